Background: an optimization exercise with open tools, aiming at small area and a short achievable clock period. Do not read the settings as production practice. Only simulation tests tie the RTL to the original design; equivalence was not proved. Order is by start time. A run may have started before the one above it ended, and the first run may already hold edits. Some runs may be left out. An edit can pass the tests and still lose a function that they never use.

File: flow/design.v
module PE (
    input clk,
    input rst,
    input signed [7:0] ifmap,
    input signed [7:0] weight,
    input signed [31:0] bias,
    input en,
    output reg signed [31:0] opsum,
    output reg valid
);
    wire signed [31:0] ifmap_adjusted = {{24{ifmap[7]}},ifmap};  
    wire signed [31:0] weight_adjusted = {{24{weight[7]}},weight};  
    always @(posedge clk) begin
        if(rst) begin
            opsum <= 32'd0;
            valid <= 1'd0;  
        end 
        else begin
            opsum <= (en)? (ifmap_adjusted * weight_adjusted + bias) : 32'd0;
            valid <= en;
        end 
    end
endmodule
module PE_block (
    input clk,
    input rst,
    input i_en,
    input [7:0] ifmap,
    input [8 * 8 - 1 : 0] weight,
    input [8 * 32 - 1 : 0] bias,
    output [8 * 32 - 1 : 0] ofmap,
    output valid
);
    wire [31:0] opsum [0 : 4 - 1][0 : 8 - 1];
    wire [8 - 1 : 0] valid_chain [0 : 4 - 1];
    assign valid = (&valid_chain[4 - 1]);
    genvar gen;
    generate
        for (gen = 0; gen < 8; gen = gen + 1) begin: ofmap_gen
            assign ofmap[gen * 32 +: 32] = opsum[4 - 1][gen];
        end
        for (gen = 0; gen < 8 * 4; gen = gen + 1) begin: PE_block
            if(gen < 8) begin  
                PE pe(
                    .clk(clk),
                    .rst(rst),
                    .ifmap(ifmap),
                    .weight(weight[gen * 8 +: 8]),
                    .bias(bias[gen * 32 +: 32]),
                    .en(i_en),
                    .opsum(opsum[0][gen]),
                    .valid(valid_chain[0][gen])
                );
            end
            else begin  
                PE pe(
                    .clk(clk),
                    .rst(rst),
                    .ifmap(ifmap),
                    .weight(weight[(gen % 8) * 8 +: 8]),
                    .bias(opsum[gen / 8 - 1][gen % 8]),
                    .en(valid_chain[gen / 8 - 1][gen % 8]),
                    .opsum(opsum[gen / 8][gen % 8]),
                    .valid(valid_chain[gen / 8][gen % 8])
                );
            end
        end
    endgenerate
endmodule
module Adder_tree (
    input clk,
    input rst,
    input en,
    input [8 * 2 * 32 - 1 : 0] data_in,
    output logic [8 * 32 - 1 : 0] data_out,
    output logic valid
);
    integer i, j;
    logic [31:0] sum [0 : 8 - 1];
    always @(*) begin
        for (i = 0; i < 8; i = i + 1) begin
            sum[i] = 32'd0;
            for (j = 0; j < 2; j = j + 1)
                sum[i] = sum[i] + data_in[(i + j * 8) * 32 +: 32];
        end
    end
    always @(posedge clk) begin
        if(rst) begin
            data_out <= '0;  
            valid <= 0;  
        end
        else begin
            for (i = 0; i < 8; i = i + 1) begin
                data_out[i * 32 +: 32] <= (en)? sum[i] : 32'd0;
            end
            valid <= en;  
        end
    end
endmodule
module PE_array (
    input clk, 
    input rst,
    input i_en,
    input [8 * 2 - 1 : 0] ifmap,
    input [8 * 8 * 2 - 1 : 0] weight,
    input [8 * 4 * 8 - 1 : 0] bias,
    output [8 * 4 * 8 - 1 : 0] ofmap,
    output valid
);
    wire [8 * 4 * 8 * 2 - 1 : 0] opsum;
    wire [2 - 1 : 0] valid_chain;
    wire valid_pe = (&valid_chain);
    wire [8 * 4 * 8 - 1 : 0] bias_zero = '0;
    genvar gen;
    generate
        for(gen = 0 ; gen < 2; gen = gen + 1) begin: PE_array
            PE_block pe_block(
                .clk(clk),
                .rst(rst),
                .i_en(i_en),
                .ifmap(ifmap[gen * 8 +: 8]),
                .weight(weight[gen * 8 * 8 +: 8 * 8]),
                .bias((gen == 0) ? bias : bias_zero),  
                .ofmap(opsum[gen * 8 * 4 * 8 +: 8 * 4 * 8]),
                .valid(valid_chain[gen])
            );
        end
    endgenerate
    Adder_tree u_Adder_tree(
        .clk(clk),
        .rst(rst),
        .en       	(valid_pe        ),
        .data_in  	(opsum   ),
        .data_out 	(ofmap  ),
        .valid    	(valid     )
    );
endmodule
File: flow/run.sh
#!/bin/bash
# synth_recipe.tcl (not shown) runs the flow's synth.tcl, then flattens the netlist and writes it again
# the make line also repeats each setting of config.mk as NAME=value (left out here)
make -C /OpenROAD-flow-scripts/flow DESIGN_CONFIG=/design/flow/config.mk WORK_HOME=/design/flow/orfs CLKGATE_MAP_FILE= SYNTH_SCRIPT=/design/flow/synth_recipe.tcl finish
File: flow/config.mk
export PLATFORM = sky130hd
export DESIGN_NAME = PE_array
export DESIGN_NICKNAME = PE_array
export VERILOG_FILES = /design/flow/design.v
export SDC_FILE = /design/flow/constraint.sdc
export NUM_CORES = 4
export LEC_CHECK = 0
export CAP_MARGIN = 20
export CORE_MARGIN = 2
export CORE_UTILIZATION = 40
export SLEW_MARGIN = 20
File: flow/constraint.sdc
create_clock -name core_clock -period 10.0 [get_ports {clk}]
set_input_delay 2.0000 -clock core_clock [delete_from_list [all_inputs] [get_ports {clk}]]
set_output_delay 2.0000 -clock core_clock [all_outputs]
set_load 0.01 [all_outputs]
==> parameters.txt, run 1 <==
Parameter                              Value

Outcome
  Run status  no timing/DRC/antenna violations

Setup path
  Flop-to-flop setup slack    5.71 ns
  Logic depth of the worst register-to-register path    15
  Critical path origin    ifmap[5]
  Worst Path Arrival    between 9 and 10 ns
  Startpoint type of the worst setup path    input port
  Data required time at the worst endpoint    10.76 ns
  Slowest-stage cell, CP    xnor2_1
  Critical path capture point type    flip-flop
  CP Max Fanout    24
  Most frequent cell on the critical path    a21oi_1
  Reg-to-Reg End    u_Adder_tree.data_out[30]
  Crit path kind    in -> reg
  Largest incremental delay on the critical path    between 0.9 and 1 ns

Layout
  Relative area change from synthesis to final layout    14.22%
  Filler cell count in the final layout    43160
  Total number of nets in the final design    25140
  Design area    202800 um2
  Share of cells above drive strength 1    0.04651

Logic synthesis
  Net Count, Synth    24250
  Library cell with the largest summed area after synthesis    dfxtp_1
  Register area share after synthesis    0.2459
  Number of distinct standard cells referenced by the synthesized netlist    99
  Asr flop ratio synth    0
  Cells after synthesis    20480
  Number of enable flip-flop cells after synthesis    0
  Area share of the largest cell type after synthesis    0.2459
  Post-synthesis average cell area    8.671 um2
  Number of synthesis warnings    4
  Synth Register Bits    approximately 2200
  Netlist area before placement    around 180000 um2
  Dominant cells by area after synthesis    dfxtp_1 25%, ha_1 17%, fa_1 11%, nor2_1 5.2%, xnor2_1 5.1%
  Commonest register cell after synthesis    dfxtp_1

STA
  Least-Margin Pin Slew    1.260 ns
  Worst slew slack as a fraction of its limit    0.1557
  Setup repair after global routing missed its margin    no
  Setup-failing EPs final    0
  Final-report max-slew violation count    0
  Fmax    110.0 MHz
  Final Critical Period    9.091 ns
  Share of the cycle needed by the critical path after routing    0.9091
  Endpoints failing hold    0
  Worst-case clock skew    between 0.05 and 0.06 ns

Route
  Drt drc    0
  Number of optimization iterations in the first detailed-route pass    6
  Detail Route Antenna Nets    0
  Initial drt markers    7543
  Average wire per standard cell    18.37 um
  Overall routed net length    between 500000 and 600000 um
  Via count    approximately 140k
  Via-to-Cell Ratio    5.206

Die
  Overall die area    449300 um2
  Die boundary height    670.3 um
  Floorplan row count    244
  Die boundary width    670.3 um
  Area of the placeable core    441800 um2
  Number of primary I/O pins    660
  Initial Utilization    0.4020

Clock network
  Total of hold buffers inserted after clock tree synthesis    0
  Sinks on Clock Net    2181
  Clock-pin slew reported for the worst setup and hold paths after clock tree synthesis    0.06 ns
  Clk latency of the worst-skew pair    0.94 ns
  H-Tree Depth    5
  Count of buffers added by post-CTS timing repair for setup    0
  Maximum number of buffers from clock root to sink    4
  Number of buffers added by the clock tree synthesis step    about 280
  Post_cts resized    0
  Root Buffer    clkbuf_16
  TritonCTS clock tree    built

Placement
  Half-perimeter wire length after detailed placement    408200 um
  Routability congestion estimate from global placement    0.9040
  Count of input and output buffers    659
  Post-Place Cell Area    193300 um2

Worst hold path
  Number of instances on the worst hold path    2
  Path category of the worst min-delay check    reg -> reg

GRT
  First-pass GRT wire length    791800 um
  Tot GR Track Use    0.2207
  Leftover overflow at the end of global routing    0
  Maximum number of pins on one net before global-route repair    158
  Antenna violations before repair    97
  Number of global-route vias before repair    142600

Job
  Max Cap Violations    0
-- metal layers --
metal | track usage | part of all wire
met5 | 0 | 0.00053
met4 | 0.08260 | 0.042
met3 | 0.03476 | 0.050
met2 | 0.3837 | 0.48
met1 | 0.2739 | 0.43
-- cells in the mapped netlist (all sizes together) (16+ instances only) --
library cell / count
fa: 960
o21bai: 284
or3: 99
a221o: 29
nor3: 393
nor4: 41
a21oi: 1394
o2111ai: 23
nand2: 858
nand3: 327
a211o: 54
a31o: 38
a311oi: 22
and4: 42
o31ai: 69
o31a: 30
clkbuf: 373
a21boi: 37
nand2b: 271
xor2: 737
a2111oi: 47
a31oi: 157
nor3b: 46
dfxtp: 2181
xnor2: 1035
or2: 53
and3: 209
a221oi: 25
o21ai: 771
o22ai: 34
o211ai: 119
ha: 2403
a41oi: 47
nor2: 2476
o41ai: 25
and2: 977
nand4: 125
mux2: 16
buf: 18
inv: 1830
nor2b: 282
a211oi: 211
a21o: 843
o21a: 226
-- layout by cell type, fill, tap and decap left out, types with 210 or more instances in the layout --
cell type,n
nor2_1,2476
fa_1,960
xor2_1,735
xnor2_1,1011
a21oi_1,1392
nor3_1,392
dfxtp_1,2181
clkbuf_16,282
nand2_1,858
nor2b_1,282
ha_1,2402
a211oi_1,210
o21bai_1,284
inv_1,1819
nand3_1,327
o21a_1,226
clkdlybuf4s50_1,643
nand2b_1,266
and2_1,977
buf_4,326
o21ai_0,705
a21o_1,843
-- state kept, by name, summed over array words and instances, names as in the netlist --
| name | cells |
|---|---|
| PE_array.pe_block.PE_block.genblk1.pe.opsum | 1920 |
| PE_array.pe_block.PE_block.genblk1.pe.valid | 4 |
| u_Adder_tree.valid | 1 |
| u_Adder_tree.data_out | 256 |
-- final cells by class --
cell class / instances / area, um2 / area share
Antenna cell: 37 / 92.59 / 0.0004565
Clock buffer: 373 / 7899 / 0.03894
Clock inverter: 114 / 1519 / 0.007489
Inverter: 1831 / 6892 / 0.03398
Multi-Input combinational cell: 16080 / 125900 / 0.6206
Sequential cell: 2181 / 43660 / 0.2153
Tap cell: 5904 / 7387 / 0.03642
Timing Repair Buffer: 1010 / 9494 / 0.04681
-- critical path: cells and delay by family --
| kind | cells | cell delay, ns |
|---|---|---|
| adder cells (fa/ha/maj) | 6 | 2.62 |
| AO/OA/AOI/OAI | 14 | 2.47 |
| buffers and inverters | 7 | 1.33 |
| XOR/XNOR | 2 | 1.13 |
| AND/OR/NAND/NOR | 3 | 0.31 |
-- stage by stage --
step                      std cells  worst slack [ns]  utilization   TNS, ns  hold WS [ns]
after CTS                     27490             1.048       0.4589         0        0.5418
after detailed placement      27000           0.06274       0.4375         0        0.5305
after global routing          27510            0.2530       0.4590         0        0.5689
after global placement        27000            0.1349       0.4375         0        0.5262
after floorplan               20480          -0.06551            -  -0.06551        0.5161
final                         27530            0.9087       0.4591         0        0.5381
-- cell families (layout without fill, tap and decap cells) --
logic type / Yosys count / after routing / share of synthesized area
other cells: 0 / 37 / 0
mux: 28 / 28 / 0.001691
simple gates: 6264 / 6264 / 0.1703
flops: 2181 / 2181 / 0.2459
xor+xnor: 1775 / 1775 / 0.08778
buf+inv: 2222 / 3328 / 0.04697
fa+ha+maj: 3363 / 3363 / 0.2775
compound gates: 4646 / 4646 / 0.1698
-- worst min path at each step --
stage | start | end
floorplan | flip-flop | flip-flop
global placement | flip-flop | flip-flop
detailed placement | flip-flop | flip-flop
CTS | flip-flop | flip-flop
global route | flip-flop | flip-flop
finish | flip-flop | flip-flop
Power of run 1 is left out: the tool's default activity adds up to more than one toggle a clock period on the data nets, which glitch-free logic cannot reach.
==> run 2: changes to the inputs <==
==> flow/design.v (replaced) <==
module PE_array (
    input clk,
    input rst,
    input i_en,
    input [15:0] ifmap,
    input [127:0] weight,
    input [255:0] bias,
    output [255:0] ofmap,
    output valid
);
    localparam ROWS = 8;
    reg [15:0]  x_r;
    reg [127:0] w_r;
    reg [4:0]   v;
    reg [31:0] ps0 [0:ROWS-1];    
    reg [31:0] ps1 [0:ROWS-1];    
    reg [31:0] ps2 [0:ROWS-1];    
    reg [31:0] ps3 [0:ROWS-1];    
    reg [31:0] y   [0:ROWS-1];    
    wire signed [16:0] p [0:ROWS-1];
    genvar r;
    generate
        for (r = 0; r < ROWS; r = r + 1) begin : row
            wire signed [7:0] x0 = x_r[7:0];
            wire signed [7:0] x1 = x_r[15:8];
            wire signed [7:0] w0 = w_r[r*8 +: 8];
            wire signed [7:0] w1 = w_r[(8+r)*8 +: 8];
            assign p[r] = x0 * w0 + x1 * w1;
            wire [31:0] pe = {{15{p[r][16]}}, p[r]};
            always @(posedge clk) begin
                ps0[r] <= bias[r*32 +: 32];
                ps1[r] <= ps0[r] + pe;
                ps2[r] <= ps1[r] + pe;
                ps3[r] <= ps2[r] + pe;
                y[r]   <= ps3[r] + pe;
            end
            assign ofmap[r*32 +: 32] = y[r];
        end
    endgenerate
    always @(posedge clk) begin
        x_r <= ifmap;
        w_r <= weight;
    end
    always @(posedge clk) begin
        if (rst) v <= 5'd0;
        else     v <= {v[3:0], i_en};
    end
    assign valid = v[4];
endmodule
==> run 2 against run 1 <==
Against the previous run: still clean; register-to-register slack got worse by 5.1 ns; cell count down 38%; hold slack worse by 0.097 ns; critical path type is now reg -> reg; largest cell class unchanged; wire length is 42% lower; design area shrank 34%; non-clock buffer count is 250 lower; highest routed layer unchanged; sequential share of layout area down 0.26 points.
==> parameters.txt, run 2 <==
Parameter                              Value

Outcome
  Run status  no timing/DRC/antenna violations

Layout
  Most common cell after layout, fill and taps aside    inv_1
  Top library cells by usage in the layout, fill and taps aside    1554 x inv_1, 1448 x ha_1, 1413 x dfxtp_1
  Relative area change from synthesis to final layout    15.47%
  Total number of nets in the final design    16050
  Share of cells above drive strength 1    0.03517
  Final instance count without filler cells    17110

Logic synthesis
  Dominant cells by area after synthesis    dfxtp_1 25%, fa_1 20%, ha_1 16%, xnor2_1 6.0%, inv_1 5.0%
  Cell with the most instances after synthesis    inv_1
  Netlist area before placement    between 100000 and 150000 um2
  Register area share after synthesis    0.2451
  Commonest register cell after synthesis    dfxtp_1
  Number of distinct standard cells referenced by the synthesized netlist    85
  Cells after synthesis    12220
  Number of synthesis warnings    6
  Area share of the largest cell type after synthesis    0.2451
  Number of enable flip-flop cells after synthesis    0
  Synth Register Bits    1429
  Asr flop ratio synth    0
  Net Count, Synth    15250
  Post-synthesis average cell area    about 9.6 um2
  Library cell with the largest summed area after synthesis    dfxtp_1
  Most frequent cells after synthesis    1558 x inv_1, 1448 x ha_1, 1429 x dfxtp_1, 1176 x fa_1, 804 x xnor2_1

Setup path
  Data required time at the worst endpoint    10.76 ns
  Crit-path leading delay family    adder cells
  Reg-to-Reg End    ps2[0][31]
  Largest incremental delay on the critical path    0.67 ns
  Critical path capture point type    flip-flop
  Critical path origin    x_r[4]
  CP bufs+invs    5
  Most frequent cell on the critical path    fa_1
  Worst Path Arrival    around 10 ns
  Slowest-stage cell, CP    nor4_1
  Source of the worst register-to-register timing path    x_r[4]
  Flop-to-flop setup slack    0.61 ns
  CP Max Fanout    26
  Crit path kind    reg -> reg
  Startpoint type of the worst setup path    flip-flop
  Logic depth of the worst register-to-register path    32

Die
  Die boundary height    between 500 and 600 um
  Die boundary width    544.2 um
  Initial Utilization    0.4017
  Overall die area    around 300000 um2
  Area of the placeable core    ~290000 um2
  Floorplan row count    198
  Number of primary I/O pins    660

GRT
  Maximum number of pins on one net before global-route repair    65
  Met1 global-route usage    0.2750
  Tot GR Track Use    0.1983
  Antenna violations before repair    63
  First-pass GRT wire length    468600 um
  Met3 Track Usage GR    0.03567
  Global-route track usage on met2    0.3148
  Leftover overflow at the end of global routing    0
  Peak-usage layer in the global routing report    met2
  Number of global-route vias before repair    86260

STA
  Worst slew slack as a fraction of its limit    0.3043
  Final Critical Period    9.393 ns
  Fmax    106.5 MHz
  Worst-case clock skew    0.04854 ns
  Setup-failing EPs final    0
  Share of the cycle needed by the critical path after routing    0.9393
  Least-Margin Pin Slew    1.044 ns
  Final-report max-slew violation count    0
  Endpoints failing hold    0
  Setup repair after global routing missed its margin    no
  Setup Total Neg Slack    0 ns

Clock network
  H-Tree Depth    4
  Clk latency of the worst-skew pair    0.87 ns
  Root Buffer    clkbuf_16
  Number of buffers added by the clock tree synthesis step    175
  Total of hold buffers inserted after clock tree synthesis    0
  Sinks on Clock Net    approximately 1400
  Clock-pin slew reported for the worst setup and hold paths after clock tree synthesis    0.06 ns
  Maximum number of buffers from clock root to sink    4
  TritonCTS clock tree    built

Placement
  Routability congestion estimate from global placement    roughly 0.86
  Half-perimeter wire length after detailed placement    235400 um
  Total placed cells including tap cells    ~17000
  Count of input and output buffers    659

Worst hold path
  Hold Path Sink    v[3]
  Path category of the worst min-delay check    reg -> reg
  Critical hold path startpoint    v[2]
  Number of instances on the worst hold path    1

Route
  Via-to-Cell Ratio    around 5
  Average wire per standard cell    roughly 17 um
  Overall routed net length    slightly below 300000 um
  Detail Route Antenna Nets    0
  Initial drt markers    4473
  Number of optimization iterations in the first detailed-route pass    5
  Drt drc    0
  Via count    approximately 85000

Job
  Max Cap Violations    0
## run 2: cell count changes after synthesis, moves of 248 or more
| cell | previous run | this run |
|---|---|---|
| a21o_1 | 843 | 383 |
| a21oi_1 | 1392 | 800 |
| and2_1 | 977 | 652 |
| dfxtp_1 | 2181 | 1429 |
| ha_1 | 2403 | 1448 |
| inv_1 | 1830 | 1558 |
| nand2_1 | 858 | 602 |
| nor2_1 | 2476 | 693 |
| nor3_1 | 393 | 145 |
| o21ai_0 | 705 | 326 |
| xor2_1 | 737 | 270 |
## run 2: how the worst max path moves through the flow
stage               cells after the start    endpoint  slack (ns)
global placement                       30  ps2[0][31]        0.61
floorplan                              33  ps1[6][30]        0.16
detailed placement                     30  ps2[0][31]        0.58
CTS                                    30  ps2[0][31]        0.58
finish                                 32  ps2[0][31]        0.61
global route                           32    y[2][30]        0.03
## run 2: logic make-up after synthesis
logic type      share of synthesized area
buf+inv                           0.05463
mux                             0.0003537
simple gates                       0.1221
xor+xnor                          0.08058
flops                              0.2451
fa+ha+maj                          0.3569
compound gates                     0.1404
## run 2: per-layer routing
metal  wire, um  share of wire
met3      16270          0.056
met4       7423          0.025
met5        296         0.0010
met1     138700           0.47
met2     130100           0.44
## run 2: repair_timing
item / 4_1_cts / 5_1_grt
endpoints found under the setup margin: 0 / 3
gates resized for setup: 0 / 3
setup buffers: 0 / 0
## run 2: final cells by class
| cell class | instances | area, um2 |
|---|---|---|
| Antenna cell | 41 | 102.6 |
| Clock buffer | 236 | 4920 |
| Clock inverter | 82 | 1023 |
| Fill cell | 27850 | 155800 |
| Inverter | 1567 | 5882 |
| Multi-Input combinational cell | 9092 | 81830 |
| Sequential cell | 1429 | 28670 |
| Tap cell | 3900 | 4880 |
| Timing Repair Buffer | 760 | 7492 |
## run 2: metrics by stage
stage	setup WS (ns)	area [um2]	hold slack, ns	util
finish	0.6067	134800	0.4414	0.4639
global route	0.02737	134800	0.4589	0.4638
CTS	0.5764	134700	0.4439	0.4635
detailed placement	0.5819	128700	0.4317	0.4430
global placement	0.6122	128700	0.4199	0.4430
floorplan	0.1631	116800	0.4138	-
Power of run 2 is left out for the same reason.
==> run 3: changes to the inputs <==
==> flow/design.v (replaced) <==
module PE_array (
    input clk,
    input rst,
    input i_en,
    input [15:0] ifmap,
    input [127:0] weight,
    input [255:0] bias,
    output [255:0] ofmap,
    output valid
);
    localparam ROWS = 8;
    reg  [3:0] neg_r [0:1];
    reg  [3:0] one_r [0:1];
    reg  [3:0] two_r [0:1];
    reg  [15:0] k_r;               
    wire [3:0] neg_c [0:1];
    wire [3:0] one_c [0:1];
    wire [3:0] two_c [0:1];
    genvar l, j;
    generate
        for (l = 0; l < 2; l = l + 1) begin : enc
            wire [8:0] xe = {ifmap[l*8 +: 8], 1'b0};
            for (j = 0; j < 4; j = j + 1) begin : dig
                wire b2 = xe[2*j+2], b1 = xe[2*j+1], b0 = xe[2*j];
                assign neg_c[l][j] = b2;
                assign one_c[l][j] = b1 ^ b0;
                assign two_c[l][j] = (b2 & ~b1 & ~b0) | (~b2 & b1 & b0);
            end
        end
    endgenerate
    wire [15:0] kc = {8'd0, neg_c[0][3], 1'b0, neg_c[0][2], 1'b0, neg_c[0][1], 1'b0, neg_c[0][0]}
                   + {8'd0, neg_c[1][3], 1'b0, neg_c[1][2], 1'b0, neg_c[1][1], 1'b0, neg_c[1][0]}
                   + 16'd22016;
    reg [127:0] w_r;
    reg [4:0]   v;
    always @(posedge clk) begin
        neg_r[0] <= neg_c[0]; neg_r[1] <= neg_c[1];
        one_r[0] <= one_c[0]; one_r[1] <= one_c[1];
        two_r[0] <= two_c[0]; two_r[1] <= two_c[1];
        k_r <= kc;
        w_r <= weight;
    end
    reg [31:0] ps0 [0:ROWS-1];    
    reg [31:0] ps1 [0:ROWS-1];    
    reg [31:0] ps2 [0:ROWS-1];    
    reg [31:0] ps3 [0:ROWS-1];    
    reg [31:0] y   [0:ROWS-1];    
    genvar r;
    generate
        for (r = 0; r < ROWS; r = r + 1) begin : row
            wire [8:0] u00;
            booth_pp pp00 (.w(w_r[(0*8 + r)*8 +: 8]), .neg(neg_r[0][0]), .one(one_r[0][0]), .two(two_r[0][0]), .u(u00));
            wire [8:0] u01;
            booth_pp pp01 (.w(w_r[(0*8 + r)*8 +: 8]), .neg(neg_r[0][1]), .one(one_r[0][1]), .two(two_r[0][1]), .u(u01));
            wire [8:0] u02;
            booth_pp pp02 (.w(w_r[(0*8 + r)*8 +: 8]), .neg(neg_r[0][2]), .one(one_r[0][2]), .two(two_r[0][2]), .u(u02));
            wire [8:0] u03;
            booth_pp pp03 (.w(w_r[(0*8 + r)*8 +: 8]), .neg(neg_r[0][3]), .one(one_r[0][3]), .two(two_r[0][3]), .u(u03));
            wire [8:0] u10;
            booth_pp pp10 (.w(w_r[(1*8 + r)*8 +: 8]), .neg(neg_r[1][0]), .one(one_r[1][0]), .two(two_r[1][0]), .u(u10));
            wire [8:0] u11;
            booth_pp pp11 (.w(w_r[(1*8 + r)*8 +: 8]), .neg(neg_r[1][1]), .one(one_r[1][1]), .two(two_r[1][1]), .u(u11));
            wire [8:0] u12;
            booth_pp pp12 (.w(w_r[(1*8 + r)*8 +: 8]), .neg(neg_r[1][2]), .one(one_r[1][2]), .two(two_r[1][2]), .u(u12));
            wire [8:0] u13;
            booth_pp pp13 (.w(w_r[(1*8 + r)*8 +: 8]), .neg(neg_r[1][3]), .one(one_r[1][3]), .two(two_r[1][3]), .u(u13));
            wire t_s1 = u00[4] ^ u01[2];
            wire t_c2 = u00[4] & u01[2];
            wire t_s3 = u00[5] ^ u01[3] ^ u02[1];
            wire t_c4 = (u00[5] & u01[3]) | (u00[5] & u02[1]) | (u01[3] & u02[1]);
            wire t_s5 = u00[6] ^ u01[4] ^ u02[2];
            wire t_c6 = (u00[6] & u01[4]) | (u00[6] & u02[2]) | (u01[4] & u02[2]);
            wire t_s7 = u03[0] ^ u10[6] ^ u11[4];
            wire t_c8 = (u03[0] & u10[6]) | (u03[0] & u11[4]) | (u10[6] & u11[4]);
            wire t_s9 = u00[7] ^ u01[5] ^ u02[3];
            wire t_c10 = (u00[7] & u01[5]) | (u00[7] & u02[3]) | (u01[5] & u02[3]);
            wire t_s11 = u03[1] ^ u10[7] ^ u11[5];
            wire t_c12 = (u03[1] & u10[7]) | (u03[1] & u11[5]) | (u10[7] & u11[5]);
            wire t_s13 = u12[3] ^ u13[1];
            wire t_c14 = u12[3] & u13[1];
            wire t_s15 = u00[8] ^ u01[6] ^ u02[4];
            wire t_c16 = (u00[8] & u01[6]) | (u00[8] & u02[4]) | (u01[6] & u02[4]);
            wire t_s17 = u03[2] ^ u10[8] ^ u11[6];
            wire t_c18 = (u03[2] & u10[8]) | (u03[2] & u11[6]) | (u10[8] & u11[6]);
            wire t_s19 = u12[4] ^ u13[2] ^ k_r[8];
            wire t_c20 = (u12[4] & u13[2]) | (u12[4] & k_r[8]) | (u13[2] & k_r[8]);
            wire t_s21 = u01[7] ^ u02[5] ^ u03[3];
            wire t_c22 = (u01[7] & u02[5]) | (u01[7] & u03[3]) | (u02[5] & u03[3]);
            wire t_s23 = u11[7] ^ u12[5] ^ u13[3];
            wire t_c24 = (u11[7] & u12[5]) | (u11[7] & u13[3]) | (u12[5] & u13[3]);
            wire t_s25 = u01[8] ^ u02[6] ^ u03[4];
            wire t_c26 = (u01[8] & u02[6]) | (u01[8] & u03[4]) | (u02[6] & u03[4]);
            wire t_s27 = u11[8] ^ u12[6];
            wire t_c28 = u11[8] & u12[6];
            wire t_s29 = u02[7] ^ u03[5];
            wire t_c30 = u02[7] & u03[5];
            wire t_s31 = u00[2] ^ u01[0];
            wire t_c32 = u00[2] & u01[0];
            wire t_s33 = u00[3] ^ u01[1] ^ u10[3];
            wire t_c34 = (u00[3] & u01[1]) | (u00[3] & u10[3]) | (u01[1] & u10[3]);
            wire t_s35 = u02[0] ^ u10[4] ^ u11[2];
            wire t_c36 = (u02[0] & u10[4]) | (u02[0] & u11[2]) | (u10[4] & u11[2]);
            wire t_s37 = u12[0] ^ k_r[4];
            wire t_c38 = u12[0] & k_r[4];
            wire t_s39 = u10[5] ^ u11[3] ^ u12[1];
            wire t_c40 = (u10[5] & u11[3]) | (u10[5] & u12[1]) | (u11[3] & u12[1]);
            wire t_s41 = k_r[5] ^ t_s3 ^ t_c2;
            wire t_c42 = (k_r[5] & t_s3) | (k_r[5] & t_c2) | (t_s3 & t_c2);
            wire t_s43 = u12[2] ^ u13[0] ^ k_r[6];
            wire t_c44 = (u12[2] & u13[0]) | (u12[2] & k_r[6]) | (u13[0] & k_r[6]);
            wire t_s45 = t_s5 ^ t_s7 ^ t_c4;
            wire t_c46 = (t_s5 & t_s7) | (t_s5 & t_c4) | (t_s7 & t_c4);
            wire t_s47 = k_r[7] ^ t_s9 ^ t_s11;
            wire t_c48 = (k_r[7] & t_s9) | (k_r[7] & t_s11) | (t_s9 & t_s11);
            wire t_s49 = t_s13 ^ t_c6 ^ t_c8;
            wire t_c50 = (t_s13 & t_c6) | (t_s13 & t_c8) | (t_c6 & t_c8);
            wire t_s51 = t_s15 ^ t_s17 ^ t_s19;
            wire t_c52 = (t_s15 & t_s17) | (t_s15 & t_s19) | (t_s17 & t_s19);
            wire t_s53 = t_c10 ^ t_c12 ^ t_c14;
            wire t_c54 = (t_c10 & t_c12) | (t_c10 & t_c14) | (t_c12 & t_c14);
            wire t_s55 = k_r[9] ^ t_s21 ^ t_s23;
            wire t_c56 = (k_r[9] & t_s21) | (k_r[9] & t_s23) | (t_s21 & t_s23);
            wire t_s57 = t_c16 ^ t_c18 ^ t_c20;
            wire t_c58 = (t_c16 & t_c18) | (t_c16 & t_c20) | (t_c18 & t_c20);
            wire t_s59 = u13[4] ^ k_r[10] ^ t_s25;
            wire t_c60 = (u13[4] & k_r[10]) | (u13[4] & t_s25) | (k_r[10] & t_s25);
            wire t_s61 = t_s27 ^ t_c22 ^ t_c24;
            wire t_c62 = (t_s27 & t_c22) | (t_s27 & t_c24) | (t_c22 & t_c24);
            wire t_s63 = u12[7] ^ u13[5] ^ k_r[11];
            wire t_c64 = (u12[7] & u13[5]) | (u12[7] & k_r[11]) | (u13[5] & k_r[11]);
            wire t_s65 = t_s29 ^ t_c26 ^ t_c28;
            wire t_c66 = (t_s29 & t_c26) | (t_s29 & t_c28) | (t_c26 & t_c28);
            wire t_s67 = u02[8] ^ u03[6] ^ u12[8];
            wire t_c68 = (u02[8] & u03[6]) | (u02[8] & u12[8]) | (u03[6] & u12[8]);
            wire t_s69 = u13[6] ^ k_r[12] ^ t_c30;
            wire t_c70 = (u13[6] & k_r[12]) | (u13[6] & t_c30) | (k_r[12] & t_c30);
            wire t_s71 = u03[7] ^ u13[7];
            wire t_c72 = u03[7] & u13[7];
            wire t_s73 = u10[2] ^ u11[0];
            wire t_c74 = u10[2] & u11[0];
            wire t_s75 = u11[1] ^ k_r[3] ^ t_s33;
            wire t_c76 = (u11[1] & k_r[3]) | (u11[1] & t_s33) | (k_r[3] & t_s33);
            wire t_s77 = t_s1 ^ t_s35 ^ t_s37;
            wire t_c78 = (t_s1 & t_s35) | (t_s1 & t_s37) | (t_s35 & t_s37);
            wire t_s79 = t_s39 ^ t_s41 ^ t_c36;
            wire t_c80 = (t_s39 & t_s41) | (t_s39 & t_c36) | (t_s41 & t_c36);
            wire t_s81 = t_s43 ^ t_s45 ^ t_c40;
            wire t_c82 = (t_s43 & t_s45) | (t_s43 & t_c40) | (t_s45 & t_c40);
            wire t_s83 = t_s47 ^ t_s49 ^ t_c44;
            wire t_c84 = (t_s47 & t_s49) | (t_s47 & t_c44) | (t_s49 & t_c44);
            wire t_s85 = t_s51 ^ t_s53 ^ t_c48;
            wire t_c86 = (t_s51 & t_s53) | (t_s51 & t_c48) | (t_s53 & t_c48);
            wire t_s87 = t_s55 ^ t_s57 ^ t_c52;
            wire t_c88 = (t_s55 & t_s57) | (t_s55 & t_c52) | (t_s57 & t_c52);
            wire t_s89 = t_s59 ^ t_s61 ^ t_c56;
            wire t_c90 = (t_s59 & t_s61) | (t_s59 & t_c56) | (t_s61 & t_c56);
            wire t_s91 = t_s63 ^ t_s65 ^ t_c60;
            wire t_c92 = (t_s63 & t_s65) | (t_s63 & t_c60) | (t_s65 & t_c60);
            wire t_s93 = t_s67 ^ t_s69 ^ t_c64;
            wire t_c94 = (t_s67 & t_s69) | (t_s67 & t_c64) | (t_s69 & t_c64);
            wire t_s95 = k_r[13] ^ t_s71 ^ t_c68;
            wire t_c96 = (k_r[13] & t_s71) | (k_r[13] & t_c68) | (t_s71 & t_c68);
            wire t_s97 = u03[8] ^ u13[8] ^ k_r[14];
            wire t_c98 = (u03[8] & u13[8]) | (u03[8] & k_r[14]) | (u13[8] & k_r[14]);
            wire t_s99 = u00[0] ^ u10[0];
            wire t_c100 = u00[0] & u10[0];
            wire t_s101 = u00[1] ^ u10[1] ^ k_r[1];
            wire t_c102 = (u00[1] & u10[1]) | (u00[1] & k_r[1]) | (u10[1] & k_r[1]);
            wire t_s103 = k_r[2] ^ t_s31 ^ t_s73;
            wire t_c104 = (k_r[2] & t_s31) | (k_r[2] & t_s73) | (t_s31 & t_s73);
            wire t_s105 = t_c32 ^ t_s75 ^ t_c74;
            wire t_c106 = (t_c32 & t_s75) | (t_c32 & t_c74) | (t_s75 & t_c74);
            wire t_s107 = t_c34 ^ t_s77 ^ t_c76;
            wire t_c108 = (t_c34 & t_s77) | (t_c34 & t_c76) | (t_s77 & t_c76);
            wire t_s109 = t_c38 ^ t_s79 ^ t_c78;
            wire t_c110 = (t_c38 & t_s79) | (t_c38 & t_c78) | (t_s79 & t_c78);
            wire t_s111 = t_c42 ^ t_s81 ^ t_c80;
            wire t_c112 = (t_c42 & t_s81) | (t_c42 & t_c80) | (t_s81 & t_c80);
            wire t_s113 = t_c46 ^ t_s83 ^ t_c82;
            wire t_c114 = (t_c46 & t_s83) | (t_c46 & t_c82) | (t_s83 & t_c82);
            wire t_s115 = t_c50 ^ t_s85 ^ t_c84;
            wire t_c116 = (t_c50 & t_s85) | (t_c50 & t_c84) | (t_s85 & t_c84);
            wire t_s117 = t_c54 ^ t_s87 ^ t_c86;
            wire t_c118 = (t_c54 & t_s87) | (t_c54 & t_c86) | (t_s87 & t_c86);
            wire t_s119 = t_c58 ^ t_s89 ^ t_c88;
            wire t_c120 = (t_c58 & t_s89) | (t_c58 & t_c88) | (t_s89 & t_c88);
            wire t_s121 = t_c62 ^ t_s91 ^ t_c90;
            wire t_c122 = (t_c62 & t_s91) | (t_c62 & t_c90) | (t_s91 & t_c90);
            wire t_s123 = t_c66 ^ t_s93 ^ t_c92;
            wire t_c124 = (t_c66 & t_s93) | (t_c66 & t_c92) | (t_s93 & t_c92);
            wire t_s125 = t_c70 ^ t_s95 ^ t_c94;
            wire t_c126 = (t_c70 & t_s95) | (t_c70 & t_c94) | (t_s95 & t_c94);
            wire t_s127 = t_c72 ^ t_s97 ^ t_c96;
            wire t_c128 = (t_c72 & t_s97) | (t_c72 & t_c96) | (t_s97 & t_c96);
            wire t_s129 = k_r[15] ^ t_c98;
            wire t_c130 = k_r[15] & t_c98;
            wire [16:0] ts = {t_c130, t_s129, t_s127, t_s125, t_s123, t_s121, t_s119, t_s117, t_s115, t_s113, t_s111, t_s109, t_s107, t_s105, t_s103, t_s101, k_r[0]};
            wire [16:0] tc = {1'b0, t_c128, t_c126, t_c124, t_c122, t_c120, t_c118, t_c116, t_c114, t_c112, t_c110, t_c108, t_c106, t_c104, t_c102, t_c100, t_s99};
            wire [31:0] s1, c1, s2, c2, s3, c3, s4, c4;
            csa32 a1 (.a(ps0[r]), .b(ts), .c(tc), .s(s1), .co(c1));
            csa32 a2 (.a(ps1[r]), .b(ts), .c(tc), .s(s2), .co(c2));
            csa32 a3 (.a(ps2[r]), .b(ts), .c(tc), .s(s3), .co(c3));
            csa32 a4 (.a(ps3[r]), .b(ts), .c(tc), .s(s4), .co(c4));
            always @(posedge clk) begin
                ps0[r] <= bias[r*32 +: 32] - 32'h0004_0000;
                ps1[r] <= s1 + c1;
                ps2[r] <= s2 + c2;
                ps3[r] <= s3 + c3;
                y[r]   <= s4 + c4;
            end
            assign ofmap[r*32 +: 32] = y[r];
        end
    endgenerate
    always @(posedge clk) begin
        if (rst) v <= 5'd0;
        else     v <= {v[3:0], i_en};
    end
    assign valid = v[4];
endmodule
module booth_pp (
    input [7:0] w,
    input neg,
    input one,
    input two,
    output [8:0] u
);
    wire [8:0] we = {w[7], w};
    wire [8:0] w2 = {w, 1'b0};
    wire [8:0] m = ({9{one}} & we) | ({9{two}} & w2);
    wire [8:0] e = m ^ {9{neg}};
    assign u = {~e[8], e[7:0]};
endmodule
module csa32 (
    input [31:0] a,
    input [17-1:0] b,
    input [17-1:0] c,
    output [31:0] s,
    output [31:0] co
);
    wire [31:0] be = {{(32-17){1'b0}}, b};
    wire [31:0] ce = {{(32-17){1'b0}}, c};
    wire [31:0] mj = (a & be) | (a & ce) | (be & ce);
    assign s = a ^ be ^ ce;
    assign co = {mj[30:0], 1'b0};
endmodule
==> run 3 against run 2 <==
Against the previous run: global-route usage is 2.5 points higher; first-iteration DRC count shrank 1.2%; clock-buffer cell count decreased by 10; via count down 19%; critical path depth fell by 15; largest cell class unchanged; highest routed layer unchanged.
==> parameters.txt, run 3 <==
Parameter                              Value

Outcome
  Run status  no timing/DRC/antenna violations

Logic synthesis
  Number of distinct standard cells referenced by the synthesized netlist    85
  Number of enable flip-flop cells after synthesis    0
  Cells after synthesis    9521
  Library cell with the largest summed area after synthesis    dfxtp_1
  Commonest register cell after synthesis    dfxtp_1
  Net Count, Synth    11500
  Most frequent cells after synthesis    1445 x dfxtp_1, 1050 x xnor2_1, 1002 x inv_1, 896 x fa_1, 684 x ha_1
  Netlist area before placement    95220 um2
  Dominant cells by area after synthesis    dfxtp_1 30%, fa_1 19%, xnor2_1 9.7%, ha_1 9.0%, xor2_1 4.9%
  Synth Register Bits    ~1400
  Post-synthesis average cell area    10.00 um2
  Number of synthesis warnings    17
  Asr flop ratio synth    0
  Register area share after synthesis    0.3038
  Area share of the largest cell type after synthesis    0.3038
  Cell with the most instances after synthesis    dfxtp_1

Layout
  Most common cell after layout, fill and taps aside    dfxtp_1
  Design area    between 100000 and 150000 um2
  Relative area change from synthesis to final layout    16.23%
  Filler cell count in the final layout    22180
  Final instance count without filler cells    13370
  Share of cells above drive strength 1    0.03778
  Total number of nets in the final design    between 10000 and 15000
  Top library cells by usage in the layout, fill and taps aside    1415 x dfxtp_1, 1050 x xnor2_1, 1000 x inv_1

STA
  Endpoints failing hold    0
  Setup repair after global routing missed its margin    no
  Final Critical Period    roughly 7.0 ns
  Fmax    around 140 MHz
  Worst slew slack as a fraction of its limit    0.2872
  Setup slack of the critical path after layout    3.020 ns
  Least-Margin Pin Slew    1.042 ns
  Worst-case clock skew    0.04535 ns
  Final-report max-slew violation count    0
  Share of the cycle needed by the critical path after routing    0.6980
  Setup Total Neg Slack    0 ns
  Setup-failing EPs final    0

Setup path
  Crit path kind    reg -> reg
  CP Max Fanout    46
  Worst Path Arrival    7.70 ns
  Source of the worst register-to-register timing path    neg_r[0][1]
  Logic depth of the worst register-to-register path    17
  Critical path origin    neg_r[0][1]
  Data required time at the worst endpoint    10.72 ns
  Reg-to-Reg End    ps2[2][26]
  Flop-to-flop setup slack    3.02 ns
  Startpoint type of the worst setup path    flip-flop
  Critical path capture point type    flip-flop
  Endpoint of the worst setup timing path    ps2[2][26]

Route
  Average wire per standard cell    20.29 um
  Wl on met1    118800 um
  Via count    approximately 70000
  Drt drc    0
  Met2 routed wirelength    125000 um
  Number of optimization iterations in the first detailed-route pass    6
  Initial drt markers    4418
  Overall routed net length    271200 um
  Detail Route Antenna Nets    0
  Via-to-Cell Ratio    5.141
  Highest routed layer    met5
  Sum of met3 wire segment lengths after detailed routing    15280 um

Placement
  Routability congestion estimate from global placement    between 0.9 and 1
  Count of input and output buffers    approximately 660
  Worst slack after detailed placement    approximately 3.1 ns
  Half-perimeter wire length after detailed placement    215000 um
  Total placed cells including tap cells    13020
  Post-Place Cell Area    roughly 100000 um2

Die
  Die boundary width    between 400 and 500 um
  Die boundary height    roughly 490 um
  Number of primary I/O pins    660
  Overall die area    242000 um2
  Initial Utilization    0.4011
  Area of the placeable core    between 200000 and 250000 um2
  Floorplan row count    179

Clock network
  TritonCTS clock tree    built
  H-Tree Depth    4
  Post_cts resized    0
  Root Buffer    clkbuf_16
  Clk latency of the worst-skew pair    0.84 ns
  Sinks on Clock Net    1445
  Count of buffers added by post-CTS timing repair for setup    0
  Maximum number of buffers from clock root to sink    3
  Number of buffers added by the clock tree synthesis step    170
  Clock-pin slew reported for the worst setup and hold paths after clock tree synthesis    about 0.060 ns
  Total of hold buffers inserted after clock tree synthesis    0

Worst hold path
  Critical hold path startpoint    ps3[6][31]
  Path category of the worst min-delay check    reg -> reg

GRT
  Leftover overflow at the end of global routing    0
  Tot GR Track Use    0.2233
  Number of global-route vias before repair    roughly 70000
  Maximum number of pins on one net before global-route repair    66
  Antenna violations before repair    68
  First-pass GRT wire length    418100 um

Job
  Max Cap Violations    0
## run 3: changes by cell type after synthesis, moves of 112 or more
| cell | delta |
|---|---|
| o21ai_0 | -112 |
| xnor2_1 | +246 |
| and2_1 | -618 |
| o21ai_1 | -122 |
| ha_1 | -764 |
| a21oi_1 | -405 |
| a22oi_1 | +445 |
| a21o_1 | -165 |
| nor2_1 | -332 |
| clkbuf_2 | +113 |
| xor2_1 | +258 |
| inv_1 | -556 |
| fa_1 | -280 |
## run 3: worst min path at each step
stage | end | slack [ns] | cells past startpoint
2_1_floorplan | ps3[6][31] | 0.41 | 1
3_3_place_gp | y[3][31] | 0.41 | 1
3_5_place_dp | y[6][31] | 0.41 | 1
4_1_cts | ps1[0][26] | 0.41 | 1
5_1_grt | ps1[0][26] | 0.44 | 1
6_report | y[6][31] | 0.42 | 1
## run 3: cell families (layout without fill, tap and decap cells)
family	count (synthesis)	in the layout	share of synthesized area
simple gates	1795	1795	0.09185
compound gates	1772	1772	0.1261
fa+ha+maj	1580	1580	0.2783
xor+xnor	1578	1578	0.1451
flops	1445	1445	0.3038
buf+inv	1349	1993	0.05468
mux	2	2	0.0002102
other cells	0	35	0
## run 3: per-layer routing
metal	track usage	up-vias
met4	0.09606	30
met5	0	-
met1	0.2955	33390
met3	0.03654	470
met2	0.3599	2018
li1	-	32810
## run 3: final cells by class
class                           count  area (um2)  area share
Timing Repair Buffer              680        6792     0.06136
Antenna cell                       35       87.58   0.0007913
Sequential cell                  1445       29030      0.2623
Tap cell                         3167        3963     0.03580
Inverter                         1003        3765     0.03402
Clock inverter                     84        1199     0.01083
Multi-Input combinational cell   6727       61090      0.5519
Clock buffer                      226        4758     0.04299
## run 3: worst max-delay path: stages (launching register included)
cell and delay (ns):
dfxtp_4 0.90, buf_4 0.58, xor2_1 0.27, fa_1 0.45
inv_1 0.08, fa_1 0.43, fa_1 0.49, fa_1 0.58
inv_1 0.15, fa_1 0.51, inv_1 0.04, ha_1 0.34
a21oi_1 0.13, o21ai_0 0.51, a31oi_1 0.31, o21ai_0 0.69
nand3_1 0.20, xnor2_1 0.17
## run 3: per-stage QoR
stage	hold WS [ns]	utilization
global placement	0.4133	0.4407
CTS	0.4104	0.4658
global route	0.4351	0.4661
floorplan	0.4095	-
finish	0.4216	0.4662
detailed placement	0.4148	0.4407
Power of run 3 is left out for the same reason.
==> run 4: changes to the inputs <==
--- a/flow/config.mk
+++ b/flow/config.mk
@@ -10,2 +10,3 @@
 export CORE_UTILIZATION = 40
+export SETUP_SLACK_MARGIN = 5
 export SLEW_MARGIN = 20
==> run 4 against run 3 <==
Against the previous run: register-to-register slack improved by 1.1 ns; clock-buffer cell count decreased by 3; still clean; utilization increased by 9.9 points; setup slack better by 1.1 ns; via count increased by 11%; first-iteration DRC count increased by 16%; global-route usage rose by 3.4 points; cell count grew 7.6%; synthesized cell count stayed put; maximum frequency increased by 19%; design area grew 21%; critical path depth rose by 1.
==> parameters.txt, run 4 <==
Parameter                              Value

Outcome
  Run status  no timing/DRC/antenna violations

Logic synthesis
  Post-synthesis average cell area    approximately 10 um2
  Netlist area before placement    95220 um2
  Net Count, Synth    11500
  Mux contribution to synthesized area    0.0002102
  Number of distinct standard cells referenced by the synthesized netlist    85
  Asr flop ratio synth    0
  Cells after synthesis    9521
  Cell with the most instances after synthesis    dfxtp_1
  Arithmetic-cell share of the synthesized area counting full adders, half adders and majority gates    0.2783
  Area share of the largest cell type after synthesis    0.3038
  Number of synthesis warnings    17
  Main combinational cell family by area after synthesis    adder cells
  Commonest register cell after synthesis    dfxtp_1
  Register area share after synthesis    0.3038
  Synth Register Bits    1445
  Dominant cells by area after synthesis    dfxtp_1 30%, fa_1 19%, xnor2_1 9.7%, ha_1 9.0%, xor2_1 4.9%
  Simple-gate portion of the synthesized area    0.09185
  Most frequent cells after synthesis    1445 x dfxtp_1, 1050 x xnor2_1, 1002 x inv_1, 896 x fa_1, 684 x ha_1
  Fraction of the mapped netlist area in compound gates    0.1261
  Library cell with the largest summed area after synthesis    dfxtp_1
  Number of enable flip-flop cells after synthesis    0
  Xor and xnor area share after synthesis    0.1451

Die
  Overall die area    242000 um2
  Number of primary I/O pins    660
  Area of the placeable core    237400 um2
  Die boundary width    491.9 um
  Initial Utilization    0.4011
  Die boundary height    between 400 and 500 um
  Floorplan row count    179

Route
  Via-to-Cell Ratio    5.279
  Number of optimization iterations in the first detailed-route pass    8
  Drt drc    0
  Via count    75960
  Average wire per standard cell    22.55 um
  Detail Route Antenna Nets    0
  Initial drt markers    5131
  Overall routed net length    324400 um

Layout
  Footprint of the flip-flops and latches    between 20000 and 30000 um2
  Most common cell after layout, fill and taps aside    dfxtp_1
  Filler cell count in the final layout    19610
  Relative area change from synthesis to final layout    40.95%
  Total number of nets in the final design    13040
  Share of cells above drive strength 1    0.2986
  Top library cells by usage in the layout, fill and taps aside    1395 x dfxtp_1, 886 x xnor2_1, 863 x inv_1
  Area occupied by multi-input gates    73400 um2

Setup path
  Logic depth of the worst register-to-register path    18
  CP Max Fanout    6
  Startpoint type of the worst setup path    flip-flop
  Worst Path Arrival    6.60 ns
  Data required time at the worst endpoint    between 10 and 15 ns
  Crit path kind    reg -> reg
  Critical path capture point type    flip-flop

GRT
  Maximum number of pins on one net before global-route repair    38
  Antenna violations before repair    52
  Leftover overflow at the end of global routing    0
  Tot GR Track Use    0.2572
  Number of global-route vias before repair    78170
  First-pass GRT wire length    476000 um

Clock network
  H-Tree Depth    4
  Clk latency of the worst-skew pair    0.87 ns
  Sinks on Clock Net    1445
  Root Buffer    clkbuf_16
  TritonCTS clock tree    built
  Number of buffers added by the clock tree synthesis step    167
  Total of hold buffers inserted after clock tree synthesis    0
  Clock-pin slew reported for the worst setup and hold paths after clock tree synthesis    approximately 0.060 ns
  Maximum number of buffers from clock root to sink    3

Job
  Max Cap Violations    0

Placement
  Routability congestion estimate from global placement    a little under 0.9
  Count of input and output buffers    around 660
  Half-perimeter wire length after detailed placement    215100 um

STA
  Least-Margin Pin Slew    around 0.84 ns
  Final-report max-slew violation count    0
  Worst slew slack as a fraction of its limit    0.4426
  Worst-case clock skew    0.05404 ns
  Endpoints failing hold    0
  Setup repair after global routing missed its margin    yes
  Final Critical Period    5.869 ns
  Fmax    170.4 MHz
  Setup-failing EPs final    0
  Worst hold slack    0.4008 ns
  Share of the cycle needed by the critical path after routing    0.5869
  Setup Total Neg Slack    0 ns

Worst hold path
  Number of instances on the worst hold path    1
  Path category of the worst min-delay check    reg -> reg
## run 4: cell count changes in the layout (fill, tap and decap cells not counted), moves of 171 or more
cell,before,now
ha_1,684,436
a21oi_1,395,190
a22oi_2,0,171
buf_4,18,538
ha_4,0,235
a22oi_1,452,281
buf_6,0,364
## run 4: layout make-up
class | count | area share
Sequential cell | 1445 | 0.2165
Multi-Input combinational cell | 6727 | 0.5469
Timing Repair Buffer | 1713 | 0.1351
Inverter | 1003 | 0.02833
Antenna cell | 28 | 0.0005221
Clock inverter | 82 | 0.008670
Clock buffer | 223 | 0.03444
Tap cell | 3167 | 0.02952
## run 4: repair_timing
item	in CTS	in global routing
pin swaps	1003	947
endpoints found under the hold margin	0	0
gates resized for setup	1568	942
endpoints found under the setup margin	859	789
cloned	25	3
setup buffers	649	359
## run 4: per-layer routing
layer	track usage	vias to the layer above	share of wire
li1	-	34880	-
met1	0.3309	37580	0.41
met2	0.4165	2749	0.47
met3	0.04668	733	0.066
met4	0.1243	18	0.053
met5	0	-	0.00033
## run 4: cell families (layout without fill, tap and decap cells)
kind of cell	Yosys count	count (layout)
adders and majority gates	1580	1580
muxes	2	2
other	0	28
xor gates and xnor gates	1578	1578
and+or+nand+nor	1795	1795
buffers and inverters	1349	3021
AOI/OAI and AO/OA	1772	1772
DFF	1445	1445
## run 4: critical path, stage by stage (launching register included)
cell       delay (ns)
dfxtp_4          0.48
buf_12           0.18
clkbuf_16        0.17
a22oi_2          0.10
xor2_2           0.19
fa_1             0.57
fa_1             0.47
fa_1             0.52
inv_2            0.04
fa_2             0.64
fa_1             0.50
ha_4             0.19
or3_4            0.38
o21bai_4         0.18
and2_4           0.16
a221o_1          0.36
a221o_1          0.33
a211oi_2         0.19
nor2_1           0.08
## run 4: path summary, 6_finish.rpt
check | end | slack (ns) | start
worst max-delay path | ps2[1][16] | 4.13 | one_r[1][1]
worst min-delay path | ps1[0][31] | 0.40 | ps0[0][31]
worst max register to register | ps2[1][16] | 4.13 | one_r[1][1]
worst min register to register | ps1[0][31] | 0.40 | ps0[0][31]
## run 4: stage by stage
stage / setup slack, ns / instance area [um2] / util / cells
finish: 4.131 / 134200 / 0.5653 / 14390
global route: 4.016 / 134200 / 0.5653 / 14380
CTS: 4.231 / 126800 / 0.5342 / 14000
detailed placement: 3.205 / 107000 / 0.4508 / 13020
global placement: 3.307 / 107000 / 0.4508 / 13020
floorplan: 4.519 / 98510 / - / 9521
Power of run 4 is left out for the same reason.
==> run 5: changes to the inputs <==
==> flow/design.v (replaced) <==
module PE_array (
    input clk,
    input rst,
    input i_en,
    input [15:0] ifmap,
    input [127:0] weight,
    input [255:0] bias,
    output [255:0] ofmap,
    output valid
);
    localparam ROWS = 8;
    wire [3:0] neg_c [0:1];
    wire [3:0] one_c [0:1];
    wire [3:0] two_c [0:1];
    reg  [3:0] neg_r [0:1];
    reg  [3:0] one_r [0:1];
    reg  [3:0] two_r [0:1];
    reg  [7:0] n_r;
    genvar l, j;
    generate
        for (l = 0; l < 2; l = l + 1) begin : enc
            wire [8:0] xe = {ifmap[l*8 +: 8], 1'b0};
            for (j = 0; j < 4; j = j + 1) begin : dig
                wire b2 = xe[2*j+2], b1 = xe[2*j+1], b0 = xe[2*j];
                assign neg_c[l][j] = b2;
                assign one_c[l][j] = b1 ^ b0;
                assign two_c[l][j] = (b2 & ~b1 & ~b0) | (~b2 & b1 & b0);
            end
        end
    endgenerate
    wire [7:0] n_c = {1'b0, neg_c[0][3], 1'b0, neg_c[0][2], 1'b0, neg_c[0][1], 1'b0, neg_c[0][0]}
                   + {1'b0, neg_c[1][3], 1'b0, neg_c[1][2], 1'b0, neg_c[1][1], 1'b0, neg_c[1][0]};
    always @(posedge clk) begin
        neg_r[0] <= neg_c[0]; neg_r[1] <= neg_c[1];
        one_r[0] <= one_c[0]; one_r[1] <= one_c[1];
        two_r[0] <= two_c[0]; two_r[1] <= two_c[1];
        n_r <= n_c;
    end
    reg [4:0] v;
    reg [31:0] ps0 [0:ROWS-1];    
    reg [31:0] ps1 [0:ROWS-1];    
    reg [31:0] ps2 [0:ROWS-1];    
    reg [31:0] ps3 [0:ROWS-1];    
    reg [31:0] y   [0:ROWS-1];    
    reg [54:0] cut_r [0:ROWS-1];
    genvar r;
    generate
        for (r = 0; r < ROWS; r = r + 1) begin : row
            wire [8:0] u00;
            booth_pp pp00 (.w(weight[(0*8 + r)*8 +: 8]), .neg(neg_c[0][0]), .one(one_c[0][0]), .two(two_c[0][0]), .u(u00));
            wire [8:0] u01;
            booth_pp pp01 (.w(weight[(0*8 + r)*8 +: 8]), .neg(neg_c[0][1]), .one(one_c[0][1]), .two(two_c[0][1]), .u(u01));
            wire [8:0] u02;
            booth_pp pp02 (.w(weight[(0*8 + r)*8 +: 8]), .neg(neg_c[0][2]), .one(one_c[0][2]), .two(two_c[0][2]), .u(u02));
            wire [8:0] u03;
            booth_pp pp03 (.w(weight[(0*8 + r)*8 +: 8]), .neg(neg_c[0][3]), .one(one_c[0][3]), .two(two_c[0][3]), .u(u03));
            wire [8:0] u10;
            booth_pp pp10 (.w(weight[(1*8 + r)*8 +: 8]), .neg(neg_c[1][0]), .one(one_c[1][0]), .two(two_c[1][0]), .u(u10));
            wire [8:0] u11;
            booth_pp pp11 (.w(weight[(1*8 + r)*8 +: 8]), .neg(neg_c[1][1]), .one(one_c[1][1]), .two(two_c[1][1]), .u(u11));
            wire [8:0] u12;
            booth_pp pp12 (.w(weight[(1*8 + r)*8 +: 8]), .neg(neg_c[1][2]), .one(one_c[1][2]), .two(two_c[1][2]), .u(u12));
            wire [8:0] u13;
            booth_pp pp13 (.w(weight[(1*8 + r)*8 +: 8]), .neg(neg_c[1][3]), .one(one_c[1][3]), .two(two_c[1][3]), .u(u13));
            wire ta_s1 = u00[4] ^ u01[2];
            wire ta_c2 = u00[4] & u01[2];
            wire ta_s3 = u00[5] ^ u01[3] ^ u02[1];
            wire ta_c4 = (u00[5] & u01[3]) | (u00[5] & u02[1]) | (u01[3] & u02[1]);
            wire ta_s5 = u00[6] ^ u01[4] ^ u02[2];
            wire ta_c6 = (u00[6] & u01[4]) | (u00[6] & u02[2]) | (u01[4] & u02[2]);
            wire ta_s7 = u03[0] ^ u10[6] ^ u11[4];
            wire ta_c8 = (u03[0] & u10[6]) | (u03[0] & u11[4]) | (u10[6] & u11[4]);
            wire ta_s9 = u00[7] ^ u01[5] ^ u02[3];
            wire ta_c10 = (u00[7] & u01[5]) | (u00[7] & u02[3]) | (u01[5] & u02[3]);
            wire ta_s11 = u03[1] ^ u10[7] ^ u11[5];
            wire ta_c12 = (u03[1] & u10[7]) | (u03[1] & u11[5]) | (u10[7] & u11[5]);
            wire ta_s13 = u12[3] ^ u13[1];
            wire ta_c14 = u12[3] & u13[1];
            wire ta_s15 = u00[8] ^ u01[6] ^ u02[4];
            wire ta_c16 = (u00[8] & u01[6]) | (u00[8] & u02[4]) | (u01[6] & u02[4]);
            wire ta_s17 = u03[2] ^ u10[8] ^ u11[6];
            wire ta_c18 = (u03[2] & u10[8]) | (u03[2] & u11[6]) | (u10[8] & u11[6]);
            wire ta_s19 = u12[4] ^ u13[2];
            wire ta_c20 = u12[4] & u13[2];
            wire ta_s21 = u01[7] ^ u02[5] ^ u03[3];
            wire ta_c22 = (u01[7] & u02[5]) | (u01[7] & u03[3]) | (u02[5] & u03[3]);
            wire ta_s23 = u11[7] ^ u12[5];
            wire ta_c24 = u11[7] & u12[5];
            wire ta_s25 = u01[8] ^ u02[6] ^ u03[4];
            wire ta_c26 = (u01[8] & u02[6]) | (u01[8] & u03[4]) | (u02[6] & u03[4]);
            wire ta_s27 = u00[2] ^ u01[0];
            wire ta_c28 = u00[2] & u01[0];
            wire ta_s29 = u00[3] ^ u01[1] ^ u10[3];
            wire ta_c30 = (u00[3] & u01[1]) | (u00[3] & u10[3]) | (u01[1] & u10[3]);
            wire ta_s31 = u02[0] ^ u10[4] ^ u11[2];
            wire ta_c32 = (u02[0] & u10[4]) | (u02[0] & u11[2]) | (u10[4] & u11[2]);
            wire ta_s33 = u12[0] ^ n_c[4];
            wire ta_c34 = u12[0] & n_c[4];
            wire ta_s35 = u10[5] ^ u11[3] ^ u12[1];
            wire ta_c36 = (u10[5] & u11[3]) | (u10[5] & u12[1]) | (u11[3] & u12[1]);
            wire ta_s37 = n_c[5] ^ ta_s3 ^ ta_c2;
            wire ta_c38 = (n_c[5] & ta_s3) | (n_c[5] & ta_c2) | (ta_s3 & ta_c2);
            wire ta_s39 = u12[2] ^ u13[0] ^ n_c[6];
            wire ta_c40 = (u12[2] & u13[0]) | (u12[2] & n_c[6]) | (u13[0] & n_c[6]);
            wire ta_s41 = ta_s5 ^ ta_s7 ^ ta_c4;
            wire ta_c42 = (ta_s5 & ta_s7) | (ta_s5 & ta_c4) | (ta_s7 & ta_c4);
            wire ta_s43 = n_c[7] ^ ta_s9 ^ ta_s11;
            wire ta_c44 = (n_c[7] & ta_s9) | (n_c[7] & ta_s11) | (ta_s9 & ta_s11);
            wire ta_s45 = ta_s13 ^ ta_c6 ^ ta_c8;
            wire ta_c46 = (ta_s13 & ta_c6) | (ta_s13 & ta_c8) | (ta_c6 & ta_c8);
            wire ta_s47 = ta_s15 ^ ta_s17 ^ ta_s19;
            wire ta_c48 = (ta_s15 & ta_s17) | (ta_s15 & ta_s19) | (ta_s17 & ta_s19);
            wire ta_s49 = ta_c10 ^ ta_c12 ^ ta_c14;
            wire ta_c50 = (ta_c10 & ta_c12) | (ta_c10 & ta_c14) | (ta_c12 & ta_c14);
            wire ta_s51 = u13[3] ^ ta_s21 ^ ta_s23;
            wire ta_c52 = (u13[3] & ta_s21) | (u13[3] & ta_s23) | (ta_s21 & ta_s23);
            wire ta_s53 = ta_c16 ^ ta_c18 ^ ta_c20;
            wire ta_c54 = (ta_c16 & ta_c18) | (ta_c16 & ta_c20) | (ta_c18 & ta_c20);
            wire ta_s55 = u11[8] ^ u12[6] ^ u13[4];
            wire ta_c56 = (u11[8] & u12[6]) | (u11[8] & u13[4]) | (u12[6] & u13[4]);
            wire ta_s57 = ta_s25 ^ ta_c22 ^ ta_c24;
            wire ta_c58 = (ta_s25 & ta_c22) | (ta_s25 & ta_c24) | (ta_c22 & ta_c24);
            wire ta_s59 = u02[7] ^ u03[5] ^ u12[7];
            wire ta_c60 = (u02[7] & u03[5]) | (u02[7] & u12[7]) | (u03[5] & u12[7]);
            wire ta_s61 = u13[5] ^ ta_c26;
            wire ta_c62 = u13[5] & ta_c26;
            wire ta_s63 = u02[8] ^ u03[6] ^ u12[8];
            wire ta_c64 = (u02[8] & u03[6]) | (u02[8] & u12[8]) | (u03[6] & u12[8]);
            always @(posedge clk) cut_r[r] <= {u13[8], u03[8], ta_c64, u13[7], u03[7], ta_c62, ta_c60, ta_s63, u13[6], ta_c58, ta_c56, ta_s61, ta_s59, ta_c54, ta_c52, ta_s57, ta_s55, ta_c50, ta_c48, ta_s53, ta_s51, ta_c46, ta_c44, ta_s49, ta_s47, ta_c42, ta_c40, ta_s45, ta_s43, ta_c38, ta_c36, ta_s41, ta_s39, ta_c34, ta_c32, ta_s37, ta_s35, ta_c30, ta_s33, ta_s31, ta_s1, ta_c28, ta_s29, n_c[3], u11[1], ta_s27, n_c[2], u11[0], u10[2], n_c[1], u10[1], u00[1], n_c[0], u10[0], u00[0]};
            wire tb_s1 = cut_r[r][6] ^ cut_r[r][7];
            wire tb_c2 = cut_r[r][6] & cut_r[r][7];
            wire tb_s3 = cut_r[r][10] ^ cut_r[r][11] ^ cut_r[r][12];
            wire tb_c4 = (cut_r[r][10] & cut_r[r][11]) | (cut_r[r][10] & cut_r[r][12]) | (cut_r[r][11] & cut_r[r][12]);
            wire tb_s5 = cut_r[r][14] ^ cut_r[r][15] ^ cut_r[r][16];
            wire tb_c6 = (cut_r[r][14] & cut_r[r][15]) | (cut_r[r][14] & cut_r[r][16]) | (cut_r[r][15] & cut_r[r][16]);
            wire tb_s7 = cut_r[r][18] ^ cut_r[r][19] ^ cut_r[r][20];
            wire tb_c8 = (cut_r[r][18] & cut_r[r][19]) | (cut_r[r][18] & cut_r[r][20]) | (cut_r[r][19] & cut_r[r][20]);
            wire tb_s9 = cut_r[r][22] ^ cut_r[r][23] ^ cut_r[r][24];
            wire tb_c10 = (cut_r[r][22] & cut_r[r][23]) | (cut_r[r][22] & cut_r[r][24]) | (cut_r[r][23] & cut_r[r][24]);
            wire tb_s11 = cut_r[r][26] ^ cut_r[r][27] ^ cut_r[r][28];
            wire tb_c12 = (cut_r[r][26] & cut_r[r][27]) | (cut_r[r][26] & cut_r[r][28]) | (cut_r[r][27] & cut_r[r][28]);
            wire tb_s13 = cut_r[r][30] ^ cut_r[r][31] ^ cut_r[r][32];
            wire tb_c14 = (cut_r[r][30] & cut_r[r][31]) | (cut_r[r][30] & cut_r[r][32]) | (cut_r[r][31] & cut_r[r][32]);
            wire tb_s15 = cut_r[r][34] ^ cut_r[r][35] ^ cut_r[r][36];
            wire tb_c16 = (cut_r[r][34] & cut_r[r][35]) | (cut_r[r][34] & cut_r[r][36]) | (cut_r[r][35] & cut_r[r][36]);
            wire tb_s17 = cut_r[r][38] ^ cut_r[r][39] ^ cut_r[r][40];
            wire tb_c18 = (cut_r[r][38] & cut_r[r][39]) | (cut_r[r][38] & cut_r[r][40]) | (cut_r[r][39] & cut_r[r][40]);
            wire tb_s19 = cut_r[r][42] ^ cut_r[r][43] ^ cut_r[r][44];
            wire tb_c20 = (cut_r[r][42] & cut_r[r][43]) | (cut_r[r][42] & cut_r[r][44]) | (cut_r[r][43] & cut_r[r][44]);
            wire tb_s21 = cut_r[r][46] ^ cut_r[r][47] ^ cut_r[r][48];
            wire tb_c22 = (cut_r[r][46] & cut_r[r][47]) | (cut_r[r][46] & cut_r[r][48]) | (cut_r[r][47] & cut_r[r][48]);
            wire tb_s23 = cut_r[r][50] ^ cut_r[r][51];
            wire tb_c24 = cut_r[r][50] & cut_r[r][51];
            wire tb_s25 = cut_r[r][0] ^ cut_r[r][1];
            wire tb_c26 = cut_r[r][0] & cut_r[r][1];
            wire tb_s27 = cut_r[r][3] ^ cut_r[r][4] ^ cut_r[r][5];
            wire tb_c28 = (cut_r[r][3] & cut_r[r][4]) | (cut_r[r][3] & cut_r[r][5]) | (cut_r[r][4] & cut_r[r][5]);
            wire tb_s29 = cut_r[r][8] ^ cut_r[r][9] ^ tb_s1;
            wire tb_c30 = (cut_r[r][8] & cut_r[r][9]) | (cut_r[r][8] & tb_s1) | (cut_r[r][9] & tb_s1);
            wire tb_s31 = cut_r[r][13] ^ tb_s3 ^ tb_c2;
            wire tb_c32 = (cut_r[r][13] & tb_s3) | (cut_r[r][13] & tb_c2) | (tb_s3 & tb_c2);
            wire tb_s33 = cut_r[r][17] ^ tb_s5 ^ tb_c4;
            wire tb_c34 = (cut_r[r][17] & tb_s5) | (cut_r[r][17] & tb_c4) | (tb_s5 & tb_c4);
            wire tb_s35 = cut_r[r][21] ^ tb_s7 ^ tb_c6;
            wire tb_c36 = (cut_r[r][21] & tb_s7) | (cut_r[r][21] & tb_c6) | (tb_s7 & tb_c6);
            wire tb_s37 = cut_r[r][25] ^ tb_s9 ^ tb_c8;
            wire tb_c38 = (cut_r[r][25] & tb_s9) | (cut_r[r][25] & tb_c8) | (tb_s9 & tb_c8);
            wire tb_s39 = cut_r[r][29] ^ tb_s11 ^ tb_c10;
            wire tb_c40 = (cut_r[r][29] & tb_s11) | (cut_r[r][29] & tb_c10) | (tb_s11 & tb_c10);
            wire tb_s41 = cut_r[r][33] ^ tb_s13 ^ tb_c12;
            wire tb_c42 = (cut_r[r][33] & tb_s13) | (cut_r[r][33] & tb_c12) | (tb_s13 & tb_c12);
            wire tb_s43 = cut_r[r][37] ^ tb_s15 ^ tb_c14;
            wire tb_c44 = (cut_r[r][37] & tb_s15) | (cut_r[r][37] & tb_c14) | (tb_s15 & tb_c14);
            wire tb_s45 = cut_r[r][41] ^ tb_s17 ^ tb_c16;
            wire tb_c46 = (cut_r[r][41] & tb_s17) | (cut_r[r][41] & tb_c16) | (tb_s17 & tb_c16);
            wire tb_s47 = cut_r[r][45] ^ tb_s19 ^ tb_c18;
            wire tb_c48 = (cut_r[r][45] & tb_s19) | (cut_r[r][45] & tb_c18) | (tb_s19 & tb_c18);
            wire tb_s49 = cut_r[r][49] ^ tb_s21 ^ tb_c20;
            wire tb_c50 = (cut_r[r][49] & tb_s21) | (cut_r[r][49] & tb_c20) | (tb_s21 & tb_c20);
            wire tb_s51 = cut_r[r][52] ^ tb_s23 ^ tb_c22;
            wire tb_c52 = (cut_r[r][52] & tb_s23) | (cut_r[r][52] & tb_c22) | (tb_s23 & tb_c22);
            wire tb_s53 = cut_r[r][53] ^ cut_r[r][54] ^ tb_c24;
            wire tb_c54 = (cut_r[r][53] & cut_r[r][54]) | (cut_r[r][53] & tb_c24) | (cut_r[r][54] & tb_c24);
            wire [15:0] ts = {tb_c54, tb_s53, tb_s51, tb_s49, tb_s47, tb_s45, tb_s43, tb_s41, tb_s39, tb_s37, tb_s35, tb_s33, tb_s31, tb_s29, tb_s27, cut_r[r][2]};
            wire [15:0] tc = {1'b0, tb_c52, tb_c50, tb_c48, tb_c46, tb_c44, tb_c42, tb_c40, tb_c38, tb_c36, tb_c34, tb_c32, tb_c30, tb_c28, tb_c26, tb_s25};
            wire [31:0] s1, c1, s2, c2, s3, c3, s4, c4;
            csa32 #(.W(16)) a1 (.a(ps0[r]), .b(ts), .c(tc), .s(s1), .co(c1));
            csa32 #(.W(16)) a2 (.a(ps1[r]), .b(ts), .c(tc), .s(s2), .co(c2));
            csa32 #(.W(16)) a3 (.a(ps2[r]), .b(ts), .c(tc), .s(s3), .co(c3));
            csa32 #(.W(16)) a4 (.a(ps3[r]), .b(ts), .c(tc), .s(s4), .co(c4));
            always @(posedge clk) begin
                ps0[r] <= bias[r*32 +: 32] - 32'd174080;
                ps1[r] <= s1 + c1;
                ps2[r] <= s2 + c2;
                ps3[r] <= s3 + c3;
                y[r]   <= s4 + c4;
            end
            assign ofmap[r*32 +: 32] = y[r];
        end
    endgenerate
    always @(posedge clk) begin
        if (rst) v <= 5'd0;
        else     v <= {v[3:0], i_en};
    end
    assign valid = v[4];
endmodule
module booth_pp (
    input [7:0] w,
    input neg,
    input one,
    input two,
    output [8:0] u
);
    wire [8:0] we = {w[7], w};
    wire [8:0] w2 = {w, 1'b0};
    wire [8:0] m = ({9{one}} & we) | ({9{two}} & w2);
    wire [8:0] e = m ^ {9{neg}};
    assign u = {~e[8], e[7:0]};
endmodule
module csa32 #(parameter W = 17) (
    input [31:0] a,
    input [W-1:0] b,
    input [W-1:0] c,
    output [31:0] s,
    output [31:0] co
);
    wire [31:0] be = {{(32-W){1'b0}}, b};
    wire [31:0] ce = {{(32-W){1'b0}}, c};
    wire [31:0] mj = (a & be) | (a & ce) | (be & ce);
    assign s = a ^ be ^ ce;
    assign co = {mj[30:0], 1'b0};
endmodule
==> run 5 against run 4 <==
Against the previous run: still clean; cell count up 9.6%; wire length up 1.7%; flip-flop and latch count up 252; hold slack better by 0.013 ns; synthesized area up 13%; critical path depth down 12; critical endpoint is now cut_r[5][30].
==> parameters.txt, run 5 <==
Parameter                              Value

Outcome
  Run status  no timing/DRC/antenna violations

Layout
  Share of cells above drive strength 1    0.04649
  Filler cell count in the final layout    between 20000 and 30000
  Biggest register    cut_r
  Flip-flop count of the largest register after layout    ~400
  Final instance count without filler cells    roughly 16000
  Total number of nets in the final design    13960
  Most common cell after layout, fill and taps aside    dfxtp_1
  Design area    between 100000 and 150000 um2
  Layout Utilization    0.4644
  Relative area change from synthesis to final layout    15.32%
  Top library cells by usage in the layout, fill and taps aside    1695 x dfxtp_1, 1223 x inv_1, 904 x fa_1

GRT
  Number of global-route vias before repair    between 80000 and 90000
  Tot GR Track Use    0.2355
  Antenna violations before repair    125
  First-pass GRT wire length    between 500000 and 600000 um
  Leftover overflow at the end of global routing    0
  Maximum number of pins on one net before global-route repair    100

STA
  Least-Margin Pin Slew    1.155 ns
  Share of the cycle needed by the critical path after routing    0.5028
  Final Critical Period    5.028 ns
  Setup-failing EPs final    0
  Setup Total Neg Slack    0 ns
  Endpoints failing hold    0
  Setup repair after global routing missed its margin    no
  Worst-case clock skew    0.07002 ns
  Fmax    198.9 MHz
  Worst slew slack as a fraction of its limit    0.2285
  Final-report max-slew violation count    0

Clock network
  Clock-pin slew reported for the worst setup and hold paths after clock tree synthesis    roughly 0.06 ns
  TritonCTS clock tree    built
  Clk latency of the worst-skew pair    0.90 ns
  Root Buffer    clkbuf_16
  Maximum number of buffers from clock root to sink    4
  Total of hold buffers inserted after clock tree synthesis    0
  Sinks on Clock Net    1697
  Number of buffers added by the clock tree synthesis step    202
  H-Tree Depth    4

Logic synthesis
  Synth Register Bits    1697
  Number of synthesis warnings    19
  Most frequent cells after synthesis    1697 x dfxtp_1, 1225 x inv_1, 904 x fa_1, 903 x nor2_1, 777 x a21oi_1
  Post-synthesis average cell area    9.206 um2
  Mux contribution to synthesized area    0.006176
  Cell with the most instances after synthesis    dfxtp_1
  Dominant cells by area after synthesis    dfxtp_1 31%, fa_1 17%, ha_1 7.4%, xnor2_1 5.2%, inv_1 4.3%
  Commonest register cell after synthesis    dfxtp_1
  Register area share after synthesis    0.3146
  Arithmetic-cell share of the synthesized area counting full adders, half adders and majority gates    0.2463
  Netlist area before placement    108000 um2
  Simple-gate portion of the synthesized area    0.1241
  Library cell with the largest summed area after synthesis    dfxtp_1
  Asr flop ratio synth    0
  Number of enable flip-flop cells after synthesis    0
  Fraction of the mapped netlist area in compound gates    0.1595
  Number of distinct standard cells referenced by the synthesized netlist    96
  Xor and xnor area share after synthesis    0.08508
  Main combinational cell family by area after synthesis    adder cells
  Cells after synthesis    11730
  Area share of the largest cell type after synthesis    0.3146
  Net Count, Synth    13670

Setup path
  Flop-to-flop setup slack    5.16 ns
  Slowest-stage cell, CP    and2_2
  Crit path kind    in -> reg
  CP Depth    6
  Startpoint type of the worst setup path    input port
  Largest incremental delay on the critical path    0.98 ns
  Data required time at the worst endpoint    10.78 ns
  Crit-path leading delay family    adder cells
  Worst Path Arrival    about 5.8 ns
  CP Max Fanout    59
  Most frequent cell on the critical path    fa_1
  CP cell instances    buf_4, xor2_4, and2_2, a221oi_1, fa_1, fa_1
  Critical path capture point type    flip-flop
  CP bufs+invs    1
  Logic depth of the worst register-to-register path    12

Die
  Floorplan row count    between 150 and 200
  Overall die area    274100 um2
  Initial Utilization    0.4027
  Die boundary width    523.6 um
  Die boundary height    roughly 520 um
  Area of the placeable core    roughly 270000 um2
  Number of primary I/O pins    660

Placement
  Total placed cells including tap cells    15350
  Count of input and output buffers    between 600 and 700
  Half-perimeter wire length after detailed placement    242000 um
  Post-Place Cell Area    117200 um2
  Routability congestion estimate from global placement    0.9081

Worst hold path
  Path category of the worst min-delay check    reg -> reg
  Number of instances on the worst hold path    1

Route
  Via count    85420
  Drt drc    0
  Number of optimization iterations in the first detailed-route pass    7
  Detail Route Antenna Nets    0
  Initial drt markers    7061
  Average wire per standard cell    ~21 um
  Via-to-Cell Ratio    5.416
  Overall routed net length    around 330000 um

Job
  Max Cap Violations    0
[run 5: cell count changes after synthesis, sizes merged, moves of 108 or more]
cell,delta
nor2,+542
xnor2,-405
o21ai,+261
dfxtp,+252
a22oi,-371
xor2,-124
o22ai,+291
a21oi,+386
nand2b,+108
clkbuf,+245
inv,+223
a221oi,+219
nand2,+134
[run 5: logic make-up (layout without fill, tap and decap cells)]
family,Yosys count,count (layout)
flip-flops,1697,1697
other,0,46
buffers and inverters,1846,2286
multiplexers,65,65
XOR/XNOR,1049,1049
AO/OA/AOI/OAI,2671,2671
adder cells (fa/ha/maj),1594,1594
AND/OR/NAND/NOR,2808,2812
[run 5: path summary, 6_finish.rpt]
check                       to          from
setup / recovery  cut_r[5][30]      ifmap[6]
hold / removal      ps3[1][31]    ps2[1][31]
setup reg to reg    ps1[2][12]  cut_r[0][11]
hold reg to reg     ps3[1][31]    ps2[1][31]
[run 5: repair_timing]
action	CTS	global route
gates cloned	1	3
buffers inserted	0	3
pin swaps	0	3
hold endpoints to repair	0	0
gates resized for setup	14	27
endpoints found under the setup margin	244	288
[run 5: final cells by class]
cell class	instances	area, um2	share of cell area
Multi-Input combinational cell	8191	67530	0.5423
Sequential cell	1697	33980	0.2728
Timing Repair Buffer	694	6863	0.05511
Clock buffer	268	5704	0.04581
Inverter	1227	4613	0.03704
Tap cell	3552	4444	0.03569
Clock inverter	97	1284	0.01031
Antenna cell	46	115.1	0.0009243
[run 5: per-stage QoR]
stage | hold slack, ns | setup WS, ns
global route | 0.4326 | 5.010
floorplan | 0.4095 | 5.401
detailed placement | 0.4149 | 3.855
global placement | 0.4131 | 3.881
CTS | 0.4229 | 4.974
finish | 0.4143 | 4.972
[run 5: worst register-to-register path, cell delays in order (launching register included)]
cell      delay, ns
dfxtp_1        0.34
inv_6          0.32
fa_1           0.50
fa_1           0.45
inv_1          0.21
fa_1           0.46
ha_1           0.34
a21oi_1        0.11
o21ai_0        0.66
a21oi_1        0.23
o21ai_0        0.60
a21boi_0       0.23
xnor2_1        0.28
[run 5: layer usage]
metal | track usage | share of wire
met1 | 0.3095 | 0.42
met2 | 0.3678 | 0.44
met3 | 0.06148 | 0.088
met4 | 0.09495 | 0.043
met5 | 0 | 0.0017
Power of run 5 is left out for the same reason.
==> run 6: changes to the inputs <==
--- a/flow/design.v
+++ b/flow/design.v
@@ -39,7 +39,8 @@
     reg [4:0] v;
-    reg [31:0] ps0 [0:ROWS-1];    
-    reg [31:0] ps1 [0:ROWS-1];    
-    reg [31:0] ps2 [0:ROWS-1];    
-    reg [31:0] ps3 [0:ROWS-1];    
-    reg [31:0] y   [0:ROWS-1];    
+    reg [16:0] q_r  [0:ROWS-1];   
+    reg [31:0] ps0  [0:ROWS-1];   
+    reg [31:0] bd   [0:ROWS-1];   
+    reg [31:0] ps2  [0:ROWS-1];   
+    reg [31:0] ps2d [0:ROWS-1];   
+    reg [31:0] y    [0:ROWS-1];   
     reg [54:0] cut_r [0:ROWS-1];
@@ -185,13 +186,17 @@
             wire [15:0] tc = {1'b0, tb_c52, tb_c50, tb_c48, tb_c46, tb_c44, tb_c42, tb_c40, tb_c38, tb_c36, tb_c34, tb_c32, tb_c30, tb_c28, tb_c26, tb_s25};
-            wire [31:0] s1, c1, s2, c2, s3, c3, s4, c4;
-            csa32 #(.W(16)) a1 (.a(ps0[r]), .b(ts), .c(tc), .s(s1), .co(c1));
-            csa32 #(.W(16)) a2 (.a(ps1[r]), .b(ts), .c(tc), .s(s2), .co(c2));
-            csa32 #(.W(16)) a3 (.a(ps2[r]), .b(ts), .c(tc), .s(s3), .co(c3));
-            csa32 #(.W(16)) a4 (.a(ps3[r]), .b(ts), .c(tc), .s(s4), .co(c4));
+            wire [16:0] q = ts + tc;
+            wire [17:0] tq = {1'b0, q_r[r]};
+            wire [17:0] t_s = tq ^ ts ^ tc;
+            wire [17:0] t_m = (tq & ts) | (tq & tc) | (ts & tc);
+            wire [17:0] t_c = {t_m[16:0], 1'b0};
+            wire [31:0] s1, c1, s2, c2;
+            csa32 #(.W(18)) a1 (.a(bd[r]),  .b(t_s), .c(t_c), .s(s1), .co(c1));
+            csa32 #(.W(18)) a2 (.a(ps2d[r]), .b(t_s), .c(t_c), .s(s2), .co(c2));
             always @(posedge clk) begin
-                ps0[r] <= bias[r*32 +: 32] - 32'd174080;
-                ps1[r] <= s1 + c1;
-                ps2[r] <= s2 + c2;
-                ps3[r] <= s3 + c3;
-                y[r]   <= s4 + c4;
+                q_r[r]  <= q;
+                ps0[r]  <= bias[r*32 +: 32] - 32'd174080;
+                bd[r]   <= ps0[r];
+                ps2[r]  <= s1 + c1;
+                ps2d[r] <= ps2[r];
+                y[r]    <= s2 + c2;
             end
--- a/flow/config.mk
+++ b/flow/config.mk
@@ -10,3 +10,2 @@
 export CORE_UTILIZATION = 40
-export SETUP_SLACK_MARGIN = 5
 export SLEW_MARGIN = 20
==> run 6 against run 5 <==
Against the previous run: die area shrank 11%; highest routed layer unchanged; critical path type is now reg -> reg; cell count shrank 14%; maximum frequency shrank 18%; sequential share of layout area grew 5.4 points; setup slack lost 1.1 ns; critical path depth grew 12; clock skew grew 0.00055 ns; via count shrank 17%; clock-buffer cell count grew 1; still clean.
==> parameters.txt, run 6 <==
Parameter                              Value

Logic synthesis
  Post-synthesis average cell area    around 9.7 um2
  Cell with the most instances after synthesis    dfxtp_1
  Library cell with the largest summed area after synthesis    dfxtp_1
  Number of synthesis warnings    21
  Most frequent cells after synthesis    1833 x dfxtp_1, 1015 x inv_1, 818 x nor2_1, 792 x fa_1, 652 x a21oi_1
  Net Count, Synth    roughly 12000
  Netlist area before placement    95950 um2
  Commonest register cell after synthesis    dfxtp_1
  Area share of the largest cell type after synthesis    0.3824
  Dominant cells by area after synthesis    dfxtp_1 38%, fa_1 17%, ha_1 6.6%, xnor2_1 4.6%, inv_1 4.0%
  Number of distinct standard cells referenced by the synthesized netlist    just under 80
  Number of enable flip-flop cells after synthesis    0
  Register area share after synthesis    0.3824
  Asr flop ratio synth    0
  Synth Register Bits    between 1500 and 2000
  Cells after synthesis    9883

Route
  Detail Route Antenna Nets    0
  Via count    71280
  Via-to-Cell Ratio    5.237
  Number of optimization iterations in the first detailed-route pass    6
  Drt drc    0
  Average wire per standard cell    20.31 um
  Initial drt markers    5736
  Overall routed net length    roughly 280000 um

GRT
  Number of global-route vias before repair    71370
  Tot GR Track Use    0.2243
  First-pass GRT wire length    421800 um
  Leftover overflow at the end of global routing    0
  Maximum number of pins on one net before global-route repair    approximately 170
  Antenna violations before repair    97

Layout
  Flip-flop count of the largest register after layout    412
  Biggest register    cut_r
  Filler cell count in the final layout    22050
  Relative area change from synthesis to final layout    17.09%
  Top library cells by usage in the layout, fill and taps aside    1831 x dfxtp_1, 1012 x inv_1, 813 x nor2_1
  Total number of nets in the final design    11910
  Most common cell after layout, fill and taps aside    dfxtp_1
  Layout Utilization    0.4714
  Share of cells above drive strength 1    0.04874

Setup path
  Worst Path Arrival    about 6.9 ns
  Source of the worst register-to-register timing path    cut_r[0][11]
  CP Max Fanout    8
  Logic depth of the worst register-to-register path    18
  Data required time at the worst endpoint    ~11 ns
  Crit path kind    reg -> reg
  Critical path capture point type    flip-flop
  Critical path origin    cut_r[0][11]
  Reg-to-Reg End    y[5][25]
  Flop-to-flop setup slack    3.84 ns
  Startpoint type of the worst setup path    flip-flop

STA
  Fmax    162.4 MHz
  Endpoints failing hold    0
  Final Critical Period    approximately 6 ns
  Final-report max-slew violation count    0
  Least-Margin Pin Slew    1.168 ns
  Worst-case clock skew    roughly 0.071 ns
  Worst slew slack as a fraction of its limit    0.2211
  Setup repair after global routing missed its margin    no
  Share of the cycle needed by the critical path after routing    0.6156
  Setup Total Neg Slack    0 ns
  Setup-failing EPs final    0

Die
  Die boundary height    493.8 um
  Initial Utilization    0.4026
  Number of primary I/O pins    between 600 and 700
  Area of the placeable core    approximately 240000 um2
  Floorplan row count    about 180
  Die boundary width    approximately 490 um
  Overall die area    approximately 240000 um2

Placement
  Half-perimeter wire length after detailed placement    between 150000 and 200000 um
  Count of input and output buffers    659
  Routability congestion estimate from global placement    approximately 0.9

Clock network
  Count of buffers added by post-CTS timing repair for setup    0
  TritonCTS clock tree    built
  Clk latency of the worst-skew pair    0.90 ns
  Clock-pin slew reported for the worst setup and hold paths after clock tree synthesis    0.07 ns
  Root Buffer    clkbuf_16
  Maximum number of buffers from clock root to sink    3
  Total of hold buffers inserted after clock tree synthesis    0
  H-Tree Depth    4
  Number of buffers added by the clock tree synthesis step    approximately 200
  Post_cts resized    0
  Sinks on Clock Net    between 1500 and 2000

Worst hold path
  Hold Path Sink    ps2d[5][15]
  Critical hold path startpoint    ps2[5][15]
  Path category of the worst min-delay check    reg -> reg
  Number of instances on the worst hold path    0

Outcome
  Run status  no timing/DRC/antenna violations

Job
  Max Cap Violations    0
## run 6: changes by cell type in the layout (fill, tap and decap cells not counted), sizes merged, moves of 130 or more
cell   change
a21oi    -130
nand2    -143
dfxtp    +136
xnor2    -143
inv      -213
xor2     -168
## run 6: final cells by class
class                   instances  area [um2]  area share
repair buffers                686        6829     0.06079
multi-input cells            6468       53560      0.4767
clock buffers                 269        5751     0.05119
inverters                    1016        3814     0.03395
flip-flops and latches       1833       36700      0.3267
clock inverters               109        1578     0.01404
diodes                         62       155.1    0.001381
well taps                    3167        3963     0.03527
## run 6: logic make-up after synthesis
group	after synthesis	share of synthesized area
adders and majority gates	1346	0.2363
DFF	1833	0.3824
muxes	61	0.006533
buffers and inverters	1582	0.06189
and+or+nand+nor	2175	0.1037
AOI/OAI and AO/OA	2148	0.1418
xor gates and xnor gates	738	0.06737
## run 6: how the worst max path moves through the flow
| stage | end | slack, ns | cells past startpoint |
|---|---|---|---|
| final | y[5][25] | 3.84 | 18 |
| after global routing | y[5][31] | 3.57 | 18 |
| after CTS | y[5][31] | 3.81 | 18 |
| after detailed placement | y[5][31] | 3.90 | 18 |
| after global placement | y[5][31] | 3.94 | 18 |
| after floorplan | y[5][23] | 4.94 | 18 |
## run 6: worst max-delay path: stages (launching register included)
cell and delay, ns:
dfxtp_1 0.32, inv_2 0.64, fa_1 0.56, fa_1 0.49, inv_1 0.06, fa_1 0.56, inv_1 0.08, fa_1 0.48
inv_1 0.05, ha_1 0.34, nor2b_1 0.17, o31a_1 0.27, o31a_1 0.29, o41ai_2 0.46, a211oi_1 0.14, a211oi_1 0.53
o21ai_1 0.22, nand2_1 0.14, xnor2_1 0.14
## run 6: metrics by stage
| step | worst slack (ns) | std cells | hold WS (ns) | cell area, um2 |
|---|---|---|---|---|
| 2_1_floorplan | 4.940 | 9883 | 0.3096 | 95950 |
| 3_5_place_dp | 3.901 | 13170 | 0.3121 | 104800 |
| 3_3_place_gp | 3.941 | 13170 | 0.3098 | 104800 |
| 5_1_grt | 3.565 | 13600 | 0.2924 | 112300 |
| 4_1_cts | 3.810 | 13550 | 0.2729 | 112200 |
| 6_report | 3.844 | 13610 | 0.2836 | 112300 |
## run 6: layer usage
layer / global-route usage / vias to the layer above / routed length, um
met5: 0 / - / 481
met4: 0.1438 / 40 / 17000
met3: 0.04589 / 656 / 20220
met2: 0.3552 / 2721 / 128100
met1: 0.2787 / 34080 / 110600
li1: - / 33780 / -
Power of run 6 is left out for the same reason.
==> run 7: changes to the inputs <==
--- a/flow/design.v
+++ b/flow/design.v
@@ -11,30 +11,4 @@
     localparam ROWS = 8;
-    wire [3:0] neg_c [0:1];
-    wire [3:0] one_c [0:1];
-    wire [3:0] two_c [0:1];
-    reg  [3:0] neg_r [0:1];
-    reg  [3:0] one_r [0:1];
-    reg  [3:0] two_r [0:1];
-    reg  [7:0] n_r;
-    genvar l, j;
-    generate
-        for (l = 0; l < 2; l = l + 1) begin : enc
-            wire [8:0] xe = {ifmap[l*8 +: 8], 1'b0};
-            for (j = 0; j < 4; j = j + 1) begin : dig
-                wire b2 = xe[2*j+2], b1 = xe[2*j+1], b0 = xe[2*j];
-                assign neg_c[l][j] = b2;
-                assign one_c[l][j] = b1 ^ b0;
-                assign two_c[l][j] = (b2 & ~b1 & ~b0) | (~b2 & b1 & b0);
-            end
-        end
-    endgenerate
-    wire [7:0] n_c = {1'b0, neg_c[0][3], 1'b0, neg_c[0][2], 1'b0, neg_c[0][1], 1'b0, neg_c[0][0]}
-                   + {1'b0, neg_c[1][3], 1'b0, neg_c[1][2], 1'b0, neg_c[1][1], 1'b0, neg_c[1][0]};
-    always @(posedge clk) begin
-        neg_r[0] <= neg_c[0]; neg_r[1] <= neg_c[1];
-        one_r[0] <= one_c[0]; one_r[1] <= one_c[1];
-        two_r[0] <= two_c[0]; two_r[1] <= two_c[1];
-        n_r <= n_c;
-    end
     reg [4:0] v;
+    reg [54:0] cut_r [0:ROWS-1];    
     reg [16:0] q_r  [0:ROWS-1];   
@@ -45,22 +19,32 @@
     reg [31:0] y    [0:ROWS-1];   
-    reg [54:0] cut_r [0:ROWS-1];
-    genvar r;
+    genvar r, j;
     generate
         for (r = 0; r < ROWS; r = r + 1) begin : row
+            wire [7:0] w0 = weight[(0*8 + r)*8 +: 8];
+            wire [3:0] neg0, one0, two0;
+            booth_enc e0 (.w(w0), .neg(neg0), .one(one0), .two(two0));
             wire [8:0] u00;
-            booth_pp pp00 (.w(weight[(0*8 + r)*8 +: 8]), .neg(neg_c[0][0]), .one(one_c[0][0]), .two(two_c[0][0]), .u(u00));
+            booth_pp pp00 (.x(ifmap[0*8 +: 8]), .neg(neg0[0]), .one(one0[0]), .two(two0[0]), .u(u00));
             wire [8:0] u01;
-            booth_pp pp01 (.w(weight[(0*8 + r)*8 +: 8]), .neg(neg_c[0][1]), .one(one_c[0][1]), .two(two_c[0][1]), .u(u01));
+            booth_pp pp01 (.x(ifmap[0*8 +: 8]), .neg(neg0[1]), .one(one0[1]), .two(two0[1]), .u(u01));
             wire [8:0] u02;
-            booth_pp pp02 (.w(weight[(0*8 + r)*8 +: 8]), .neg(neg_c[0][2]), .one(one_c[0][2]), .two(two_c[0][2]), .u(u02));
+            booth_pp pp02 (.x(ifmap[0*8 +: 8]), .neg(neg0[2]), .one(one0[2]), .two(two0[2]), .u(u02));
             wire [8:0] u03;
-            booth_pp pp03 (.w(weight[(0*8 + r)*8 +: 8]), .neg(neg_c[0][3]), .one(one_c[0][3]), .two(two_c[0][3]), .u(u03));
+            booth_pp pp03 (.x(ifmap[0*8 +: 8]), .neg(neg0[3]), .one(one0[3]), .two(two0[3]), .u(u03));
+            wire [7:0] w1 = weight[(1*8 + r)*8 +: 8];
+            wire [3:0] neg1, one1, two1;
+            booth_enc e1 (.w(w1), .neg(neg1), .one(one1), .two(two1));
             wire [8:0] u10;
-            booth_pp pp10 (.w(weight[(1*8 + r)*8 +: 8]), .neg(neg_c[1][0]), .one(one_c[1][0]), .two(two_c[1][0]), .u(u10));
+            booth_pp pp10 (.x(ifmap[1*8 +: 8]), .neg(neg1[0]), .one(one1[0]), .two(two1[0]), .u(u10));
             wire [8:0] u11;
-            booth_pp pp11 (.w(weight[(1*8 + r)*8 +: 8]), .neg(neg_c[1][1]), .one(one_c[1][1]), .two(two_c[1][1]), .u(u11));
+            booth_pp pp11 (.x(ifmap[1*8 +: 8]), .neg(neg1[1]), .one(one1[1]), .two(two1[1]), .u(u11));
             wire [8:0] u12;
-            booth_pp pp12 (.w(weight[(1*8 + r)*8 +: 8]), .neg(neg_c[1][2]), .one(one_c[1][2]), .two(two_c[1][2]), .u(u12));
+            booth_pp pp12 (.x(ifmap[1*8 +: 8]), .neg(neg1[2]), .one(one1[2]), .two(two1[2]), .u(u12));
             wire [8:0] u13;
-            booth_pp pp13 (.w(weight[(1*8 + r)*8 +: 8]), .neg(neg_c[1][3]), .one(one_c[1][3]), .two(two_c[1][3]), .u(u13));
+            booth_pp pp13 (.x(ifmap[1*8 +: 8]), .neg(neg1[3]), .one(one1[3]), .two(two1[3]), .u(u13));
+            wire [7:0] nn;
+            for (j = 0; j < 4; j = j + 1) begin : nsum
+                assign nn[2*j]   = neg0[j] ^ neg1[j];
+                assign nn[2*j+1] = neg0[j] & neg1[j];
+            end
             wire ta_s1 = u00[4] ^ u01[2];
@@ -97,14 +81,14 @@
             wire ta_c32 = (u02[0] & u10[4]) | (u02[0] & u11[2]) | (u10[4] & u11[2]);
-            wire ta_s33 = u12[0] ^ n_c[4];
-            wire ta_c34 = u12[0] & n_c[4];
+            wire ta_s33 = u12[0] ^ nn[4];
+            wire ta_c34 = u12[0] & nn[4];
             wire ta_s35 = u10[5] ^ u11[3] ^ u12[1];
             wire ta_c36 = (u10[5] & u11[3]) | (u10[5] & u12[1]) | (u11[3] & u12[1]);
-            wire ta_s37 = n_c[5] ^ ta_s3 ^ ta_c2;
-            wire ta_c38 = (n_c[5] & ta_s3) | (n_c[5] & ta_c2) | (ta_s3 & ta_c2);
-            wire ta_s39 = u12[2] ^ u13[0] ^ n_c[6];
-            wire ta_c40 = (u12[2] & u13[0]) | (u12[2] & n_c[6]) | (u13[0] & n_c[6]);
+            wire ta_s37 = nn[5] ^ ta_s3 ^ ta_c2;
+            wire ta_c38 = (nn[5] & ta_s3) | (nn[5] & ta_c2) | (ta_s3 & ta_c2);
+            wire ta_s39 = u12[2] ^ u13[0] ^ nn[6];
+            wire ta_c40 = (u12[2] & u13[0]) | (u12[2] & nn[6]) | (u13[0] & nn[6]);
             wire ta_s41 = ta_s5 ^ ta_s7 ^ ta_c4;
             wire ta_c42 = (ta_s5 & ta_s7) | (ta_s5 & ta_c4) | (ta_s7 & ta_c4);
-            wire ta_s43 = n_c[7] ^ ta_s9 ^ ta_s11;
-            wire ta_c44 = (n_c[7] & ta_s9) | (n_c[7] & ta_s11) | (ta_s9 & ta_s11);
+            wire ta_s43 = nn[7] ^ ta_s9 ^ ta_s11;
+            wire ta_c44 = (nn[7] & ta_s9) | (nn[7] & ta_s11) | (ta_s9 & ta_s11);
             wire ta_s45 = ta_s13 ^ ta_c6 ^ ta_c8;
@@ -129,3 +113,3 @@
             wire ta_c64 = (u02[8] & u03[6]) | (u02[8] & u12[8]) | (u03[6] & u12[8]);
-            always @(posedge clk) cut_r[r] <= {u13[8], u03[8], ta_c64, u13[7], u03[7], ta_c62, ta_c60, ta_s63, u13[6], ta_c58, ta_c56, ta_s61, ta_s59, ta_c54, ta_c52, ta_s57, ta_s55, ta_c50, ta_c48, ta_s53, ta_s51, ta_c46, ta_c44, ta_s49, ta_s47, ta_c42, ta_c40, ta_s45, ta_s43, ta_c38, ta_c36, ta_s41, ta_s39, ta_c34, ta_c32, ta_s37, ta_s35, ta_c30, ta_s33, ta_s31, ta_s1, ta_c28, ta_s29, n_c[3], u11[1], ta_s27, n_c[2], u11[0], u10[2], n_c[1], u10[1], u00[1], n_c[0], u10[0], u00[0]};
+            always @(posedge clk) cut_r[r] <= {u13[8], u03[8], ta_c64, u13[7], u03[7], ta_c62, ta_c60, ta_s63, u13[6], ta_c58, ta_c56, ta_s61, ta_s59, ta_c54, ta_c52, ta_s57, ta_s55, ta_c50, ta_c48, ta_s53, ta_s51, ta_c46, ta_c44, ta_s49, ta_s47, ta_c42, ta_c40, ta_s45, ta_s43, ta_c38, ta_c36, ta_s41, ta_s39, ta_c34, ta_c32, ta_s37, ta_s35, ta_c30, ta_s33, ta_s31, ta_s1, ta_c28, ta_s29, nn[3], u11[1], ta_s27, nn[2], u11[0], u10[2], nn[1], u10[1], u00[1], nn[0], u10[0], u00[0]};
             wire tb_s1 = cut_r[r][6] ^ cut_r[r][7];
@@ -184,12 +168,15 @@
             wire tb_c54 = (cut_r[r][53] & cut_r[r][54]) | (cut_r[r][53] & tb_c24) | (cut_r[r][54] & tb_c24);
-            wire [15:0] ts = {tb_c54, tb_s53, tb_s51, tb_s49, tb_s47, tb_s45, tb_s43, tb_s41, tb_s39, tb_s37, tb_s35, tb_s33, tb_s31, tb_s29, tb_s27, cut_r[r][2]};
-            wire [15:0] tc = {1'b0, tb_c52, tb_c50, tb_c48, tb_c46, tb_c44, tb_c42, tb_c40, tb_c38, tb_c36, tb_c34, tb_c32, tb_c30, tb_c28, tb_c26, tb_s25};
-            wire [16:0] q = ts + tc;
+            wire [16:0] ts = {1'b0, tb_c54, tb_s53, tb_s51, tb_s49, tb_s47, tb_s45, tb_s43, tb_s41, tb_s39, tb_s37, tb_s35, tb_s33, tb_s31, tb_s29, tb_s27, cut_r[r][2]};
+            wire [16:0] tc = {1'b0, 1'b0, tb_c52, tb_c50, tb_c48, tb_c46, tb_c44, tb_c42, tb_c40, tb_c38, tb_c36, tb_c34, tb_c32, tb_c30, tb_c28, tb_c26, tb_s25};
+            wire [16:0] q;
+            add17 aq (.a(ts), .b(tc), .s(q));
             wire [17:0] tq = {1'b0, q_r[r]};
-            wire [17:0] t_s = tq ^ ts ^ tc;
-            wire [17:0] t_m = (tq & ts) | (tq & tc) | (ts & tc);
-            wire [17:0] t_c = {t_m[16:0], 1'b0};
-            wire [31:0] s1, c1, s2, c2;
-            csa32 #(.W(18)) a1 (.a(bd[r]),  .b(t_s), .c(t_c), .s(s1), .co(c1));
+            wire [17:0] t_s = tq ^ {1'b0, ts} ^ {1'b0, tc};
+            wire [16:0] t_m = (q_r[r] & ts) | (q_r[r] & tc) | (ts & tc);
+            wire [17:0] t_c = {t_m, 1'b0};
+            wire [31:0] s1, c1, s2, c2, y1, y2;
+            csa32 #(.W(18)) a1 (.a(bd[r]),   .b(t_s), .c(t_c), .s(s1), .co(c1));
             csa32 #(.W(18)) a2 (.a(ps2d[r]), .b(t_s), .c(t_c), .s(s2), .co(c2));
+            add32 ay1 (.a(s1), .b(c1), .s(y1));
+            add32 ay2 (.a(s2), .b(c2), .s(y2));
             always @(posedge clk) begin
@@ -198,5 +185,5 @@
                 bd[r]   <= ps0[r];
-                ps2[r]  <= s1 + c1;
+                ps2[r]  <= y1;
                 ps2d[r] <= ps2[r];
-                y[r]    <= s2 + c2;
+                y[r]    <= y2;
             end
@@ -211,4 +198,21 @@
 endmodule
-module booth_pp (
+module booth_enc (
     input [7:0] w,
+    output [3:0] neg,
+    output [3:0] one,
+    output [3:0] two
+);
+    wire [8:0] we = {w, 1'b0};
+    genvar j;
+    generate
+        for (j = 0; j < 4; j = j + 1) begin : dig
+            wire b2 = we[2*j+2], b1 = we[2*j+1], b0 = we[2*j];
+            assign neg[j] = b2;
+            assign one[j] = b1 ^ b0;
+            assign two[j] = (b2 & ~b1 & ~b0) | (~b2 & b1 & b0);
+        end
+    endgenerate
+endmodule
+module booth_pp (
+    input [7:0] x,
     input neg,
@@ -218,5 +222,5 @@
 );
-    wire [8:0] we = {w[7], w};
-    wire [8:0] w2 = {w, 1'b0};
-    wire [8:0] m = ({9{one}} & we) | ({9{two}} & w2);
+    wire [8:0] xe = {x[7], x};
+    wire [8:0] x2 = {x, 1'b0};
+    wire [8:0] m = ({9{one}} & xe) | ({9{two}} & x2);
     wire [8:0] e = m ^ {9{neg}};
@@ -237 +241,134 @@
 endmodule
+module add17 (input [16:0] a, input [16:0] b, output [16:0] s);
+    wire [16:0] g0 = a & b;
+    wire [16:0] p0 = a ^ b;
+    wire G1 = g0[1] | (p0[1] & g0[0]);
+    wire G2 = g0[3] | (p0[3] & g0[2]);
+    wire P2 = p0[3] & p0[2];
+    wire G3 = g0[5] | (p0[5] & g0[4]);
+    wire P3 = p0[5] & p0[4];
+    wire G4 = g0[7] | (p0[7] & g0[6]);
+    wire P4 = p0[7] & p0[6];
+    wire G5 = g0[9] | (p0[9] & g0[8]);
+    wire P5 = p0[9] & p0[8];
+    wire G6 = g0[11] | (p0[11] & g0[10]);
+    wire P6 = p0[11] & p0[10];
+    wire G7 = g0[13] | (p0[13] & g0[12]);
+    wire P7 = p0[13] & p0[12];
+    wire G8 = g0[15] | (p0[15] & g0[14]);
+    wire P8 = p0[15] & p0[14];
+    wire G9 = G2 | (P2 & G1);
+    wire G10 = G4 | (P4 & G3);
+    wire P10 = P4 & P3;
+    wire G11 = G6 | (P6 & G5);
+    wire P11 = P6 & P5;
+    wire G12 = G8 | (P8 & G7);
+    wire P12 = P8 & P7;
+    wire G13 = G10 | (P10 & G9);
+    wire G14 = G12 | (P12 & G11);
+    wire P14 = P12 & P11;
+    wire G15 = G14 | (P14 & G13);
+    wire G16 = G11 | (P11 & G13);
+    wire G17 = G3 | (P3 & G9);
+    wire G18 = G5 | (P5 & G13);
+    wire G19 = G7 | (P7 & G16);
+    wire G20 = g0[2] | (p0[2] & G1);
+    wire G21 = g0[4] | (p0[4] & G9);
+    wire G22 = g0[6] | (p0[6] & G17);
+    wire G23 = g0[8] | (p0[8] & G13);
+    wire G24 = g0[10] | (p0[10] & G18);
+    wire G25 = g0[12] | (p0[12] & G16);
+    wire G26 = g0[14] | (p0[14] & G19);
+    wire G27 = g0[16] | (p0[16] & G15);
+    wire [16:0] cy = {G15, G26, G19, G25, G16, G24, G18, G23, G13, G22, G17, G21, G9, G20, G1, g0[0], 1'b0};
+    assign s = p0 ^ cy;
+endmodule
+module add32 (input [31:0] a, input [31:0] b, output [31:0] s);
+    wire [31:0] g0 = a & b;
+    wire [31:0] p0 = a ^ b;
+    wire G1 = g0[1] | (p0[1] & g0[0]);
+    wire G2 = g0[3] | (p0[3] & g0[2]);
+    wire P2 = p0[3] & p0[2];
+    wire G3 = g0[5] | (p0[5] & g0[4]);
+    wire P3 = p0[5] & p0[4];
+    wire G4 = g0[7] | (p0[7] & g0[6]);
+    wire P4 = p0[7] & p0[6];
+    wire G5 = g0[9] | (p0[9] & g0[8]);
+    wire P5 = p0[9] & p0[8];
+    wire G6 = g0[11] | (p0[11] & g0[10]);
+    wire P6 = p0[11] & p0[10];
+    wire G7 = g0[13] | (p0[13] & g0[12]);
+    wire P7 = p0[13] & p0[12];
+    wire G8 = g0[15] | (p0[15] & g0[14]);
+    wire P8 = p0[15] & p0[14];
+    wire G9 = g0[17] | (p0[17] & g0[16]);
+    wire P9 = p0[17] & p0[16];
+    wire G10 = g0[19] | (p0[19] & g0[18]);
+    wire P10 = p0[19] & p0[18];
+    wire G11 = g0[21] | (p0[21] & g0[20]);
+    wire P11 = p0[21] & p0[20];
+    wire G12 = g0[23] | (p0[23] & g0[22]);
+    wire P12 = p0[23] & p0[22];
+    wire G13 = g0[25] | (p0[25] & g0[24]);
+    wire P13 = p0[25] & p0[24];
+    wire G14 = g0[27] | (p0[27] & g0[26]);
+    wire P14 = p0[27] & p0[26];
+    wire G15 = g0[29] | (p0[29] & g0[28]);
+    wire P15 = p0[29] & p0[28];
+    wire G16 = g0[31] | (p0[31] & g0[30]);
+    wire P16 = p0[31] & p0[30];
+    wire G17 = G2 | (P2 & G1);
+    wire G18 = G4 | (P4 & G3);
+    wire P18 = P4 & P3;
+    wire G19 = G6 | (P6 & G5);
+    wire P19 = P6 & P5;
+    wire G20 = G8 | (P8 & G7);
+    wire P20 = P8 & P7;
+    wire G21 = G10 | (P10 & G9);
+    wire P21 = P10 & P9;
+    wire G22 = G12 | (P12 & G11);
+    wire P22 = P12 & P11;
+    wire G23 = G14 | (P14 & G13);
+    wire P23 = P14 & P13;
+    wire G24 = G16 | (P16 & G15);
+    wire P24 = P16 & P15;
+    wire G25 = G18 | (P18 & G17);
+    wire G26 = G20 | (P20 & G19);
+    wire P26 = P20 & P19;
+    wire G27 = G22 | (P22 & G21);
+    wire P27 = P22 & P21;
+    wire G28 = G24 | (P24 & G23);
+    wire P28 = P24 & P23;
+    wire G29 = G26 | (P26 & G25);
+    wire G30 = G28 | (P28 & G27);
+    wire P30 = P28 & P27;
+    wire G31 = G30 | (P30 & G29);
+    wire G32 = G27 | (P27 & G29);
+    wire G33 = G19 | (P19 & G25);
+    wire G34 = G21 | (P21 & G29);
+    wire G35 = G23 | (P23 & G32);
+    wire G36 = G3 | (P3 & G17);
+    wire G37 = G5 | (P5 & G25);
+    wire G38 = G7 | (P7 & G33);
+    wire G39 = G9 | (P9 & G29);
+    wire G40 = G11 | (P11 & G34);
+    wire G41 = G13 | (P13 & G32);
+    wire G42 = G15 | (P15 & G35);
+    wire G43 = g0[2] | (p0[2] & G1);
+    wire G44 = g0[4] | (p0[4] & G17);
+    wire G45 = g0[6] | (p0[6] & G36);
+    wire G46 = g0[8] | (p0[8] & G25);
+    wire G47 = g0[10] | (p0[10] & G37);
+    wire G48 = g0[12] | (p0[12] & G33);
+    wire G49 = g0[14] | (p0[14] & G38);
+    wire G50 = g0[16] | (p0[16] & G29);
+    wire G51 = g0[18] | (p0[18] & G39);
+    wire G52 = g0[20] | (p0[20] & G34);
+    wire G53 = g0[22] | (p0[22] & G40);
+    wire G54 = g0[24] | (p0[24] & G32);
+    wire G55 = g0[26] | (p0[26] & G41);
+    wire G56 = g0[28] | (p0[28] & G35);
+    wire G57 = g0[30] | (p0[30] & G42);
+    wire [31:0] cy = {G57, G42, G56, G35, G55, G41, G54, G32, G53, G40, G52, G34, G51, G39, G50, G29, G49, G38, G48, G33, G47, G37, G46, G25, G45, G36, G44, G17, G43, G1, g0[0], 1'b0};
+    assign s = p0 ^ cy;
+endmodule
--- a/flow/config.mk
+++ b/flow/config.mk
@@ -10,2 +10,3 @@
 export CORE_UTILIZATION = 40
+export SETUP_SLACK_MARGIN = 5
 export SLEW_MARGIN = 20
==> run 7 against run 6 <==
Against the previous run: synthesized cell count is 2.5% lower; via count is 4.4% lower; global-route usage down 3.0 points; non-clock buffer count up 46; maximum frequency grew 29%; hold slack lost 0.028 ns; largest cell class unchanged; flip-flop and latch count rose by 28; synthesized area increased by 2.9%; still clean; critical path type unchanged; wire length decreased by 11%; first-iteration DRC count fell by 25%.
==> parameters.txt, run 7 <==
Parameter                              Value

Outcome
  Run status  no timing/DRC/antenna violations

Route
  Via count    approximately 68000
  Detail Route Antenna Nets    0
  Via-to-Cell Ratio    5.075
  Drt drc    0
  Average wire per standard cell    18.21 um
  Number of optimization iterations in the first detailed-route pass    6
  Overall routed net length    244600 um
  Initial drt markers    about 4300

Setup path
  Crit path kind    reg -> reg
  Startpoint type of the worst setup path    flip-flop
  Most frequent cell on the critical path    fa_1
  CP cell instances    inv_1, fa_1, fa_1, inv_1, fa_1, fa_1, ha_1, a21oi_1, o21bai_1, a2111oi_1, nand2b_1, a211oi_1, ha_1, xor2_1
  CP Max Fanout    4
  Largest incremental delay on the critical path    0.80 ns
  Critical path capture point type    flip-flop
  Slowest-stage cell, CP    a2111oi_1
  Flop-to-flop setup slack    5.23 ns
  Worst Path Arrival    5.53 ns
  Data required time at the worst endpoint    10.75 ns

STA
  Worst slew slack as a fraction of its limit    0.2636
  Setup repair after global routing missed its margin    no
  Worst-case clock skew    0.08006 ns
  Fmax    209.6 MHz
  Final Critical Period    4.772 ns
  Share of the cycle needed by the critical path after routing    0.4772
  Final-report max-slew violation count    0
  Setup-failing EPs final    0
  Least-Margin Pin Slew    1.105 ns
  Setup Total Neg Slack    0 ns
  Setup slack of the critical path after layout    approximately 5.2 ns
  Endpoints failing hold    0

Die
  Area of the placeable core    245700 um2
  Overall die area    250800 um2
  Die boundary width    500.8 um
  Floorplan row count    182
  Initial Utilization    0.4017
  Die boundary height    500.8 um
  Number of primary I/O pins    660

Clock network
  Total of hold buffers inserted after clock tree synthesis    0
  Sinks on Clock Net    1861
  Maximum number of buffers from clock root to sink    3
  TritonCTS clock tree    built
  Clk latency of the worst-skew pair    0.88 ns
  Clock-pin slew reported for the worst setup and hold paths after clock tree synthesis    0.06 ns
  H-Tree Depth    4
  Root Buffer    clkbuf_16
  Number of buffers added by the clock tree synthesis step    200

Logic synthesis
  Post-synthesis average cell area    roughly 10 um2
  Cells after synthesis    9632
  Commonest register cell after synthesis    dfxtp_1
  Asr flop ratio synth    0
  Library cell with the largest summed area after synthesis    dfxtp_1
  Cell with the most instances after synthesis    dfxtp_1
  Number of enable flip-flop cells after synthesis    0
  Dominant cells by area after synthesis    dfxtp_1 38%, fa_1 19%, ha_1 8.1%, inv_1 4.0%, a21oi_1 3.0%
  Netlist area before placement    98710 um2
  Net Count, Synth    approximately 12000
  Register area share after synthesis    0.3774
  Area share of the largest cell type after synthesis    0.3774
  Most frequent cells after synthesis    1861 x dfxtp_1, 1041 x inv_1, 960 x fa_1, 658 x nand2_1, 640 x ha_1
  Synth Register Bits    roughly 1900
  Number of distinct standard cells referenced by the synthesized netlist    72
  Number of synthesis warnings    15

Job
  Max Cap Violations    0

Layout
  Total number of nets in the final design    12030
  Relative area change from synthesis to final layout    16.75%
  Share of cells above drive strength 1    0.04872
  Most common cell after layout, fill and taps aside    dfxtp_1
  Biggest register    cut_r
  Final instance count without filler cells    around 13000
  Top library cells by usage in the layout, fill and taps aside    1861 x dfxtp_1, 1038 x inv_1, 960 x fa_1
  Flip-flop count of the largest register after layout    440

GRT
  Tot GR Track Use    0.1943
  Antenna violations before repair    52
  Number of global-route vias before repair    ~70000
  Leftover overflow at the end of global routing    0
  First-pass GRT wire length    around 390000 um
  Maximum number of pins on one net before global-route repair    121

Placement
  Routability congestion estimate from global placement    0.8489
  Total placed cells including tap cells    13050
  Count of input and output buffers    659
  Worst slack after detailed placement    4.394 ns
  Half-perimeter wire length after detailed placement    183400 um

Worst hold path
  Path category of the worst min-delay check    reg -> reg
==> run 7: repair_timing <==
action	4_1_cts	5_1_grt
gates resized for setup	13	43
endpoints found under the setup margin	25	108
buffers inserted	0	0
pin swaps	0	1
hold endpoints to repair	0	0
==> run 7: metrics by stage <==
step                  util  area, um2  hold slack, ns
floorplan                -      98710          0.3096
global placement    0.4389     107800          0.3097
detailed placement  0.4389     107800          0.3121
CTS                 0.4681     115000          0.2615
global route        0.4690     115200          0.2604
finish              0.4690     115200          0.2554
==> run 7: logic make-up (layout without fill, tap and decap cells) <==
kind of cell,Yosys count,in the layout,share of synthesized area
other,0,13,0
XOR/XNOR,548,548,0.04862
multiplexers,55,55,0.005577
buffers and inverters,1581,2150,0.06012
AND/OR/NAND/NOR,1896,1896,0.09141
AO/OA/AOI/OAI,1969,1969,0.1286
flip-flops,1861,1861,0.3774
adder cells (fa/ha/maj),1722,1722,0.2882
==> run 7: area by class of cell <==
cell class	count	area, um2
Sequential cell	1861	37260
Timing Repair Buffer	732	7114
Fill cell	22480	130500
Clock inverter	106	1464
Multi-Input combinational cell	6190	55740
Clock buffer	269	5685
Inverter	1043	3916
Tap cell	3220	4029
Antenna cell	13	32.53
==> run 7: final timing paths <==
kind / startpoint / end / cells past startpoint
worst max-delay path: cut_r[5][46] / y[5][31] / 14
worst min register to register: ps0[2][16] / bd[2][16] / 0
worst max register to register: cut_r[5][46] / y[5][31] / 14
worst min-delay path: ps0[2][16] / bd[2][16] / 0
==> run 7: worst max-delay path, delay by kind of cell (launching register included) <==
| family | cells | cell delay (ns) |
|---|---|---|
| flops | 1 | 0.31 |
| fa+ha+maj | 6 | 2.42 |
| xor+xnor | 1 | 0.16 |
| compound gates | 4 | 1.26 |
| buf+inv | 2 | 0.19 |
| simple gates | 1 | 0.31 |
==> run 7: layer usage <==
layer  vias up  wire length (um)  global-route usage
met5         -               293                   0
met4        46              5627             0.05549
met3       403             13780             0.03657
met2      1784            115800              0.3233
met1     33000            109100              0.2570
li1      32940                 -                   -
Power of run 7 is left out for the same reason.
==> run 8: changes to the inputs <==
--- a/flow/design.v
+++ b/flow/design.v
@@ -12,3 +12,3 @@
     reg [4:0] v;
-    reg [54:0] cut_r [0:ROWS-1];    
+    reg [44:0] cut_r [0:ROWS-1];    
     reg [16:0] q_r  [0:ROWS-1];   
@@ -113,59 +113,59 @@
             wire ta_c64 = (u02[8] & u03[6]) | (u02[8] & u12[8]) | (u03[6] & u12[8]);
-            always @(posedge clk) cut_r[r] <= {u13[8], u03[8], ta_c64, u13[7], u03[7], ta_c62, ta_c60, ta_s63, u13[6], ta_c58, ta_c56, ta_s61, ta_s59, ta_c54, ta_c52, ta_s57, ta_s55, ta_c50, ta_c48, ta_s53, ta_s51, ta_c46, ta_c44, ta_s49, ta_s47, ta_c42, ta_c40, ta_s45, ta_s43, ta_c38, ta_c36, ta_s41, ta_s39, ta_c34, ta_c32, ta_s37, ta_s35, ta_c30, ta_s33, ta_s31, ta_s1, ta_c28, ta_s29, nn[3], u11[1], ta_s27, nn[2], u11[0], u10[2], nn[1], u10[1], u00[1], nn[0], u10[0], u00[0]};
-            wire tb_s1 = cut_r[r][6] ^ cut_r[r][7];
-            wire tb_c2 = cut_r[r][6] & cut_r[r][7];
-            wire tb_s3 = cut_r[r][10] ^ cut_r[r][11] ^ cut_r[r][12];
-            wire tb_c4 = (cut_r[r][10] & cut_r[r][11]) | (cut_r[r][10] & cut_r[r][12]) | (cut_r[r][11] & cut_r[r][12]);
-            wire tb_s5 = cut_r[r][14] ^ cut_r[r][15] ^ cut_r[r][16];
-            wire tb_c6 = (cut_r[r][14] & cut_r[r][15]) | (cut_r[r][14] & cut_r[r][16]) | (cut_r[r][15] & cut_r[r][16]);
-            wire tb_s7 = cut_r[r][18] ^ cut_r[r][19] ^ cut_r[r][20];
-            wire tb_c8 = (cut_r[r][18] & cut_r[r][19]) | (cut_r[r][18] & cut_r[r][20]) | (cut_r[r][19] & cut_r[r][20]);
-            wire tb_s9 = cut_r[r][22] ^ cut_r[r][23] ^ cut_r[r][24];
-            wire tb_c10 = (cut_r[r][22] & cut_r[r][23]) | (cut_r[r][22] & cut_r[r][24]) | (cut_r[r][23] & cut_r[r][24]);
-            wire tb_s11 = cut_r[r][26] ^ cut_r[r][27] ^ cut_r[r][28];
-            wire tb_c12 = (cut_r[r][26] & cut_r[r][27]) | (cut_r[r][26] & cut_r[r][28]) | (cut_r[r][27] & cut_r[r][28]);
-            wire tb_s13 = cut_r[r][30] ^ cut_r[r][31] ^ cut_r[r][32];
-            wire tb_c14 = (cut_r[r][30] & cut_r[r][31]) | (cut_r[r][30] & cut_r[r][32]) | (cut_r[r][31] & cut_r[r][32]);
-            wire tb_s15 = cut_r[r][34] ^ cut_r[r][35] ^ cut_r[r][36];
-            wire tb_c16 = (cut_r[r][34] & cut_r[r][35]) | (cut_r[r][34] & cut_r[r][36]) | (cut_r[r][35] & cut_r[r][36]);
-            wire tb_s17 = cut_r[r][38] ^ cut_r[r][39] ^ cut_r[r][40];
-            wire tb_c18 = (cut_r[r][38] & cut_r[r][39]) | (cut_r[r][38] & cut_r[r][40]) | (cut_r[r][39] & cut_r[r][40]);
-            wire tb_s19 = cut_r[r][42] ^ cut_r[r][43] ^ cut_r[r][44];
-            wire tb_c20 = (cut_r[r][42] & cut_r[r][43]) | (cut_r[r][42] & cut_r[r][44]) | (cut_r[r][43] & cut_r[r][44]);
-            wire tb_s21 = cut_r[r][46] ^ cut_r[r][47] ^ cut_r[r][48];
-            wire tb_c22 = (cut_r[r][46] & cut_r[r][47]) | (cut_r[r][46] & cut_r[r][48]) | (cut_r[r][47] & cut_r[r][48]);
-            wire tb_s23 = cut_r[r][50] ^ cut_r[r][51];
-            wire tb_c24 = cut_r[r][50] & cut_r[r][51];
-            wire tb_s25 = cut_r[r][0] ^ cut_r[r][1];
-            wire tb_c26 = cut_r[r][0] & cut_r[r][1];
-            wire tb_s27 = cut_r[r][3] ^ cut_r[r][4] ^ cut_r[r][5];
-            wire tb_c28 = (cut_r[r][3] & cut_r[r][4]) | (cut_r[r][3] & cut_r[r][5]) | (cut_r[r][4] & cut_r[r][5]);
-            wire tb_s29 = cut_r[r][8] ^ cut_r[r][9] ^ tb_s1;
-            wire tb_c30 = (cut_r[r][8] & cut_r[r][9]) | (cut_r[r][8] & tb_s1) | (cut_r[r][9] & tb_s1);
-            wire tb_s31 = cut_r[r][13] ^ tb_s3 ^ tb_c2;
-            wire tb_c32 = (cut_r[r][13] & tb_s3) | (cut_r[r][13] & tb_c2) | (tb_s3 & tb_c2);
-            wire tb_s33 = cut_r[r][17] ^ tb_s5 ^ tb_c4;
-            wire tb_c34 = (cut_r[r][17] & tb_s5) | (cut_r[r][17] & tb_c4) | (tb_s5 & tb_c4);
-            wire tb_s35 = cut_r[r][21] ^ tb_s7 ^ tb_c6;
-            wire tb_c36 = (cut_r[r][21] & tb_s7) | (cut_r[r][21] & tb_c6) | (tb_s7 & tb_c6);
-            wire tb_s37 = cut_r[r][25] ^ tb_s9 ^ tb_c8;
-            wire tb_c38 = (cut_r[r][25] & tb_s9) | (cut_r[r][25] & tb_c8) | (tb_s9 & tb_c8);
-            wire tb_s39 = cut_r[r][29] ^ tb_s11 ^ tb_c10;
-            wire tb_c40 = (cut_r[r][29] & tb_s11) | (cut_r[r][29] & tb_c10) | (tb_s11 & tb_c10);
-            wire tb_s41 = cut_r[r][33] ^ tb_s13 ^ tb_c12;
-            wire tb_c42 = (cut_r[r][33] & tb_s13) | (cut_r[r][33] & tb_c12) | (tb_s13 & tb_c12);
-            wire tb_s43 = cut_r[r][37] ^ tb_s15 ^ tb_c14;
-            wire tb_c44 = (cut_r[r][37] & tb_s15) | (cut_r[r][37] & tb_c14) | (tb_s15 & tb_c14);
-            wire tb_s45 = cut_r[r][41] ^ tb_s17 ^ tb_c16;
-            wire tb_c46 = (cut_r[r][41] & tb_s17) | (cut_r[r][41] & tb_c16) | (tb_s17 & tb_c16);
-            wire tb_s47 = cut_r[r][45] ^ tb_s19 ^ tb_c18;
-            wire tb_c48 = (cut_r[r][45] & tb_s19) | (cut_r[r][45] & tb_c18) | (tb_s19 & tb_c18);
-            wire tb_s49 = cut_r[r][49] ^ tb_s21 ^ tb_c20;
-            wire tb_c50 = (cut_r[r][49] & tb_s21) | (cut_r[r][49] & tb_c20) | (tb_s21 & tb_c20);
-            wire tb_s51 = cut_r[r][52] ^ tb_s23 ^ tb_c22;
-            wire tb_c52 = (cut_r[r][52] & tb_s23) | (cut_r[r][52] & tb_c22) | (tb_s23 & tb_c22);
-            wire tb_s53 = cut_r[r][53] ^ cut_r[r][54] ^ tb_c24;
-            wire tb_c54 = (cut_r[r][53] & cut_r[r][54]) | (cut_r[r][53] & tb_c24) | (cut_r[r][54] & tb_c24);
-            wire [16:0] ts = {1'b0, tb_c54, tb_s53, tb_s51, tb_s49, tb_s47, tb_s45, tb_s43, tb_s41, tb_s39, tb_s37, tb_s35, tb_s33, tb_s31, tb_s29, tb_s27, cut_r[r][2]};
-            wire [16:0] tc = {1'b0, 1'b0, tb_c52, tb_c50, tb_c48, tb_c46, tb_c44, tb_c42, tb_c40, tb_c38, tb_c36, tb_c34, tb_c32, tb_c30, tb_c28, tb_c26, tb_s25};
+            wire ta_s65 = u10[2] ^ u11[0];
+            wire ta_c66 = u10[2] & u11[0];
+            wire ta_s67 = u11[1] ^ nn[3] ^ ta_s29;
+            wire ta_c68 = (u11[1] & nn[3]) | (u11[1] & ta_s29) | (nn[3] & ta_s29);
+            wire ta_s69 = ta_s1 ^ ta_s31 ^ ta_s33;
+            wire ta_c70 = (ta_s1 & ta_s31) | (ta_s1 & ta_s33) | (ta_s31 & ta_s33);
+            wire ta_s71 = ta_s35 ^ ta_s37 ^ ta_c32;
+            wire ta_c72 = (ta_s35 & ta_s37) | (ta_s35 & ta_c32) | (ta_s37 & ta_c32);
+            wire ta_s73 = ta_s39 ^ ta_s41 ^ ta_c36;
+            wire ta_c74 = (ta_s39 & ta_s41) | (ta_s39 & ta_c36) | (ta_s41 & ta_c36);
+            wire ta_s75 = ta_s43 ^ ta_s45 ^ ta_c40;
+            wire ta_c76 = (ta_s43 & ta_s45) | (ta_s43 & ta_c40) | (ta_s45 & ta_c40);
+            wire ta_s77 = ta_s47 ^ ta_s49 ^ ta_c44;
+            wire ta_c78 = (ta_s47 & ta_s49) | (ta_s47 & ta_c44) | (ta_s49 & ta_c44);
+            wire ta_s79 = ta_s51 ^ ta_s53 ^ ta_c48;
+            wire ta_c80 = (ta_s51 & ta_s53) | (ta_s51 & ta_c48) | (ta_s53 & ta_c48);
+            wire ta_s81 = ta_s55 ^ ta_s57 ^ ta_c52;
+            wire ta_c82 = (ta_s55 & ta_s57) | (ta_s55 & ta_c52) | (ta_s57 & ta_c52);
+            wire ta_s83 = ta_s59 ^ ta_s61 ^ ta_c56;
+            wire ta_c84 = (ta_s59 & ta_s61) | (ta_s59 & ta_c56) | (ta_s61 & ta_c56);
+            wire ta_s85 = u13[6] ^ ta_s63 ^ ta_c60;
+            wire ta_c86 = (u13[6] & ta_s63) | (u13[6] & ta_c60) | (ta_s63 & ta_c60);
+            wire ta_s87 = u03[7] ^ u13[7];
+            wire ta_c88 = u03[7] & u13[7];
+            always @(posedge clk) cut_r[r] <= {ta_c88, u13[8], u03[8], ta_c86, ta_s87, ta_c64, ta_c84, ta_s85, ta_c62, ta_c82, ta_s83, ta_c58, ta_c80, ta_s81, ta_c54, ta_c78, ta_s79, ta_c50, ta_c76, ta_s77, ta_c46, ta_c74, ta_s75, ta_c42, ta_c72, ta_s73, ta_c38, ta_c70, ta_s71, ta_c34, ta_c68, ta_s69, ta_c30, ta_c66, ta_s67, ta_c28, ta_s65, ta_s27, nn[2], nn[1], u10[1], u00[1], nn[0], u10[0], u00[0]};
+            wire tb_s1 = cut_r[r][0] ^ cut_r[r][1];
+            wire tb_c2 = cut_r[r][0] & cut_r[r][1];
+            wire tb_s3 = cut_r[r][3] ^ cut_r[r][4] ^ cut_r[r][5];
+            wire tb_c4 = (cut_r[r][3] & cut_r[r][4]) | (cut_r[r][3] & cut_r[r][5]) | (cut_r[r][4] & cut_r[r][5]);
+            wire tb_s5 = cut_r[r][6] ^ cut_r[r][7] ^ cut_r[r][8];
+            wire tb_c6 = (cut_r[r][6] & cut_r[r][7]) | (cut_r[r][6] & cut_r[r][8]) | (cut_r[r][7] & cut_r[r][8]);
+            wire tb_s7 = cut_r[r][9] ^ cut_r[r][10] ^ cut_r[r][11];
+            wire tb_c8 = (cut_r[r][9] & cut_r[r][10]) | (cut_r[r][9] & cut_r[r][11]) | (cut_r[r][10] & cut_r[r][11]);
+            wire tb_s9 = cut_r[r][12] ^ cut_r[r][13] ^ cut_r[r][14];
+            wire tb_c10 = (cut_r[r][12] & cut_r[r][13]) | (cut_r[r][12] & cut_r[r][14]) | (cut_r[r][13] & cut_r[r][14]);
+            wire tb_s11 = cut_r[r][15] ^ cut_r[r][16] ^ cut_r[r][17];
+            wire tb_c12 = (cut_r[r][15] & cut_r[r][16]) | (cut_r[r][15] & cut_r[r][17]) | (cut_r[r][16] & cut_r[r][17]);
+            wire tb_s13 = cut_r[r][18] ^ cut_r[r][19] ^ cut_r[r][20];
+            wire tb_c14 = (cut_r[r][18] & cut_r[r][19]) | (cut_r[r][18] & cut_r[r][20]) | (cut_r[r][19] & cut_r[r][20]);
+            wire tb_s15 = cut_r[r][21] ^ cut_r[r][22] ^ cut_r[r][23];
+            wire tb_c16 = (cut_r[r][21] & cut_r[r][22]) | (cut_r[r][21] & cut_r[r][23]) | (cut_r[r][22] & cut_r[r][23]);
+            wire tb_s17 = cut_r[r][24] ^ cut_r[r][25] ^ cut_r[r][26];
+            wire tb_c18 = (cut_r[r][24] & cut_r[r][25]) | (cut_r[r][24] & cut_r[r][26]) | (cut_r[r][25] & cut_r[r][26]);
+            wire tb_s19 = cut_r[r][27] ^ cut_r[r][28] ^ cut_r[r][29];
+            wire tb_c20 = (cut_r[r][27] & cut_r[r][28]) | (cut_r[r][27] & cut_r[r][29]) | (cut_r[r][28] & cut_r[r][29]);
+            wire tb_s21 = cut_r[r][30] ^ cut_r[r][31] ^ cut_r[r][32];
+            wire tb_c22 = (cut_r[r][30] & cut_r[r][31]) | (cut_r[r][30] & cut_r[r][32]) | (cut_r[r][31] & cut_r[r][32]);
+            wire tb_s23 = cut_r[r][33] ^ cut_r[r][34] ^ cut_r[r][35];
+            wire tb_c24 = (cut_r[r][33] & cut_r[r][34]) | (cut_r[r][33] & cut_r[r][35]) | (cut_r[r][34] & cut_r[r][35]);
+            wire tb_s25 = cut_r[r][36] ^ cut_r[r][37] ^ cut_r[r][38];
+            wire tb_c26 = (cut_r[r][36] & cut_r[r][37]) | (cut_r[r][36] & cut_r[r][38]) | (cut_r[r][37] & cut_r[r][38]);
+            wire tb_s27 = cut_r[r][39] ^ cut_r[r][40] ^ cut_r[r][41];
+            wire tb_c28 = (cut_r[r][39] & cut_r[r][40]) | (cut_r[r][39] & cut_r[r][41]) | (cut_r[r][40] & cut_r[r][41]);
+            wire tb_s29 = cut_r[r][42] ^ cut_r[r][43] ^ cut_r[r][44];
+            wire tb_c30 = (cut_r[r][42] & cut_r[r][43]) | (cut_r[r][42] & cut_r[r][44]) | (cut_r[r][43] & cut_r[r][44]);
+            wire [16:0] ts = {1'b0, tb_c30, tb_s29, tb_s27, tb_s25, tb_s23, tb_s21, tb_s19, tb_s17, tb_s15, tb_s13, tb_s11, tb_s9, tb_s7, tb_s5, tb_s3, cut_r[r][2]};
+            wire [16:0] tc = {1'b0, 1'b0, tb_c28, tb_c26, tb_c24, tb_c22, tb_c20, tb_c18, tb_c16, tb_c14, tb_c12, tb_c10, tb_c8, tb_c6, tb_c4, tb_c2, tb_s1};
             wire [16:0] q;
--- a/flow/config.mk
+++ b/flow/config.mk
@@ -10,2 +10,4 @@
 export CORE_UTILIZATION = 40
+export CTS_CLUSTER_DIAMETER = 100
+export CTS_CLUSTER_SIZE = 30
 export SETUP_SLACK_MARGIN = 5
==> run 8 against run 7 <==
Against the previous run: still clean; register-to-register slack lost 0.08 ns; first-iteration DRC count shrank 3.4%; global-route usage shrank 0.54 points; utilization shrank 1.8 points; cell count shrank 4.3%; maximum frequency shrank 1.7%; flip-flop and latch count shrank 80; clock skew shrank 0.0035 ns; wire length shrank 5.2%; clock-buffer cell count shrank 180; non-clock buffer count shrank 3; design area shrank 6.0%; critical path type is now in -> reg; largest cell class unchanged.
==> parameters.txt, run 8 <==
Parameter                              Value

Die
  Floorplan row count    180
  Overall die area    ~240000 um2
  Area of the placeable core    240100 um2
  Die boundary width    494.7 um
  Die boundary height    494.7 um
  Initial Utilization    0.4011
  Number of primary I/O pins    between 600 and 700

Route
  Via count    65630
  Initial drt markers    4133
  Number of optimization iterations in the first detailed-route pass    6
  Drt drc    0
  Detail Route Antenna Nets    0
  Average wire per standard cell    between 15 and 20 um
  Via-to-Cell Ratio    5.103
  Overall routed net length    231900 um

Layout
  Share of cells above drive strength 1    0.03035
  Total number of nets in the final design    11610
  Relative area change from synthesis to final layout    12.51%
  Flip-flop count of the largest register after layout    360
  Footprint of the flip-flops and latches    around 36000 um2
  Biggest register    cut_r
  Area occupied by multi-input gates    between 50000 and 60000 um2
  Most common cell after layout, fill and taps aside    dfxtp_1
  Top library cells by usage in the layout, fill and taps aside    1781 x dfxtp_1, 960 x fa_1, 932 x nand2_1
  Filler cell count in the final layout    22460

Logic synthesis
  Area share of the largest cell type after synthesis    0.3702
  Library cell with the largest summed area after synthesis    dfxtp_1
  Number of enable flip-flop cells after synthesis    0
  Commonest register cell after synthesis    dfxtp_1
  Net Count, Synth    between 10000 and 15000
  Asr flop ratio synth    0
  Most frequent cells after synthesis    1781 x dfxtp_1, 960 x fa_1, 932 x nand2_1, 640 x ha_1, 640 x inv_1
  Post-synthesis average cell area    10.28 um2
  Number of synthesis warnings    15
  Number of distinct standard cells referenced by the synthesized netlist    65
  Register area share after synthesis    0.3702
  Netlist area before placement    96300 um2
  Cells after synthesis    around 9400
  Cell with the most instances after synthesis    dfxtp_1
  Synth Register Bits    1781
  Dominant cells by area after synthesis    dfxtp_1 37%, fa_1 20%, ha_1 8.3%, nand2_1 3.6%, a21oi_1 3.1%

Setup path
  CP Max Fanout    73
  Data required time at the worst endpoint    ~11 ns
  CP cell instances    buf_4, buf_4, nor2b_1, a21oi_1, o22ai_1, a21oi_1, fa_1, inv_1, fa_1, inv_1, fa_1
  Crit path kind    in -> reg
  Source of the worst register-to-register timing path    cut_r[5][15]
  Reg-to-Reg End    y[5][31]
  Largest incremental delay on the critical path    0.79 ns
  Endpoint of the worst setup timing path    cut_r[3][22]
  Logic depth of the worst register-to-register path    14
  Flop-to-flop setup slack    5.15 ns
  Critical path capture point type    flip-flop
  Critical path origin    ifmap[2]
  Slowest-stage cell, CP    buf_4
  Worst Path Arrival    5.51 ns
  Most frequent cell on the critical path    fa_1
  Startpoint type of the worst setup path    input port

Clock network
  H-Tree Depth    3
  Maximum number of buffers from clock root to sink    3
  Root Buffer    clkbuf_16
  TritonCTS clock tree    built
  Sinks on Clock Net    about 1800
  Total of hold buffers inserted after clock tree synthesis    0
  Number of buffers added by the clock tree synthesis step    85
  Clk latency of the worst-skew pair    around 0.81 ns
  Clock-pin slew reported for the worst setup and hold paths after clock tree synthesis    around 0.10 ns

Placement
  Count of input and output buffers    659
  Half-perimeter wire length after detailed placement    between 150000 and 200000 um
  Routability congestion estimate from global placement    0.8623

Job
  Max Cap Violations    0

GRT
  First-pass GRT wire length    366200 um
  Leftover overflow at the end of global routing    0
  Tot GR Track Use    0.1889
  Antenna violations before repair    58
  Number of global-route vias before repair    between 60000 and 70000
  Maximum number of pins on one net before global-route repair    74

STA
  Final-report max-slew violation count    0
  Least-Margin Pin Slew    about 1.1 ns
  Endpoints failing hold    0
  Worst-case clock skew    0.07660 ns
  Final Critical Period    4.855 ns
  Setup Total Neg Slack    0 ns
  Setup-failing EPs final    0
  Worst slew slack as a fraction of its limit    0.2843
  Share of the cycle needed by the critical path after routing    0.4855
  Setup repair after global routing missed its margin    yes
  Fmax    206.0 MHz

Worst hold path
  Path category of the worst min-delay check    reg -> reg

Outcome
  Run status  no timing/DRC/antenna violations
run 8: changes by cell type in the layout (fill, tap and decap cells not counted), moves of 80 or more:
cell / change
a221oi_1: -81
clkbuf_16: -115
nand3_1: -130
dfxtp_1: -80
inv_1: -399
nand2_1: +274
maj3_1: +114
run 8: area by class of cell:
class | count | area share
Multi-Input combinational cell | 6372 | 0.5191
Sequential cell | 1781 | 0.3291
Timing Repair Buffer | 729 | 0.06549
Tap cell | 3185 | 0.03678
Inverter | 640 | 0.02219
Clock buffer | 89 | 0.02006
Clock inverter | 44 | 0.006790
Antenna cell | 21 | 0.0004850
run 8: logic make-up after synthesis:
family | synth area share
AO/OA/AOI/OAI | 0.1203
flip-flops | 0.3702
buffers and inverters | 0.04728
adder cells (fa/ha/maj) | 0.3072
multiplexers | 0.008211
AND/OR/NAND/NOR | 0.09761
XOR/XNOR | 0.04911
run 8: critical path, delay by kind of cell:
kind / cells / cell delay (ns)
buffers and inverters: 4 / 1.38
and+or+nand+nor: 1 / 0.23
AOI/OAI and AO/OA: 3 / 0.30
adders and majority gates: 3 / 1.51
run 8: repair_timing:
item                       4_1_cts  5_1_grt
setup buffers                    2        1
pin swaps                        2        2
resized for setup                9       18
gates cloned                     0        0
setup endpoints to repair       54       48
run 8: stage by stage:
stage	setup WS [ns]	area, um2	utilization	hold slack, ns	std cells
6_report	5.145	108400	0.4513	0.3014	12860
5_1_grt	4.950	108300	0.4512	0.3181	12850
4_1_cts	5.000	108200	0.4506	0.2940	12840
3_5_place_dp	4.217	105200	0.4381	0.3121	12700
3_3_place_gp	4.268	105200	0.4381	0.3096	12700
2_1_floorplan	5.253	96300	-	0.3096	9366
run 8: worst min path at each step:
stage	from	slack (ns)	cells past startpoint	end
floorplan	ps0[0][0]	0.31	0	bd[0][0]
global placement	ps2[4][4]	0.31	0	ps2d[4][4]
detailed placement	ps0[0][0]	0.31	0	bd[0][0]
CTS	ps0[7][29]	0.29	0	bd[7][29]
global route	ps0[7][29]	0.32	0	bd[7][29]
finish	ps0[7][30]	0.30	0	bd[7][30]
run 8: metal layers:
metal,vias to the layer above,GRT usage,wire length [um]
met3,333,0.03494,13350
met1,31830,0.2501,103300
met2,1573,0.3137,109400
li1,31840,-,-
met5,-,0,368
met4,54,0.05562,5384
Power of run 8 is left out for the same reason.
==> run 9: changes to the inputs <==
==> flow/flow/run.sh (new file) <==
#!/bin/bash
# Standard ORFS layout (standard.sh, unchanged synthesis), except that the
# port buffers that placement inserts on every input and output are the platform's
# smallest buffer instead of the one the resizer picks by default; the resizer
# still resizes them where timing or slew needs it.
set -euo pipefail
export BUFFER_PORTS_ARGS="-buffer_cell sky130_fd_sc_hd__buf_1"
bash standard.sh > standard.log 2>&1
==> flow/standard.sh (new file) <==
#!/bin/bash
# synth_recipe.tcl (not shown) runs the flow's synth.tcl, then flattens the netlist and writes it again
# the make line also repeats each setting of config.mk as NAME=value (left out here)
make -C /OpenROAD-flow-scripts/flow DESIGN_CONFIG=/design/flow/config.mk WORK_HOME=/design/flow/orfs CLKGATE_MAP_FILE= SYNTH_SCRIPT=/design/flow/synth_recipe.tcl "${@:-finish}"
removed: flow/run.sh
==> run 9 against run 8 <==
Against the previous run: still clean on timing, DRC and antenna; critical path depth stayed put; maximum frequency is 0.34% higher; hold slack better by 0.012 ns; setup slack better by 0.016 ns; sequential share of layout area is 1.2 points higher; largest cell class unchanged.
==> parameters.txt, run 9 <==
Parameter                              Value

Route
  Average wire per standard cell    18.23 um
  Via count    65670
  Initial drt markers    around 3700
  Overall routed net length    234600 um
  Drt drc    0
  Number of optimization iterations in the first detailed-route pass    6
  Via-to-Cell Ratio    just over 5
  Detail Route Antenna Nets    0

STA
  Least-Margin Pin Slew    1.157 ns
  Worst hold slack    0.3136 ns
  Worst-case clock skew    0.04220 ns
  Setup Total Neg Slack    0 ns
  Final-report max-slew violation count    0
  Fmax    206.7 MHz
  Final Critical Period    4.839 ns
  Worst slew slack as a fraction of its limit    0.2285
  Setup repair after global routing missed its margin    no
  Share of the cycle needed by the critical path after routing    0.4839
  Endpoints failing hold    0
  Setup-failing EPs final    0

Job
  Max Cap Violations    0

Clock network
  H-Tree Depth    3
  Number of buffers added by the clock tree synthesis step    88
  TritonCTS clock tree    built
  Sinks on Clock Net    1781
  Clk latency of the worst-skew pair    0.80 ns
  Root Buffer    clkbuf_16
  Clock-pin slew reported for the worst setup and hold paths after clock tree synthesis    0.11 ns
  Maximum number of buffers from clock root to sink    3

GRT
  Leftover overflow at the end of global routing    0
  Maximum number of pins on one net before global-route repair    72
  Antenna violations before repair    78
  First-pass GRT wire length    between 300000 and 400000 um
  Number of global-route vias before repair    66010
  Tot GR Track Use    0.1903

Outcome
  Run status  no timing/DRC/antenna violations

Layout
  Total number of nets in the final design    11610
  Top library cells by usage in the layout, fill and taps aside    1781 x dfxtp_1, 960 x fa_1, 932 x nand2_1
  Most common cell after layout, fill and taps aside    dfxtp_1
  Relative area change from synthesis to final layout    8.577%
  Flip-flop count of the largest register after layout    360
  Biggest register    cut_r
  Share of cells above drive strength 1    0.03219
  Layout Utilization    0.4355

Logic synthesis
  Synth Register Bits    roughly 1800
  Dominant cells by area after synthesis    dfxtp_1 37%, fa_1 20%, ha_1 8.3%, nand2_1 3.6%, a21oi_1 3.1%
  Cell with the most instances after synthesis    dfxtp_1
  Area share of the largest cell type after synthesis    0.3702
  Commonest register cell after synthesis    dfxtp_1
  Netlist area before placement    96300 um2
  Most frequent cells after synthesis    1781 x dfxtp_1, 960 x fa_1, 932 x nand2_1, 640 x ha_1, 640 x inv_1
  Cells after synthesis    ~9400
  Number of distinct standard cells referenced by the synthesized netlist    65
  Net Count, Synth    11370
  Register area share after synthesis    0.3702
  Library cell with the largest summed area after synthesis    dfxtp_1
  Post-synthesis average cell area    about 10 um2
  Asr flop ratio synth    0
  Number of enable flip-flop cells after synthesis    0
  Number of synthesis warnings    15

Worst hold path
  Critical hold path startpoint    ps2[1][13]
  Number of instances on the worst hold path    0
  Hold Path Sink    ps2d[1][13]
  Path category of the worst min-delay check    reg -> reg

Setup path
  Crit path kind    in -> reg
  CP Max Fanout    59
  Largest incremental delay on the critical path    0.68 ns
  Reg-to-Reg End    y[5][21]
  Most frequent cell on the critical path    fa_1
  Data required time at the worst endpoint    10.67 ns
  Critical path capture point type    flip-flop
  Flop-to-flop setup slack    approximately 5.2 ns
  Slowest-stage cell, CP    buf_4
  Startpoint type of the worst setup path    input port
  Source of the worst register-to-register timing path    cut_r[5][6]
  Logic depth of the worst register-to-register path    14
  Worst Path Arrival    5.51 ns
  CP cell instances    clkbuf_4, buf_4, nor2b_1, a21oi_1, o22ai_1, a21oi_1, fa_1, inv_1, fa_1, inv_1, fa_1

Die
  Number of primary I/O pins    between 600 and 700
  Initial Utilization    0.4011
  Die boundary width    494.7 um
  Floorplan row count    180
  Area of the placeable core    around 240000 um2
  Die boundary height    about 500 um
  Overall die area    244700 um2

Placement
  Count of input and output buffers    659
  Half-perimeter wire length after detailed placement    around 180000 um
  Routability congestion estimate from global placement    0.8455
run 9: cell counts after synthesis:
Identical to the previous run, type by type.
run 9: what timing repair did:
item                                    in CTS  in global routing
gates cloned                                 0                  0
gates resized for setup                      5                 16
endpoints found under the setup margin      63                130
pin swaps                                    2                  4
setup buffers                                2                  2
hold buffers                                 0                  0
run 9: how the worst max path moves through the flow:
stage,start,to,slack (ns),depth (start not counted)
2_1_floorplan,ifmap[15],cut_r[0][22],5.25,9
3_3_place_gp,ifmap[3],cut_r[0][31],4.17,11
3_5_place_dp,ifmap[3],cut_r[0][31],4.15,11
4_1_cts,cut_r[4][6],ps2[4][31],5.02,13
5_1_grt,cut_r[6][3],ps2[6][31],5.01,14
6_report,ifmap[4],cut_r[3][22],5.16,11
run 9: critical path: cells and delay by family:
family                   cells  cell delay (ns)
AO/OA/AOI/OAI                3             0.31
adder cells (fa/ha/maj)      3             1.48
buffers and inverters        4             1.40
AND/OR/NAND/NOR              1             0.26
run 9: layout make-up:
class / count / area (um2)
clock inverters: 47 / 805.8
clock buffers: 94 / 2298
inverters: 640 / 2402
flip-flops and latches: 1781 / 35650
well taps: 3185 / 3985
diodes: 23 / 57.56
fillers: 22740 / 135500
repair buffers: 728 / 3133
multi-input cells: 6372 / 56230
run 9: through the flow:
stage          instances  worst slack, ns  area (um2)
3_3_place_gp       12700            4.171      101200
6_report           12870            5.161      104600
5_1_grt            12860            5.005      104500
4_1_cts            12850            5.024      104400
2_1_floorplan       9366            5.253       96300
3_5_place_dp       12700            4.148      101200
run 9: cell families after synthesis:
kind of cell             after synthesis  share of synthesized area
AND/OR/NAND/NOR                     2061                    0.09761
AO/OA/AOI/OAI                       1856                     0.1203
adder cells (fa/ha/maj)             1836                     0.3072
flip-flops                          1781                     0.3702
buffers and inverters               1213                    0.04728
XOR/XNOR                             540                    0.04911
multiplexers                          79                   0.008211
run 9: metal layers:
layer  vias up  wire (um)  track usage  share of wire
met5         -        377            0         0.0016
met4        64       5386      0.05083          0.023
met3       330      14130      0.03892          0.060
met2      1585     110900       0.3157           0.47
met1     31840     103900       0.2516           0.44
li1      31850          -            -              -
Power of run 9 is left out for the same reason.
==> run 10: changes to the inputs <==
==> flow/flow/run.sh (replaced) <==
#!/bin/bash
# Standard ORFS layout (standard.sh, unchanged synthesis), with two changes:
# - the port buffers that placement inserts on every input and output are the
#   platform's smallest buffer instead of the one the resizer picks by default (the
#   resizer still resizes them where timing or slew needs it);
# - clock tree synthesis adds no dummy load cells for balancing.
set -euo pipefail
export BUFFER_PORTS_ARGS="-buffer_cell sky130_fd_sc_hd__buf_1"
export CTS_ARGS="-sink_clustering_enable -repair_clock_nets -sink_clustering_size 24 -sink_clustering_max_diameter 90 -dont_use_dummy_load"
bash standard.sh > standard.log 2>&1
--- a/flow/config.mk
+++ b/flow/config.mk
@@ -9,5 +9,3 @@
 export CORE_MARGIN = 2
-export CORE_UTILIZATION = 40
-export CTS_CLUSTER_DIAMETER = 100
-export CTS_CLUSTER_SIZE = 30
+export CORE_UTILIZATION = 50
 export SETUP_SLACK_MARGIN = 5
==> run 10 against run 9 <==
Against the previous run: non-clock buffer count is 3 higher; global-route usage increased by 3.5 points; clock-buffer cell count rose by 8; critical path depth decreased by 2; maximum frequency barely moved; critical path type unchanged; critical endpoint is now cut_r[0][25]; die area is 20% lower; clock skew grew 0.069 ns; first-iteration DRC count grew 14%; largest cell class unchanged.
==> parameters.txt, run 10 <==
Parameter                              Value

Worst hold path
  Critical hold path startpoint    ps2[2][20]
  Path category of the worst min-delay check    reg -> reg
  Number of instances on the worst hold path    0
  Hold Path Sink    ps2d[2][20]

Logic synthesis
  Cell with the most instances after synthesis    dfxtp_1
  Most frequent cells after synthesis    1781 x dfxtp_1, 960 x fa_1, 932 x nand2_1, 640 x ha_1, 640 x inv_1
  Area share of the largest cell type after synthesis    0.3702
  Commonest register cell after synthesis    dfxtp_1
  Dominant cells by area after synthesis    dfxtp_1 37%, fa_1 20%, ha_1 8.3%, nand2_1 3.6%, a21oi_1 3.1%
  Number of enable flip-flop cells after synthesis    0
  Library cell with the largest summed area after synthesis    dfxtp_1
  Net Count, Synth    11370
  Number of distinct standard cells referenced by the synthesized netlist    65
  Number of synthesis warnings    15
  Asr flop ratio synth    0
  Register area share after synthesis    0.3702
  Netlist area before placement    a little under 100000 um2
  Cells after synthesis    9366
  Post-synthesis average cell area    10.28 um2
  Synth Register Bits    1781

Clock network
  Maximum number of buffers from clock root to sink    3
  Clk latency of the worst-skew pair    0.77 ns
  TritonCTS clock tree    built
  Sinks on Clock Net    1781
  Total of hold buffers inserted after clock tree synthesis    0
  Number of buffers added by the clock tree synthesis step    102
  H-Tree Depth    3
  Clock-pin slew reported for the worst setup and hold paths after clock tree synthesis    roughly 0.09 ns
  Root Buffer    clkbuf_16

Layout
  Flip-flop count of the largest register after layout    360
  Biggest register    cut_r
  Top library cells by usage in the layout, fill and taps aside    1781 x dfxtp_1, 960 x fa_1, 932 x nand2_1
  Most common cell after layout, fill and taps aside    dfxtp_1
  Relative area change from synthesis to final layout    7.177%
  Total number of nets in the final design    11630
  Filler cell count in the final layout    17080
  Share of cells above drive strength 1    0.02867

Setup path
  CP cell instances    clkbuf_4, buf_6, nand3_1, a21oi_1, nor2_1, a221oi_1, fa_1, fa_1, fa_1
  Critical path capture point type    flip-flop
  Largest incremental delay on the critical path    around 0.6 ns
  Startpoint type of the worst setup path    input port
  Source of the worst register-to-register timing path    cut_r[5][6]
  Flop-to-flop setup slack    5.24 ns
  Slowest-stage cell, CP    clkbuf_4
  Most frequent cell on the critical path    fa_1
  Logic depth of the worst register-to-register path    13
  Reg-to-Reg End    ps2[5][31]
  CP Max Fanout    57
  Crit path kind    in -> reg
  Data required time at the worst endpoint    10.56 ns
  Worst Path Arrival    5.40 ns

Route
  Via-to-Cell Ratio    5.356
  Average wire per standard cell    ~18 um
  Detail Route Antenna Nets    0
  Drt drc    0
  Number of optimization iterations in the first detailed-route pass    6
  Overall routed net length    about 220000 um
  Via count    65210
  Initial drt markers    around 4200

STA
  Setup repair after global routing missed its margin    yes
  Worst-case clock skew    0.1111 ns
  Share of the cycle needed by the critical path after routing    0.4840
  Setup Total Neg Slack    0 ns
  Least-Margin Pin Slew    1.081 ns
  Endpoints failing hold    0
  Worst slew slack as a fraction of its limit    0.2794
  Final-report max-slew violation count    0
  Setup-failing EPs final    0
  Fmax    206.6 MHz
  Final Critical Period    4.840 ns

Job
  Max Cap Violations    0

GRT
  Antenna violations before repair    46
  Leftover overflow at the end of global routing    0
  Tot GR Track Use    0.2252
  First-pass GRT wire length    353900 um
  Maximum number of pins on one net before global-route repair    approximately 130
  Number of global-route vias before repair    65080

Placement
  Routability congestion estimate from global placement    ~0.84
  Half-perimeter wire length after detailed placement    166800 um
  Count of input and output buffers    659

Die
  Overall die area    196100 um2
  Floorplan row count    approximately 160
  Number of primary I/O pins    between 600 and 700
  Area of the placeable core    between 150000 and 200000 um2
  Die boundary width    442.9 um
  Initial Utilization    0.5016
  Die boundary height    about 440 um

Outcome
  Run status  no timing/DRC/antenna violations
## run 10: cell types whose count changed in the layout (fill, tap and decap cells not counted), sizes merged
cell,previous run,this run
clkbuf,132,140
clkinvlp,2,0
diode,23,24
buf,690,693
bufinv,2,0
inv,666,640
clkinv,17,0
## run 10: kinds of logic (layout without fill, tap and decap cells)
group	after synthesis	in the layout	synth area share
compound gates	1856	1856	0.1203
xor+xnor	540	540	0.04911
fa+ha+maj	1836	1836	0.3072
buf+inv	1213	1473	0.04728
flops	1781	1781	0.3702
mux	79	79	0.008211
other cells	0	24	0
simple gates	2061	2061	0.09761
## run 10: area by class of cell
cell class / count / area (um2) / share of cell area
Inverter: 640 / 2405 / 0.02330
Clock buffer: 102 / 2552 / 0.02473
Timing Repair Buffer: 731 / 3171 / 0.03072
Multi-Input combinational cell: 6372 / 56210 / 0.5446
Sequential cell: 1781 / 35650 / 0.3454
Tap cell: 2526 / 3161 / 0.03062
Antenna cell: 24 / 60.06 / 0.0005819
## run 10: worst max-delay path, delay by kind of cell
family                     cells  cell delay (ns)
adders and majority gates      3             1.50
buffers and inverters          2             1.13
AOI/OAI and AO/OA              2             0.52
and+or+nand+nor                2             0.18
## run 10: routing by layer
layer  vias up  track usage  share of wire
li1      31840            -              -
met1     31590       0.3050           0.44
met2      1455       0.3787           0.48
met3       298      0.02933          0.049
met4        30      0.06197          0.024
met5         -            0        0.00086
## run 10: repair_timing
item | CTS | global route
hold endpoints to repair | 0 | 0
pin swaps | 1 | 1
gates resized for setup | 6 | 23
buffers inserted | 0 | 1
endpoints found under the setup margin | 41 | 132
## run 10: worst max-delay path by stage
stage,start,endpoint,slack [ns],cells past startpoint
after floorplan,ifmap[15],cut_r[0][22],5.25,9
after global placement,ifmap[3],cut_r[2][31],4.24,12
after detailed placement,ifmap[3],cut_r[1][31],4.17,12
after CTS,cut_r[2][3],y[2][31],5.01,13
after global routing,cut_r[2][3],y[2][31],4.99,14
final,ifmap[1],cut_r[0][25],5.16,9
## run 10: stage by stage
step                      cells  instance area (um2)    util  hold slack (ns)  setup WS, ns
after floorplan            9366                96300       -           0.3096         5.253
after global placement    12050               100400  0.5231           0.3096         4.243
after detailed placement  12050               100400  0.5232           0.3121         4.175
after CTS                 12150               103000  0.5367           0.2908         5.009
after global routing      12170               103200  0.5375           0.2913         4.987
final                     12180               103200  0.5376           0.2879         5.160
Power of run 10 is left out for the same reason.
==> run 11: changes to the inputs <==
--- a/flow/config.mk
+++ b/flow/config.mk
@@ -9,3 +9,3 @@
 export CORE_MARGIN = 2
-export CORE_UTILIZATION = 50
+export CORE_UTILIZATION = 40
 export SETUP_SLACK_MARGIN = 5
==> run 11 against run 10 <==
Against the previous run: synthesized cell count stayed put; design area rose by 0.78%; cell count up 5.4%; synthesized area unchanged; via count rose by 0.64%; setup slack worse by 0.025 ns; first-iteration DRC count shrank 11%; sequential share of layout area down 0.27 points; non-clock buffer count is 4 lower; utilization shrank 10 points; register-to-register slack got worse by 0.04 ns; critical path type unchanged; largest cell class unchanged.
==> parameters.txt, run 11 <==
Parameter                              Value

Layout
  Total number of nets in the final design    11630
  Most common cell after layout, fill and taps aside    dfxtp_1
  Flip-flop count of the largest register after layout    360
  Biggest register    cut_r
  Filler cell count in the final layout    22800
  Relative area change from synthesis to final layout    8.010%
  Share of cells above drive strength 1    0.02847
  Final instance count without filler cells    12830
  Design area    104000 um2
  Top library cells by usage in the layout, fill and taps aside    1781 x dfxtp_1, 960 x fa_1, 932 x nand2_1

STA
  Share of the cycle needed by the critical path after routing    0.4865
  Endpoints failing hold    0
  Setup-failing EPs final    0
  Least-Margin Pin Slew    1.122 ns
  Final Critical Period    4.865 ns
  Fmax    just over 200 MHz
  Worst slew slack as a fraction of its limit    0.2522
  Setup repair after global routing missed its margin    yes
  Setup slack of the critical path after layout    about 5.1 ns
  Setup Total Neg Slack    0 ns
  Worst-case clock skew    0.06470 ns
  Final-report max-slew violation count    0

Die
  Area of the placeable core    240100 um2
  Initial Utilization    0.4011
  Die boundary height    494.7 um
  Number of primary I/O pins    660
  Overall die area    ~240000 um2
  Die boundary width    slightly below 500 um
  Floorplan row count    180

Route
  Drt drc    0
  Via-to-Cell Ratio    just over 5
  Number of optimization iterations in the first detailed-route pass    6
  Via count    65630
  Initial drt markers    3727
  Detail Route Antenna Nets    0
  Average wire per standard cell    ~18 um
  Overall routed net length    234400 um

Setup path
  Data required time at the worst endpoint    10.65 ns
  Largest incremental delay on the critical path    0.70 ns
  Crit path kind    in -> reg
  Flop-to-flop setup slack    around 5.2 ns
  CP cell instances    clkbuf_4, buf_4, nor2b_1, nand2_1, o311a_1, o22ai_1, fa_1, inv_1, fa_1, fa_1
  Critical path capture point type    flip-flop
  CP Max Fanout    68
  Startpoint type of the worst setup path    input port
  Slowest-stage cell, CP    buf_4
  Most frequent cell on the critical path    fa_1
  Worst Path Arrival    5.52 ns

Logic synthesis
  Arithmetic-cell share of the synthesized area counting full adders, half adders and majority gates    0.3072
  Mux contribution to synthesized area    0.008211
  Cells after synthesis    ~9400
  Post-synthesis average cell area    10.28 um2
  Dominant cells by area after synthesis    dfxtp_1 37%, fa_1 20%, ha_1 8.3%, nand2_1 3.6%, a21oi_1 3.1%
  Commonest register cell after synthesis    dfxtp_1
  Asr flop ratio synth    0
  Main combinational cell family by area after synthesis    adder cells
  Number of enable flip-flop cells after synthesis    0
  Area share of the largest cell type after synthesis    0.3702
  Synth Register Bits    between 1500 and 2000
  Xor and xnor area share after synthesis    0.04911
  Fraction of the mapped netlist area in compound gates    0.1203
  Netlist area before placement    just under 100000 um2
  Register area share after synthesis    0.3702
  Library cell with the largest summed area after synthesis    dfxtp_1
  Simple-gate portion of the synthesized area    0.09761
  Net Count, Synth    11370
  Number of distinct standard cells referenced by the synthesized netlist    65
  Most frequent cells after synthesis    1781 x dfxtp_1, 960 x fa_1, 932 x nand2_1, 640 x ha_1, 640 x inv_1
  Cell with the most instances after synthesis    dfxtp_1
  Number of synthesis warnings    15

Placement
  Worst slack after detailed placement    4.148 ns
  Post-Place Cell Area    about 100000 um2
  Count of input and output buffers    659
  Half-perimeter wire length after detailed placement    between 150000 and 200000 um
  Routability congestion estimate from global placement    approximately 0.85
  Total placed cells including tap cells    12700

GRT
  First-pass GRT wire length    368300 um
  Maximum number of pins on one net before global-route repair    72
  Leftover overflow at the end of global routing    0
  Number of global-route vias before repair    66030
  Antenna violations before repair    77
  Tot GR Track Use    0.1902

Worst hold path
  Path category of the worst min-delay check    reg -> reg

Outcome
  Run status  no timing/DRC/antenna violations

Clock network
  Maximum number of buffers from clock root to sink    3
  Sinks on Clock Net    1781
  Number of buffers added by the clock tree synthesis step    103
  TritonCTS clock tree    built
  Root Buffer    clkbuf_16
  Clk latency of the worst-skew pair    0.79 ns
  H-Tree Depth    3
  Clock-pin slew reported for the worst setup and hold paths after clock tree synthesis    0.09 ns

Job
  Max Cap Violations    0
## run 11: layout make-up
type	count	area (um2)	share of cell area
diodes	25	62.56	0.0006014
clock buffers	103	2577	0.02478
inverters	640	2402	0.02310
multi-input cells	6372	56210	0.5404
flip-flops and latches	1781	35650	0.3428
well taps	3185	3985	0.03831
repair buffers	727	3129	0.03008
## run 11: path summary, 6_finish.rpt
kind,startpoint,to,cells after the start
setup / recovery,ifmap[6],cut_r[2][31],10
hold / removal,ps0[0][1],bd[0][1],0
setup reg to reg,cut_r[5][15],y[5][31],14
hold reg to reg,ps0[0][1],bd[0][1],0
## run 11: what timing repair did
action	CTS	global route
setup endpoints to repair	51	117
gates resized for setup	5	15
hold buffers	0	0
pin swaps	2	2
setup buffers	2	1
## run 11: per-layer routing
| layer | global-route usage | vias to the layer above | wire (um) |
|---|---|---|---|
| li1 | - | 31830 | - |
| met1 | 0.2525 | 31830 | 103500 |
| met2 | 0.3149 | 1572 | 110300 |
| met3 | 0.03908 | 335 | 14850 |
| met4 | 0.04987 | 64 | 5382 |
| met5 | 0 | - | 374 |
## run 11: worst max-delay path: cells and delay by family
kind / cells / cell delay (ns)
buffers and inverters: 3 / 1.28
adder cells (fa/ha/maj): 3 / 1.40
AO/OA/AOI/OAI: 2 / 0.39
AND/OR/NAND/NOR: 2 / 0.33
## run 11: cell families after synthesis
kind of cell	Yosys count
and+or+nand+nor	2061
buffers and inverters	1213
xor gates and xnor gates	540
adders and majority gates	1836
AOI/OAI and AO/OA	1856
DFF	1781
muxes	79
## run 11: per-stage QoR
stage,hold slack (ns),utilization
2_1_floorplan,0.3096,-
3_3_place_gp,0.3099,0.4215
3_5_place_dp,0.3121,0.4215
4_1_cts,0.2766,0.4326
5_1_grt,0.2878,0.4332
6_report,0.2738,0.4333
Power of run 11 is left out for the same reason.
==> run 12: changes to the inputs <==
--- a/flow/config.mk
+++ b/flow/config.mk
@@ -7,6 +7,6 @@
 export LEC_CHECK = 0
-export CAP_MARGIN = 20
+export CAP_MARGIN = 60
 export CORE_MARGIN = 2
-export CORE_UTILIZATION = 40
+export CORE_UTILIZATION = 50
 export SETUP_SLACK_MARGIN = 5
-export SLEW_MARGIN = 20
+export SLEW_MARGIN = 60
==> run 12 against run 11 <==
Against the previous run: still clean; via count is 0.40% lower; register-to-register slack better by 0.03 ns; global-route usage up 3.5 points; sequential share of layout area rose by 0.13 points; synthesized area unchanged; design area shrank 0.37%; critical path depth rose by 3; cell count fell by 5.1%; wire length decreased by 5.8%; critical path type is now reg -> reg; largest cell class unchanged.
==> parameters.txt, run 12 <==
Parameter                              Value

Outcome
  Run status  no timing/DRC/antenna violations

Setup path
  Flop-to-flop setup slack    about 5.2 ns
  CP Max Fanout    7
  Data required time at the worst endpoint    10.66 ns
  Most frequent cell on the critical path    fa_1
  Crit-path leading delay family    adder cells
  Reg-to-Reg End    y[3][25]
  Logic depth of the worst register-to-register path    13
  Source of the worst register-to-register timing path    cut_r[3][3]
  CP cell instances    fa_1, fa_1, fa_1, ha_1, a211oi_1, o21a_1, a211oi_1, a211oi_4, o31ai_4, o31ai_4, nor3_1, ha_1, xor2_1
  Worst Path Arrival    5.43 ns
  Crit path kind    reg -> reg
  CP bufs+invs    0
  Critical path origin    cut_r[3][3]
  Largest incremental delay on the critical path    between 0.6 and 0.7 ns
  Startpoint type of the worst setup path    flip-flop
  Critical path capture point type    flip-flop
  Slowest-stage cell, CP    fa_1

Die
  Number of primary I/O pins    660
  Initial Utilization    0.5016
  Floorplan row count    161
  Die boundary width    442.9 um
  Area of the placeable core    ~190000 um2
  Die boundary height    442.9 um
  Overall die area    196100 um2

GRT
  Leftover overflow at the end of global routing    0
  Tot GR Track Use    0.2256
  Number of global-route vias before repair    65100
  First-pass GRT wire length    354600 um
  Antenna violations before repair    51
  Maximum number of pins on one net before global-route repair    74

Clock network
  Clock-pin slew reported for the worst setup and hold paths after clock tree synthesis    ~0.090 ns
  TritonCTS clock tree    built
  Sinks on Clock Net    1781
  Clk latency of the worst-skew pair    0.78 ns
  Number of buffers added by the clock tree synthesis step    101
  Maximum number of buffers from clock root to sink    3
  H-Tree Depth    3
  Root Buffer    clkbuf_16
  Count of buffers added by post-CTS timing repair for setup    0
  Post_cts resized    0
  Total of hold buffers inserted after clock tree synthesis    0

Layout
  Final instance count without filler cells    12180
  Flip-flop count of the largest register after layout    360
  Relative area change from synthesis to final layout    7.615%
  Most common cell after layout, fill and taps aside    dfxtp_1
  Area occupied by multi-input gates    56270 um2
  Total number of nets in the final design    approximately 12000
  Filler cell count in the final layout    16940
  Biggest register    cut_r
  Share of cells above drive strength 1    0.03641
  Top library cells by usage in the layout, fill and taps aside    1781 x dfxtp_1, 960 x fa_1, 932 x nand2_1
  Footprint of the flip-flops and latches    35650 um2

Logic synthesis
  Commonest register cell after synthesis    dfxtp_1
  Most frequent cells after synthesis    1781 x dfxtp_1, 960 x fa_1, 932 x nand2_1, 640 x ha_1, 640 x inv_1
  Number of distinct standard cells referenced by the synthesized netlist    65
  Cells after synthesis    9366
  Area share of the largest cell type after synthesis    0.3702
  Netlist area before placement    96300 um2
  Number of synthesis warnings    15
  Register area share after synthesis    0.3702
  Post-synthesis average cell area    around 10 um2
  Asr flop ratio synth    0
  Net Count, Synth    approximately 11000
  Cell with the most instances after synthesis    dfxtp_1
  Number of enable flip-flop cells after synthesis    0
  Synth Register Bits    1781
  Library cell with the largest summed area after synthesis    dfxtp_1
  Dominant cells by area after synthesis    dfxtp_1 37%, fa_1 20%, ha_1 8.3%, nand2_1 3.6%, a21oi_1 3.1%

Placement
  Total placed cells including tap cells    12060
  Routability congestion estimate from global placement    0.8382
  Half-perimeter wire length after detailed placement    167400 um
  Count of input and output buffers    659

Worst hold path
  Hold Path Sink    ps2d[0][30]
  Number of instances on the worst hold path    0
  Critical hold path startpoint    ps2[0][30]
  Path category of the worst min-delay check    reg -> reg

Route
  Initial drt markers    4056
  Detail Route Antenna Nets    0
  Overall routed net length    220900 um
  Via count    65370
  Number of optimization iterations in the first detailed-route pass    6
  Via-to-Cell Ratio    5.365
  Average wire per standard cell    between 15 and 20 um
  Drt drc    0

Job
  Max Cap Violations    0

STA
  Least-Margin Pin Slew    0.5800 ns
  Endpoints failing hold    0
  Setup repair after global routing missed its margin    no
  Final-report max-slew violation count    0
  Final Critical Period    around 4.8 ns
  Share of the cycle needed by the critical path after routing    0.4766
  Fmax    209.8 MHz
  Worst-case clock skew    0.08838 ns
  Setup Total Neg Slack    0 ns
  Setup-failing EPs final    0
  Worst slew slack as a fraction of its limit    0.6133
[run 12: cell counts after synthesis]
No cell type changed its count.
[run 12: cell families after synthesis]
logic type      share of synthesized area
simple gates                      0.09761
compound gates                     0.1203
fa+ha+maj                          0.3072
flops                              0.3702
buf+inv                           0.04728
xor+xnor                          0.04911
mux                              0.008211
[run 12: cell type report]
| cell class | instances | share of cell area |
|---|---|---|
| repair buffers | 747 | 0.03453 |
| flip-flops and latches | 1781 | 0.3440 |
| well taps | 2526 | 0.03050 |
| multi-input cells | 6372 | 0.5429 |
| diodes | 17 | 0.0004105 |
| inverters | 640 | 0.02323 |
| clock buffers | 101 | 0.02439 |
[run 12: stage by stage]
stage	cell area, um2	utilization	setup slack [ns]	hold slack (ns)
finish	103600	0.5398	5.234	0.2960
CTS	103400	0.5386	5.159	0.2941
floorplan	96300	-	5.253	0.3096
global placement	100400	0.5231	4.243	0.3096
global route	103600	0.5398	5.029	0.2992
detailed placement	100900	0.5254	4.434	0.3121
[run 12: per-layer routing]
layer  GRT usage  vias to the layer above  share of wire
li1            -                    31870              -
met1      0.3044                    31650           0.44
met2      0.3775                     1500           0.48
met3     0.03237                      317          0.051
met4     0.06436                       24          0.026
met5           0                        -        0.00069
[run 12: worst max path at each step]
| stage | endpoint | slack, ns | depth (start not counted) |
|---|---|---|---|
| 2_1_floorplan | cut_r[0][22] | 5.25 | 9 |
| 4_1_cts | y[2][31] | 5.16 | 14 |
| 6_report | y[3][25] | 5.23 | 13 |
| 3_5_place_dp | cut_r[1][28] | 4.43 | 9 |
| 3_3_place_gp | cut_r[2][31] | 4.24 | 12 |
| 5_1_grt | y[3][31] | 5.03 | 13 |
Power of run 12 is left out for the same reason.
==> run 13: changes to the inputs <==
==> flow/design.v: back to that of run 7 <==
--- a/flow/config.mk
+++ b/flow/config.mk
@@ -7,3 +7,3 @@
 export LEC_CHECK = 0
-export CAP_MARGIN = 60
+export CAP_MARGIN = 20
 export CORE_MARGIN = 2
@@ -11,2 +11,2 @@
 export SETUP_SLACK_MARGIN = 5
-export SLEW_MARGIN = 60
+export SLEW_MARGIN = 20
==> run 13 against run 12 <==
Against the previous run: still clean on timing, DRC and antenna; hold slack worse by 0.0051 ns; design area up 2.3%; die area up 2.5%; critical path type unchanged; highest routed layer unchanged.
==> parameters.txt, run 13 <==
Parameter                              Value

GRT
  Tot GR Track Use    0.2286
  Maximum number of pins on one net before global-route repair    86
  Leftover overflow at the end of global routing    0
  Number of global-route vias before repair    67750
  First-pass GRT wire length    365100 um
  Antenna violations before repair    47

Die
  Initial Utilization    0.5015
  Die boundary width    between 400 and 500 um
  Overall die area    201000 um2
  Area of the placeable core    196800 um2
  Die boundary height    448.3 um
  Floorplan row count    163
  Number of primary I/O pins    660

Setup path
  CP Max Fanout    4
  Largest incremental delay on the critical path    0.54 ns
  CP cell instances    inv_1, fa_1, fa_1, inv_1, fa_1, fa_1, ha_1, o211ai_1, o21a_1, a211oi_4, o211ai_1, a2111oi_0, ha_1, xor2_1
  Critical path origin    cut_r[4][18]
  Data required time at the worst endpoint    10.69 ns
  Source of the worst register-to-register timing path    cut_r[4][18]
  Flop-to-flop setup slack    5.21 ns
  Worst Path Arrival    5.49 ns
  Startpoint type of the worst setup path    flip-flop
  Most frequent cell on the critical path    fa_1
  Crit-path leading delay family    adder cells
  Crit path kind    reg -> reg
  Slowest-stage cell, CP    fa_1
  CP bufs+invs    2
  Critical path capture point type    flip-flop

Route
  Via count    67330
  Initial drt markers    approximately 3800
  Average wire per standard cell    approximately 18 um
  Detail Route Antenna Nets    0
  Drt drc    0
  Via-to-Cell Ratio    5.337
  Number of optimization iterations in the first detailed-route pass    6
  Overall routed net length    between 200000 and 250000 um

Placement
  Worst slack after detailed placement    4.733 ns
  Count of input and output buffers    around 660
  Routability congestion estimate from global placement    0.8693
  Half-perimeter wire length after detailed placement    174900 um
  Total placed cells including tap cells    roughly 12000

Logic synthesis
  Commonest register cell after synthesis    dfxtp_1
  Asr flop ratio synth    0
  Main combinational cell family by area after synthesis    adder cells
  Synth Register Bits    ~1900
  Number of enable flip-flop cells after synthesis    0
  Most frequent cells after synthesis    1861 x dfxtp_1, 1041 x inv_1, 960 x fa_1, 658 x nand2_1, 640 x ha_1
  Cell with the most instances after synthesis    dfxtp_1
  Arithmetic-cell share of the synthesized area counting full adders, half adders and majority gates    0.2882
  Cells after synthesis    9632
  Register area share after synthesis    0.3774
  Library cell with the largest summed area after synthesis    dfxtp_1
  Fraction of the mapped netlist area in compound gates    0.1286
  Number of synthesis warnings    15
  Simple-gate portion of the synthesized area    0.09141
  Dominant cells by area after synthesis    dfxtp_1 38%, fa_1 19%, ha_1 8.1%, inv_1 4.0%, a21oi_1 3.0%
  Net Count, Synth    11640
  Area share of the largest cell type after synthesis    0.3774
  Mux contribution to synthesized area    0.005577
  Netlist area before placement    98710 um2
  Post-synthesis average cell area    10.25 um2
  Number of distinct standard cells referenced by the synthesized netlist    72
  Xor and xnor area share after synthesis    0.04862

Clock network
  Number of buffers added by the clock tree synthesis step    between 100 and 150
  Sinks on Clock Net    between 1500 and 2000
  Total of hold buffers inserted after clock tree synthesis    0
  Root Buffer    clkbuf_16
  Maximum number of buffers from clock root to sink    3
  Clk latency of the worst-skew pair    0.77 ns
  H-Tree Depth    3
  TritonCTS clock tree    built
  Clock-pin slew reported for the worst setup and hold paths after clock tree synthesis    roughly 0.10 ns

STA
  Least-Margin Pin Slew    0.9946 ns
  Worst slew slack as a fraction of its limit    0.3369
  Share of the cycle needed by the critical path after routing    0.4794
  Setup repair after global routing missed its margin    yes
  Fmax    208.6 MHz
  Worst hold slack    0.2909 ns
  Setup-failing EPs final    0
  Setup Total Neg Slack    0 ns
  Setup slack of the critical path after layout    around 5.2 ns
  Final Critical Period    4.794 ns
  Worst-case clock skew    approximately 0.071 ns
  Final-report max-slew violation count    0
  Endpoints failing hold    0

Layout
  Flip-flop count of the largest register after layout    440
  Relative area change from synthesis to final layout    7.454%
  Final instance count without filler cells    12620
  Total number of nets in the final design    11950
  Top library cells by usage in the layout, fill and taps aside    1861 x dfxtp_1, 1038 x inv_1, 960 x fa_1
  Biggest register    cut_r
  Most common cell after layout, fill and taps aside    dfxtp_1
  Share of cells above drive strength 1    0.02664

Worst hold path
  Path category of the worst min-delay check    reg -> reg
  Critical hold path startpoint    ps0[1][29]

Job
  Max Cap Violations    0

Outcome
  Run status  no timing/DRC/antenna violations
[run 13: cell count changes in the layout (fill, tap and decap cells not counted), moves of 79 or more]
| cell | change |
|---|---|
| inv_1 | +399 |
| nand2_1 | -274 |
| nand3_1 | +130 |
| maj3_1 | -114 |
| dfxtp_1 | +80 |
| a221oi_1 | +79 |
[run 13: cells by family (layout without fill, tap and decap cells)]
group,after synthesis,count (layout)
compound gates,1969,1969
simple gates,1896,1896
flops,1861,1861
fa+ha+maj,1722,1722
buf+inv,1581,1896
xor+xnor,548,548
mux,55,55
other cells,0,28
[run 13: path summary, 6_finish.rpt]
check | end | cells past startpoint
max | ps2[4][31] | 14
min | bd[1][29] | 0
max reg2reg | ps2[4][31] | 14
min reg2reg | bd[1][29] | 0
[run 13: layer usage]
| layer | wire length, um | GRT usage |
|---|---|---|
| met1 | 99280 | 0.2996 |
| met2 | 112200 | 0.3889 |
| met3 | 11370 | 0.02847 |
| met4 | 7047 | 0.08124 |
| met5 | 167 | 0 |
[run 13: final cells by class]
| class | count | area (um2) |
|---|---|---|
| fill | 17580 | 90740 |
| multi-input combinational | 6190 | 55710 |
| sequential | 1861 | 37260 |
| inverter | 1043 | 3915 |
| tap | 2640 | 3303 |
| timing repair buffer | 749 | 3209 |
| clock buffer | 104 | 2603 |
| antenna | 28 | 70.07 |
[run 13: stage by stage]
step                utilization  cell area, um2
detailed placement       0.5243          103200
finish                   0.5389          106100
global placement         0.5243          103200
floorplan                     -           98710
CTS                      0.5377          105800
global route             0.5389          106100
[run 13: timing repair]
action	in CTS	in global routing
endpoints found under the setup margin	11	97
gates resized for setup	9	48
buffers inserted	0	1
pin swaps	0	2
gates cloned	0	0
Power of run 13 is left out for the same reason.
==> run 14: changes to the inputs <==
==> flow/design.v: back to that of run 8 <==
--- a/flow/config.mk
+++ b/flow/config.mk
@@ -7,3 +7,3 @@
 export LEC_CHECK = 0
-export CAP_MARGIN = 20
+export CAP_MARGIN = 80
 export CORE_MARGIN = 2
@@ -11,2 +11,2 @@
 export SETUP_SLACK_MARGIN = 5
-export SLEW_MARGIN = 20
+export SLEW_MARGIN = 80
==> run 14 against run 13 <==
Against the previous run: still clean; register-to-register slack about the same; die area down 2.4%; setup slack worse by 0.012 ns; critical path depth up 4; clock skew up 0.0077 ns; hold slack better by 0.0021 ns; non-clock buffer count up 208; flip-flop and latch count down 80; wire length down 2.4%; cell count down 1.8%; first-iteration DRC count up 0.39%; clock-buffer cell count down 6.
==> parameters.txt, run 14 <==
Parameter                              Value

Outcome
  Run status  no timing/DRC/antenna violations

Clock network
  Sinks on Clock Net    1781
  H-Tree Depth    3
  Clock-pin slew reported for the worst setup and hold paths after clock tree synthesis    0.10 ns
  Total of hold buffers inserted after clock tree synthesis    0
  Root Buffer    clkbuf_16
  Maximum number of buffers from clock root to sink    3
  Number of buffers added by the clock tree synthesis step    98
  Clk latency of the worst-skew pair    0.76 ns
  TritonCTS clock tree    built

STA
  Fmax    208.1 MHz
  Final-report max-slew violation count    0
  Setup Total Neg Slack    0 ns
  Setup-failing EPs final    0
  Setup repair after global routing missed its margin    yes
  Share of the cycle needed by the critical path after routing    0.4806
  Endpoints failing hold    0
  Worst-case clock skew    0.07864 ns
  Final Critical Period    4.806 ns
  Worst slew slack as a fraction of its limit    0.7880
  Least-Margin Pin Slew    0.3153 ns

Die
  Die boundary width    442.9 um
  Die boundary height    442.9 um
  Number of primary I/O pins    660
  Initial Utilization    0.5016
  Overall die area    196100 um2
  Floorplan row count    161
  Area of the placeable core    192000 um2

Logic synthesis
  Synth Register Bits    roughly 1800
  Number of synthesis warnings    15
  Fraction of the mapped netlist area in compound gates    0.1203
  Number of enable flip-flop cells after synthesis    0
  Cells after synthesis    9366
  Most frequent cells after synthesis    1781 x dfxtp_1, 960 x fa_1, 932 x nand2_1, 640 x ha_1, 640 x inv_1
  Area share of the largest cell type after synthesis    0.3702
  Arithmetic-cell share of the synthesized area counting full adders, half adders and majority gates    0.3072
  Net Count, Synth    between 10000 and 15000
  Commonest register cell after synthesis    dfxtp_1
  Register area share after synthesis    0.3702
  Asr flop ratio synth    0
  Library cell with the largest summed area after synthesis    dfxtp_1
  Dominant cells by area after synthesis    dfxtp_1 37%, fa_1 20%, ha_1 8.3%, nand2_1 3.6%, a21oi_1 3.1%
  Simple-gate portion of the synthesized area    0.09761
  Number of distinct standard cells referenced by the synthesized netlist    65
  Netlist area before placement    96300 um2
  Cell with the most instances after synthesis    dfxtp_1
  Main combinational cell family by area after synthesis    adder cells
  Xor and xnor area share after synthesis    0.04911
  Mux contribution to synthesized area    0.008211
  Post-synthesis average cell area    10.28 um2

Setup path
  Largest incremental delay on the critical path    around 0.6 ns
  Startpoint type of the worst setup path    flip-flop
  Critical path capture point type    flip-flop
  Slowest-stage cell, CP    fa_1
  CP Max Fanout    4
  Worst Path Arrival    5.49 ns
  Most frequent cell on the critical path    buf_2
  CP cell instances    fa_1, fa_1, fa_1, ha_1, o211ai_1, o21a_2, a211oi_4, a211oi_4, buf_2, buf_2, o31ai_4, buf_2, o31ai_4, buf_2, buf_2, nor3_1, ha_1, xor2_2
  Crit path kind    reg -> reg
  Crit-path leading delay family    adder cells
  CP bufs+invs    5
  Data required time at the worst endpoint    about 11 ns

Placement
  Half-perimeter wire length after detailed placement    175200 um
  Routability congestion estimate from global placement    roughly 0.84
  Total placed cells including tap cells    12240
  Count of input and output buffers    659

Layout
  Relative area change from synthesis to final layout    12.69%
  Biggest register    cut_r
  Most common cell after layout, fill and taps aside    dfxtp_1
  Final instance count without filler cells    12390
  Filler cell count in the final layout    16680
  Top library cells by usage in the layout, fill and taps aside    1781 x dfxtp_1, 944 x fa_1, 932 x nand2_1
  Flip-flop count of the largest register after layout    between 300 and 400
  Share of cells above drive strength 1    0.08601
  Total number of nets in the final design    approximately 12000

Route
  Overall routed net length    224500 um
  Via-to-Cell Ratio    5.363
  Initial drt markers    3820
  Average wire per standard cell    18.11 um
  Number of optimization iterations in the first detailed-route pass    6
  Drt drc    0
  Detail Route Antenna Nets    0
  Via count    between 60000 and 70000

GRT
  Antenna violations before repair    48
  First-pass GRT wire length    358500 um
  Number of global-route vias before repair    between 60000 and 70000
  Leftover overflow at the end of global routing    0
  Maximum number of pins on one net before global-route repair    63
  Tot GR Track Use    0.2277

Worst hold path
  Path category of the worst min-delay check    reg -> reg

Job
  Max Cap Violations    0
-- run 14: cell count changes in the layout (fill, tap and decap cells not counted), sizes merged, moves of 39 or more --
cell	before	now
dfxtp	1861	1781
nand3b	43	4
nand3	266	136
maj3	122	236
o21ai	322	406
a211oi	124	66
a2111oi	40	0
o211ai	83	37
inv	1042	639
nand2	658	932
a221oi	118	42
buf	733	895
o22ai	137	197
-- run 14: timing repair --
action | in CTS | in global routing
setup endpoints to repair | 1 | 20
resized for setup | 1 | 11
setup buffers | 0 | 3
pin swaps | 0 | 3
-- run 14: logic make-up (layout without fill, tap and decap cells) --
family | count (synthesis) | in the layout
and+or+nand+nor | 2061 | 2061
AOI/OAI and AO/OA | 1856 | 1856
adders and majority gates | 1836 | 1836
DFF | 1781 | 1781
buffers and inverters | 1213 | 1695
xor gates and xnor gates | 540 | 540
muxes | 79 | 79
other | 0 | 17
-- run 14: cell type report --
type                    instances  area (um2)  share of cell area
diodes                         17       42.54           0.0003920
clock buffers                  98        2452             0.02260
inverters                     640        2410             0.02221
multi-input cells            6372       58260              0.5369
flip-flops and latches       1781       35650              0.3285
well taps                    2526        3161             0.02912
repair buffers                957        6539             0.06025
-- run 14: path summary, 6_finish.rpt --
kind              slack [ns]          end   startpoint  cells after the start
setup / recovery        5.19     y[3][25]  cut_r[3][9]                     18
hold / removal          0.29  ps2d[2][20]   ps2[2][20]                      0
setup reg to reg        5.19     y[3][25]  cut_r[3][9]                     18
hold reg to reg         0.29  ps2d[2][20]   ps2[2][20]                      0
-- run 14: layer usage --
metal | GRT usage | up-vias | routed length (um)
met5 | 0 | - | 172
met4 | 0.06224 | 26 | 5028
met3 | 0.03005 | 288 | 10480
met2 | 0.3864 | 1415 | 109600
met1 | 0.3054 | 32440 | 99130
li1 | - | 32280 | -
-- run 14: per-stage QoR --
stage,setup slack (ns),util,cell area [um2],hold WS (ns)
6_report,5.194,0.5653,108500,0.2929
5_1_grt,4.969,0.5653,108500,0.3105
4_1_cts,5.089,0.5596,107400,0.2861
3_5_place_dp,4.544,0.5469,105000,0.3121
3_3_place_gp,4.243,0.5231,100400,0.3096
2_1_floorplan,5.253,-,96300,0.3096
Power of run 14 is left out for the same reason.
==> run 15: changes to the inputs <==
--- a/flow/config.mk
+++ b/flow/config.mk
@@ -7,3 +7,3 @@
 export LEC_CHECK = 0
-export CAP_MARGIN = 80
+export CAP_MARGIN = 60
 export CORE_MARGIN = 2
==> run 15 against run 14 <==
Against the previous run: via count decreased by 0.15%; synthesized area unchanged; non-clock buffer count unchanged; flip-flop and latch count unchanged; design area about the same; register-to-register slack got worse by 0.04 ns; maximum frequency decreased by 0.73%; global-route usage about the same; synthesized cell count unchanged; clock-buffer cell count increased by 1; die area unchanged; critical path type unchanged; critical endpoint is now ps2[0][31].
==> parameters.txt, run 15 <==
Parameter                              Value

Layout
  Biggest register    cut_r
  Top library cells by usage in the layout, fill and taps aside    1781 x dfxtp_1, 944 x fa_1, 932 x nand2_1
  Layout Utilization    0.5658
  Filler cell count in the final layout    between 15000 and 20000
  Most common cell after layout, fill and taps aside    dfxtp_1
  Relative area change from synthesis to final layout    12.80%
  Flip-flop count of the largest register after layout    360
  Design area    around 110000 um2
  Total number of nets in the final design    11850
  Share of cells above drive strength 1    0.08559

Clock network
  Clock-pin slew reported for the worst setup and hold paths after clock tree synthesis    ~0.090 ns
  Sinks on Clock Net    1781
  Clk latency of the worst-skew pair    0.77 ns
  Root Buffer    clkbuf_16
  Maximum number of buffers from clock root to sink    3
  TritonCTS clock tree    built
  H-Tree Depth    3
  Number of buffers added by the clock tree synthesis step    99

STA
  Share of the cycle needed by the critical path after routing    0.4841
  Worst slew slack as a fraction of its limit    0.7938
  Setup Total Neg Slack    0 ns
  Setup-failing EPs final    0
  Final-report max-slew violation count    0
  Setup repair after global routing missed its margin    no
  Final Critical Period    between 4 and 5 ns
  Endpoints failing hold    0
  Least-Margin Pin Slew    0.3007 ns
  Fmax    a little over 200 MHz
  Worst-case clock skew    0.07397 ns
  Setup slack of the critical path after layout    5.159 ns

Placement
  Half-perimeter wire length after detailed placement    175100 um
  Worst slack after detailed placement    4.544 ns
  Routability congestion estimate from global placement    0.8382
  Post-Place Cell Area    about 100000 um2
  Count of input and output buffers    659

Route
  Average wire per standard cell    18.05 um
  Via-to-Cell Ratio    5.350
  Via count    66350
  Drt drc    0
  Detail Route Antenna Nets    0
  Initial drt markers    3878
  Overall routed net length    223900 um
  Number of optimization iterations in the first detailed-route pass    8

Worst hold path
  Hold Path Sink    ps2d[0][30]
  Number of instances on the worst hold path    0
  Critical hold path startpoint    ps2[0][30]
  Path category of the worst min-delay check    reg -> reg

Outcome
  Run status  no timing/DRC/antenna violations

Logic synthesis
  Library cell with the largest summed area after synthesis    dfxtp_1
  Most frequent cells after synthesis    1781 x dfxtp_1, 960 x fa_1, 932 x nand2_1, 640 x ha_1, 640 x inv_1
  Cells after synthesis    9366
  Number of distinct standard cells referenced by the synthesized netlist    65
  Netlist area before placement    96300 um2
  Net Count, Synth    11370
  Register area share after synthesis    0.3702
  Commonest register cell after synthesis    dfxtp_1
  Dominant cells by area after synthesis    dfxtp_1 37%, fa_1 20%, ha_1 8.3%, nand2_1 3.6%, a21oi_1 3.1%
  Number of enable flip-flop cells after synthesis    0
  Synth Register Bits    1781
  Asr flop ratio synth    0
  Area share of the largest cell type after synthesis    0.3702
  Number of synthesis warnings    15
  Post-synthesis average cell area    10.28 um2
  Cell with the most instances after synthesis    dfxtp_1

GRT
  Number of global-route vias before repair    66550
  Leftover overflow at the end of global routing    0
  First-pass GRT wire length    358700 um
  Tot GR Track Use    0.2278
  Maximum number of pins on one net before global-route repair    63
  Antenna violations before repair    between 40 and 50

Setup path
  Crit path kind    reg -> reg
  Logic depth of the worst register-to-register path    14
  CP Max Fanout    3
  Source of the worst register-to-register timing path    cut_r[0][28]
  Critical path capture point type    flip-flop
  Data required time at the worst endpoint    10.60 ns
  Flop-to-flop setup slack    5.16 ns
  Reg-to-Reg End    ps2[0][31]
  Worst Path Arrival    5.45 ns
  Startpoint type of the worst setup path    flip-flop

Die
  Initial Utilization    0.5016
  Floorplan row count    approximately 160
  Die boundary width    442.9 um
  Area of the placeable core    192000 um2
  Overall die area    196100 um2
  Number of primary I/O pins    660
  Die boundary height    approximately 440 um

Job
  Max Cap Violations    0
[run 15: layer usage]
layer / up-vias / track usage / part of all wire
met4: 16 / 0.06757 / 0.024
met1: 32280 / 0.3053 / 0.44
li1: 32290 / - / -
met3: 280 / 0.03018 / 0.048
met5: - / 0 / 0.00046
met2: 1480 / 0.3843 / 0.49
[run 15: final cells by class]
class / instances / area (um2) / area share
inverter: 640 / 2410 / 0.02218
sequential: 1781 / 35650 / 0.3282
multi-input combinational: 6372 / 58230 / 0.5361
antenna: 26 / 65.06 / 0.0005990
clock buffer: 99 / 2477 / 0.02281
timing repair buffer: 957 / 6626 / 0.06100
tap: 2526 / 3161 / 0.02910
[run 15: worst max path at each step]
stage | cells after the start | to | start
3_3_place_gp | 12 | cut_r[2][31] | ifmap[3]
5_1_grt | 18 | y[3][25] | cut_r[3][9]
2_1_floorplan | 9 | cut_r[0][22] | ifmap[15]
6_report | 14 | ps2[0][31] | cut_r[0][28]
3_5_place_dp | 12 | cut_r[2][25] | ifmap[2]
4_1_cts | 18 | ps2[5][31] | cut_r[5][6]
[run 15: per-stage QoR]
| stage | std cells | hold slack [ns] |
|---|---|---|
| after global routing | 12390 | 0.3080 |
| after global placement | 12050 | 0.3096 |
| after floorplan | 9366 | 0.3096 |
| after detailed placement | 12240 | 0.3121 |
| after CTS | 12340 | 0.2951 |
| final | 12400 | 0.2985 |
[run 15: worst max-delay path: stages (launching register included)]
cell,delay (ns)
dfxtp_1,0.33
fa_1,0.53
fa_1,0.59
fa_1,0.45
ha_1,0.34
a21o_1,0.21
a21o_1,0.18
a21o_1,0.20
a22oi_1,0.18
clkdlybuf4s50_1,0.54
and3_1,0.28
nor4_2,0.08
clkdlybuf4s50_1,0.45
ha_1,0.20
xor2_1,0.16
[run 15: kinds of logic (layout without fill, tap and decap cells)]
group	count (synthesis)	in the layout	share of synthesized area
DFF	1781	1781	0.3702
other	0	26	0
adders and majority gates	1836	1836	0.3072
muxes	79	79	0.008211
xor gates and xnor gates	540	540	0.04911
and+or+nand+nor	2061	2061	0.09761
AOI/OAI and AO/OA	1856	1856	0.1203
buffers and inverters	1213	1696	0.04728
[run 15: what timing repair did]
action	4_1_cts	5_1_grt
pin swaps	0	1
hold buffers	0	0
buffers inserted	0	1
resized for setup	1	10
endpoints found under the setup margin	2	17
Power of run 15 is left out for the same reason.

## static timing again, ports no longer ideal
The results above use ideal ports. As a check the final layouts listed here were re-extracted and re-timed, cells and wires unchanged. Step 1, drivers: a clkbuf_16 drives clk and a buf_2 each remaining input, both assumed. Step 2, shift: input delay + t, output delay - t, t = (earliest + latest rising clock arrival at the registers) / 2. This alone moves slack from input paths to output paths. Slacks: no drivers / after step 1 / after step 2; pairs: no drivers / after step 1.
run | shift t [ns] | setup WS [ns] | slew at the worst register clock pin (ns) | worst data-port slew with drivers (ns)
run 1 | 1.026 | 0.909 / 0.986 / -0.041 | 0.07 / 0.07 | 0.24
run 2 | 0.954 | 0.607 / 0.607 / 0.607 | 0.07 / 0.07 | 0.19
run 3 | 0.915 | 3.020 / 3.020 / 3.020 | 0.06 / 0.06 | 0.21
run 4 | 0.930 | 4.131 / 4.131 / 4.131 | 0.07 / 0.07 | 0.21
run 5 | 0.959 | 4.972 / 4.929 / 3.970 | 0.07 / 0.07 | 0.30
run 6 | 0.958 | 3.844 / 3.844 / 3.844 | 0.07 / 0.07 | 0.29
run 7 | 0.935 | 5.228 / 5.228 / 4.347 | 0.08 / 0.08 | 0.24
run 8 | 0.871 | 5.145 / 5.140 / 4.269 | 0.12 / 0.12 | 0.19
run 9 | 0.873 | 5.161 / 5.149 / 4.276 | 0.12 / 0.12 | 0.19
run 10 | 0.810 | 5.160 / 5.154 / 4.344 | 0.11 / 0.11 | 0.20
run 11 | 0.857 | 5.135 / 5.103 / 4.245 | 0.10 / 0.10 | 0.18
run 12 | 0.822 | 5.234 / 5.234 / 4.441 | 0.10 / 0.10 | 0.21
run 13 | 0.826 | 5.206 / 5.206 / 4.660 | 0.10 / 0.10 | 0.21
run 14 | 0.818 | 5.194 / 5.194 / 4.479 | 0.10 / 0.10 | 0.20
run 15 | 0.819 | 5.159 / 5.159 / 4.459 | 0.10 / 0.10 | 0.20
Met with ideal ports but missed after step 2: setup timing in run 1. The setup slack of run 5, which loses most, moves by -0.043 ns with the drivers and by -1.002 ns with both steps.
